Source: an optimization exercise on an open RTL-to-GDS flow (aim: small area, a short achievable clock period and few clock cycles per item). Production flows keep margins and buffers that such runs may drop.
At most, simulation tests tie the RTL to the original design; equivalence was not proved.
Order is by start time. A run may have started before the one above it ended, and the first run may already hold edits.
Not every run is shown, and edits may drop behaviour that the tests do not exercise.
The RTL of runs 5, 7 to 9, 12 and 13 was laid out without a check of its function.

`flow/design.v`:
```
module joltage #(parameter int LENGTH = 100) (
    input logic clk, rst, start, data_valid,
    input logic [4*LENGTH-1:0] line_flat,
    output logic [15:0] joltage1_out,
    output logic [63:0] joltage2_out,
    output logic done
    );
    logic [3:0] line [0:LENGTH-1];
    genvar k;
    generate
        for (k = 0; k < LENGTH; k++) begin : unflatten
            assign line[k] = line_flat[4*k +: 4];
        end
    endgenerate
    parameter IDLE   = 4'b000_0,
              DATA   = 4'b001_0,
              CALC_1 = 4'b010_0,
              CALC_2 = 4'b011_0,
              SUM    = 4'b100_0,
              DONE   = 4'b101_1;
    logic [3:0] state;
    assign done = state[0];
    logic [3:0] buffer [0:LENGTH-1-2];
    logic [3:0] shift_last;
    assign shift_last = buffer[LENGTH-1-2];
    logic [$clog2(LENGTH)-1:0] counter;
    logic [3:0] p1_curr_jolt [0:1];
    logic p1_jolt_en [0:1];
    always_comb begin : p1_comb 
        p1_jolt_en[0] = shift_last >= p1_curr_jolt[0];
        p1_jolt_en[1] = (p1_curr_jolt[0] >= p1_curr_jolt[1]) && p1_jolt_en[0];
    end
    always_ff @(posedge clk) begin : p1_seq
        if (state == DATA) begin
            p1_curr_jolt[0] <= line[LENGTH-2];
            p1_curr_jolt[1] <= line[LENGTH-1];
        end
        else if (state == CALC_1 || state == CALC_2) begin
            p1_curr_jolt[0] <= p1_jolt_en[0] ? shift_last : p1_curr_jolt[0];
            p1_curr_jolt[1] <= p1_jolt_en[1] ? p1_curr_jolt[0] : p1_curr_jolt[1];
        end
        if (state == IDLE)
            joltage1_out <= 16'd0;
        else if (state == SUM)
            joltage1_out <= joltage1_out + p1_curr_jolt[0] * 4'd10 + p1_curr_jolt[1];
    end
    logic [3:0] p2_curr_jolt [0:11];
    logic p2_jolt_en [0:11];
    always_comb begin : p2_comb
        p2_jolt_en[0] = (shift_last >= p2_curr_jolt[0]);
        for (int z = 1; z < 12; z++) begin
            p2_jolt_en[z] = (p2_curr_jolt[z-1] >= p2_curr_jolt[z]) && p2_jolt_en[z-1];
        end
    end
    genvar i;
    generate
        for (i = 0; i < 12; i++) begin
            always_ff @(posedge clk) begin : p2_seq
                if (state == DATA) begin
                    p2_curr_jolt[i] <= line[LENGTH-12+i];
                end
                else if (state == CALC_2) begin
                    if (i == 0)
                        p2_curr_jolt[i] <= p2_jolt_en[i] ? shift_last : p2_curr_jolt[i];
                    else
                        p2_curr_jolt[i] <= p2_jolt_en[i] ? p2_curr_jolt[i-1] : p2_curr_jolt[i];
                end
            end
        end
    endgenerate
    logic [39:0] stage1, stage2, stage3, stage4, stage5, stage6;
    logic [39:0] stage7, stage8, stage9, stage10, stage11, stage12;
    always_comb begin : mult_add  
        stage1  = p2_curr_jolt[0];
        stage2  = (stage1  * 10) + p2_curr_jolt[1];
        stage3  = (stage2  * 10) + p2_curr_jolt[2];
        stage4  = (stage3  * 10) + p2_curr_jolt[3];
        stage5  = (stage4  * 10) + p2_curr_jolt[4];
        stage6  = (stage5  * 10) + p2_curr_jolt[5];
        stage7  = (stage6  * 10) + p2_curr_jolt[6];
        stage8  = (stage7  * 10) + p2_curr_jolt[7];
        stage9  = (stage8  * 10) + p2_curr_jolt[8];
        stage10 = (stage9  * 10) + p2_curr_jolt[9];
        stage11 = (stage10 * 10) + p2_curr_jolt[10];
        stage12 = (stage11 * 10) + p2_curr_jolt[11];
    end
    always_ff @(posedge clk) begin : p2_joltage_sum
        if (state == IDLE)
            joltage2_out <= 64'd0;
        else if (state == SUM) begin
            joltage2_out <= joltage2_out + stage12;
        end
    end
    always_ff @(posedge clk) begin : counter_logic
        if (state == DATA)
            counter <= '0;
        else if (state == CALC_1 || state == CALC_2)
            counter <= counter + 1'b1;
    end
    genvar j;
    generate
        for (j = 0; j < LENGTH-2; j++) begin
            always_ff @(posedge clk) begin : shift_reg
                if ((state == DATA) && data_valid) begin
                    buffer[j] <= line[j];
                end
                if (state == CALC_1 || state == CALC_2) begin
                    buffer[j] <= buffer[j-1];
                    if (j == 0)
                        buffer[j] <= 4'd0;
                end
            end
        end
    endgenerate
    always_ff @(posedge clk) begin : state_transitions
        if (rst) begin
            state <= IDLE;
        end
        else begin
            case (state)
                IDLE: state <= start ? DATA : IDLE;
                DATA: state <= data_valid ? CALC_1 : DATA;
                CALC_1: state <= counter == 4'd9 ? CALC_2 : CALC_1;
                CALC_2: state <= counter == LENGTH - 2'd3 ? SUM : CALC_2;
                SUM: state <= DONE;
                DONE: state <= start ? DATA : DONE;
                default : ;
            endcase
        end
    end
endmodule
```
`flow/run.sh`:
```
#!/bin/bash
# synth_recipe.tcl (not shown) runs the flow's synth.tcl, then flattens the netlist and writes it again
# the make line also repeats each setting of config.mk as NAME=value (left out here)
make -C /OpenROAD-flow-scripts/flow DESIGN_CONFIG=/design/flow/config.mk WORK_HOME=/design/flow/orfs CLKGATE_MAP_FILE= SYNTH_SCRIPT=/design/flow/synth_recipe.tcl finish
```
`flow/config.mk`:
```
export PLATFORM = sky130hd
export DESIGN_NAME = joltage
export DESIGN_NICKNAME = joltage
export VERILOG_FILES = /design/flow/design.v
export SDC_FILE = /design/flow/constraint.sdc
export NUM_CORES = 4
export LEC_CHECK = 0
export CAP_MARGIN = 20
export CORE_MARGIN = 2
export CORE_UTILIZATION = 40
export SLEW_MARGIN = 20
```
`flow/constraint.sdc`:
```
create_clock -name core_clock -period 25.0 [get_ports {clk}]
set_input_delay 5.0000 -clock core_clock [delete_from_list [all_inputs] [get_ports {clk}]]
set_output_delay 5.0000 -clock core_clock [all_outputs]
set_load 0.01 [all_outputs]
```
==> impl_metrics.toml, run 1 <==
[global_route]
grt_max_degree = 234
antenna_found_initial = 52
grt_pass1_vias = 40800
grt_pass1_wl_um = 209000
grtUsageTotal = 0.201
grt_overflow = 0

[detailed_routing]
num_vias = 42100
routedWlPerCell_um = 16.3
drc_errors = 0
routed_wl_um = 130000
drt-initial-drc-count = 2452
vias_per_cell = 5.27
ant_nets = 0
drtPass1Iterations = 5

[setup_path]
cp_data_arrival_time_ns = 24.22
cp-end-kind = "register"
critPathLaunchType = "register"
critical-path-top-delay-family = "adder cells"
crit_slowest_cell = "or3b_2"
cp_num_buf_inv = 6
path_max_fanout = 8
critical_path_class = "reg -> reg"
cpMostUsedCell = "ha_1"
crit_required_ns = 25.52
slowest_delay_ns = 0.53

[sta]
finalSetupViolCount = 0
fin_crit_ns = 23.70
max_freq_ghz = 0.0422
tightestPinTransition_ns = 1.20
slew_headroom = 0.200
setup_slack_ns = 1.30
maxSlewViolCount = 0
fin_skew_ns = 0.0605
timing.hold.ws_ns = 0.458
fin_crit_sh = 0.948
hold_viol = 0

[logic_synthesis]
yosysSeqAreaShare = 0.310
synthCells = 5869
yosysTopAreaCellShare = 0.271
netlist_area_um2 = 49100
synth_edf_count = 444
yosysTopAreaCell = "edfxtp_1"
synth.area.top_cells = "edfxtp_1 (27%), ha_1 (17%), nand2_1 (12%)"
async_flop_share = 0
yosysWarnings = 7
synthFlopType = "edfxtp_1"
yosysUniqueCellTypes = 104
synth_seq_cells = 539
avgSynthCellArea_um2 = 8.37

[run_status]
status = "complete, no violations"

[clocking]
insertion_delay_ns = 0.68
cts_tree = "yes"
holdBufCountCts = 0
ctsHtreeMaxLevel = 2
cts_max_path_buffers = 3
cts_root_buf = "clkbuf_16"
cts_inserted_buffers = 61
cts.sinks = 539
clk_pin_slew_ns = 0.06

[placed_design]
dp_hpwl_um = 102000
io_buffers = 484
gp_congestion = 0.854
post-place-ws_ns = -0.0578
dpl_cell_area_um2 = 55600

[floorplanning]
io_pins = 485
row_count = 128
die_area_um2 = 126000
core-area_um2 = 122000
die_y_um = 354
fp.dieW_um = 354
start_util = 0.403

[finish]
final_common_cell = "nand2_1"
finalInstanceArea_um2 = 58700
drive_gt1_frac = 0.0590
fill_cells = 11800
syn2layout_area_growth_pct = 19.6
utilization = 0.482
final_cell_mix = "nand2_1 (1535), ha_1 (638), clkdlybuf4s50_1 (484)"
nets = 7389

[worst_hold_path]
hold_class = "reg -> reg"

[flow_run]
cap_violations = 0
==> cell usage after synthesis, drive strengths merged (12+ instances only) <==
master and number:
nand2 1538, ha 655, edfxtp 444, xnor2 334
a21oi 320, nor2 299, inv 263, o21ai 226
xor2 179, clkbuf 150, nand3 136, a21o 135
nor3 106, dfxtp 95, nand2b 60, nor2b 57
a211oi 55, and3 53, o21a 50, nand4 45
and2 40, o21bai 40, a31oi 39, or3 39
nor4 35, nor3b 32, o211ai 30, o31ai 29
fa 28, or2 26, buf 22, nand3b 22
o2111ai 20, a21boi 19, a211o 17, and4 17
mux2i 17, or4 15, a2111oi 13, a311oi 12
o31a 12
==> repair_timing <==
item	CTS	global route
pin swaps	0	35
setup endpoints to repair	5	31
setup buffers	0	27
resized for setup	2	188
==> path summary, 6_finish.rpt <==
path	startpoint	end	slack (ns)	cells after the start
worst max-delay path	p2_curr_jolt[0][2]	joltage2_out[60]	1.30	104
worst min-delay path	buffer[90][3]	buffer[91][3]	0.46	2
worst max register to register	p2_curr_jolt[0][2]	joltage2_out[60]	1.30	104
worst min register to register	buffer[90][3]	buffer[91][3]	0.46	2
==> flip-flops by register name, indices dropped and copies added, names as in the netlist <==
signal        count
buffer          392
counter           7
joltage1_out     16
joltage2_out     64
p1_curr_jolt      8
p2_curr_jolt     48
state             4
==> metal layers <==
metal	up-vias	GRT usage	wire length (um)
li1	21600	-	-
met3	191	0.0521	8630
met2	702	0.346	61900
met1	19600	0.251	56900
met4	66	0.0447	2540
met5	-	0	434
==> tightest hold or removal path, delay by kind of cell, from the launching register on <==
kind | cells | cell delay (ns)
flip-flops | 1 | 0.32
AND/OR/NAND/NOR | 2 | 0.09
==> cell type report <==
class | instances | area, um^2 | area share
diodes | 16 | 40.0 | 0.000682
repair buffers | 538 | 5290 | 0.0900
clock inverters | 37 | 363 | 0.00618
inverters | 263 | 987 | 0.0168
well taps | 1625 | 2030 | 0.0346
flip-flops and latches | 539 | 15200 | 0.259
clock buffers | 79 | 1600 | 0.0273
multi-input cells | 4899 | 33200 | 0.565
==> stage by stage <==
stage	setup TNS, ns	std cells
after floorplan	0	5873
after global placement	0	7837
after detailed placement	-0.206	7837
after CTS	0	7953
after global routing	-1.59	7988
final	0	7996
==> logic make-up after synthesis <==
| logic type | after synthesis | synth area share |
|---|---|---|
| AO/OA/AOI/OAI | 1108 | 0.146 |
| XOR/XNOR | 517 | 0.0933 |
| adder cells (fa/ha/maj) | 683 | 0.178 |
| buffers and inverters | 435 | 0.0338 |
| flip-flops | 539 | 0.310 |
| multiplexers | 19 | 0.00392 |
| other | 1 | 0.0000763 |
| AND/OR/NAND/NOR | 2567 | 0.234 |
Testbench counts, summed over its fixed seeds: cycles 24,248, lines 240.
Power of run 1 is not shown: default switching activity piles up to over one toggle a cycle in this logic, so the estimate is an artifact.
==> run 2, diff against run 1 <==
==> flow/design.v (replaced) <==
module joltage #(parameter int LENGTH = 100) (
    input logic clk, rst, start, data_valid,
    input logic [4*LENGTH-1:0] line_flat,
    output logic [15:0] joltage1_out,
    output logic [63:0] joltage2_out,
    output logic done
    );
    localparam int K    = 12;                 
    localparam int N    = 5;                  
    localparam int HEAD = LENGTH - K;         
    localparam int NC   = (HEAD + N - 1) / N;
    localparam int SR   = NC * N;             
    localparam int PAD  = SR - HEAD;          
    localparam int NB   = (K + N - 1) / N;
    localparam int TBL  = NB * N;             
    localparam int TPAD = TBL - K;
    localparam int CW   = $clog2(NC + 1);
    logic [3:0] line [0:LENGTH-1];
    genvar k;
    generate
        for (k = 0; k < LENGTH; k++) begin : unflatten
            assign line[k] = line_flat[4*k +: 4];
        end
    endgenerate
    function automatic logic ge4(input logic [3:0] a, input logic [3:0] b);
        logic r;
        r = a[0] | ~b[0];
        for (int i = 1; i < 4; i++) r = (a[i] & ~b[i]) | (~(~a[i] & b[i]) & r);
        ge4 = r;
    endfunction
    function automatic logic ge8(input logic [7:0] a, input logic [7:0] b);
        logic r;
        r = a[0] | ~b[0];
        for (int i = 1; i < 8; i++) r = (a[i] & ~b[i]) | (~(~a[i] & b[i]) & r);
        ge8 = r;
    endfunction
    logic waitd, run, first, conv, acc;
    logic [CW-1:0] cnt;
    wire load = data_valid;
    always_ff @(posedge clk) begin : control
        if (rst) begin
            waitd <= 1'b0;
            run   <= 1'b0;
            first <= 1'b0;
            conv  <= 1'b0;
            acc   <= 1'b0;
            done  <= 1'b0;
            cnt   <= '0;
        end else begin
            first <= 1'b0;
            conv  <= 1'b0;
            acc   <= conv;
            if (start) begin
                waitd <= 1'b1;
                done  <= 1'b0;
            end
            if (waitd && data_valid) begin
                waitd <= 1'b0;
                run   <= 1'b1;
                first <= 1'b1;
                cnt   <= '0;
            end
            if (run) begin
                cnt <= cnt + 1'b1;
                if (cnt == CW'(NC - 1)) begin
                    run  <= 1'b0;
                    conv <= 1'b1;
                end
            end
            if (acc)
                done <= 1'b1;
        end
    end
    logic [3:0] sr [0:SR-1];
    generate
        for (k = 0; k < SR; k++) begin : shreg
            logic [3:0] ld;
            if (k < PAD) assign ld = 4'd0;
            else         assign ld = line[k-PAD];
            if (k < N) begin : bottom
                always_ff @(posedge clk) sr[k] <= ld;
            end else begin : upper
                always_ff @(posedge clk) sr[k] <= load ? ld : sr[k-N];
            end
        end
    endgenerate
    logic [3:0] tb [0:TBL-1];
    generate
        for (k = 0; k < TBL; k++) begin : tailreg
            logic [3:0] ld;
            if (k < TPAD) assign ld = 4'd0;
            else          assign ld = line[HEAD-TPAD+k];
            if (k < N) begin : bottom
                always_ff @(posedge clk) tb[k] <= load ? ld : 4'd0;
            end else begin : upper
                always_ff @(posedge clk) tb[k] <= load ? ld : tb[k-N];
            end
        end
    endgenerate
    logic [3:0] stk [0:K-1];
    logic [3:0] cs [0:N][0:K-1];
    logic [3:0] cx;
    logic ce;
    always_comb begin : chain
        for (int z = 0; z < K; z++) cs[0][z] = stk[z];
        for (int s = 0; s < N; s++) begin
            cx = sr[SR-1-s];
            ce = ge4(cx, cs[s][0]);
            cs[s+1][0] = ce ? cx : cs[s][0];
            for (int z = 1; z < K; z++) begin
                ce = ce && ge4(cs[s][z-1], cs[s][z]);
                cs[s+1][z] = ce ? cs[s][z-1] : cs[s][z];
            end
        end
    end
    generate
        for (k = 0; k < K; k++) begin : stack
            always_ff @(posedge clk) stk[k] <= load ? line[HEAD+k] : cs[N][k];
        end
    endgenerate
    function automatic logic [11:0] p1_block(input logic [4*N-1:0] w, input logic [11:0] st, input logic fst);
        logic [3:0] pm, mx;
        logic [7:0] b, c;
        pm = w[3:0];
        b = {4'd0, 4'd0};
        for (int j = 1; j < N; j++) begin
            c = {pm, w[4*j +: 4]};
            if (j == 1 || !ge8(b, c)) b = c;
            if (!ge4(pm, w[4*j +: 4])) pm = w[4*j +: 4];
        end
        if (!fst) begin
            c = {pm, st[11:8]};
            if (!ge8(b, c)) b = c;
            if (!ge8(b, st[7:0])) b = st[7:0];
            mx = ge4(pm, st[11:8]) ? pm : st[11:8];
        end else
            mx = pm;
        p1_block = {mx, b};
    endfunction
    logic [4*N-1:0] wa, wb;
    always_comb begin
        for (int j = 0; j < N; j++) begin
            wa[4*j +: 4] = sr[SR-N+j];
            wb[4*j +: 4] = tb[TBL-N+j];
        end
    end
    logic [11:0] pa, pb;
    always_ff @(posedge clk) begin : p1_seq
        pa <= p1_block(wa, pa, first);
        pb <= p1_block(wb, pb, first);
    end
    logic [39:0] v2;
    logic [6:0]  v1;
    logic [7:0]  p1b;
    logic [39:0] cv;
    always_comb begin : convert
        logic [6:0]  a [0:5];
        logic [13:0] b [0:2];
        logic [7:0]  c;
        for (int i = 0; i < 6; i++) a[i] = 7'(stk[2*i] * 4'd10) + 7'(stk[2*i+1]);
        for (int i = 0; i < 3; i++) b[i] = 14'(a[2*i] * 7'd100) + 14'(a[2*i+1]);
        cv = 40'(b[0]) * 40'd100000000 + 40'(b[1]) * 40'd10000 + 40'(b[2]);
        p1b = pa[7:0];
        c = {pa[11:8], pb[11:8]};
        if (!ge8(p1b, c)) p1b = c;
        if (!ge8(p1b, pb[7:0])) p1b = pb[7:0];
    end
    always_ff @(posedge clk) begin : conv_seq
        v2 <= cv;
        v1 <= 7'(p1b[7:4] * 4'd10) + 7'(p1b[3:0]);
    end
    always_ff @(posedge clk) begin : totals
        if (rst) begin
            joltage1_out <= 16'd0;
            joltage2_out <= 64'd0;
        end else if (acc) begin
            joltage1_out <= joltage1_out + 16'(v1);
            joltage2_out <= joltage2_out + 64'(v2);
        end
    end
endmodule
==> run 2 against run 1 <==
Die area decreased by 9.3%. Utilization decreased by 0.058 points. Final area decreased by 9.4%. Count of clock-buffer cells in the layout increased by 30. Via count decreased by 13%. Worst hold slack got worse by 0.027 ns. Flip-flop and latch count increased by 71. Critical path type unchanged. Critical endpoint is now stk[11][0].
==> impl_metrics.toml, run 2 <==
[logic_synthesis]
avgSynthCellArea_um2 = 9.11
yosysUniqueCellTypes = 122
synth_commonest_cells = "dfxtp_1 (586), inv_1 (448), ha_1 (391)"
synth_edf_count = 24
yosysTopAreaCellShare = 0.264
yosysMostFrequentCell = "dfxtp_1"
yosysSeqAreaShare = 0.280
synthCells = 4886
synth.area.top_cells = "dfxtp_1 (26%), ha_1 (11%), mux2_2 (9.7%)"
synth_seq_cells = 610
yosysTopAreaCell = "dfxtp_1"
async_flop_share = 0
synthFlopType = "dfxtp_1"
yosysWarnings = 8
netlist_area_um2 = 44500

[detailed_routing]
ant_nets = 0
num_vias = 36700
routed_wl_um = 130000
highest_layer = "met5"
drtPass1Iterations = 6
drt-initial-drc-count = 2451
wl_met3_um = 10000
drt-met1-wl_um = 54400
met2_wirelength_um = 62200
routedWlPerCell_um = 19.0
drc_errors = 0
vias_per_cell = 5.35

[run_status]
status = "complete, no violations"

[clocking]
ctsHtreeMaxLevel = 3
holdBufCountCts = 0
cts_root_buf = "clkbuf_16"
clk_pin_slew_ns = 0.06
cts_inserted_buffers = 74
insertion_delay_ns = 0.66
cts_max_path_buffers = 3
ctsResizeCount = 0
cts_tree = "yes"
postCtsSetupBuffers = 0
cts.sinks = 610

[worst_hold_path]
min_from = "tb[7][2]"
min_path_cells = 2
hold_path_end = "tb[12][2]"
hold_class = "reg -> reg"

[setup_path]
crit_slowest_cell = "nor2_2"
cp-end-kind = "register"
worstRegToRegCells = 31
critPathLaunchType = "register"
r2r_start = "stk[1][0]"
slowest_delay_ns = 0.80
cp_data_arrival_time_ns = 12.04
reg2reg_slack_ns = 13.51
crit_required_ns = 25.54
r2r_end = "stk[11][0]"
critical_path_class = "reg -> reg"
path_max_fanout = 19

[floorplanning]
core-area_um2 = 111000
row_count = 122
die_area_um2 = 114000
fp.dieW_um = 338
start_util = 0.403
die_y_um = 338
io_pins = 485

[global_route]
grt_overflow = 0
antenna_found_initial = 29
grt_pass1_vias = 35600
grt_pass1_wl_um = 201000
grtUsageTotal = 0.223
grt_max_degree = 171

[sta]
finalSetupViolCount = 0
fin_crit_sh = 0.460
slew_headroom = 0.306
max_freq_ghz = 0.0870
hold_viol = 0
maxSlewViolCount = 0
fin_skew_ns = 0.0392
tightestPinTransition_ns = 1.02
rsz0062_at_grt = "no"
fin_setup_tns_ns = 0
fin_crit_ns = 11.49

[placed_design]
gp_congestion = 0.929
io_buffers = 484
dpl_cell_area_um2 = 50700
dp_hpwl_um = 105000

[flow_run]
cap_violations = 0

[finish]
top_register = "sr"
largest_reg_flops = 352
finalInstanceArea_um2 = 53200
final_cell_mix = "dfxtp_1 (585), clkdlybuf4s50_1 (482), inv_1 (448)"
nets = 6255
drive_gt1_frac = 0.118
final_common_cell = "dfxtp_1"
syn2layout_area_growth_pct = 19.5
reg.largest.list = "sr (352), joltage2_out (64)"
fill_cells = 10600
run 2: metrics by stage:
stage,cells,setup WS [ns],utilization,hold WS [ns]
3_3_place_gp,6721,14.01,0.459,0.416
3_5_place_dp,6721,13.81,0.459,0.422
4_1_cts,6857,13.76,0.481,0.432
6_report,6863,13.51,0.481,0.431
2_1_floorplan,4886,14.91,-,0.363
5_1_grt,6859,12.50,0.481,0.449
run 2: cell type report:
class / instances / area, um^2 / area share
sequential: 610 / 12500 / 0.234
clock inverter: 27 / 324 / 0.00609
antenna: 6 / 15.0 / 0.000282
inverter: 451 / 1690 / 0.0318
timing repair buffer: 504 / 5010 / 0.0942
multi-input combinational: 3668 / 29700 / 0.558
tap: 1488 / 1860 / 0.0350
clock buffer: 109 / 2170 / 0.0407
run 2: worst max-delay path by stage:
stage	start	to	cells past startpoint
2_1_floorplan	stk[0][1]	v2[39]	38
3_3_place_gp	stk[0][3]	v2[39]	40
3_5_place_dp	stk[0][3]	v2[39]	38
4_1_cts	stk[0][3]	v2[39]	38
5_1_grt	stk[1][0]	stk[11][0]	31
6_report	stk[1][0]	stk[11][0]	31
run 2: worst max-delay path: cells and delay by family (launching register included):
kind	cells	cell delay [ns]
DFF	1	0.66
muxes	4	2.01
and+or+nand+nor	11	4.08
buffers and inverters	1	0.24
AOI/OAI and AO/OA	15	4.37
run 2: cells by family (layout without fill, tap and decap cells):
group,Yosys count,in the layout,share of synthesized area
xor+xnor,218,218,0.0429
compound gates,1145,1145,0.169
fa+ha+maj,636,636,0.199
mux,546,546,0.134
other cells,0,6,0
simple gates,1123,1123,0.121
buf+inv,608,1091,0.0537
flops,610,610,0.280
run 2: per-layer routing:
layer / track usage / vias to the layer above
li1: - / 18200
met2: 0.384 / 1107
met3: 0.0613 / 200
met4: 0.0593 / 32
met5: 0 / -
met1: 0.272 / 17200
Testbench counts for the RTL of run 2, summed over its fixed seeds: cycles 5,288, lines 240.
Power of run 2 is left out for the same reason.
==> run 3, diff against run 2 <==
==> flow/design.v (replaced) <==
module joltage #(parameter int LENGTH = 100) (
    input logic clk, rst, start, data_valid,
    input logic [4*LENGTH-1:0] line_flat,
    output logic [15:0] joltage1_out,
    output logic [63:0] joltage2_out,
    output logic done
    );
    localparam int K    = 12;                
    localparam int HEAD = LENGTH - K + 1;    
    localparam int TL   = K - 1;             
    logic [3:0] line [0:LENGTH-1];
    genvar k;
    generate
        for (k = 0; k < LENGTH; k++) begin : unflatten
            assign line[k] = line_flat[4*k +: 4];
        end
    endgenerate
    function automatic logic ge4(input logic [3:0] a, input logic [3:0] b);
        logic r;
        r = a[0] | ~b[0];
        for (int i = 1; i < 4; i++) r = (a[i] & ~b[i]) | (~(~a[i] & b[i]) & r);
        ge4 = r;
    endfunction
    function automatic logic ge8(input logic [7:0] a, input logic [7:0] b);
        logic r;
        r = a[0] | ~b[0];
        for (int i = 1; i < 8; i++) r = (a[i] & ~b[i]) | (~(~a[i] & b[i]) & r);
        ge8 = r;
    endfunction
    logic [3:0] ln [0:LENGTH-1];
    always_ff @(posedge clk) begin : line_reg
        if (data_valid)
            for (int i = 0; i < LENGTH; i++) ln[i] <= line[i];
    end
    logic [LENGTH-1:0] pl [0:3];
    always_comb begin
        for (int b = 0; b < 4; b++)
            for (int i = 0; i < LENGTH; i++) pl[b][i] = ln[i][b];
    end
    logic waitd, sel, fin;
    logic [3:0] j;
    always_ff @(posedge clk) begin : control
        if (rst) begin
            waitd <= 1'b0;
            sel   <= 1'b0;
            fin   <= 1'b0;
            done  <= 1'b0;
            j     <= '0;
        end else begin
            fin <= 1'b0;
            if (start) begin
                waitd <= 1'b1;
                done  <= 1'b0;
            end
            if (waitd && data_valid) begin
                waitd <= 1'b0;
                sel   <= 1'b1;
                j     <= '0;
            end
            if (sel) begin
                j <= j + 1'b1;
                if (j == 4'(K - 1)) begin
                    sel <= 1'b0;
                    fin <= 1'b1;
                end
            end
            if (fin)
                done <= 1'b1;
        end
    end
    logic first;                    
    logic [LENGTH-1:0] act;         
    logic [TL-1:0] hiok;            
    logic [LENGTH-1:0] cand [0:4];
    logic [3:0] mx;
    logic [LENGTH-1:0] nxt;
    always_comb begin : select
        cand[4] = {act[LENGTH-1:HEAD] & hiok & {TL{~first}}, act[HEAD-1:0] | {HEAD{first}}};
        for (int b = 3; b >= 0; b--) begin
            mx[b] = |(cand[b+1] & pl[b]);
            cand[b] = cand[b+1] & (pl[b] | {LENGTH{~mx[b]}});
        end
        nxt[0] = 1'b0;
        for (int i = 1; i < LENGTH; i++) nxt[i] = nxt[i-1] | cand[0][i-1];
    end
    always_ff @(posedge clk) begin : select_seq
        first <= waitd && data_valid;
        act   <= nxt;
        hiok  <= first ? {{(TL-1){1'b0}}, 1'b1} : {hiok[TL-2:0], 1'b1};
    end
    logic [3:0] mreg, m0, m1;
    logic [39:0] v;
    always_ff @(posedge clk) begin : horner
        mreg <= mx;
        if (sel && j == 4'd0) m0 <= mx;
        if (sel && j == 4'd1) m1 <= mx;
        if (j == 4'd0)
            v <= 40'd0;
        else
            v <= (v << 3) + (v << 1) + 40'(mreg);
    end
    logic [3:0] td;
    always_comb begin : tail_digit
        td = 4'd0;
        for (int t = 0; t < TL; t++)
            if (j == 4'(t)) td = td | ln[HEAD+t];
    end
    logic [3:0] pm, rt;
    logic [7:0] t2;
    logic [6:0] p1v;
    always_ff @(posedge clk) begin : part1
        logic [7:0] ca, p;
        if (j == 4'd0) begin
            pm <= td;
        end else if (sel && j < 4'(TL)) begin
            if (j == 4'd1 || !ge8(t2, {pm, td})) t2 <= {pm, td};
            if (!ge4(pm, td)) pm <= td;
            if (j == 4'd1 || !ge4(rt, td)) rt <= td;
        end
        ca = {m0, ge4(m1, rt) ? m1 : rt};
        p = ge8(ca, t2) ? ca : t2;
        p1v <= 7'(p[7:4] * 4'd10) + 7'(p[3:0]);
    end
    always_ff @(posedge clk) begin : totals
        if (rst) begin
            joltage1_out <= 16'd0;
            joltage2_out <= 64'd0;
        end else if (fin) begin
            joltage1_out <= joltage1_out + 16'(p1v);
            joltage2_out <= joltage2_out + (64'(v) << 3) + (64'(v) << 1) + 64'(mreg);
        end
    end
endmodule
==> run 3 against run 2 <==
Fmax about the same. Count of clock-buffer cells in the layout is 23 lower. Area after synthesis down 14%. Flip-flop and latch count up 63. Critical endpoint is now act[86].
==> impl_metrics.toml, run 3 <==
[run_status]
status = "complete, no violations"

[detailed_routing]
num_vias = 38200
drc_errors = 0
drtPass1Iterations = 7
vias_per_cell = 6.97
routed_wl_um = 236000
routedWlPerCell_um = 43.1
ant_nets = 0
drt-initial-drc-count = 6451

[logic_synthesis]
synth.area.top_cells = "edfxtp_1 (33%), dfxtp_1 (13%), ha_1 (5.9%)"
synthCells = 3669
yosysUniqueCellTypes = 105
yosysSeqAreaShare = 0.464
yosysTopAreaCell = "edfxtp_1"
async_flop_share = 0
synth_seq_cells = 673
yosysTopAreaCellShare = 0.334
synth_commonest_cells = "edfxtp_1 (424), nor2_1 (321), dfxtp_1 (249)"
synthFlopType = "edfxtp_1"
netlist_area_um2 = 38200
yosysMostFrequentCell = "edfxtp_1"
synth_edf_count = 424
yosysWarnings = 5
avgSynthCellArea_um2 = 10.4

[floorplanning]
core-area_um2 = 94700
start_util = 0.403
die_y_um = 313
row_count = 113
fp.dieW_um = 313
die_area_um2 = 97900
io_pins = 485

[setup_path]
critPathLaunchType = "register"
reg2reg_slack_ns = 13.51
r2r_end = "act[86]"
r2r_start = "first"
crit_end = "act[86]"
path_max_fanout = 67
cp_data_arrival_time_ns = 11.97
setup.worst_path.start = "first"
cp-end-kind = "register"
worstRegToRegCells = 27
critical_path_class = "reg -> reg"
crit_required_ns = 25.48

[placed_design]
gp_congestion = 1.16
dp_hpwl_um = 186000
place_inst = 5324
io_buffers = 484

[sta]
max_freq_ghz = 0.0870
fin_crit_ns = 11.49
fin_setup_tns_ns = 0
fin_crit_sh = 0.460
hold_viol = 0
fin_skew_ns = 0.0249
rsz0062_at_grt = "no"
tightestPinTransition_ns = 1.38
slew_headroom = 0.0720
maxSlewViolCount = 0
finalSetupViolCount = 0

[global_route]
met3_usage = 0.198
grtUsageMet1 = 0.549
antenna_found_initial = 31
grt_pass1_vias = 35900
grt_overflow = 0
busiest_layer = "met2"
grtUsageTotal = 0.470
grt_pass1_wl_um = 311000
grt_max_degree = 166
met2_usage = 0.685

[finish]
final_cell_mix = "clkdlybuf4s50_1 (482), edfxtp_1 (424), nor2_1 (321)"
final_common_cell = "clkdlybuf4s50_1"
utilization = 0.495
drive_gt1_frac = 0.0718
top_register = "ln"
seqCellArea_um2 = 17700
fill_cells = 8639
reg.largest.list = "ln (400), act (99), joltage2_out (64)"
syn2layout_area_growth_pct = 22.9
largest_reg_flops = 400
multi_input_area_um2 = 19000
nets = 4768
fin_cells = 5484

[clocking]
cts_max_path_buffers = 3
insertion_delay_ns = 0.66
ctsResizeCount = 0
holdBufCountCts = 0
ctsHtreeMaxLevel = 3
cts_tree = "yes"
cts_root_buf = "clkbuf_16"
clk_pin_slew_ns = 0.07
postCtsSetupBuffers = 0
cts_inserted_buffers = 75
cts.sinks = 673

[worst_hold_path]
hold_class = "reg -> reg"

[flow_run]
cap_violations = 0
==> run 3: layer usage <==
| metal | part of all wire | wire length [um] |
|---|---|---|
| met2 | 0.42 | 98700 |
| met4 | 0.092 | 21800 |
| met1 | 0.36 | 85300 |
| met5 | 0.00083 | 195 |
| met3 | 0.13 | 30100 |
==> run 3: worst min-delay path by stage <==
stage                  from        to  cells after the start
floorplan           hiok[9]  hiok[10]                      1
global placement    hiok[2]   hiok[3]                      1
detailed placement  hiok[2]   hiok[3]                      1
CTS                 hiok[2]   hiok[3]                      1
global route        hiok[2]   hiok[3]                      1
finish              hiok[2]   hiok[3]                      1
==> run 3: cell type report <==
class / count / area share
sequential: 673 / 0.378
timing repair buffer: 545 / 0.114
antenna: 24 / 0.00128
clock inverter: 48 / 0.0116
clock buffer: 86 / 0.0418
inverter: 177 / 0.0142
tap: 1265 / 0.0338
multi-input combinational: 2666 / 0.406
==> run 3: kinds of logic after synthesis <==
| logic type | after synthesis | synth area share |
|---|---|---|
| multiplexers | 39 | 0.0103 |
| flip-flops | 673 | 0.464 |
| AND/OR/NAND/NOR | 1128 | 0.152 |
| buffers and inverters | 330 | 0.0385 |
| adder cells (fa/ha/maj) | 241 | 0.0873 |
| AO/OA/AOI/OAI | 1174 | 0.229 |
| XOR/XNOR | 84 | 0.0193 |
==> run 3: critical path, stage by stage (launching register included) <==
cell	delay, ns
dfxtp_4	0.76
buf_4	0.70
buf_4	0.72
nor4b_2	0.32
nand4_1	0.18
o211ai_1	0.24
nand4_1	0.27
nor3_4	0.31
buf_4	0.66
o22a_1	0.40
a22o_1	0.25
nor4_1	0.15
a31oi_1	0.25
o211a_4	0.50
buf_4	0.59
o221ai_1	0.27
o22ai_1	0.48
nor4_1	0.16
nand2_1	0.44
nor3_4	0.04
buf_4	0.30
inv_2	0.09
buf_4	0.63
o221ai_1	0.30
nor4_1	0.41
nand4_2	0.42
nor3_2	1.01
nand3_1	0.20
==> run 3: through the flow <==
stage                     hold WS [ns]  setup WS, ns  cell area [um^2]
after floorplan                  0.430         19.05             38200
after global placement           0.440         14.38             44300
after detailed placement         0.450         14.24             44300
after CTS                        0.462         14.18             46800
after global routing             0.476         13.38             46800
final                            0.463         13.51             46900
Testbench counts for the RTL of run 3, summed over its fixed seeds: cycles 3,608, lines 240.
Power of run 3 is not shown: the default activity estimate is doubtful for this run.
==> run 4, diff against run 3 <==
--- a/flow/design.v
+++ b/flow/design.v
@@ -29,5 +29,6 @@
     endfunction
+    logic waitd;
     logic [3:0] ln [0:LENGTH-1];
     always_ff @(posedge clk) begin : line_reg
-        if (data_valid)
+        if (waitd)
             for (int i = 0; i < LENGTH; i++) ln[i] <= line[i];
@@ -39,3 +40,3 @@
     end
-    logic waitd, sel, fin;
+    logic sel, fin;
     logic [3:0] j;
@@ -92,2 +93,4 @@
     logic [39:0] v;
+    logic [63:0] sum;
+    assign sum = (fin ? joltage2_out : 64'd0) + (64'(v) << 3) + (64'(v) << 1) + 64'(mreg);
     always_ff @(posedge clk) begin : horner
@@ -99,3 +102,3 @@
         else
-            v <= (v << 3) + (v << 1) + 40'(mreg);
+            v <= sum[39:0];
     end
@@ -123,4 +126,6 @@
     end
+    logic rst_q;
+    always_ff @(posedge clk) rst_q <= rst;
     always_ff @(posedge clk) begin : totals
-        if (rst) begin
+        if (rst_q) begin
             joltage1_out <= 16'd0;
@@ -129,3 +134,3 @@
             joltage1_out <= joltage1_out + 16'(p1v);
-            joltage2_out <= joltage2_out + (64'(v) << 3) + (64'(v) << 1) + 64'(mreg);
+            joltage2_out <= sum;
         end
==> run 4 against run 3 <==
Global-route usage grew 0.94 points. Wire length shrank 0.92%. Worst hold slack gained 0.0027 ns. Cell count shrank 1.3%. Non-clock buffer count grew 19. Sequential share of layout area grew 0.55 points. Clock skew grew 0.038 ns. Utilization grew 0.84 points. Critical path type unchanged. Highest routed layer unchanged.
==> impl_metrics.toml, run 4 <==
[logic_synthesis]
yosysUniqueCellTypes = 97
avgSynthCellArea_um2 = 10.3
yosysWarnings = 5
synth.area.top_cells = "edfxtp_1 (34%), dfxtp_1 (13%), ha_1 (3.5%)"
synth_edf_count = 424
netlist_area_um2 = 37300
yosysMostFrequentCell = "edfxtp_1"
synthFlopType = "edfxtp_1"
synth_commonest_cells = "edfxtp_1 (424), nor2_1 (299), dfxtp_1 (250)"
yosysTopAreaCellShare = 0.342
synth_seq_cells = 674
synthCells = 3620
async_flop_share = 0
yosysSeqAreaShare = 0.476
yosysTopAreaCell = "edfxtp_1"

[finish]
final_cell_mix = "clkdlybuf4s50_1 (484), edfxtp_1 (424), nor2_1 (297)"
syn2layout_area_growth_pct = 24.2
drive_gt1_frac = 0.0822
reg.largest.list = "ln (400), act (99), joltage2_out (64)"
final_common_cell = "clkdlybuf4s50_1"
top_register = "ln"
largest_reg_flops = 400
nets = 4638

[floorplanning]
die_area_um2 = 95600
core-area_um2 = 91900
fp.dieW_um = 309
io_pins = 485
start_util = 0.405
row_count = 111
die_y_um = 309

[clocking]
ctsHtreeMaxLevel = 3
postCtsSetupBuffers = 0
cts_root_buf = "clkbuf_16"
ctsResizeCount = 0
insertion_delay_ns = 0.72
cts_tree = "yes"
cts_max_path_buffers = 3
clk_pin_slew_ns = 0.07
cts_inserted_buffers = 77
holdBufCountCts = 0
cts.sinks = 674

[global_route]
grt_max_degree = 151
grt_pass1_vias = 36100
met3_usage = 0.230
grt_overflow = 0
grtUsageTotal = 0.479
antenna_found_initial = 38
grtUsageMet1 = 0.541
grt_pass1_wl_um = 307000
met2_usage = 0.677
busiest_layer = "met2"

[setup_path]
critical-path-top-delay-family = "buffers and inverters"
setup.worst_path.start = "first"
critPathLaunchType = "register"
crit_slowest_cell = "buf_4"
path_max_fanout = 150
r2r_start = "first"
slowest_delay_ns = 0.74
cp_data_arrival_time_ns = 12.18
cp_num_buf_inv = 8
cpMostUsedCell = "buf_4"
critical_path_class = "reg -> reg"
crit_required_ns = 25.53
cp-end-kind = "register"

[placed_design]
dp_hpwl_um = 181000
io_buffers = 484
gp_congestion = 1.17

[flow_run]
cap_violations = 0

[detailed_routing]
drtPass1Iterations = 12
drt-initial-drc-count = 7041
routedWlPerCell_um = 43.2
vias_per_cell = 7.09
drc_errors = 0
ant_nets = 0
num_vias = 38400
routed_wl_um = 234000

[worst_hold_path]
hold_class = "reg -> reg"
min_from = "hiok[9]"

[sta]
fin_crit_sh = 0.466
tightestPinTransition_ns = 1.20
fin_crit_ns = 11.64
rsz0062_at_grt = "no"
slew_headroom = 0.190
fin_skew_ns = 0.0632
finalSetupViolCount = 0
max_freq_ghz = 0.0859
hold_viol = 0
fin_setup_tns_ns = 0
maxSlewViolCount = 0

[run_status]
status = "complete, no violations"
## run 4: cell types whose count changed after synthesis, moves of 18 or more
cell / previous run / this run
a22oi_1: 119 / 67
nand4_1: 77 / 109
a22o_1: 17 / 41
clkbuf_1: 69 / 105
ha_1: 179 / 105
o2111ai_1: 44 / 72
and2_1: 31 / 99
o221ai_1: 88 / 53
nor2_1: 321 / 299
o211ai_1: 98 / 79
nor3_1: 67 / 49
nand3_1: 132 / 165
a221oi_1: 34 / 55
## run 4: path summary, 6_finish.rpt
path / slack [ns] / depth (start not counted) / end
max reg2reg: 13.36 / 27 / act[94]
min reg2reg: 0.47 / 1 / hiok[10]
min: 0.47 / 1 / hiok[10]
max: 13.36 / 27 / act[94]
## run 4: logic make-up (layout without fill, tap and decap cells)
| group | after synthesis | count (layout) | share of synthesized area |
|---|---|---|---|
| AOI/OAI and AO/OA | 1143 | 1143 | 0.229 |
| xor gates and xnor gates | 63 | 63 | 0.0148 |
| adders and majority gates | 165 | 165 | 0.0634 |
| buffers and inverters | 351 | 880 | 0.0416 |
| DFF | 674 | 674 | 0.476 |
| muxes | 29 | 29 | 0.00806 |
| other | 0 | 19 | 0 |
| and+or+nand+nor | 1195 | 1195 | 0.167 |
## run 4: cell type report
class | instances | area (um^2)
flip-flops and latches | 674 | 17700
well taps | 1243 | 1560
diodes | 19 | 47.5
repair buffers | 564 | 5480
clock inverters | 36 | 492
multi-input cells | 2595 | 18100
inverters | 172 | 646
clock buffers | 108 | 2210
fillers | 8417 | 45700
## run 4: through the flow
stage	hold slack, ns	utilization	area, um^2	instances	setup WS, ns
after global placement	0.452	0.472	43400	5243	14.28
after floorplan	0.430	-	37300	3620	14.53
final	0.466	0.503	46300	5411	13.36
after global routing	0.475	0.503	46200	5394	13.24
after CTS	0.466	0.502	46100	5387	14.13
after detailed placement	0.455	0.472	43400	5243	14.12
## run 4: per-layer routing
layer | up-vias | share of wire
li1 | 15200 | -
met5 | - | 0.0010
met1 | 18500 | 0.35
met3 | 1229 | 0.14
met2 | 3425 | 0.41
met4 | 32 | 0.11
Testbench counts for the RTL of run 4, summed over its fixed seeds: cycles 3,608, lines 240.
Power of run 4 is not shown: the default activity estimate is doubtful for this run.
==> run 5, diff against run 4 <==
--- a/flow/design.v
+++ b/flow/design.v
@@ -30,2 +30,10 @@
     logic waitd;
+    function automatic logic [LENGTH-1:0] pfx_or(input logic [LENGTH-1:0] x);
+        logic [LENGTH-1:0] p;
+        p = x;
+        for (int l = 0; (1 << l) < LENGTH; l++)
+            for (int i = 0; i < LENGTH; i++)
+                if ((i >> l) & 1) p[i] = p[i] | p[((i >> l) << l) - 1];
+        pfx_or = {p[LENGTH-2:0], 1'b0};
+    endfunction
     logic [3:0] ln [0:LENGTH-1];
@@ -71,6 +79,5 @@
     end
-    logic first;                    
     logic [LENGTH-1:0] act;         
     logic [TL-1:0] hiok;            
-    logic [LENGTH-1:0] cand [0:4];
+    logic [LENGTH-1:0] c4, c2, c1;    
     logic [3:0] mx;
@@ -78,14 +85,26 @@
     always_comb begin : select
-        cand[4] = {act[LENGTH-1:HEAD] & hiok & {TL{~first}}, act[HEAD-1:0] | {HEAD{first}}};
-        for (int b = 3; b >= 0; b--) begin
-            mx[b] = |(cand[b+1] & pl[b]);
-            cand[b] = cand[b+1] & (pl[b] | {LENGTH{~mx[b]}});
-        end
-        nxt[0] = 1'b0;
-        for (int i = 1; i < LENGTH; i++) nxt[i] = nxt[i-1] | cand[0][i-1];
+        logic [LENGTH-1:0] t0, p0, p1;
+        logic h8, h4;
+        c4 = act & {hiok, {HEAD{1'b1}}};
+        h8 = |(c4 & pl[3]);
+        h4 = |(c4 & pl[2]);
+        mx[3] = h8;
+        mx[2] = ~h8 & h4;
+        c2 = c4 & (h8 ? pl[3] : (pl[2] | {LENGTH{~h4}}));
+        mx[1] = |(c2 & pl[1]);
+        c1 = c2 & (pl[1] | {LENGTH{~mx[1]}});
+        t0 = c1 & pl[0];
+        mx[0] = |t0;
+        p0 = pfx_or(t0);
+        p1 = pfx_or(c1);
+        nxt = mx[0] ? p0 : p1;
     end
     always_ff @(posedge clk) begin : select_seq
-        first <= waitd && data_valid;
-        act   <= nxt;
-        hiok  <= first ? {{(TL-1){1'b0}}, 1'b1} : {hiok[TL-2:0], 1'b1};
+        if (waitd) begin
+            act  <= '1;
+            hiok <= '0;
+        end else begin
+            act  <= nxt;
+            hiok <= {hiok[TL-2:0], 1'b1};
+        end
     end
==> flow/flow/run.sh (new file) <==
#!/bin/bash
# Standard layout, with repair_timing asked to leave a setup margin so that it
# sizes and buffers the design for the period it can reach, not just 25 ns.
# The SDC (clock period and I/O delays) is the design's, unchanged.
set -euo pipefail
export SETUP_SLACK_MARGIN=19
bash standard.sh > standard.log 2>&1
==> flow/standard.sh (new file) <==
#!/bin/bash
# synth_recipe.tcl (not shown) runs the flow's synth.tcl, then flattens the netlist and writes it again
# the make line also repeats each setting of config.mk as NAME=value (left out here)
make -C /OpenROAD-flow-scripts/flow DESIGN_CONFIG=/design/flow/config.mk WORK_HOME=/design/flow/orfs CLKGATE_MAP_FILE= SYNTH_SCRIPT=/design/flow/synth_recipe.tcl "${@:-finish}"
removed: flow/run.sh
==> run 5 against run 4 <==
Still clean. Count of clock-buffer cells in the layout is 9 lower. Synthesized cell count decreased by 18%. Setup slack better by 4.6 ns. Die area shrank 11%. Final area increased by 7.6%. Register-to-register slack improved by 4.6 ns. Via count decreased by 18%. Area after synthesis down 11%. Non-clock buffer count is 316 higher. Clock skew is 0.032 ns lower. Wire length shrank 29%. Sequential share of layout area decreased by 2.4 points.
==> impl_metrics.toml, run 5 <==
[logic_synthesis]
netlist_area_um2 = 33300
synth.area.top_cells = "edfxtp_1 (38%), dfxtp_1 (15%), ha_1 (3.9%)"
yosysUniqueCellTypes = 104
synthCells = 2967
synth_seq_cells = 675
synth_commonest_cells = "edfxtp_1 (424), dfxtp_1 (251), nor2_1 (246)"
yosysSeqAreaShare = 0.533
yosysTopAreaCellShare = 0.383
yosysWarnings = 4
async_flop_share = 0
yosysTopAreaCell = "edfxtp_1"
yosysMostFrequentCell = "edfxtp_1"
synthFlopType = "edfxtp_1"
synth_edf_count = 424
avgSynthCellArea_um2 = 11.2

[floorplanning]
fp.dieW_um = 292
start_util = 0.405
row_count = 105
io_pins = 485
die_y_um = 292
die_area_um2 = 85500
core-area_um2 = 82200

[finish]
nets = 4358
top_register = "ln"
multi_input_area_um2 = 17800
largest_reg_flops = 400
final_cell_mix = "edfxtp_1 (424), clkdlybuf4s50_1 (403), buf_4 (258)"
drive_gt1_frac = 0.285
syn2layout_area_growth_pct = 49.6
final_common_cell = "edfxtp_1"
seqCellArea_um2 = 17900
fill_cells = 6552
reg.largest.list = "ln (400), act (100), joltage2_out (64)"

[setup_path]
r2r_start = "ln[16][3]"
reg2reg_slack_ns = 17.99
critical_path_class = "reg -> reg"
cp-end-kind = "register"
critPathLaunchType = "register"
crit_required_ns = 25.54
worstRegToRegCells = 25
cp_data_arrival_time_ns = 7.55
r2r_end = "act[31]"
path_max_fanout = 11

[clocking]
insertion_delay_ns = 0.65
cts.sinks = 675
cts_inserted_buffers = 75
cts_max_path_buffers = 3
cts_tree = "yes"
clk_pin_slew_ns = 0.06
ctsHtreeMaxLevel = 3
cts_root_buf = "clkbuf_16"

[worst_hold_path]
min_path_cells = 1
min_from = "hiok[4]"
hold_path_end = "hiok[5]"
hold_class = "reg -> reg"

[sta]
finalSetupViolCount = 0
rsz0062_at_grt = "yes"
tightestPinTransition_ns = 1.04
fin_skew_ns = 0.0312
fin_setup_tns_ns = 0
maxSlewViolCount = 0
max_freq_ghz = 0.143
hold_viol = 0
fin_crit_sh = 0.281
slew_headroom = 0.305
fin_crit_ns = 7.01

[global_route]
antenna_found_initial = 17
grt_max_degree = 89
grt_overflow = 0
grt_pass1_wl_um = 228000
grt_pass1_vias = 31000
grtUsageTotal = 0.377

[run_status]
status = "complete, no violations"

[detailed_routing]
wl_met3_um = 19900
ant_nets = 0
routedWlPerCell_um = 33.5
vias_per_cell = 6.40
drtPass1Iterations = 7
num_vias = 31600
met2_wirelength_um = 72300
drc_errors = 0
drt-met1-wl_um = 58800
routed_wl_um = 166000
highest_layer = "met5"
drt-initial-drc-count = 3887

[placed_design]
io_buffers = 484
gp_congestion = 1.02
dp_hpwl_um = 110000

[flow_run]
cap_violations = 0
[run 5: changes by cell type in the layout (fill, tap and decap cells not counted), moves of 58 or more]
cell,previous run,this run
buf_4,77,258
buf_6,1,131
nand3_1,165,48
o21ai_0,160,69
clkdlybuf4s50_1,484,403
dfxtp_1,246,167
o21a_1,89,11
nor2_1,297,221
nand4_1,109,36
dfxtp_2,2,72
nand2_1,186,125
o2111ai_1,72,14
[run 5: how the worst max path moves through the flow]
stage                     startpoint                to  slack (ns)  cells after the start
final                      ln[16][3]           act[31]       17.99                     25
after global routing        ln[1][3]           act[31]       18.08                     27
after CTS                  ln[67][3]            act[5]       18.38                     26
after detailed placement   ln[67][3]            act[5]       14.38                     24
after global placement     ln[67][3]            act[5]       14.42                     24
after floorplan                  fin  joltage2_out[62]       19.03                     27
[run 5: logic make-up (layout without fill, tap and decap cells)]
| family | Yosys count | count (layout) | share of synthesized area |
|---|---|---|---|
| muxes | 48 | 48 | 0.0145 |
| buffers and inverters | 288 | 1180 | 0.0371 |
| other | 0 | 8 | 0 |
| AOI/OAI and AO/OA | 877 | 877 | 0.193 |
| xor gates and xnor gates | 67 | 67 | 0.0176 |
| and+or+nand+nor | 848 | 851 | 0.133 |
| adders and majority gates | 164 | 164 | 0.0707 |
| DFF | 675 | 675 | 0.533 |
[run 5: through the flow]
| stage | hold slack, ns | setup slack (ns) | cells | util | area, um^2 |
|---|---|---|---|---|---|
| after floorplan | 0.429 | 19.03 | 2967 | - | 33300 |
| final | 0.479 | 17.99 | 4940 | 0.605 | 49800 |
| after global placement | 0.458 | 14.42 | 4431 | 0.476 | 39200 |
| after global routing | 0.488 | 18.08 | 4932 | 0.605 | 49800 |
| after detailed placement | 0.450 | 14.38 | 4431 | 0.476 | 39200 |
| after CTS | 0.477 | 18.38 | 4845 | 0.583 | 47900 |
[run 5: layout make-up]
type,count,share of cell area
Clock buffer,99,0.0410
Sequential cell,675,0.359
Antenna cell,8,0.000402
Timing Repair Buffer,880,0.192
Tap cell,1070,0.0269
Multi-Input combinational cell,2007,0.357
Clock inverter,36,0.00885
Inverter,163,0.0133
Timing Repair inverter,2,0.000729
[run 5: what timing repair did]
| item | in CTS | in global routing |
|---|---|---|
| setup endpoints to repair | 215 | 207 |
| hold endpoints to repair | 0 | 0 |
| gates resized for setup | 1105 | 210 |
| setup buffers | 236 | 83 |
| pin swaps | 123 | 106 |
| gates cloned | 43 | 3 |
| hold buffers | 0 | 0 |
[run 5: worst max-delay path: stages, from the launching register on]
cell and delay (ns):
edfxtp_1 0.52, a22oi_1 0.26, nand4_1 0.55, or4_4 0.79
nor2_8 0.21, buf_4 0.14, buf_4 0.10, bufbuf_16 0.31
o221ai_1 0.33, o2111a_1 0.39, nand4bb_4 0.12, buf_6 0.12
nor3_4 0.04, buf_6 0.15, buf_6 0.13, buf_16 0.16
a21oi_4 0.19, o21ai_4 0.13, a221oi_4 0.37, nand3_2 0.19
or2_4 0.29, nor3_4 0.26, bufinv_16 0.24, buf_16 0.15
or3_4 0.39, a221o_1 0.36
[run 5: routing by layer]
| metal | track usage | vias up |
|---|---|---|
| li1 | - | 13100 |
| met3 | 0.132 | 810 |
| met5 | 0 | - |
| met4 | 0.233 | 20 |
| met2 | 0.583 | 2330 |
| met1 | 0.451 | 15400 |
Power of run 5 is not shown: the default activity estimate is doubtful for this run.
==> run 6, diff against run 5 <==
--- a/flow/design.v
+++ b/flow/design.v
@@ -81,3 +81,3 @@
     logic [TL-1:0] hiok;            
-    logic [LENGTH-1:0] c4, c2, c1;    
+    logic [LENGTH-1:0] cand [1:4];
     logic [3:0] mx;
@@ -86,15 +86,11 @@
         logic [LENGTH-1:0] t0, p0, p1;
-        logic h8, h4;
-        c4 = act & {hiok, {HEAD{1'b1}}};
-        h8 = |(c4 & pl[3]);
-        h4 = |(c4 & pl[2]);
-        mx[3] = h8;
-        mx[2] = ~h8 & h4;
-        c2 = c4 & (h8 ? pl[3] : (pl[2] | {LENGTH{~h4}}));
-        mx[1] = |(c2 & pl[1]);
-        c1 = c2 & (pl[1] | {LENGTH{~mx[1]}});
-        t0 = c1 & pl[0];
+        cand[4] = act & {hiok, {HEAD{1'b1}}};
+        for (int b = 3; b >= 1; b--) begin
+            mx[b] = |(cand[b+1] & pl[b]);
+            cand[b] = cand[b+1] & (pl[b] | {LENGTH{~mx[b]}});
+        end
+        t0 = cand[1] & pl[0];
         mx[0] = |t0;
         p0 = pfx_or(t0);
-        p1 = pfx_or(c1);
+        p1 = pfx_or(cand[1]);
         nxt = mx[0] ? p0 : p1;
--- a/flow/flow/run.sh
+++ b/flow/flow/run.sh
@@ -5,3 +5,3 @@
 set -euo pipefail
-export SETUP_SLACK_MARGIN=19
+export SETUP_SLACK_MARGIN=18
 bash standard.sh > standard.log 2>&1
==> run 6 against run 5 <==
Still clean on timing, DRC and antenna. Register-to-register slack lost 0.27 ns. Global-route usage down 3.8 points. Sequential share of layout area increased by 3.5 points. Die area increased by 3.4%. Flip-flop and latch count unchanged. Non-clock buffer count decreased by 257. Critical endpoint is now act[94].
==> impl_metrics.toml, run 6 <==
[run_status]
status = "complete, no violations"

[logic_synthesis]
yosysUniqueCellTypes = 96
synthAdderAreaFrac = 0.0687
synthXorXnorAreaFrac = 0.0170
synthFlopType = "edfxtp_1"
synth.area.top_cells = "edfxtp_1 (37%), dfxtp_1 (15%), ha_1 (3.8%)"
netlist_area_um2 = 34400
yosysTopAreaCell = "edfxtp_1"
yosysWarnings = 5
synth_top_family_by_area = "compound AO/OA/AOI/OAI gates"
yosysMostFrequentCell = "edfxtp_1"
synth_edf_count = 424
synth_compound_area_frac = 0.202
synthCells = 3148
yosysTopAreaCellShare = 0.370
avgSynthCellArea_um2 = 10.9
yosysSeqAreaShare = 0.516
synth-simple-area-share = 0.149
synth_commonest_cells = "edfxtp_1 (424), dfxtp_1 (251), nor2_1 (241)"
synth_seq_cells = 675
async_flop_share = 0
synth.area.mux_share = 0.0163

[finish]
syn2layout_area_growth_pct = 30.9
nets = 4294
fill_cells = 7612
reg.largest.list = "ln (400), act (100), joltage2_out (64)"
largest_reg_flops = 400
final_common_cell = "clkdlybuf4s50_1"
final_cell_mix = "clkdlybuf4s50_1 (484), edfxtp_1 (424), dfxtp_1 (242)"
top_register = "ln"
drive_gt1_frac = 0.115

[flow_run]
cap_violations = 0

[placed_design]
dp_hpwl_um = 116000
io_buffers = 484
gp_congestion = 1.04

[sta]
fin_crit_ns = 7.28
hold_viol = 0
tightestPinTransition_ns = 1.07
fin_crit_sh = 0.291
finalSetupViolCount = 0
fin_setup_tns_ns = 0
rsz0062_at_grt = "yes"
slew_headroom = 0.286
fin_skew_ns = 0.0225
maxSlewViolCount = 0
max_freq_ghz = 0.137

[clocking]
holdBufCountCts = 0
cts_inserted_buffers = 80
clk_pin_slew_ns = 0.06
cts_max_path_buffers = 3
ctsHtreeMaxLevel = 3
cts.sinks = 675
insertion_delay_ns = 0.65
cts_root_buf = "clkbuf_16"
cts_tree = "yes"

[worst_hold_path]
hold_class = "reg -> reg"

[global_route]
grt_overflow = 0
grtUsageTotal = 0.340
grt_max_degree = 167
antenna_found_initial = 8
grt_pass1_vias = 30200
grt_pass1_wl_um = 216000

[floorplanning]
start_util = 0.404
core-area_um2 = 85300
die_y_um = 297
fp.dieW_um = 297
row_count = 107
die_area_um2 = 88500
io_pins = 485

[setup_path]
path_max_fanout = 21
cp-end-kind = "register"
critPathLaunchType = "register"
crit_slowest_cell = "or4b_1"
slowest_delay_ns = 0.57
critical_path_class = "reg -> reg"
cp_data_arrival_time_ns = 7.80
crit_required_ns = 25.52
cpMostUsedCell = "buf_12"

[detailed_routing]
num_vias = 31100
vias_per_cell = 6.28
drt-initial-drc-count = 4201
routedWlPerCell_um = 31.5
routed_wl_um = 156000
ant_nets = 0
drc_errors = 0
drtPass1Iterations = 9
run 6: changes by cell type after synthesis, sizes merged, moves of 20 or more:
cell | before | now
nand3 | 54 | 174
o211ai | 50 | 80
nand4 | 38 | 74
o21a | 12 | 52
nand2 | 127 | 162
o21bai | 77 | 29
a21o | 43 | 63
nor3 | 52 | 29
o21ai | 106 | 158
o311ai | 71 | 1
o221a | 7 | 30
inv | 162 | 134
a21oi | 151 | 113
run 6: final cells by class:
type                            count  area [um^2]  area share
Sequential cell                   675        17800       0.394
Multi-Input combinational cell   2224        16300       0.362
Timing Repair Buffer              623         6400       0.142
Clock buffer                      101         2170      0.0482
Tap cell                         1144         1430      0.0318
Inverter                          136          524      0.0116
Clock inverter                     49          455      0.0101
Antenna cell                        6         15.0    0.000333
run 6: routing by layer:
layer  routed length, um  global-route usage  part of all wire  vias up
met3               16100              0.0852              0.10      555
li1                    -                   -                 -    13500
met1               60900               0.432              0.39    15000
met2               67400               0.517              0.43     2100
met5                  33                   0           0.00021        -
met4               11900               0.214             0.076        6
run 6: path summary, 6_finish.rpt:
kind	startpoint	endpoint	slack, ns	cells after the start
setup / recovery	ln[31][3]	act[94]	17.72	28
hold / removal	hiok[0]	hiok[1]	0.45	1
setup reg to reg	ln[31][3]	act[94]	17.72	28
hold reg to reg	hiok[0]	hiok[1]	0.45	1
run 6: kinds of logic (layout without fill, tap and decap cells):
kind of cell / after synthesis / in the layout
buffers and inverters: 253 / 909
adders and majority gates: 165 / 165
muxes: 56 / 56
AOI/OAI and AO/OA: 937 / 937
xor gates and xnor gates: 67 / 67
DFF: 675 / 675
and+or+nand+nor: 995 / 999
other: 0 / 6
run 6: critical path: cells and delay by family (launching register included):
family | cells | cell delay, ns
buf+inv | 9 | 1.71
compound gates | 8 | 1.51
flops | 1 | 0.45
simple gates | 11 | 3.39
run 6: repair_timing:
action,in CTS,in global routing
setup endpoints to repair,105,95
gates resized for setup,121,53
gates cloned,10,5
pin swaps,35,19
buffers inserted,64,30
run 6: per-stage QoR:
| step | cell area [um^2] | worst slack (ns) | std cells | hold slack, ns | util |
|---|---|---|---|---|---|
| detailed placement | 40400 | 14.53 | 4693 | 0.442 | 0.474 |
| CTS | 44500 | 17.99 | 4917 | 0.448 | 0.521 |
| floorplan | 34400 | 18.61 | 3148 | 0.429 | - |
| global placement | 40400 | 14.41 | 4693 | 0.440 | 0.474 |
| global route | 45100 | 17.88 | 4952 | 0.463 | 0.528 |
| finish | 45100 | 17.72 | 4958 | 0.453 | 0.529 |
Testbench counts for the RTL of run 6, summed over its fixed seeds: cycles 3,608, lines 240.
Power of run 6 is not shown: the default activity estimate is doubtful for this run.
==> run 7, diff against run 6 <==
==> flow/design.v (replaced) <==
module joltage #(parameter int LENGTH = 100) (
    input logic clk, rst, start, data_valid,
    input logic [4*LENGTH-1:0] line_flat,
    output logic [15:0] joltage1_out,
    output logic [63:0] joltage2_out,
    output logic done
    );
    localparam int K    = 12;                
    localparam int HEAD = LENGTH - K + 1;    
    localparam int TL   = K - 1;             
    logic [3:0] line [0:LENGTH-1];
    genvar k;
    generate
        for (k = 0; k < LENGTH; k++) begin : unflatten
            assign line[k] = line_flat[4*k +: 4];
        end
    endgenerate
    function automatic logic ge4(input logic [3:0] a, input logic [3:0] b);
        logic r;
        r = a[0] | ~b[0];
        for (int i = 1; i < 4; i++) r = (a[i] & ~b[i]) | (~(~a[i] & b[i]) & r);
        ge4 = r;
    endfunction
    function automatic logic ge8(input logic [7:0] a, input logic [7:0] b);
        logic r;
        r = a[0] | ~b[0];
        for (int i = 1; i < 8; i++) r = (a[i] & ~b[i]) | (~(~a[i] & b[i]) & r);
        ge8 = r;
    endfunction
    function automatic logic [2*LENGTH-1:0] pfx2(input logic [LENGTH-1:0] x);
        logic [LENGTH-1:0] p1, p2;
        p1 = x;
        p2 = '0;
        for (int l = 0; (1 << l) < LENGTH; l++)
            for (int i = 0; i < LENGTH; i++)
                if ((i >> l) & 1) begin
                    p2[i] = p2[i] | p2[((i >> l) << l) - 1] | (p1[i] & p1[((i >> l) << l) - 1]);
                    p1[i] = p1[i] | p1[((i >> l) << l) - 1];
                end
        pfx2 = {p2[LENGTH-2:0], 1'b0, p1[LENGTH-2:0], 1'b0};
    endfunction
    function automatic logic [4+11-1:0] max11(input logic [43:0] d, input logic [10:0] c);
        logic [10:0] p [0:3];
        logic [10:0] m;
        logic h8, h4, h1, h0;
        for (int b = 0; b < 4; b++)
            for (int i = 0; i < 11; i++) p[b][i] = d[4*i+b];
        h8 = |(c & p[3]);
        h4 = |(c & p[2]);
        m = c & (h8 ? p[3] : (p[2] | {11{~h4}}));
        h1 = |(m & p[1]);
        m = m & (p[1] | {11{~h1}});
        h0 = |(m & p[0]);
        m = m & (p[0] | {11{~h0}});
        max11 = {h8, ~h8 & h4, h1, h0, m};
    endfunction
    logic waitd, sel, fin, first;
    logic [3:0] j;                   
    logic take2;                     
    always_ff @(posedge clk) begin : control
        if (rst) begin
            waitd <= 1'b0;
            sel   <= 1'b0;
            fin   <= 1'b0;
            done  <= 1'b0;
            first <= 1'b0;
            j     <= '0;
        end else begin
            fin   <= 1'b0;
            first <= 1'b0;
            if (start) begin
                waitd <= 1'b1;
                done  <= 1'b0;
            end
            if (waitd && data_valid) begin
                waitd <= 1'b0;
                sel   <= 1'b1;
                first <= 1'b1;
                j     <= '0;
            end
            if (sel) begin
                j <= j + 4'd1 + 4'(take2);
                if (j + 4'd1 + 4'(take2) == 4'(K)) begin
                    sel <= 1'b0;
                    fin <= 1'b1;
                end
            end
            if (fin)
                done <= 1'b1;
        end
    end
    logic [3:0] ln [0:LENGTH-1];
    always_ff @(posedge clk) begin : line_reg
        if (waitd)
            for (int i = 0; i < LENGTH; i++) ln[i] <= line[i];
    end
    logic [LENGTH-1:0] pl [0:3];
    always_comb begin
        for (int b = 0; b < 4; b++)
            for (int i = 0; i < LENGTH; i++) pl[b][i] = ln[i][b];
    end
    logic [3:0] nd;
    always_comb begin : next_digit
        nd = 4'd0;
        for (int t = 0; t < TL; t++)
            if (j == 4'(t)) nd = nd | ln[HEAD+t];
    end
    logic [LENGTH-1:0] act;          
    logic [TL+1:0] hiok;             
    logic [LENGTH-1:0] c4, c2, c1, c0, a1, a2;
    logic [3:0] mx;
    always_comb begin : select
        logic h8, h4;
        c4 = act & {hiok[TL-1:0], {HEAD{1'b1}}};
        h8 = |(c4 & pl[3]);
        h4 = |(c4 & pl[2]);
        mx[3] = h8;
        mx[2] = ~h8 & h4;
        c2 = c4 & (h8 ? pl[3] : (pl[2] | {LENGTH{~h4}}));
        mx[1] = |(c2 & pl[1]);
        c1 = c2 & (pl[1] | {LENGTH{~mx[1]}});
        mx[0] = |(c1 & pl[0]);
        c0 = c1 & (pl[0] | {LENGTH{~mx[0]}});
        {a2, a1} = pfx2(c0);
        take2 = (a2[LENGTH-1] | (a1[LENGTH-1] & c0[LENGTH-1])) && ge4(mx, nd) && j != 4'(K - 1);
    end
    always_ff @(posedge clk) begin : select_seq
        if (waitd) begin
            act  <= '1;
            hiok <= '0;
        end else begin
            act  <= take2 ? a2 : a1;
            hiok <= take2 ? {hiok[TL-1:0], 2'b11} : {hiok[TL:0], 1'b1};
        end
    end
    logic [3:0] mreg, m0, m1, pd;
    logic two;                       
    logic pend;                      
    logic upd;                       
    logic [6:0] dd;                  
    logic [39:0] v;
    logic [63:0] sum;
    always_comb begin : horner_add
        upd = pend | two;
        dd = pend ? 7'(pd * 4'd10) + 7'(mreg) : 7'(mreg * 4'd11);
        sum = (fin ? joltage2_out : 64'd0) + (64'(v) << 6) + (64'(v) << 5) + (64'(v) << 2) + 64'(dd);
    end
    always_ff @(posedge clk) begin : horner
        mreg <= mx;
        two  <= take2;
        if (sel && j == 4'd0) begin
            m0 <= mx;
            if (take2) m1 <= mx;
        end
        if (sel && j == 4'd1) m1 <= mx;
        if (first) begin
            v    <= 40'd0;
            pend <= 1'b0;
        end else begin
            if (upd) v <= sum[39:0];
            if (pend == two) pd <= mreg;
            pend <= pend ^ ~two;
        end
    end
    logic [43:0] tdig;
    always_comb
        for (int t = 0; t < TL; t++) tdig[4*t +: 4] = ln[HEAD+t];
    logic [3:0] pm, rt, y;
    logic [10:0] pmm, aft;
    always_comb begin : tail
        {pm, pmm} = max11(tdig, 11'b01111111111);
        aft = 11'(pfx2(100'(pmm)));
        {y, aft} = {max11(tdig, aft)};
        rt = 4'(max11(tdig, 11'b11111111110) >> 11);
    end
    logic [7:0] t2r;
    logic [3:0] rtr;
    logic [6:0] p1v;
    always_ff @(posedge clk) begin : part1
        logic [7:0] ca, p;
        t2r <= {pm, y};
        rtr <= rt;
        ca = {m0, ge4(m1, rtr) ? m1 : rtr};
        p = ge8(ca, t2r) ? ca : t2r;
        p1v <= 7'(p[7:4] * 4'd10) + 7'(p[3:0]);
    end
    logic rst_q;
    always_ff @(posedge clk) rst_q <= rst;
    always_ff @(posedge clk) begin : totals
        if (rst_q) begin
            joltage1_out <= 16'd0;
            joltage2_out <= 64'd0;
        end else if (fin) begin
            joltage1_out <= joltage1_out + 16'(p1v);
            joltage2_out <= sum;
        end
    end
endmodule
==> flow/flow/run.sh (replaced) <==
#!/bin/bash
# Standard layout with three changes to how it is made (the SDC, clock period
# and I/O delays are the design's, unchanged):
# - repair_timing is asked for a setup margin, so that it sizes and buffers
#   the design for the period it can reach rather than just 25 ns;
# - the port buffers are buf_1 cells instead of the default choice;
# - the clock tree uses clkbuf_4 cells (set in config.mk).
set -euo pipefail
export SETUP_SLACK_MARGIN=18
export BUFFER_PORTS_ARGS="-buffer_cell sky130_fd_sc_hd__buf_1"
bash standard.sh > standard.log 2>&1
--- a/flow/config.mk
+++ b/flow/config.mk
@@ -9,3 +9,4 @@
 export CORE_MARGIN = 2
-export CORE_UTILIZATION = 40
+export CORE_UTILIZATION = 45
+export CTS_BUF_LIST = sky130_fd_sc_hd__clkbuf_4
 export SLEW_MARGIN = 20
==> run 7 against run 6 <==
Still clean on timing, DRC and antenna. Synthesized cell count rose by 32%. Clock skew rose by 0.056 ns. Wire length rose by 49%. Setup slack got worse by 2.2 ns. Fmax fell by 23%. Critical path type unchanged. Highest routed layer unchanged.
==> impl_metrics.toml, run 7 <==
[floorplanning]
io_pins = 485
die_y_um = 307
start_util = 0.452
fp.dieW_um = 307
die_area_um2 = 94200
core-area_um2 = 91200
row_count = 111

[clocking]
insertion_delay_ns = 1.22
cts.sinks = 678
cts_max_path_buffers = 3
cts_inserted_buffers = 184
ctsHtreeMaxLevel = 4
cts_tree = "yes"
cts_root_buf = "clkbuf_4"
holdBufCountCts = 0
clk_pin_slew_ns = 0.07

[sta]
fin_crit_ns = 9.51
slew_headroom = 0.0690
finalSetupViolCount = 0
fin_setup_tns_ns = 0
tightestPinTransition_ns = 1.39
rsz0062_at_grt = "yes"
max_freq_ghz = 0.105
fin_skew_ns = 0.0785
hold_viol = 0
fin_crit_sh = 0.380
maxSlewViolCount = 0

[finish]
drive_gt1_frac = 0.206
syn2layout_area_growth_pct = 26.1
final_cell_mix = "buf_1 (484), edfxtp_1 (412), nor2_1 (336)"
top_register = "ln"
largest_reg_flops = 400
finalInstanceArea_um2 = 52100
nets = 5527
reg.largest.list = "ln (400), act (100), joltage2_out (64)"
final_common_cell = "buf_1"

[logic_synthesis]
synthXorXnorAreaFrac = 0.0174
yosysWarnings = 7
synth_compound_area_frac = 0.254
avgSynthCellArea_um2 = 9.91
netlist_area_um2 = 41300
synth_seq_cells = 678
synthCells = 4164
yosysTopAreaCellShare = 0.300
yosysSeqAreaShare = 0.429
yosysUniqueCellTypes = 108
synth_top_family_by_area = "compound AO/OA/AOI/OAI gates"
yosysTopAreaCell = "edfxtp_1"
synth.area.mux_share = 0.0197
synthAdderAreaFrac = 0.0898
synth.area.top_cells = "edfxtp_1 (30%), dfxtp_1 (13%), fa_1 (4.3%)"
synthFlopType = "edfxtp_1"
synth_edf_count = 412
yosysMostFrequentCell = "edfxtp_1"
async_flop_share = 0
synth-simple-area-share = 0.149
synth_commonest_cells = "edfxtp_1 (412), nor2_1 (356), nand2_1 (267)"

[detailed_routing]
routedWlPerCell_um = 37.2
drt-initial-drc-count = 7326
drc_errors = 0
drtPass1Iterations = 9
num_vias = 43900
ant_nets = 0
routed_wl_um = 233000
vias_per_cell = 7.00

[placed_design]
dpl_cell_area_um2 = 44400
io_buffers = 484
dp_hpwl_um = 166000
gp_congestion = 1.16

[run_status]
status = "complete, no violations"

[setup_path]
critical_path_class = "reg -> reg"
cp-end-kind = "register"
slowest_delay_ns = 1.18
path_max_fanout = 32
critPathLaunchType = "register"
cp_data_arrival_time_ns = 10.54
crit_slowest_cell = "o32ai_1"
reg2reg_slack_ns = 15.49
crit_required_ns = 26.03

[global_route]
antenna_found_initial = 34
grt_overflow = 0
grt_max_degree = 90
grt_pass1_wl_um = 312000
grt_pass1_vias = 40300
grtUsageTotal = 0.479

[flow_run]
cap_violations = 0

[worst_hold_path]
hold_class = "reg -> reg"
==> run 7: cell types whose count changed after synthesis, sizes merged, moves of 34 or more <==
cell / previous run / this run
nor2: 245 / 357
nand2: 162 / 267
a21oi: 113 / 212
nand3: 174 / 80
o21ai: 158 / 237
nor3: 29 / 104
clkbuf: 64 / 130
a22oi: 48 / 108
inv: 134 / 189
fa: 45 / 88
a21o: 63 / 101
o2111ai: 30 / 68
buf: 53 / 87
==> run 7: kinds of logic after synthesis <==
| kind of cell | count (synthesis) |
|---|---|
| AO/OA/AOI/OAI | 1438 |
| XOR/XNOR | 82 |
| adder cells (fa/ha/maj) | 248 |
| buffers and inverters | 408 |
| flip-flops | 678 |
| multiplexers | 81 |
| AND/OR/NAND/NOR | 1229 |
==> run 7: layout make-up <==
class / count / area (um^2)
inverter: 191 / 754
sequential: 678 / 17700
clock buffer: 286 / 2150
timing repair inverter: 2 / 32.5
clock inverter: 50 / 265
tap: 1186 / 1480
timing repair buffer: 759 / 4890
multi-input combinational: 3083 / 24700
fill: 8070 / 39200
antenna: 27 / 67.6
==> run 7: worst max-delay path, delay by kind of cell, from the launching register on <==
family | cells | cell delay [ns]
flops | 1 | 0.50
compound gates | 9 | 4.29
buf+inv | 8 | 1.45
simple gates | 10 | 3.03
==> run 7: path summary, 6_finish.rpt <==
check	startpoint	endpoint	cells past startpoint
max	ln[13][3]	act[63]	27
min	done	done	2
max reg2reg	ln[13][3]	act[63]	27
min reg2reg	done	done	2
==> run 7: stage by stage <==
stage / setup slack [ns] / instances / hold slack (ns) / util
6_report: 15.49 / 6262 / 0.471 / 0.571
3_5_place_dp: 12.63 / 5680 / 0.462 / 0.486
4_1_cts: 16.74 / 6174 / 0.471 / 0.552
2_1_floorplan: 18.00 / 4164 / 0.440 / -
5_1_grt: 15.85 / 6241 / 0.513 / 0.570
3_3_place_gp: 12.85 / 5680 / 0.459 / 0.486
==> run 7: repair_timing <==
item | in CTS | in global routing
setup endpoints to repair | 161 | 153
buffers inserted | 139 | 55
endpoints found under the hold margin | 0 | 0
pin swaps | 134 | 139
gates cloned | 19 | 5
resized for setup | 395 | 212
==> run 7: metal layers <==
layer	track usage	part of all wire
met1	0.584	0.36
met2	0.668	0.40
met3	0.218	0.15
met4	0.335	0.094
met5	0.0186	0.0013
Power of run 7 is not shown: the default activity estimate is doubtful for this run.
==> run 8, diff against run 7 <==
==> flow/design.v (replaced) <==
module joltage #(parameter int LENGTH = 100) (
    input logic clk, rst, start, data_valid,
    input logic [4*LENGTH-1:0] line_flat,
    output logic [15:0] joltage1_out,
    output logic [63:0] joltage2_out,
    output logic done
    );
    localparam int K    = 12;                
    localparam int HEAD = LENGTH - K + 1;    
    localparam int TL   = K - 1;             
    logic [3:0] line [0:LENGTH-1];
    genvar k;
    generate
        for (k = 0; k < LENGTH; k++) begin : unflatten
            assign line[k] = line_flat[4*k +: 4];
        end
    endgenerate
    function automatic logic ge4(input logic [3:0] a, input logic [3:0] b);
        logic r;
        r = a[0] | ~b[0];
        for (int i = 1; i < 4; i++) r = (a[i] & ~b[i]) | (~(~a[i] & b[i]) & r);
        ge4 = r;
    endfunction
    function automatic logic ge8(input logic [7:0] a, input logic [7:0] b);
        logic r;
        r = a[0] | ~b[0];
        for (int i = 1; i < 8; i++) r = (a[i] & ~b[i]) | (~(~a[i] & b[i]) & r);
        ge8 = r;
    endfunction
    logic waitd;
    function automatic logic [LENGTH-1:0] pfx_or(input logic [LENGTH-1:0] x);
        logic [LENGTH-1:0] p;
        p = x;
        for (int l = 0; (1 << l) < LENGTH; l++)
            for (int i = 0; i < LENGTH; i++)
                if ((i >> l) & 1) p[i] = p[i] | p[((i >> l) << l) - 1];
        pfx_or = {p[LENGTH-2:0], 1'b0};
    endfunction
    logic [3:0] ln [0:LENGTH-1];
    always_ff @(posedge clk) begin : line_reg
        if (waitd)
            for (int i = 0; i < LENGTH; i++) ln[i] <= line[i];
    end
    logic [LENGTH-1:0] pl [0:3];
    always_comb begin
        for (int b = 0; b < 4; b++)
            for (int i = 0; i < LENGTH; i++) pl[b][i] = ln[i][b];
    end
    logic sel, fin;
    logic [3:0] j;
    always_ff @(posedge clk) begin : control
        if (rst) begin
            waitd <= 1'b0;
            sel   <= 1'b0;
            fin   <= 1'b0;
            done  <= 1'b0;
            j     <= '0;
        end else begin
            fin <= 1'b0;
            if (start) begin
                waitd <= 1'b1;
                done  <= 1'b0;
            end
            if (waitd && data_valid) begin
                waitd <= 1'b0;
                sel   <= 1'b1;
                j     <= '0;
            end
            if (sel) begin
                j <= j + 1'b1;
                if (j == 4'(K - 1)) begin
                    sel <= 1'b0;
                    fin <= 1'b1;
                end
            end
            if (fin)
                done <= 1'b1;
        end
    end
    logic [LENGTH-1:0] act;         
    logic [TL-1:0] hiok;            
    logic [LENGTH-1:0] c4, c2, c0;    
    logic [3:0] mx;
    logic [LENGTH-1:0] nxt;
    always_comb begin : select
        logic h8, h4, l3, l2, l1;
        logic [LENGTH-1:0] e3, e2, e1, e0;
        c4 = act & {hiok, {HEAD{1'b1}}};
        h8 = |(c4 & pl[3]);
        h4 = |(c4 & pl[2]);
        c2 = c4 & (h8 ? pl[3] : (pl[2] | {LENGTH{~h4}}));
        e3 = pl[1] & pl[0];
        e2 = pl[1] & ~pl[0];
        e1 = ~pl[1] & pl[0];
        e0 = ~pl[1] & ~pl[0];
        l3 = |(c2 & e3);
        l2 = |(c2 & e2);
        l1 = |(c2 & e1);
        c0 = c2 & (l3 ? e3 : l2 ? e2 : l1 ? e1 : e0);
        mx = {h8, ~h8 & h4, l3 | l2, l3 | (~l2 & l1)};
        nxt = pfx_or(c0);
    end
    always_ff @(posedge clk) begin : select_seq
        if (waitd) begin
            act  <= '1;
            hiok <= '0;
        end else begin
            act  <= nxt;
            hiok <= {hiok[TL-2:0], 1'b1};
        end
    end
    logic [3:0] mreg, m0, m1;
    logic [39:0] v;
    logic [63:0] sum;
    assign sum = (fin ? joltage2_out : 64'd0) + (64'(v) << 3) + (64'(v) << 1) + 64'(mreg);
    always_ff @(posedge clk) begin : horner
        mreg <= mx;
        if (sel && j == 4'd0) m0 <= mx;
        if (sel && j == 4'd1) m1 <= mx;
        if (j == 4'd0)
            v <= 40'd0;
        else
            v <= sum[39:0];
    end
    logic [3:0] td;
    always_comb begin : tail_digit
        td = 4'd0;
        for (int t = 0; t < TL; t++)
            if (j == 4'(t)) td = td | ln[HEAD+t];
    end
    logic [3:0] pm, rt;
    logic [7:0] t2;
    logic [6:0] p1v;
    always_ff @(posedge clk) begin : part1
        logic [7:0] ca, p;
        if (j == 4'd0) begin
            pm <= td;
        end else if (sel && j < 4'(TL)) begin
            if (j == 4'd1 || !ge8(t2, {pm, td})) t2 <= {pm, td};
            if (!ge4(pm, td)) pm <= td;
            if (j == 4'd1 || !ge4(rt, td)) rt <= td;
        end
        ca = {m0, ge4(m1, rt) ? m1 : rt};
        p = ge8(ca, t2) ? ca : t2;
        p1v <= 7'(p[7:4] * 4'd10) + 7'(p[3:0]);
    end
    logic rst_q;
    always_ff @(posedge clk) rst_q <= rst;
    always_ff @(posedge clk) begin : totals
        if (rst_q) begin
            joltage1_out <= 16'd0;
            joltage2_out <= 64'd0;
        end else if (fin) begin
            joltage1_out <= joltage1_out + 16'(p1v);
            joltage2_out <= sum;
        end
    end
endmodule
--- a/flow/flow/run.sh
+++ b/flow/flow/run.sh
@@ -6,5 +6,5 @@
 # - the port buffers are buf_1 cells instead of the default choice;
-# - the clock tree uses clkbuf_4 cells (set in config.mk).
+
 set -euo pipefail
-export SETUP_SLACK_MARGIN=18
+export SETUP_SLACK_MARGIN=18.5
 export BUFFER_PORTS_ARGS="-buffer_cell sky130_fd_sc_hd__buf_1"
--- a/flow/config.mk
+++ b/flow/config.mk
@@ -10,3 +10,2 @@
 export CORE_UTILIZATION = 45
-export CTS_BUF_LIST = sky130_fd_sc_hd__clkbuf_4
 export SLEW_MARGIN = 20
==> run 8 against run 7 <==
Highest routed layer unchanged. Sequential share of layout area is 2.5 points higher. Via count is 19% lower. Critical path depth is 1 lower. Wire length is 17% lower.
==> impl_metrics.toml, run 8 <==
[run_status]
status = "complete, no violations"

[worst_hold_path]
hold_class = "reg -> reg"

[clocking]
cts_max_path_buffers = 3
cts.sinks = 675
ctsHtreeMaxLevel = 3
insertion_delay_ns = 0.67
cts_tree = "yes"
holdBufCountCts = 0
cts_root_buf = "clkbuf_16"
cts_inserted_buffers = 76
clk_pin_slew_ns = 0.07

[detailed_routing]
drc_errors = 0
drtPass1Iterations = 10
drt-initial-drc-count = 5382
vias_per_cell = 6.86
routed_wl_um = 193000
num_vias = 35700
routedWlPerCell_um = 37.2
ant_nets = 0

[logic_synthesis]
yosysUniqueCellTypes = 102
async_flop_share = 0
synth.area.top_cells = "edfxtp_1 (35%), dfxtp_1 (14%), o2111ai_1 (5.4%)"
synthCells = 3312
yosysTopAreaCell = "edfxtp_1"
synth_commonest_cells = "edfxtp_1 (424), dfxtp_1 (251), o2111ai_1 (222)"
yosysWarnings = 4
avgSynthCellArea_um2 = 11.0
yosysSeqAreaShare = 0.489
synth_seq_cells = 675
netlist_area_um2 = 36300
synth_edf_count = 424
yosysTopAreaCellShare = 0.351
yosysMostFrequentCell = "edfxtp_1"
synthFlopType = "edfxtp_1"

[finish]
largest_reg_flops = 400
drive_gt1_frac = 0.214
final_common_cell = "buf_1"
seqCellArea_um2 = 17800
nets = 4624
reg.largest.list = "ln (400), act (100), joltage2_out (64)"
fill_cells = 6722
multi_input_area_um2 = 20500
syn2layout_area_growth_pct = 33.8
final_cell_mix = "buf_1 (484), edfxtp_1 (424), dfxtp_1 (242)"
top_register = "ln"

[sta]
rsz0062_at_grt = "yes"
finalSetupViolCount = 0
fin_skew_ns = 0.0244
hold_viol = 0
max_freq_ghz = 0.133
slew_headroom = 0.336
tightestPinTransition_ns = 0.996
fin_crit_sh = 0.300
maxSlewViolCount = 0
fin_crit_ns = 7.50
fin_setup_tns_ns = 0

[placed_design]
dp_hpwl_um = 131000
io_buffers = 484
gp_congestion = 1.08

[floorplanning]
fp.dieW_um = 288
io_pins = 485
core-area_um2 = 80200
row_count = 104
start_util = 0.453
die_area_um2 = 83000
die_y_um = 288

[setup_path]
crit_required_ns = 25.52
cp-end-kind = "register"
critical_path_class = "reg -> reg"
path_max_fanout = 21
critPathLaunchType = "register"
cp_data_arrival_time_ns = 8.02

[global_route]
grt_max_degree = 87
grt_pass1_vias = 33400
grtUsageTotal = 0.447
antenna_found_initial = 15
grt_overflow = 0
grt_pass1_wl_um = 255000

[flow_run]
cap_violations = 0
[run 8: changes by cell type after synthesis, sizes merged, moves of 44 or more]
| cell | before | now |
|---|---|---|
| o2111ai | 68 | 223 |
| nor2 | 357 | 206 |
| a21oi | 212 | 75 |
| o21ai | 237 | 118 |
| clkbuf | 130 | 51 |
| nand2 | 267 | 190 |
| nor2b | 24 | 87 |
| inv | 189 | 137 |
| xnor2 | 51 | 98 |
| nand4 | 87 | 41 |
| o221ai | 61 | 17 |
[run 8: critical path: stages, from the launching register on]
cell	delay, ns
edfxtp_1	0.57
a22o_1	0.29
a221oi_4	0.38
nand4_1	0.36
or4_4	0.70
o211ai_4	0.23
buf_6	0.16
buf_12	0.13
buf_12	0.11
buf_16	0.16
o21ai_1	0.10
o32ai_2	0.66
nor4_4	0.14
nand4_4	0.17
nor3_4	0.08
buf_12	0.15
bufbuf_16	0.33
o21ai_0	0.28
o22ai_2	0.21
a21oi_2	0.21
o2111ai_4	0.30
nor4_4	0.35
buf_4	0.18
and3_4	0.29
and4_4	0.28
inv_2	0.05
or4_1	0.40
[run 8: cell type report]
class                   instances  area share
multi-input cells            2361       0.421
diodes                          9    0.000464
repair buffers                819       0.122
clock buffers                 103      0.0430
clock inverters                37     0.00945
inverters                     137      0.0107
well taps                    1060      0.0273
flip-flops and latches        675       0.366
[run 8: path summary, 6_finish.rpt]
check,slack (ns),endpoint,start,depth (start not counted)
setup / recovery,17.50,act[72],ln[81][2],26
hold reg to reg,0.45,t2[5],pm[1],0
hold / removal,0.45,t2[5],pm[1],0
setup reg to reg,17.50,act[72],ln[81][2],26
[run 8: timing repair]
action | in CTS | in global routing
setup endpoints to repair | 125 | 113
setup buffers | 188 | 65
pin swaps | 142 | 63
resized for setup | 544 | 133
cloned | 34 | 9
[run 8: per-stage QoR]
step                      setup WS, ns  hold WS [ns]   util  instance area, um^2  cells
after detailed placement         14.02         0.432  0.486                38900   4755
after floorplan                  18.68         0.426      -                36300   3312
final                            17.50         0.448  0.606                48600   5201
after global routing             17.64         0.466  0.606                48600   5194
after global placement           13.92         0.432  0.486                38900   4755
after CTS                        18.17         0.446  0.588                47100   5117
[run 8: per-layer routing]
layer,share of wire,track usage,routed length (um),vias to the layer above
met1,0.35,0.522,67100,17100
met3,0.14,0.174,26500,1054
met2,0.42,0.666,80500,3048
met4,0.097,0.329,18800,16
met5,0.0013,0.00814,260,-
li1,-,-,-,14500
[run 8: cells by family after synthesis]
group	after synthesis	share of synthesized area
and+or+nand+nor	1009	0.148
AOI/OAI and AO/OA	985	0.208
buffers and inverters	281	0.0397
muxes	62	0.0173
adders and majority gates	166	0.0654
DFF	675	0.489
xor gates and xnor gates	134	0.0323
Power of run 8 is not shown: the default activity estimate is doubtful for this run.
==> run 9, diff against run 8 <==
--- a/flow/design.v
+++ b/flow/design.v
@@ -29,23 +29,32 @@
     endfunction
-    logic waitd;
-    function automatic logic [LENGTH-1:0] pfx_or(input logic [LENGTH-1:0] x);
-        logic [LENGTH-1:0] p;
-        p = x;
+    function automatic logic [2*LENGTH-1:0] pfx2(input logic [LENGTH-1:0] x);
+        logic [LENGTH-1:0] p1, p2;
+        p1 = x;
+        p2 = '0;
         for (int l = 0; (1 << l) < LENGTH; l++)
             for (int i = 0; i < LENGTH; i++)
-                if ((i >> l) & 1) p[i] = p[i] | p[((i >> l) << l) - 1];
-        pfx_or = {p[LENGTH-2:0], 1'b0};
-    endfunction
-    logic [3:0] ln [0:LENGTH-1];
-    always_ff @(posedge clk) begin : line_reg
-        if (waitd)
-            for (int i = 0; i < LENGTH; i++) ln[i] <= line[i];
-    end
-    logic [LENGTH-1:0] pl [0:3];
-    always_comb begin
+                if ((i >> l) & 1) begin
+                    p2[i] = p2[i] | p2[((i >> l) << l) - 1] | (p1[i] & p1[((i >> l) << l) - 1]);
+                    p1[i] = p1[i] | p1[((i >> l) << l) - 1];
+                end
+        pfx2 = {p2[LENGTH-2:0], 1'b0, p1[LENGTH-2:0], 1'b0};
+    endfunction
+    function automatic logic [4+11-1:0] max11(input logic [43:0] d, input logic [10:0] c);
+        logic [10:0] p [0:3];
+        logic [10:0] m;
+        logic h8, h4, h1, h0;
         for (int b = 0; b < 4; b++)
-            for (int i = 0; i < LENGTH; i++) pl[b][i] = ln[i][b];
-    end
-    logic sel, fin;
-    logic [3:0] j;
+            for (int i = 0; i < 11; i++) p[b][i] = d[4*i+b];
+        h8 = |(c & p[3]);
+        h4 = |(c & p[2]);
+        m = c & (h8 ? p[3] : (p[2] | {11{~h4}}));
+        h1 = |(m & p[1]);
+        m = m & (p[1] | {11{~h1}});
+        h0 = |(m & p[0]);
+        m = m & (p[0] | {11{~h0}});
+        max11 = {h8, ~h8 & h4, h1, h0, m};
+    endfunction
+    logic waitd, sel, fin, first;
+    logic [3:0] j;                   
+    logic take2;                     
     always_ff @(posedge clk) begin : control
@@ -56,5 +65,7 @@
             done  <= 1'b0;
+            first <= 1'b0;
             j     <= '0;
         end else begin
-            fin <= 1'b0;
+            fin   <= 1'b0;
+            first <= 1'b0;
             if (start) begin
@@ -66,2 +77,3 @@
                 sel   <= 1'b1;
+                first <= 1'b1;
                 j     <= '0;
@@ -69,4 +81,4 @@
             if (sel) begin
-                j <= j + 1'b1;
-                if (j == 4'(K - 1)) begin
+                j <= j + 4'd1 + 4'(take2);
+                if (j + 4'd1 + 4'(take2) == 4'(K)) begin
                     sel <= 1'b0;
@@ -79,7 +91,22 @@
     end
-    logic [LENGTH-1:0] act;         
-    logic [TL-1:0] hiok;            
-    logic [LENGTH-1:0] c4, c2, c0;    
+    logic [3:0] ln [0:LENGTH-1];
+    always_ff @(posedge clk) begin : line_reg
+        if (waitd)
+            for (int i = 0; i < LENGTH; i++) ln[i] <= line[i];
+    end
+    logic [LENGTH-1:0] pl [0:3];
+    always_comb begin
+        for (int b = 0; b < 4; b++)
+            for (int i = 0; i < LENGTH; i++) pl[b][i] = ln[i][b];
+    end
+    logic [3:0] nd;
+    always_comb begin : next_digit
+        nd = 4'd0;
+        for (int t = 0; t < TL; t++)
+            if (j == 4'(t)) nd = nd | ln[HEAD+t];
+    end
+    logic [LENGTH-1:0] act;          
+    logic [TL+1:0] hiok;             
+    logic [LENGTH-1:0] c4, c2, c0, a1, a2;
     logic [3:0] mx;
-    logic [LENGTH-1:0] nxt;
     always_comb begin : select
@@ -87,3 +114,3 @@
         logic [LENGTH-1:0] e3, e2, e1, e0;
-        c4 = act & {hiok, {HEAD{1'b1}}};
+        c4 = act & {hiok[TL-1:0], {HEAD{1'b1}}};
         h8 = |(c4 & pl[3]);
@@ -100,3 +127,4 @@
         mx = {h8, ~h8 & h4, l3 | l2, l3 | (~l2 & l1)};
-        nxt = pfx_or(c0);
+        {a2, a1} = pfx2(c0);
+        take2 = (a2[LENGTH-1] | (a1[LENGTH-1] & c0[LENGTH-1])) && ge4(mx, nd) && j != 4'(K - 1);
     end
@@ -107,27 +135,48 @@
         end else begin
-            act  <= nxt;
-            hiok <= {hiok[TL-2:0], 1'b1};
-        end
-    end
-    logic [3:0] mreg, m0, m1;
+            act  <= take2 ? a2 : a1;
+            hiok <= take2 ? {hiok[TL-1:0], 2'b11} : {hiok[TL:0], 1'b1};
+        end
+    end
+    logic [3:0] mreg, m0, m1, pd;
+    logic two;                       
+    logic pend;                      
+    logic upd;                       
+    logic [6:0] dd;                  
     logic [39:0] v;
     logic [63:0] sum;
-    assign sum = (fin ? joltage2_out : 64'd0) + (64'(v) << 3) + (64'(v) << 1) + 64'(mreg);
+    always_comb begin : horner_add
+        upd = pend | two;
+        dd = pend ? 7'(pd * 4'd10) + 7'(mreg) : 7'(mreg * 4'd11);
+        sum = (fin ? joltage2_out : 64'd0) + (64'(v) << 6) + (64'(v) << 5) + (64'(v) << 2) + 64'(dd);
+    end
     always_ff @(posedge clk) begin : horner
         mreg <= mx;
-        if (sel && j == 4'd0) m0 <= mx;
+        two  <= take2;
+        if (sel && j == 4'd0) begin
+            m0 <= mx;
+            if (take2) m1 <= mx;
+        end
         if (sel && j == 4'd1) m1 <= mx;
-        if (j == 4'd0)
-            v <= 40'd0;
-        else
-            v <= sum[39:0];
-    end
-    logic [3:0] td;
-    always_comb begin : tail_digit
-        td = 4'd0;
-        for (int t = 0; t < TL; t++)
-            if (j == 4'(t)) td = td | ln[HEAD+t];
-    end
-    logic [3:0] pm, rt;
-    logic [7:0] t2;
+        if (first) begin
+            v    <= 40'd0;
+            pend <= 1'b0;
+        end else begin
+            if (upd) v <= sum[39:0];
+            if (pend == two) pd <= mreg;
+            pend <= pend ^ ~two;
+        end
+    end
+    logic [43:0] tdig;
+    always_comb
+        for (int t = 0; t < TL; t++) tdig[4*t +: 4] = ln[HEAD+t];
+    logic [3:0] pm, rt, y;
+    logic [10:0] pmm, aft;
+    always_comb begin : tail
+        {pm, pmm} = max11(tdig, 11'b01111111111);
+        aft = 11'(pfx2(100'(pmm)));
+        {y, aft} = {max11(tdig, aft)};
+        rt = 4'(max11(tdig, 11'b11111111110) >> 11);
+    end
+    logic [7:0] t2r;
+    logic [3:0] rtr;
     logic [6:0] p1v;
@@ -135,11 +184,6 @@
         logic [7:0] ca, p;
-        if (j == 4'd0) begin
-            pm <= td;
-        end else if (sel && j < 4'(TL)) begin
-            if (j == 4'd1 || !ge8(t2, {pm, td})) t2 <= {pm, td};
-            if (!ge4(pm, td)) pm <= td;
-            if (j == 4'd1 || !ge4(rt, td)) rt <= td;
-        end
-        ca = {m0, ge4(m1, rt) ? m1 : rt};
-        p = ge8(ca, t2) ? ca : t2;
+        t2r <= {pm, y};
+        rtr <= rt;
+        ca = {m0, ge4(m1, rtr) ? m1 : rtr};
+        p = ge8(ca, t2r) ? ca : t2r;
         p1v <= 7'(p[7:4] * 4'd10) + 7'(p[3:0]);
--- a/flow/flow/run.sh
+++ b/flow/flow/run.sh
@@ -6,5 +6,5 @@
 # - the port buffers are buf_1 cells instead of the default choice;
-
+# - the clock tree uses clkbuf_8 cells (set in config.mk).
 set -euo pipefail
-export SETUP_SLACK_MARGIN=18.5
+export SETUP_SLACK_MARGIN=17.5
 export BUFFER_PORTS_ARGS="-buffer_cell sky130_fd_sc_hd__buf_1"
--- a/flow/config.mk
+++ b/flow/config.mk
@@ -10,2 +10,3 @@
 export CORE_UTILIZATION = 45
+export CTS_BUF_LIST = sky130_fd_sc_hd__clkbuf_8
 export SLEW_MARGIN = 20
==> run 9 against run 8 <==
Still clean on timing, DRC and antenna. Non-clock buffer count up 101. Utilization down 0.45 points. Die area up 16%. Register-to-register slack got worse by 2.1 ns. First-iteration DRC count increased by 12%. Synthesized cell count up 29%. Area after synthesis rose by 16%. Flip-flop and latch count is 3 higher. Fmax shrank 22%. Count of clock-buffer cells in the layout rose by 19. Via count grew 21%. Global-route usage increased by 2.4 points. Largest cell class unchanged.
==> impl_metrics.toml, run 9 <==
[setup_path]
critPathLaunchType = "register"
crit_slowest_cell = "o211ai_1"
cp-end-kind = "register"
critical_path_class = "reg -> reg"
crit_required_ns = 25.73
reg2reg_slack_ns = 15.44
cp_data_arrival_time_ns = 10.29
path_max_fanout = 6
cpMostUsedCell = "buf_12"
slowest_delay_ns = 0.81

[logic_synthesis]
avgSynthCellArea_um2 = 9.88
yosysUniqueCellTypes = 119
synthCells = 4269
yosysTopAreaCell = "edfxtp_1"
netlist_area_um2 = 42200
yosysTopAreaCellShare = 0.293
async_flop_share = 0
yosysWarnings = 7
synth_seq_cells = 678
synth.area.top_cells = "edfxtp_1 (29%), dfxtp_1 (13%), fa_1 (4.2%)"
synth_commonest_cells = "edfxtp_1 (412), nor2_1 (362), nand2_1 (302)"
synthFlopType = "edfxtp_1"
synth_edf_count = 412
yosysSeqAreaShare = 0.419
yosysMostFrequentCell = "edfxtp_1"

[floorplanning]
die_y_um = 310
row_count = 112
fp.dieW_um = 310
die_area_um2 = 96200
io_pins = 485
start_util = 0.453
core-area_um2 = 93000

[clocking]
cts_max_path_buffers = 3
insertion_delay_ns = 0.87
cts_root_buf = "clkbuf_8"
cts_tree = "yes"
cts_inserted_buffers = 116
clk_pin_slew_ns = 0.06
cts.sinks = 678
ctsHtreeMaxLevel = 3

[global_route]
grtUsageTotal = 0.471
grt_pass1_wl_um = 312000
antenna_found_initial = 19
grt_pass1_vias = 40000
grt_overflow = 0
grt_max_degree = 166

[detailed_routing]
vias_per_cell = 6.66
drt-initial-drc-count = 6021
drtPass1Iterations = 9
routedWlPerCell_um = 36.0
drc_errors = 0
routed_wl_um = 233000
num_vias = 43000
ant_nets = 0

[flow_run]
cap_violations = 0

[finish]
nets = 5717
largest_reg_flops = 400
final_cell_mix = "buf_1 (484), edfxtp_1 (412), nor2_1 (336)"
seqCellArea_um2 = 17700
top_register = "ln"
reg.largest.list = "ln (400), act (100), joltage2_out (64)"
fin_cells = 6458
syn2layout_area_growth_pct = 32.7
utilization = 0.602
drive_gt1_frac = 0.232
fill_cells = 7980
multi_input_area_um2 = 26300
final_common_cell = "buf_1"

[placed_design]
place_inst = 5862
gp_congestion = 1.07
dp_hpwl_um = 166000
io_buffers = 484

[sta]
max_freq_ghz = 0.105
tightestPinTransition_ns = 1.35
finalSetupViolCount = 0
fin_skew_ns = 0.0743
slew_headroom = 0.0947
fin_crit_sh = 0.382
hold_viol = 0
timing.hold.ws_ns = 0.479
maxSlewViolCount = 0
fin_crit_ns = 9.56
fin_setup_tns_ns = 0
rsz0062_at_grt = "yes"

[worst_hold_path]
hold_class = "reg -> reg"

[run_status]
status = "complete, no violations"
==> run 9: cell types whose count changed after synthesis, sizes merged, moves of 35 or more <==
cell,previous run,this run
inv,137,226
nand2,190,303
o21ai,118,216
nor2b,87,37
o2111ai,223,52
o311ai,4,54
nor2,206,364
a21oi,75,180
clkbuf,51,152
o21bai,15,129
and2,129,69
mux2i,57,92
fa,45,88
==> run 9: repair_timing <==
action	4_1_cts	5_1_grt
hold buffers	0	0
endpoints found under the setup margin	157	140
gates cloned	36	3
pin swaps	197	181
gates resized for setup	609	262
buffers inserted	233	89
==> run 9: worst max-delay path, delay by kind of cell (launching register included) <==
| family | cells | cell delay (ns) |
|---|---|---|
| buf+inv | 13 | 1.68 |
| compound gates | 10 | 3.47 |
| simple gates | 13 | 3.74 |
| flops | 1 | 0.47 |
==> run 9: kinds of logic after synthesis <==
group	after synthesis	synth area share
buffers and inverters	459	0.0455
and+or+nand+nor	1280	0.154
DFF	678	0.419
AOI/OAI and AO/OA	1333	0.233
xor gates and xnor gates	161	0.0334
adders and majority gates	257	0.0899
muxes	101	0.0242
==> run 9: area by class of cell <==
| type | instances | area share |
|---|---|---|
| diodes | 15 | 0.000671 |
| multi-input cells | 3136 | 0.470 |
| clock inverters | 96 | 0.0159 |
| repair inverters | 10 | 0.00338 |
| clock buffers | 122 | 0.0300 |
| well taps | 1254 | 0.0280 |
| inverters | 227 | 0.0157 |
| repair buffers | 920 | 0.119 |
| flip-flops and latches | 678 | 0.317 |
==> run 9: stage by stage <==
stage	setup WS (ns)	cell area (um^2)
floorplan	17.37	42400
global placement	12.09	45500
detailed placement	12.21	45500
CTS	16.12	53800
global route	15.57	55900
finish	15.44	56000
==> run 9: final timing paths <==
path                              start  endpoint  cells past startpoint
worst max-delay path            act[28]   act[62]                     36
worst min-delay path             t2r[0]    p1v[0]                      2
worst min register to register   t2r[0]    p1v[0]                      2
worst max register to register  act[28]   act[62]                     36
==> run 9: routing by layer <==
| layer | track usage | wire [um] |
|---|---|---|
| met2 | 0.690 | 97200 |
| met1 | 0.542 | 79600 |
| met4 | 0.421 | 26100 |
| met5 | 0.00404 | 82 |
| met3 | 0.166 | 29700 |
Power of run 9 is not shown: the default activity estimate is doubtful for this run.
==> run 10, diff against run 9 <==
==> flow/design.v: back to that of run 6 <==
==> flow/flow/run.sh (replaced) <==
#!/bin/bash
# Standard layout with two changes to how it is made (the SDC, clock period
# and I/O delays are the design's, unchanged):
# - repair_timing is asked for a setup margin, so that it sizes and buffers
#   the design for the period it can reach rather than just 25 ns;
# - the port buffers are buf_1 cells instead of the default choice.
set -euo pipefail
export SETUP_SLACK_MARGIN=18.5
export BUFFER_PORTS_ARGS="-buffer_cell sky130_fd_sc_hd__buf_1"
bash standard.sh > standard.log 2>&1
--- a/flow/config.mk
+++ b/flow/config.mk
@@ -7,6 +7,6 @@
 export LEC_CHECK = 0
+export ABC_AREA = 1
 export CAP_MARGIN = 20
 export CORE_MARGIN = 2
-export CORE_UTILIZATION = 45
-export CTS_BUF_LIST = sky130_fd_sc_hd__clkbuf_8
+export CORE_UTILIZATION = 40
 export SLEW_MARGIN = 20
==> run 10 against run 9 <==
Fmax up 48%. Highest routed layer unchanged. Worst hold slack worse by 0.051 ns. Sequential share of layout area up 9.5 points. Global-route usage down 18 points. Synthesized cell count up 6.4%. Critical endpoint is now act[66]. Wire length down 39%.
==> impl_metrics.toml, run 10 <==
[worst_hold_path]
hold_class = "reg -> reg"
min_path_cells = 2

[logic_synthesis]
yosysSeqAreaShare = 0.492
yosysTopAreaCellShare = 0.353
synth_commonest_cells = "nand2_1 (1422), inv_1 (670), nand3_1 (478)"
async_flop_share = 0
synth_edf_count = 424
avgSynthCellArea_um2 = 7.94
yosysMostFrequentCell = "nand2_1"
yosysUniqueCellTypes = 44
synth.area.top_cells = "edfxtp_1 (35%), nand2_1 (15%), dfxtp_1 (14%)"
yosysWarnings = 5
netlist_area_um2 = 36100
yosysTopAreaCell = "edfxtp_1"
synthFlopType = "edfxtp_1"
synth_seq_cells = 675
synthCells = 4544

[detailed_routing]
drc_errors = 0
drtPass1Iterations = 9
routedWlPerCell_um = 22.5
drt-initial-drc-count = 3797
ant_nets = 0
routed_wl_um = 142000
num_vias = 33400
vias_per_cell = 5.28

[finish]
utilization = 0.481
fill_cells = 8852
final_cell_mix = "nand2_1 (1396), inv_1 (667), buf_1 (484)"
reg.largest.list = "ln (400), act (100), joltage2_out (64)"
largest_reg_flops = 400
syn2layout_area_growth_pct = 19.6
multi_input_area_um2 = 15600
final_common_cell = "nand2_1"
nets = 5641
top_register = "ln"
drive_gt1_frac = 0.0598
finalInstanceArea_um2 = 43100
seqCellArea_um2 = 17800

[placed_design]
dp_hpwl_um = 103000
dpl_cell_area_um2 = 38900
io_buffers = 484
gp_congestion = 0.975
post-place-ws_ns = 14.86

[sta]
slew_headroom = 0.253
fin_crit_ns = 6.46
finalSetupViolCount = 0
fin_setup_tns_ns = 0
tightestPinTransition_ns = 1.12
fin_crit_sh = 0.258
maxSlewViolCount = 0
hold_viol = 0
max_freq_ghz = 0.155
fin_skew_ns = 0.0392
rsz0062_at_grt = "no"
setup_slack_ns = 18.54

[clocking]
cts_tree = "yes"
cts_max_path_buffers = 3
insertion_delay_ns = 0.67
ctsHtreeMaxLevel = 3
cts_root_buf = "clkbuf_16"
holdBufCountCts = 0
cts.sinks = 675
cts_inserted_buffers = 79
clk_pin_slew_ns = 0.06

[setup_path]
critical_path_class = "reg -> reg"
critPathLaunchType = "register"
cpMostUsedCell = "nand2_1"
cp-end-kind = "register"
cp_data_arrival_time_ns = 6.99
worstRegToRegCells = 46
crit_slowest_cell = "edfxtp_1"
slowest_delay_ns = 0.43
path_max_fanout = 18
crit_required_ns = 25.53

[flow_run]
cap_violations = 0

[global_route]
grt_pass1_wl_um = 200000
antenna_found_initial = 12
grt_overflow = 0
grtUsageTotal = 0.293
grt_pass1_vias = 30900
grt_max_degree = 140

[floorplanning]
die_area_um2 = 92600
start_util = 0.402
io_pins = 485
fp.dieW_um = 304
row_count = 110
die_y_um = 304
core-area_um2 = 89700

[run_status]
status = "complete, no violations"
run 10: changes by cell type after synthesis, sizes merged, moves of 58 or more:
cell / previous run / this run
a21o: 62 / 4
clkbuf: 152 / 49
o21ai: 216 / 134
mux2i: 92 / 0
nand2: 303 / 1428
o21bai: 129 / 1
nor2: 364 / 465
nand3: 79 / 478
xnor2: 129 / 24
inv: 226 / 675
and2: 69 / 0
run 10: layer usage:
| metal | vias up | global-route usage | share of wire |
|---|---|---|---|
| li1 | 15800 | - | - |
| met1 | 15400 | 0.382 | 0.40 |
| met2 | 1837 | 0.459 | 0.44 |
| met3 | 389 | 0.0618 | 0.10 |
| met4 | 6 | 0.152 | 0.058 |
| met5 | - | 0 | 0.00034 |
run 10: layout make-up:
class	instances	share of cell area
well taps	1176	0.0341
clock buffers	106	0.0515
repair buffers	571	0.0723
flip-flops and latches	675	0.412
clock inverters	39	0.00856
multi-input cells	3083	0.362
inverters	677	0.0593
diodes	3	0.000174
run 10: logic make-up (layout without fill, tap and decap cells):
kind of cell | Yosys count | after routing | synth area share
buffers and inverters | 795 | 1393 | 0.0878
AO/OA/AOI/OAI | 357 | 357 | 0.0560
XOR/XNOR | 49 | 49 | 0.0119
flip-flops | 675 | 675 | 0.492
AND/OR/NAND/NOR | 2517 | 2526 | 0.290
other | 0 | 3 | 0
adder cells (fa/ha/maj) | 151 | 151 | 0.0617
run 10: metrics by stage:
step / cells / hold WS [ns]
2_1_floorplan: 4544 / 0.403
3_3_place_gp: 6107 / 0.410
3_5_place_dp: 6107 / 0.412
4_1_cts: 6288 / 0.427
5_1_grt: 6327 / 0.459
6_report: 6330 / 0.429
run 10: path summary, 6_finish.rpt:
path                                start       to  slack, ns
worst min register to register    hiok[4]  hiok[5]       0.43
worst max register to register  ln[93][3]  act[66]      18.54
worst min-delay path              hiok[4]  hiok[5]       0.43
worst max-delay path            ln[93][3]  act[66]      18.54
run 10: repair_timing:
action,in CTS,in global routing
pin swaps,13,14
resized for setup,83,63
endpoints found under the setup margin,113,118
cloned,15,13
buffers inserted,21,26
run 10: worst max-delay path: cells and delay by family (launching register included):
kind	cells	cell delay (ns)
DFF	1	0.43
buffers and inverters	10	1.78
and+or+nand+nor	36	4.06
Testbench counts for the RTL of run 10, summed over its fixed seeds: cycles 3,608, lines 240.
Power of run 10 is not shown: the default activity estimate is doubtful for this run.
==> run 11, diff against run 10 <==
==> flow/design.v (replaced) <==
module joltage #(parameter int LENGTH = 100) (
    input logic clk, rst, start, data_valid,
    input logic [4*LENGTH-1:0] line_flat,
    output logic [15:0] joltage1_out,
    output logic [63:0] joltage2_out,
    output logic done
    );
    localparam int K    = 12;                
    localparam int HEAD = LENGTH - K + 1;    
    localparam int TL   = K - 1;             
    logic [3:0] line [0:LENGTH-1];
    genvar k;
    generate
        for (k = 0; k < LENGTH; k++) begin : unflatten
            assign line[k] = line_flat[4*k +: 4];
        end
    endgenerate
    function automatic logic ge4(input logic [3:0] a, input logic [3:0] b);
        logic r;
        r = a[0] | ~b[0];
        for (int i = 1; i < 4; i++) r = (a[i] & ~b[i]) | (~(~a[i] & b[i]) & r);
        ge4 = r;
    endfunction
    function automatic logic ge8(input logic [7:0] a, input logic [7:0] b);
        logic r;
        r = a[0] | ~b[0];
        for (int i = 1; i < 8; i++) r = (a[i] & ~b[i]) | (~(~a[i] & b[i]) & r);
        ge8 = r;
    endfunction
    function automatic logic [2*LENGTH-1:0] pfx2(input logic [LENGTH-1:0] x);
        logic [LENGTH-1:0] p1, p2;
        p1 = x;
        p2 = '0;
        for (int l = 0; (1 << l) < LENGTH; l++)
            for (int i = 0; i < LENGTH; i++)
                if ((i >> l) & 1) begin
                    p2[i] = p2[i] | p2[((i >> l) << l) - 1] | (p1[i] & p1[((i >> l) << l) - 1]);
                    p1[i] = p1[i] | p1[((i >> l) << l) - 1];
                end
        pfx2 = {p2[LENGTH-2:0], 1'b0, p1[LENGTH-2:0], 1'b0};
    endfunction
    function automatic logic two_ones(input logic [LENGTH-1:0] x);
        logic [LENGTH-1:0] p1, p2;
        int n;
        p1 = x;
        p2 = '0;
        for (n = LENGTH; n > 1; n = (n + 1) / 2)
            for (int i = 0; i < n / 2; i++) begin
                p2[i] = p2[2*i] | p2[2*i+1] | (p1[2*i] & p1[2*i+1]);
                p1[i] = p1[2*i] | p1[2*i+1];
                if (i == n / 2 - 1 && n % 2 == 1) begin
                    p2[i+1] = p2[n-1];
                    p1[i+1] = p1[n-1];
                end
            end
        two_ones = p2[0];
    endfunction
    function automatic logic [4+11-1:0] max11(input logic [43:0] d, input logic [10:0] c);
        logic [10:0] p [0:3];
        logic [10:0] m;
        logic h8, h4, h1, h0;
        for (int b = 0; b < 4; b++)
            for (int i = 0; i < 11; i++) p[b][i] = d[4*i+b];
        h8 = |(c & p[3]);
        h4 = |(c & p[2]);
        m = c & (h8 ? p[3] : (p[2] | {11{~h4}}));
        h1 = |(m & p[1]);
        m = m & (p[1] | {11{~h1}});
        h0 = |(m & p[0]);
        m = m & (p[0] | {11{~h0}});
        max11 = {h8, ~h8 & h4, h1, h0, m};
    endfunction
    logic waitd, sel, fin, first;
    logic [3:0] j;                   
    logic take2;                     
    always_ff @(posedge clk) begin : control
        if (rst) begin
            waitd <= 1'b0;
            sel   <= 1'b0;
            fin   <= 1'b0;
            done  <= 1'b0;
            first <= 1'b0;
            j     <= '0;
        end else begin
            fin   <= 1'b0;
            first <= 1'b0;
            if (start) begin
                waitd <= 1'b1;
                done  <= 1'b0;
            end
            if (waitd && data_valid) begin
                waitd <= 1'b0;
                sel   <= 1'b1;
                first <= 1'b1;
                j     <= '0;
            end
            if (sel) begin
                j <= j + 4'd1 + 4'(take2);
                if (j + 4'd1 + 4'(take2) == 4'(K)) begin
                    sel <= 1'b0;
                    fin <= 1'b1;
                end
            end
            if (fin)
                done <= 1'b1;
        end
    end
    logic [3:0] ln [0:LENGTH-1];
    always_ff @(posedge clk) begin : line_reg
        if (waitd)
            for (int i = 0; i < LENGTH; i++) ln[i] <= line[i];
    end
    logic [LENGTH-1:0] pl [0:3];
    always_comb begin
        for (int b = 0; b < 4; b++)
            for (int i = 0; i < LENGTH; i++) pl[b][i] = ln[i][b];
    end
    logic [3:0] nd;
    always_comb begin : next_digit
        nd = 4'd0;
        for (int t = 0; t < TL; t++)
            if (j == 4'(t)) nd = nd | ln[HEAD+t];
    end
    logic [LENGTH-1:0] act;          
    logic [TL+1:0] hiok;             
    logic [LENGTH-1:0] c4, c2, c1, c0, a1, a2;
    logic [3:0] mx;
    always_comb begin : select
        logic h8, h4;
        c4 = act & {hiok[TL-1:0], {HEAD{1'b1}}};
        h8 = |(c4 & pl[3]);
        h4 = |(c4 & pl[2]);
        mx[3] = h8;
        mx[2] = ~h8 & h4;
        c2 = c4 & (h8 ? pl[3] : (pl[2] | {LENGTH{~h4}}));
        mx[1] = |(c2 & pl[1]);
        c1 = c2 & (pl[1] | {LENGTH{~mx[1]}});
        mx[0] = |(c1 & pl[0]);
        c0 = c1 & (pl[0] | {LENGTH{~mx[0]}});
        {a2, a1} = pfx2(c0);
        take2 = (mx[0] ? two_ones(c1 & pl[0]) : two_ones(c1)) && ge4(mx, nd) && j != 4'(K - 1);
    end
    always_ff @(posedge clk) begin : select_seq
        if (waitd) begin
            act  <= '1;
            hiok <= '0;
        end else begin
            act  <= take2 ? a2 : a1;
            hiok <= take2 ? {hiok[TL-1:0], 2'b11} : {hiok[TL:0], 1'b1};
        end
    end
    logic [3:0] mreg, m0, m1, pd;
    logic two;                       
    logic pend;                      
    logic upd;                       
    logic [6:0] dd;                  
    logic [39:0] v;
    logic [63:0] sum;
    always_comb begin : horner_add
        upd = pend | two;
        dd = pend ? 7'(pd * 4'd10) + 7'(mreg) : 7'(mreg * 4'd11);
        sum = (fin ? joltage2_out : 64'd0) + (64'(v) << 6) + (64'(v) << 5) + (64'(v) << 2) + 64'(dd);
    end
    always_ff @(posedge clk) begin : horner
        mreg <= mx;
        two  <= take2;
        if (sel && j == 4'd0) begin
            m0 <= mx;
            if (take2) m1 <= mx;
        end
        if (sel && j == 4'd1) m1 <= mx;
        if (first) begin
            v    <= 40'd0;
            pend <= 1'b0;
        end else begin
            if (upd) v <= sum[39:0];
            if (pend == two) pd <= mreg;
            pend <= pend ^ ~two;
        end
    end
    logic [43:0] tdig;
    always_comb
        for (int t = 0; t < TL; t++) tdig[4*t +: 4] = ln[HEAD+t];
    logic [3:0] pm, rt, y;
    logic [10:0] pmm, aft;
    always_comb begin : tail
        {pm, pmm} = max11(tdig, 11'b01111111111);
        aft = 11'(pfx2(100'(pmm)));
        {y, aft} = {max11(tdig, aft)};
        rt = 4'(max11(tdig, 11'b11111111110) >> 11);
    end
    logic [7:0] t2r;
    logic [3:0] rtr;
    logic [6:0] p1v;
    always_ff @(posedge clk) begin : part1
        logic [7:0] ca, p;
        t2r <= {pm, y};
        rtr <= rt;
        ca = {m0, ge4(m1, rtr) ? m1 : rtr};
        p = ge8(ca, t2r) ? ca : t2r;
        p1v <= 7'(p[7:4] * 4'd10) + 7'(p[3:0]);
    end
    logic rst_q;
    always_ff @(posedge clk) rst_q <= rst;
    always_ff @(posedge clk) begin : totals
        if (rst_q) begin
            joltage1_out <= 16'd0;
            joltage2_out <= 64'd0;
        end else if (fin) begin
            joltage1_out <= joltage1_out + 16'(p1v);
            joltage2_out <= sum;
        end
    end
endmodule
--- a/flow/flow/run.sh
+++ b/flow/flow/run.sh
@@ -7,3 +7,3 @@
 set -euo pipefail
-export SETUP_SLACK_MARGIN=18.5
+export SETUP_SLACK_MARGIN=17
 export BUFFER_PORTS_ARGS="-buffer_cell sky130_fd_sc_hd__buf_1"
==> run 11 against run 10 <==
Count of clock-buffer cells in the layout grew 1. Register-to-register slack lost 1.5 ns. Wire length grew 37%. Global-route usage grew 5.0 points. Largest cell class is now multi-input combinational cells. Highest routed layer unchanged.
==> impl_metrics.toml, run 11 <==
[logic_synthesis]
yosysTopAreaCell = "edfxtp_1"
avgSynthCellArea_um2 = 7.35
yosysWarnings = 7
netlist_area_um2 = 43200
synthCells = 5877
synth_seq_cells = 678
synthFlopType = "edfxtp_1"
async_flop_share = 0
yosysTopAreaCellShare = 0.286
synth_commonest_cells = "nand2_1 (1714), inv_1 (852), nor2_1 (745)"
yosysMostFrequentCell = "nand2_1"
synth_edf_count = 412
synth.area.top_cells = "edfxtp_1 (29%), nand2_1 (15%), dfxtp_1 (12%)"
yosysSeqAreaShare = 0.410
yosysUniqueCellTypes = 58

[sta]
rsz0062_at_grt = "yes"
slew_headroom = 0.280
fin_skew_ns = 0.0422
tightestPinTransition_ns = 1.08
max_freq_ghz = 0.126
finalSetupViolCount = 0
fin_setup_tns_ns = 0
fin_crit_sh = 0.318
fin_crit_ns = 7.95
hold_viol = 0
maxSlewViolCount = 0

[flow_run]
cap_violations = 0

[clocking]
cts_inserted_buffers = 78
cts_root_buf = "clkbuf_16"
cts_max_path_buffers = 3
insertion_delay_ns = 0.69
clk_pin_slew_ns = 0.06
cts_tree = "yes"
cts.sinks = 678
ctsHtreeMaxLevel = 3

[setup_path]
critPathLaunchType = "register"
crit_slowest_cell = "edfxtp_1"
slowest_delay_ns = 0.39
cpMostUsedCell = "nand2_1"
crit_required_ns = 25.51
critical_path_class = "reg -> reg"
cp-end-kind = "register"
path_max_fanout = 39
worstRegToRegCells = 46
cp_data_arrival_time_ns = 8.46

[global_route]
grt_max_degree = 164
grtUsageTotal = 0.343
grt_pass1_wl_um = 274000
grt_overflow = 0
grt_pass1_vias = 40100
antenna_found_initial = 17

[detailed_routing]
vias_per_cell = 5.45
routedWlPerCell_um = 24.9
drtPass1Iterations = 7
drt-initial-drc-count = 4925
drc_errors = 0
ant_nets = 0
num_vias = 42700
routed_wl_um = 195000

[finish]
syn2layout_area_growth_pct = 15.6
largest_reg_flops = 400
reg.largest.list = "ln (400), act (100), joltage2_out (64)"
fill_cells = 10900
drive_gt1_frac = 0.0560
final_common_cell = "nand2_1"
nets = 6998
top_register = "ln"
final_cell_mix = "nand2_1 (1699), inv_1 (852), nor2_1 (722)"

[floorplanning]
row_count = 120
fp.dieW_um = 333
die_area_um2 = 111000
io_pins = 485
core-area_um2 = 107000
start_util = 0.403
die_y_um = 333

[worst_hold_path]
min_path_cells = 2
hold_class = "reg -> reg"

[placed_design]
dp_hpwl_um = 155000
io_buffers = 484
gp_congestion = 1.07

[run_status]
status = "complete, no violations"
run 11: cell count changes after synthesis, moves of 39 or more:
cell / change
nand2_1: +292
nand3b_1: +39
o21ai_0: +148
a21boi_0: +42
o22ai_1: +53
fa_1: +43
nor2_1: +292
inv_1: +182
a21oi_1: +78
run 11: timing repair:
item                                    4_1_cts  5_1_grt
endpoints found under the setup margin      125      131
gates cloned                                  4        4
buffers inserted                             18       16
hold buffers                                  0        0
resized for setup                            70       92
pin swaps                                    11       10
run 11: metrics by stage:
step                      std cells  worst slack, ns  instance area (um^2)  utilization  hold slack, ns
after floorplan                5877            18.30                 43200            -           0.429
after global placement         7651            14.68                 46300        0.432           0.449
after detailed placement       7651            14.61                 46300        0.432           0.454
after CTS                      7813            17.01                 49400        0.461           0.468
after global routing           7833            16.93                 49900        0.466           0.488
final                          7837            17.05                 49900        0.467           0.467
run 11: cell families after synthesis:
family	Yosys count	share of synthesized area
flip-flops	678	0.410
AND/OR/NAND/NOR	3150	0.304
AO/OA/AOI/OAI	748	0.101
XOR/XNOR	59	0.0120
adder cells (fa/ha/maj)	224	0.0802
multiplexers	1	0.000232
buffers and inverters	1017	0.0937
run 11: critical path, delay by kind of cell (launching register included):
family | cells | cell delay [ns]
AND/OR/NAND/NOR | 36 | 5.26
buffers and inverters | 10 | 1.95
flip-flops | 1 | 0.39
run 11: worst paths after layout:
check | start | endpoint | slack (ns)
setup / recovery | ln[62][3] | act[80] | 17.05
hold / removal | done | done | 0.47
setup reg to reg | ln[62][3] | act[80] | 17.05
hold reg to reg | done | done | 0.47
run 11: cell type report:
type / count / area, um^2 / share of cell area
inverters: 874 / 3290 / 0.0658
multi-input cells: 4188 / 21900 / 0.439
repair buffers: 550 / 2590 / 0.0518
clock buffers: 107 / 2220 / 0.0445
flip-flops and latches: 678 / 17700 / 0.355
well taps: 1403 / 1760 / 0.0351
diodes: 4 / 10.0 / 0.000200
clock inverters: 33 / 418 / 0.00837
run 11: routing by layer:
layer / part of all wire / GRT usage / vias to the layer above
met1: 0.40 / 0.438 / 20000
met5: 0.00050 / 0 / -
met3: 0.090 / 0.0608 / 501
met4: 0.068 / 0.198 / 16
met2: 0.45 / 0.546 / 2212
li1: - / - / 20000
Testbench counts for the RTL of run 11, summed over its fixed seeds: cycles 2,384, lines 240.
Power of run 11 is not shown: the default activity estimate is doubtful for this run.
==> run 12, diff against run 11 <==
--- a/flow/design.v
+++ b/flow/design.v
@@ -40,18 +40,2 @@
         pfx2 = {p2[LENGTH-2:0], 1'b0, p1[LENGTH-2:0], 1'b0};
-    endfunction
-    function automatic logic two_ones(input logic [LENGTH-1:0] x);
-        logic [LENGTH-1:0] p1, p2;
-        int n;
-        p1 = x;
-        p2 = '0;
-        for (n = LENGTH; n > 1; n = (n + 1) / 2)
-            for (int i = 0; i < n / 2; i++) begin
-                p2[i] = p2[2*i] | p2[2*i+1] | (p1[2*i] & p1[2*i+1]);
-                p1[i] = p1[2*i] | p1[2*i+1];
-                if (i == n / 2 - 1 && n % 2 == 1) begin
-                    p2[i+1] = p2[n-1];
-                    p1[i+1] = p1[n-1];
-                end
-            end
-        two_ones = p2[0];
     endfunction
@@ -125,6 +109,7 @@
     logic [TL+1:0] hiok;             
-    logic [LENGTH-1:0] c4, c2, c1, c0, a1, a2;
+    logic [LENGTH-1:0] c4, c2, c1, t0, nxt;
     logic [3:0] mx;
     always_comb begin : select
-        logic h8, h4;
+        logic h8, h4, last, tk1, tk0;
+        logic [LENGTH-1:0] q1, q2, r1, r2;
         c4 = act & {hiok[TL-1:0], {HEAD{1'b1}}};
@@ -137,6 +122,11 @@
         c1 = c2 & (pl[1] | {LENGTH{~mx[1]}});
-        mx[0] = |(c1 & pl[0]);
-        c0 = c1 & (pl[0] | {LENGTH{~mx[0]}});
-        {a2, a1} = pfx2(c0);
-        take2 = (mx[0] ? two_ones(c1 & pl[0]) : two_ones(c1)) && ge4(mx, nd) && j != 4'(K - 1);
+        t0 = c1 & pl[0];
+        mx[0] = |t0;
+        {q2, q1} = pfx2(t0);
+        {r2, r1} = pfx2(c1);
+        last = j == 4'(K - 1);
+        tk1 = (q2[LENGTH-1] | (q1[LENGTH-1] & t0[LENGTH-1])) && ge4({mx[3:1], 1'b1}, nd) && !last;
+        tk0 = (r2[LENGTH-1] | (r1[LENGTH-1] & c1[LENGTH-1])) && ge4({mx[3:1], 1'b0}, nd) && !last;
+        take2 = mx[0] ? tk1 : tk0;
+        nxt = mx[0] ? (tk1 ? q2 : q1) : (tk0 ? r2 : r1);
     end
@@ -147,3 +137,3 @@
         end else begin
-            act  <= take2 ? a2 : a1;
+            act  <= nxt;
             hiok <= take2 ? {hiok[TL-1:0], 2'b11} : {hiok[TL:0], 1'b1};
==> flow/flow/run.sh (replaced) <==
#!/bin/bash
# Standard layout with three changes to how it is made (the SDC, clock period
# and I/O delays are the design's, unchanged):
# - repair_timing is asked for a setup margin, so that it sizes and buffers
#   the design for the period it can reach rather than just 25 ns;
# - the port buffers are buf_1 cells instead of the default choice;
# - the clock tree uses clkbuf_8 cells (set in config.mk).
set -euo pipefail
export SETUP_SLACK_MARGIN=17.5
export BUFFER_PORTS_ARGS="-buffer_cell sky130_fd_sc_hd__buf_1"
bash standard.sh > standard.log 2>&1
--- a/flow/config.mk
+++ b/flow/config.mk
@@ -11,2 +11,3 @@
 export CORE_UTILIZATION = 40
+export CTS_BUF_LIST = sky130_fd_sc_hd__clkbuf_8
 export SLEW_MARGIN = 20
==> run 12 against run 11 <==
Register-to-register slack gained 0.58 ns. Cell count grew 12%. Setup slack gained 0.58 ns. Flip-flop and latch count is the same. Fmax grew 7.8%. Clock skew grew 0.046 ns. Critical endpoint is now act[36]. Largest cell class unchanged. Highest routed layer unchanged.
==> impl_metrics.toml, run 12 <==
[clocking]
clk_pin_slew_ns = 0.06
cts_tree = "yes"
insertion_delay_ns = 0.90
cts_max_path_buffers = 3
holdBufCountCts = 0
cts_root_buf = "clkbuf_8"
cts_inserted_buffers = 118
cts.sinks = 678
ctsHtreeMaxLevel = 3

[finish]
utilization = 0.459
fill_cells = 12100
drive_gt1_frac = 0.0658
final_common_cell = "nand2_1"
finalInstanceArea_um2 = 53300
multi_input_area_um2 = 25100
seqCellArea_um2 = 17700
final_cell_mix = "nand2_1 (1815), inv_1 (931), nor2_1 (845)"
top_register = "ln"
nets = 7761
reg.largest.list = "ln (400), act (100), joltage2_out (64)"
largest_reg_flops = 400
syn2layout_area_growth_pct = 13.9

[detailed_routing]
num_vias = 47600
routedWlPerCell_um = 22.9
vias_per_cell = 5.43
drc_errors = 0
drtPass1Iterations = 8
ant_nets = 0
drt-initial-drc-count = 5566
routed_wl_um = 201000

[placed_design]
io_buffers = 484
post-place-ws_ns = 14.38
gp_congestion = 0.995
dp_hpwl_um = 148000
dpl_cell_area_um2 = 49700

[logic_synthesis]
async_flop_share = 0
synthCells = 6647
synthFlopType = "edfxtp_1"
yosysTopAreaCellShare = 0.264
synth.area.top_cells = "edfxtp_1 (26%), nand2_1 (15%), dfxtp_1 (11%)"
yosysUniqueCellTypes = 64
yosysSeqAreaShare = 0.378
yosysMostFrequentCell = "nand2_1"
yosysTopAreaCell = "edfxtp_1"
avgSynthCellArea_um2 = 7.04
synth_seq_cells = 678
netlist_area_um2 = 46800
yosysWarnings = 7
synth_commonest_cells = "nand2_1 (1831), inv_1 (895), nor2_1 (865)"
synth_edf_count = 412

[setup_path]
critical_path_class = "reg -> reg"
cpMostUsedCell = "nand2_1"
path_max_fanout = 47
critPathLaunchType = "register"
crit_required_ns = 25.80
slowest_delay_ns = 0.47
cp_num_buf_inv = 5
crit_slowest_cell = "buf_4"
critical-path-top-delay-family = "simple AND/OR/NAND/NOR gates"
cp_data_arrival_time_ns = 8.17
cp-end-kind = "register"

[flow_run]
cap_violations = 0

[global_route]
grt_max_degree = 147
grtUsageTotal = 0.323
grt_pass1_wl_um = 288000
grt_pass1_vias = 45100
grt_overflow = 0
antenna_found_initial = 10

[run_status]
status = "complete, no violations"

[sta]
fin_crit_ns = 7.37
tightestPinTransition_ns = 0.932
setup_slack_ns = 17.63
rsz0062_at_grt = "no"
fin_crit_sh = 0.295
fin_setup_tns_ns = 0
maxSlewViolCount = 0
fin_skew_ns = 0.0885
max_freq_ghz = 0.136
slew_headroom = 0.379
hold_viol = 0
finalSetupViolCount = 0

[worst_hold_path]
hold_class = "reg -> reg"

[floorplanning]
core-area_um2 = 116000
die_area_um2 = 120000
fp.dieW_um = 346
die_y_um = 346
row_count = 125
start_util = 0.403
io_pins = 485
==> run 12: cell count changes after synthesis, moves of 27 or more <==
cell and delta:
clkbuf_1 +42, nand2_1 +117, a21oi_1 +60, a21boi_0 -31, inv_1 +43, inv_2 +27, nor2_1 +120, nor3_1 +85
o22ai_1 -37, nand3_1 +215
==> run 12: final timing paths <==
check / from / endpoint / slack (ns) / cells past startpoint
hold reg to reg: done / done / 0.46 / 2
setup reg to reg: ln[61][3] / act[36] / 17.63 / 36
hold / removal: done / done / 0.46 / 2
setup / recovery: ln[61][3] / act[36] / 17.63 / 36
==> run 12: cells by family (layout without fill, tap and decap cells) <==
family	Yosys count	in the layout	synth area share
other cells	0	8	0
flops	678	678	0.378
simple gates	3737	3751	0.339
xor+xnor	58	58	0.0109
mux	2	2	0.000428
buf+inv	1156	1729	0.100
fa+ha+maj	226	226	0.0744
compound gates	790	790	0.0967
==> run 12: worst reg2reg max path: cells and delay by family, from the launching register on <==
| kind | cells | cell delay, ns |
|---|---|---|
| flops | 1 | 0.42 |
| simple gates | 28 | 4.59 |
| buf+inv | 5 | 1.35 |
| compound gates | 3 | 0.98 |
==> run 12: final cells by class <==
cell class	count	area share
Antenna cell	8	0.000376
Clock buffer	127	0.0328
Clock inverter	94	0.0134
Inverter	946	0.0669
Multi-Input combinational cell	4827	0.470
Sequential cell	678	0.332
Tap cell	1524	0.0358
Timing Repair Buffer	562	0.0483
==> run 12: what timing repair did <==
item | 4_1_cts | 5_1_grt
gates resized for setup | 70 | 74
setup endpoints to repair | 129 | 134
buffers inserted | 18 | 22
pin swaps | 13 | 16
gates cloned | 11 | 5
==> run 12: per-stage QoR <==
step,hold slack (ns),std cells
3_3_place_gp,0.449,8481
2_1_floorplan,0.429,6647
5_1_grt,0.492,8762
4_1_cts,0.466,8731
3_5_place_dp,0.456,8481
6_report,0.464,8766
==> run 12: routing by layer <==
metal | share of wire | global-route usage | routed length [um]
met3 | 0.092 | 0.0750 | 18400
met2 | 0.44 | 0.504 | 87800
met4 | 0.067 | 0.188 | 13400
met5 | 0.00011 | 0 | 23
met1 | 0.40 | 0.408 | 80900
Power of run 12 is not shown: the default activity estimate is doubtful for this run.
==> run 13, diff against run 12 <==
--- a/flow/design.v
+++ b/flow/design.v
@@ -40,2 +40,18 @@
         pfx2 = {p2[LENGTH-2:0], 1'b0, p1[LENGTH-2:0], 1'b0};
+    endfunction
+    function automatic logic two_ones(input logic [LENGTH-1:0] x);
+        logic [LENGTH-1:0] p1, p2;
+        int n;
+        p1 = x;
+        p2 = '0;
+        for (n = LENGTH; n > 1; n = (n + 1) / 2)
+            for (int i = 0; i < n / 2; i++) begin
+                p2[i] = p2[2*i] | p2[2*i+1] | (p1[2*i] & p1[2*i+1]);
+                p1[i] = p1[2*i] | p1[2*i+1];
+                if (i == n / 2 - 1 && n % 2 == 1) begin
+                    p2[i+1] = p2[n-1];
+                    p1[i+1] = p1[n-1];
+                end
+            end
+        two_ones = p2[0];
     endfunction
@@ -109,24 +125,17 @@
     logic [TL+1:0] hiok;             
-    logic [LENGTH-1:0] c4, c2, c1, t0, nxt;
+    logic [LENGTH-1:0] c4, c0, a1, a2;
     logic [3:0] mx;
     always_comb begin : select
-        logic h8, h4, last, tk1, tk0;
-        logic [LENGTH-1:0] q1, q2, r1, r2;
+        logic [9:1] any;
+        logic [LENGTH-1:0] ge [1:9];
         c4 = act & {hiok[TL-1:0], {HEAD{1'b1}}};
-        h8 = |(c4 & pl[3]);
-        h4 = |(c4 & pl[2]);
-        mx[3] = h8;
-        mx[2] = ~h8 & h4;
-        c2 = c4 & (h8 ? pl[3] : (pl[2] | {LENGTH{~h4}}));
-        mx[1] = |(c2 & pl[1]);
-        c1 = c2 & (pl[1] | {LENGTH{~mx[1]}});
-        t0 = c1 & pl[0];
-        mx[0] = |t0;
-        {q2, q1} = pfx2(t0);
-        {r2, r1} = pfx2(c1);
-        last = j == 4'(K - 1);
-        tk1 = (q2[LENGTH-1] | (q1[LENGTH-1] & t0[LENGTH-1])) && ge4({mx[3:1], 1'b1}, nd) && !last;
-        tk0 = (r2[LENGTH-1] | (r1[LENGTH-1] & c1[LENGTH-1])) && ge4({mx[3:1], 1'b0}, nd) && !last;
-        take2 = mx[0] ? tk1 : tk0;
-        nxt = mx[0] ? (tk1 ? q2 : q1) : (tk0 ? r2 : r1);
+        for (int v = 1; v <= 9; v++) begin
+            for (int i = 0; i < LENGTH; i++) ge[v][i] = ln[i] >= 4'(v);
+            any[v] = |(c4 & ge[v]);
+        end
+        mx = 4'd0;
+        for (int v = 1; v <= 9; v++) if (any[v]) mx = 4'(v);
+        for (int i = 0; i < LENGTH; i++) c0[i] = c4[i] & (ln[i] == mx);
+        {a2, a1} = pfx2(c0);
+        take2 = (a2[LENGTH-1] | (a1[LENGTH-1] & c0[LENGTH-1])) && ge4(mx, nd) && j != 4'(K - 1);
     end
@@ -137,3 +146,3 @@
         end else begin
-            act  <= nxt;
+            act  <= take2 ? a2 : a1;
             hiok <= take2 ? {hiok[TL-1:0], 2'b11} : {hiok[TL:0], 1'b1};
@@ -174,8 +183,17 @@
     logic [3:0] pm, rt, y;
-    logic [10:0] pmm, aft;
     always_comb begin : tail
+        logic [3:0] sf [0:TL-1];     
+        logic [10:0] pmm;
+        logic seen;
+        sf[TL-1] = ln[LENGTH-1];
+        for (int t = TL - 2; t >= 0; t--)
+            sf[t] = ge4(ln[HEAD+t], sf[t+1]) ? ln[HEAD+t] : sf[t+1];
+        rt = sf[1];
         {pm, pmm} = max11(tdig, 11'b01111111111);
-        aft = 11'(pfx2(100'(pmm)));
-        {y, aft} = {max11(tdig, aft)};
-        rt = 4'(max11(tdig, 11'b11111111110) >> 11);
+        y = 4'd0;
+        seen = 1'b0;
+        for (int t = 0; t < TL - 1; t++) begin
+            if (pmm[t] && !seen) y = sf[t+1];
+            seen = seen | pmm[t];
+        end
     end
--- a/flow/flow/run.sh
+++ b/flow/flow/run.sh
@@ -8,3 +8,3 @@
 set -euo pipefail
-export SETUP_SLACK_MARGIN=17.5
+export SETUP_SLACK_MARGIN=17
 export BUFFER_PORTS_ARGS="-buffer_cell sky130_fd_sc_hd__buf_1"
==> run 13 against run 12 <==
Wire length rose by 19%. Synthesized cell count fell by 8.9%. Critical path depth shrank 1. Fmax fell by 6.5%. Area after synthesis down 0.66%. Clock skew down 0.032 ns. Largest cell class unchanged.
==> impl_metrics.toml, run 13 <==
[placed_design]
io_buffers = 484
dp_hpwl_um = 190000
gp_congestion = 1.12
place_inst = 7966

[clocking]
insertion_delay_ns = 0.92
cts_root_buf = "clkbuf_8"
ctsHtreeMaxLevel = 4
cts.sinks = 678
clk_pin_slew_ns = 0.06
cts_tree = "yes"
cts_inserted_buffers = 131
cts_max_path_buffers = 3
holdBufCountCts = 0

[sta]
rsz0062_at_grt = "yes"
fin_skew_ns = 0.0567
tightestPinTransition_ns = 1.13
hold_viol = 0
slew_headroom = 0.245
fin_crit_sh = 0.316
fin_crit_ns = 7.89
maxSlewViolCount = 0
finalSetupViolCount = 0
max_freq_ghz = 0.127
fin_setup_tns_ns = 0

[detailed_routing]
highest_layer = "met5"
num_vias = 48100
vias_per_cell = 5.77
drc_errors = 0
routedWlPerCell_um = 28.5
ant_nets = 0
drt-met1-wl_um = 91200
wl_met3_um = 21100
routed_wl_um = 238000
met2_wirelength_um = 104000
drt-initial-drc-count = 5213
drtPass1Iterations = 8

[floorplanning]
start_util = 0.402
row_count = 125
fp.dieW_um = 345
die_area_um2 = 119000
io_pins = 485
die_y_um = 345
core-area_um2 = 116000

[logic_synthesis]
yosysTopAreaCellShare = 0.266
synthCells = 6057
synth_commonest_cells = "nand2_1 (983), inv_1 (846), nor2_1 (805)"
avgSynthCellArea_um2 = 7.68
synth.area.top_cells = "edfxtp_1 (27%), dfxtp_1 (11%), nand2_1 (7.9%)"
synth_edf_count = 412
netlist_area_um2 = 46500
yosysWarnings = 7
synthFlopType = "edfxtp_1"
yosysTopAreaCell = "edfxtp_1"
yosysMostFrequentCell = "nand2_1"
synth_seq_cells = 678
async_flop_share = 0
yosysUniqueCellTypes = 80
yosysSeqAreaShare = 0.381

[finish]
reg.largest.list = "ln (400), act (100), joltage2_out (64)"
fin_cells = 8334
final_common_cell = "nand2_1"
largest_reg_flops = 400
top_register = "ln"
nets = 7328
final_cell_mix = "nand2_1 (962), inv_1 (868), nor2_1 (785)"
syn2layout_area_growth_pct = 17.9
utilization = 0.474
drive_gt1_frac = 0.113

[worst_hold_path]
hold_class = "reg -> reg"
min_path_cells = 2
min_from = "done"
hold_path_end = "done"

[setup_path]
cp-end-kind = "register"
crit_slowest_cell = "or4_4"
cp_data_arrival_time_ns = 8.70
r2r_start = "ln[14][3]"
reg2reg_slack_ns = 17.11
setup.worst_path.start = "ln[14][3]"
slowest_delay_ns = 0.56
worstRegToRegCells = 35
r2r_end = "act[49]"
crit_required_ns = 25.81
path_max_fanout = 51
critical_path_class = "reg -> reg"
critPathLaunchType = "register"

[global_route]
grt_pass1_vias = 45100
antenna_found_initial = 18
grt_pass1_wl_um = 324000
grtUsageTotal = 0.387
grt_max_degree = 143
grt_overflow = 0

[flow_run]
cap_violations = 0

[run_status]
status = "complete, no violations"
run 13: how the worst max path moves through the flow:
stage | endpoint | slack [ns] | cells past startpoint
3_5_place_dp | act[49] | 14.35 | 38
2_1_floorplan | joltage2_out[63] | 17.03 | 50
5_1_grt | joltage2_out[63] | 16.64 | 50
6_report | act[49] | 17.11 | 35
3_3_place_gp | act[34] | 14.40 | 36
4_1_cts | joltage2_out[63] | 16.98 | 49
run 13: per-layer routing:
metal | vias up | global-route usage
met5 | - | 0
met4 | 10 | 0.286
met3 | 693 | 0.0775
met2 | 2666 | 0.601
met1 | 22800 | 0.476
li1 | 21900 | -
run 13: worst max-delay path, delay by kind of cell, from the launching register on:
| kind | cells | cell delay [ns] |
|---|---|---|
| buffers and inverters | 11 | 2.54 |
| flip-flops | 1 | 0.53 |
| AO/OA/AOI/OAI | 4 | 0.62 |
| AND/OR/NAND/NOR | 20 | 3.90 |
run 13: what timing repair did:
action                                  in CTS  in global routing
setup buffers                               38                 75
resized for setup                          148                117
pin swaps                                   29                 67
gates cloned                                 3                  7
endpoints found under the setup margin     156                128
run 13: layout make-up:
| type | count | area (um^2) |
|---|---|---|
| clock buffers | 140 | 1930 |
| multi-input cells | 4299 | 25500 |
| well taps | 1524 | 1910 |
| inverters | 937 | 3560 |
| diodes | 7 | 17.5 |
| fillers | 11600 | 60900 |
| flip-flops and latches | 678 | 17700 |
| clock inverters | 96 | 818 |
| repair buffers | 653 | 3430 |
run 13: cells by family (layout without fill, tap and decap cells):
family,Yosys count,count (layout),synth area share
xor+xnor,222,222,0.0418
other cells,0,7,0
mux,1,1,0.000215
compound gates,1348,1348,0.172
buf+inv,1086,1826,0.0943
simple gates,2497,2503,0.236
flops,678,678,0.381
fa+ha+maj,225,225,0.0747
run 13: metrics by stage:
stage	setup WS [ns]	instance area, um^2	hold WS (ns)
after floorplan	17.03	46500	0.454
after global placement	14.40	49800	0.452
after detailed placement	14.35	49800	0.460
after CTS	16.98	53600	0.469
after global routing	16.64	54800	0.494
final	17.11	54800	0.466
Power of run 13 is not shown: the default activity estimate is doubtful for this run.
==> run 14, diff against run 13 <==
--- a/flow/design.v
+++ b/flow/design.v
@@ -125,17 +125,18 @@
     logic [TL+1:0] hiok;             
-    logic [LENGTH-1:0] c4, c0, a1, a2;
+    logic [LENGTH-1:0] c4, c2, c1, c0, a1, a2;
     logic [3:0] mx;
     always_comb begin : select
-        logic [9:1] any;
-        logic [LENGTH-1:0] ge [1:9];
+        logic h8, h4;
         c4 = act & {hiok[TL-1:0], {HEAD{1'b1}}};
-        for (int v = 1; v <= 9; v++) begin
-            for (int i = 0; i < LENGTH; i++) ge[v][i] = ln[i] >= 4'(v);
-            any[v] = |(c4 & ge[v]);
-        end
-        mx = 4'd0;
-        for (int v = 1; v <= 9; v++) if (any[v]) mx = 4'(v);
-        for (int i = 0; i < LENGTH; i++) c0[i] = c4[i] & (ln[i] == mx);
+        h8 = |(c4 & pl[3]);
+        h4 = |(c4 & pl[2]);
+        mx[3] = h8;
+        mx[2] = ~h8 & h4;
+        c2 = c4 & (h8 ? pl[3] : (pl[2] | {LENGTH{~h4}}));
+        mx[1] = |(c2 & pl[1]);
+        c1 = c2 & (pl[1] | {LENGTH{~mx[1]}});
+        mx[0] = |(c1 & pl[0]);
+        c0 = c1 & (pl[0] | {LENGTH{~mx[0]}});
         {a2, a1} = pfx2(c0);
-        take2 = (a2[LENGTH-1] | (a1[LENGTH-1] & c0[LENGTH-1])) && ge4(mx, nd) && j != 4'(K - 1);
+        take2 = (mx[0] ? two_ones(c1 & pl[0]) : two_ones(c1)) && ge4(mx, nd) && j != 4'(K - 1);
     end
@@ -183,17 +184,8 @@
     logic [3:0] pm, rt, y;
+    logic [10:0] pmm, aft;
     always_comb begin : tail
-        logic [3:0] sf [0:TL-1];     
-        logic [10:0] pmm;
-        logic seen;
-        sf[TL-1] = ln[LENGTH-1];
-        for (int t = TL - 2; t >= 0; t--)
-            sf[t] = ge4(ln[HEAD+t], sf[t+1]) ? ln[HEAD+t] : sf[t+1];
-        rt = sf[1];
         {pm, pmm} = max11(tdig, 11'b01111111111);
-        y = 4'd0;
-        seen = 1'b0;
-        for (int t = 0; t < TL - 1; t++) begin
-            if (pmm[t] && !seen) y = sf[t+1];
-            seen = seen | pmm[t];
-        end
+        aft = 11'(pfx2(100'(pmm)));
+        {y, aft} = {max11(tdig, aft)};
+        rt = 4'(max11(tdig, 11'b11111111110) >> 11);
     end
==> run 14 against run 13 <==
Critical path depth grew 7. Utilization down 0.91 points. First-iteration DRC count decreased by 9.0%. Flip-flop and latch count did not move. Register-to-register slack lost 0.02 ns. Die area fell by 7.0%. Setup slack got worse by 0.022 ns.
==> impl_metrics.toml, run 14 <==
[detailed_routing]
met2_wirelength_um = 87300
wl_met3_um = 17200
vias_per_cell = 5.40
routed_wl_um = 195000
drt-initial-drc-count = 4743
drt-met1-wl_um = 77700
drtPass1Iterations = 6
highest_layer = "met5"
routedWlPerCell_um = 24.7
drc_errors = 0
ant_nets = 0
num_vias = 42800

[logic_synthesis]
yosysTopAreaCellShare = 0.286
yosysWarnings = 7
synth.area.top_cells = "edfxtp_1 (29%), nand2_1 (15%), dfxtp_1 (12%)"
synth_commonest_cells = "nand2_1 (1714), inv_1 (852), nor2_1 (745)"
yosysTopAreaCell = "edfxtp_1"
synth_edf_count = 412
yosysMostFrequentCell = "nand2_1"
async_flop_share = 0
yosysUniqueCellTypes = 58
synthFlopType = "edfxtp_1"
yosysSeqAreaShare = 0.410
netlist_area_um2 = 43200
avgSynthCellArea_um2 = 7.35
synthCells = 5877
synth_seq_cells = 678

[setup_path]
slowest_delay_ns = 0.39
cp-end-kind = "register"
cpMostUsedCell = "nand2_1"
path_max_fanout = 39
critical_path_class = "reg -> reg"
cp_data_arrival_time_ns = 8.54
critPathLaunchType = "register"
crit_required_ns = 25.63
crit_slowest_cell = "edfxtp_1"

[floorplanning]
die_y_um = 333
row_count = 120
io_pins = 485
start_util = 0.403
core-area_um2 = 107000
fp.dieW_um = 333
die_area_um2 = 111000

[clocking]
holdBufCountCts = 0
ctsHtreeMaxLevel = 3
cts_max_path_buffers = 3
insertion_delay_ns = 0.83
cts_tree = "yes"
cts_root_buf = "clkbuf_8"
cts_inserted_buffers = 117
clk_pin_slew_ns = 0.07
cts.sinks = 678

[global_route]
antenna_found_initial = 13
grtUsageTotal = 0.344
grt_pass1_wl_um = 275000
grt_max_degree = 164
grt_overflow = 0
grt_pass1_vias = 40400

[sta]
tightestPinTransition_ns = 1.10
maxSlewViolCount = 0
max_freq_ghz = 0.126
finalSetupViolCount = 0
rsz0062_at_grt = "yes"
fin_skew_ns = 0.0366
fin_crit_sh = 0.316
fin_crit_ns = 7.91
slew_headroom = 0.264
hold_viol = 0
fin_setup_tns_ns = 0

[finish]
top_register = "ln"
largest_reg_flops = 400
fill_cells = 11000
drive_gt1_frac = 0.0648
final_cell_mix = "nand2_1 (1699), inv_1 (875), nor2_1 (720)"
nets = 7032
reg.largest.list = "ln (400), act (100), joltage2_out (64)"
syn2layout_area_growth_pct = 15.2
final_common_cell = "nand2_1"

[worst_hold_path]
hold_class = "reg -> reg"

[run_status]
status = "complete, no violations"

[placed_design]
dp_hpwl_um = 155000
gp_congestion = 1.07
io_buffers = 484

[flow_run]
cap_violations = 0
[run 14: cell count changes in the layout (fill, tap and decap cells not counted), sizes merged, moves of 78 or more]
cell,previous run,this run
a21oi,424,203
xor2,158,40
buf,649,544
nor2,848,770
nor4,115,6
nand3,202,450
o21ai,526,303
nand2,1046,1732
[run 14: repair_timing]
action | CTS | global route
gates cloned | 4 | 3
setup endpoints to repair | 124 | 136
setup buffers | 16 | 14
gates resized for setup | 70 | 91
pin swaps | 11 | 7
[run 14: final timing paths]
check,startpoint,end,slack (ns),depth (start not counted)
max,ln[62][3],act[49],17.09,42
min,done,done,0.47,2
max reg2reg,ln[62][3],act[49],17.09,42
min reg2reg,done,done,0.47,2
[run 14: kinds of logic (layout without fill, tap and decap cells)]
kind of cell	Yosys count	in the layout	synth area share
and+or+nand+nor	3150	3155	0.304
DFF	678	678	0.410
other	0	6	0
buffers and inverters	1017	1643	0.0937
AOI/OAI and AO/OA	748	748	0.101
muxes	1	1	0.000232
xor gates and xnor gates	59	59	0.0120
adders and majority gates	224	224	0.0802
[run 14: stage by stage]
step | area [um^2] | cells | setup WS, ns | hold slack [ns] | utilization
after floorplan | 43200 | 5877 | 18.30 | 0.429 | -
after global placement | 46300 | 7651 | 14.68 | 0.449 | 0.432
after detailed placement | 46300 | 7651 | 14.61 | 0.454 | 0.432
after CTS | 49200 | 7894 | 17.00 | 0.468 | 0.460
after global routing | 49700 | 7913 | 16.93 | 0.487 | 0.465
final | 49700 | 7917 | 17.09 | 0.465 | 0.465
[run 14: routing by layer]
metal | vias up | global-route usage
li1 | 20100 | -
met3 | 497 | 0.0695
met1 | 20000 | 0.435
met4 | 10 | 0.198
met5 | - | 0
met2 | 2195 | 0.546
[run 14: cell type report]
type                       instances  area, um^2  share of cell area
antenna                            6        15.0            0.000302
multi-input combinational       4187       21900               0.440
clock inverter                    86         631              0.0127
timing repair buffer             546        2550              0.0512
tap                             1403        1760              0.0353
clock buffer                     137        1890              0.0379
sequential                       678       17700               0.356
inverter                         874        3290              0.0661
[run 14: critical path: cells and delay by family, from the launching register on]
kind            cells  cell delay [ns]
buf+inv             9             1.76
compound gates      1             0.27
flops               1             0.39
simple gates       32             5.13
Testbench counts for the RTL of run 14, summed over its fixed seeds: cycles 2,384, lines 240.
Power of run 14 is not shown: the default activity estimate is doubtful for this run.
==> run 15, diff against run 14 <==
==> flow/run.sh (new file) <==
#!/bin/bash
# synth_recipe.tcl (not shown) runs the flow's synth.tcl, then flattens the netlist and writes it again
# the make line also repeats each setting of config.mk as NAME=value (left out here)
make -C /OpenROAD-flow-scripts/flow DESIGN_CONFIG=/design/flow/config.mk WORK_HOME=/design/flow/orfs CLKGATE_MAP_FILE= SYNTH_SCRIPT=/design/flow/synth_recipe.tcl finish
--- a/flow/config.mk
+++ b/flow/config.mk
@@ -11,3 +11,3 @@
 export CORE_UTILIZATION = 40
-export CTS_BUF_LIST = sky130_fd_sc_hd__clkbuf_8
+export SETUP_SLACK_MARGIN = 5
 export SLEW_MARGIN = 20
removed: flow/flow/run.sh
removed: flow/standard.sh
==> run 15 against run 14 <==
Die area stayed put. Flip-flop and latch count stayed put. Area after synthesis stayed put. Non-clock buffer count is 29 lower. Fmax is 33% lower. Cell count is 1.4% lower. Clock skew is 0.0070 ns lower. Final area is 4.4% higher. Synthesized cell count stayed put. Highest routed layer unchanged.
==> impl_metrics.toml, run 15 <==
[run_status]
status = "complete, no violations"

[logic_synthesis]
yosysWarnings = 7
yosysSeqAreaShare = 0.410
synth.area.top_cells = "edfxtp_1 (29%), nand2_1 (15%), dfxtp_1 (12%)"
synth_commonest_cells = "nand2_1 (1714), inv_1 (852), nor2_1 (745)"
synth_edf_count = 412
yosysMostFrequentCell = "nand2_1"
synth-simple-area-share = 0.304
netlist_area_um2 = 43200
synth_compound_area_frac = 0.101
synthXorXnorAreaFrac = 0.0120
synthFlopType = "edfxtp_1"
avgSynthCellArea_um2 = 7.35
synth_top_family_by_area = "simple AND/OR/NAND/NOR gates"
synthCells = 5877
yosysUniqueCellTypes = 58
synth_seq_cells = 678
yosysTopAreaCell = "edfxtp_1"
synth.area.mux_share = 0.000232
yosysTopAreaCellShare = 0.286
async_flop_share = 0
synthAdderAreaFrac = 0.0802

[setup_path]
critPathLaunchType = "register"
critical_path_class = "reg -> reg"
reg2reg_slack_ns = 13.13
setup.worst_path.start = "ln[34][3]"
worstRegToRegCells = 50
crit_slowest_cell = "buf_4"
crit_end = "fin"
cp-end-kind = "register"
cp_data_arrival_time_ns = 12.49
r2r_start = "ln[34][3]"
path_max_fanout = 68
cpMostUsedCell = "nand2_1"
crit_required_ns = 25.62
slowest_delay_ns = 0.84
r2r_end = "fin"

[clocking]
ctsHtreeMaxLevel = 3
cts_inserted_buffers = 79
cts_tree = "yes"
cts.sinks = 678
clk_pin_slew_ns = 0.06
cts_root_buf = "clkbuf_16"
ctsResizeCount = 0
holdBufCountCts = 0
postCtsSetupBuffers = 0
insertion_delay_ns = 0.69
cts_max_path_buffers = 3

[finish]
reg.largest.list = "ln (400), act (100), joltage2_out (64)"
syn2layout_area_growth_pct = 20.3
drive_gt1_frac = 0.0410
final_common_cell = "nand2_1"
largest_reg_flops = 400
final_cell_mix = "nand2_1 (1713), inv_1 (851), nor2_1 (745)"
nets = 6960
top_register = "ln"

[detailed_routing]
ant_nets = 0
vias_per_cell = 5.41
routed_wl_um = 196000
routedWlPerCell_um = 25.1
num_vias = 42200
drt-initial-drc-count = 4566
drc_errors = 0
drtPass1Iterations = 8

[global_route]
grtUsageTotal = 0.348
antenna_found_initial = 14
grt_pass1_wl_um = 277000
grt_overflow = 0
grt_max_degree = 84
grt_pass1_vias = 39800

[floorplanning]
die_area_um2 = 111000
fp.dieW_um = 333
start_util = 0.403
die_y_um = 333
core-area_um2 = 107000
row_count = 120
io_pins = 485

[sta]
max_freq_ghz = 0.0843
slew_headroom = 0.238
rsz0062_at_grt = "no"
tightestPinTransition_ns = 1.13
fin_crit_sh = 0.475
fin_crit_ns = 11.87
fin_skew_ns = 0.0297
hold_viol = 0
fin_setup_tns_ns = 0
finalSetupViolCount = 0
timing.hold.ws_ns = 0.464
maxSlewViolCount = 0

[placed_design]
io_buffers = 484
gp_congestion = 1.07
dp_hpwl_um = 159000

[worst_hold_path]
hold_class = "reg -> reg"

[flow_run]
cap_violations = 0
==> run 15: cell counts after synthesis <==
No cell type changed its count.
==> run 15: stage by stage <==
stage / setup WS, ns / cells / area (um^2) / util
2_1_floorplan: 14.74 / 5877 / 43200 / -
3_3_place_gp: 13.54 / 7653 / 49300 / 0.460
3_5_place_dp: 13.43 / 7653 / 49300 / 0.460
4_1_cts: 13.42 / 7800 / 51900 / 0.485
5_1_grt: 12.72 / 7805 / 51900 / 0.485
6_report: 13.13 / 7807 / 51900 / 0.485
==> run 15: worst min-delay path by stage <==
stage	startpoint	endpoint	slack (ns)	depth (start not counted)
6_report	done	done	0.46	2
5_1_grt	joltage2_out[63]	joltage2_out[63]	0.49	2
4_1_cts	done	done	0.47	2
3_5_place_dp	done	done	0.46	2
3_3_place_gp	joltage2_out[63]	joltage2_out[63]	0.45	2
2_1_floorplan	t2r[0]	p1v[0]	0.43	2
==> run 15: logic make-up after synthesis <==
| family | after synthesis |
|---|---|
| buf+inv | 1017 |
| compound gates | 748 |
| mux | 1 |
| flops | 678 |
| xor+xnor | 59 |
| fa+ha+maj | 224 |
| simple gates | 3150 |
==> run 15: layer usage <==
metal	global-route usage	share of wire	up-vias
met5	0	0.00033	-
met4	0.206	0.066	10
met3	0.0662	0.090	455
met2	0.556	0.45	2192
met1	0.439	0.39	19700
li1	-	-	19900
==> run 15: critical path, delay by kind of cell, from the launching register on <==
| kind | cells | cell delay [ns] |
|---|---|---|
| and+or+nand+nor | 37 | 6.58 |
| buffers and inverters | 10 | 3.89 |
| adders and majority gates | 2 | 0.44 |
| DFF | 1 | 0.41 |
| AOI/OAI and AO/OA | 1 | 0.19 |
==> run 15: final cells by class <==
class	instances	area (um^2)
repair buffers	517	5100
fillers	10600	55100
multi-input cells	4182	21500
clock buffers	101	2120
flip-flops and latches	678	17700
clock inverters	46	510
diodes	6	15.0
well taps	1403	1760
inverters	874	3280
Power of run 15 is not shown: the default activity estimate is doubtful for this run.
==> run 16, diff against run 15 <==
--- a/flow/design.v
+++ b/flow/design.v
@@ -125,4 +125,5 @@
     logic [TL+1:0] hiok;             
-    logic [LENGTH-1:0] c4, c2, c1, c0, a1, a2;
-    logic [3:0] mx;
+    logic [LENGTH-1:0] c4, c2, c1, c0, a1, a2, an;
+    logic [3:0] mx, sv;               
+    logic nle;                        
     always_comb begin : select
@@ -140,3 +141,6 @@
         {a2, a1} = pfx2(c0);
-        take2 = (mx[0] ? two_ones(c1 & pl[0]) : two_ones(c1)) && ge4(mx, nd) && j != 4'(K - 1);
+        nle = ge4(mx, nd);
+        take2 = ((mx[0] ? two_ones(c1 & pl[0]) : two_ones(c1)) || !nle) && j != 4'(K - 1);
+        sv = nle ? mx : nd;
+        an = {~{hiok[TL-2:0], 1'b1}, {HEAD{1'b0}}};
     end
@@ -147,3 +151,3 @@
         end else begin
-            act  <= take2 ? a2 : a1;
+            act  <= take2 ? (nle ? a2 : an) : a1;
             hiok <= take2 ? {hiok[TL-1:0], 2'b11} : {hiok[TL:0], 1'b1};
@@ -151,3 +155,3 @@
     end
-    logic [3:0] mreg, m0, m1, pd;
+    logic [3:0] mreg, sreg, m0, m1, pd;
     logic two;                       
@@ -160,3 +164,3 @@
         upd = pend | two;
-        dd = pend ? 7'(pd * 4'd10) + 7'(mreg) : 7'(mreg * 4'd11);
+        dd = pend ? 7'(pd * 4'd10) + 7'(mreg) : 7'(mreg * 4'd10) + 7'(sreg);
         sum = (fin ? joltage2_out : 64'd0) + (64'(v) << 6) + (64'(v) << 5) + (64'(v) << 2) + 64'(dd);
@@ -165,2 +169,3 @@
         mreg <= mx;
+        sreg <= sv;
         two  <= take2;
@@ -168,3 +173,3 @@
             m0 <= mx;
-            if (take2) m1 <= mx;
+            if (take2) m1 <= sv;
         end
@@ -176,3 +181,3 @@
             if (upd) v <= sum[39:0];
-            if (pend == two) pd <= mreg;
+            if (pend == two) pd <= pend ? sreg : mreg;
             pend <= pend ^ ~two;
==> flow/flow/run.sh (new file) <==
#!/bin/bash
# Standard layout with three changes to how it is made (the SDC, clock period
# and I/O delays are the design's, unchanged):
# - repair_timing is asked for a setup margin, so that it sizes and buffers
#   the design for the period it can reach rather than just 25 ns;
# - the port buffers are buf_1 cells instead of the default choice;
# - the clock tree uses clkbuf_8 cells (set in config.mk).
set -euo pipefail
export SETUP_SLACK_MARGIN=17
export BUFFER_PORTS_ARGS="-buffer_cell sky130_fd_sc_hd__buf_1"
bash standard.sh > standard.log 2>&1
==> flow/standard.sh (new file) <==
#!/bin/bash
# synth_recipe.tcl (not shown) runs the flow's synth.tcl, then flattens the netlist and writes it again
# the make line also repeats each setting of config.mk as NAME=value (left out here)
make -C /OpenROAD-flow-scripts/flow DESIGN_CONFIG=/design/flow/config.mk WORK_HOME=/design/flow/orfs CLKGATE_MAP_FILE= SYNTH_SCRIPT=/design/flow/synth_recipe.tcl "${@:-finish}"
--- a/flow/config.mk
+++ b/flow/config.mk
@@ -11,3 +11,3 @@
 export CORE_UTILIZATION = 40
-export SETUP_SLACK_MARGIN = 5
+export CTS_BUF_LIST = sky130_fd_sc_hd__clkbuf_8
 export SLEW_MARGIN = 20
removed: flow/run.sh
==> run 16 against run 15 <==
Highest routed layer unchanged. Clock skew up 0.0089 ns. Register-to-register slack improved by 3.8 ns. Cell count rose by 0.19%. Still clean on timing, DRC and antenna. Fmax grew 48%. Critical endpoint is now act[17]. Synthesized cell count shrank 1.8%. Flip-flop and latch count grew 4. Area after synthesis is 0.55% lower. Sequential share of layout area is 1.7 points higher. First-iteration DRC count down 0.57%. Global-route usage grew 1.5 points. Critical path type unchanged. Wire length increased by 5.0%.
==> impl_metrics.toml, run 16 <==
[clocking]
cts_inserted_buffers = 120
cts_max_path_buffers = 3
cts.sinks = 682
insertion_delay_ns = 0.85
clk_pin_slew_ns = 0.06
cts_tree = "yes"
ctsHtreeMaxLevel = 3
holdBufCountCts = 0
cts_root_buf = "clkbuf_8"

[placed_design]
post-place-ws_ns = 12.99
gp_congestion = 1.09
dp_hpwl_um = 163000
io_buffers = 484

[floorplanning]
fp.dieW_um = 332
die_y_um = 332
die_area_um2 = 110000
core-area_um2 = 107000
row_count = 120
start_util = 0.402
io_pins = 485

[detailed_routing]
drtPass1Iterations = 10
num_vias = 42800
drc_errors = 0
vias_per_cell = 5.48
routedWlPerCell_um = 26.3
routed_wl_um = 206000
ant_nets = 0
drt-initial-drc-count = 4540

[setup_path]
r2r_start = "ln[72][3]"
cp-end-kind = "register"
path_max_fanout = 46
crit_required_ns = 25.74
cp_data_arrival_time_ns = 8.78
slowest_delay_ns = 0.62
cpMostUsedCell = "nand2_1"
critical_path_class = "reg -> reg"
critPathLaunchType = "register"
crit_slowest_cell = "a21boi_0"
setup.worst_path.start = "ln[72][3]"

[worst_hold_path]
hold_class = "reg -> reg"
min_from = "done"

[sta]
finalSetupViolCount = 0
fin_skew_ns = 0.0386
fin_crit_sh = 0.321
rsz0062_at_grt = "yes"
fin_crit_ns = 8.04
tightestPinTransition_ns = 1.05
setup_slack_ns = 16.96
slew_headroom = 0.298
fin_setup_tns_ns = 0
maxSlewViolCount = 0
timing.hold.ws_ns = 0.462
hold_viol = 0
max_freq_ghz = 0.124

[finish]
top_register = "ln"
final_cell_mix = "nand2_1 (1637), inv_1 (815), nor2_1 (681)"
reg.largest.list = "ln (400), act (100), joltage2_out (64)"
nets = 6933
final_common_cell = "nand2_1"
largest_reg_flops = 400
syn2layout_area_growth_pct = 15.8
drive_gt1_frac = 0.0691

[logic_synthesis]
synthFlopType = "edfxtp_1"
yosysTopAreaCellShare = 0.288
yosysTopAreaCell = "edfxtp_1"
netlist_area_um2 = 42900
yosysUniqueCellTypes = 62
yosysMostFrequentCell = "nand2_1"
synth_commonest_cells = "nand2_1 (1662), inv_1 (791), nor2_1 (717)"
synth_seq_cells = 682
yosysWarnings = 7
synthCells = 5772
synth.area.top_cells = "edfxtp_1 (29%), nand2_1 (15%), dfxtp_1 (13%)"
synth_edf_count = 412
async_flop_share = 0
avgSynthCellArea_um2 = 7.44
yosysSeqAreaShare = 0.414

[flow_run]
cap_violations = 0

[global_route]
grtUsageTotal = 0.364
grt_pass1_vias = 40500
grt_overflow = 0
grt_max_degree = 81
grt_pass1_wl_um = 286000
antenna_found_initial = 10

[run_status]
status = "complete, no violations"
==> run 16: changes by cell type in the layout (fill, tap and decap cells not counted), moves of 22 or more <==
cell	delta
buf_1	+484
clkdlybuf4s50_1	-484
clkbuf_8	+119
clkbuf_16	-76
nand2_1	-76
nor2_1	-64
nand3_1	-63
inv_1	-36
nor2_2	+26
nand3_2	+22
==> run 16: area by class of cell <==
type / instances / area, um^2
fill: 10900 / 57000
antenna: 6 / 15.0
inverter: 814 / 3070
multi-input combinational: 4130 / 21900
timing repair buffer: 561 / 2740
clock buffer: 124 / 1710
clock inverter: 102 / 806
tap: 1403 / 1760
sequential: 682 / 17800
==> run 16: timing repair <==
action | 4_1_cts | 5_1_grt
cloned | 7 | 4
gates resized for setup | 110 | 78
pin swaps | 11 | 11
setup buffers | 16 | 20
setup endpoints to repair | 130 | 131
==> run 16: per-layer routing <==
metal  track usage  part of all wire
met2         0.587              0.45
met4         0.294             0.096
met5             0           0.00034
met3        0.0663             0.080
met1         0.425              0.37
==> run 16: final timing paths <==
check | to | slack, ns | cells after the start
setup / recovery | act[17] | 16.96 | 39
hold / removal | done | 0.46 | 2
setup reg to reg | act[17] | 16.96 | 39
hold reg to reg | done | 0.46 | 2
==> run 16: logic make-up after synthesis <==
| family | after synthesis | synth area share |
|---|---|---|
| AOI/OAI and AO/OA | 807 | 0.108 |
| and+or+nand+nor | 3039 | 0.295 |
| DFF | 682 | 0.414 |
| buffers and inverters | 965 | 0.0914 |
| muxes | 1 | 0.000233 |
| xor gates and xnor gates | 57 | 0.0116 |
| adders and majority gates | 221 | 0.0799 |
==> run 16: critical path, delay by kind of cell, from the launching register on <==
family / cells / cell delay, ns
and+or+nand+nor: 29 / 4.22
AOI/OAI and AO/OA: 3 / 1.26
buffers and inverters: 7 / 1.78
DFF: 1 / 0.48
==> run 16: stage by stage <==
step / utilization / cell area, um^2 / instances
floorplan: - / 43000 / 5772
global placement: 0.430 / 45900 / 7542
finish: 0.466 / 49700 / 7822
global route: 0.466 / 49700 / 7820
detailed placement: 0.430 / 45900 / 7542
CTS: 0.461 / 49200 / 7791
Testbench counts for the RTL of run 16, summed over its fixed seeds: cycles 2,313, lines 240.
Power of run 16 is not shown: the default activity estimate is doubtful for this run.
==> run 17, diff against run 16 <==
--- a/flow/design.v
+++ b/flow/design.v
@@ -125,3 +125,3 @@
     logic [TL+1:0] hiok;             
-    logic [LENGTH-1:0] c4, c2, c1, c0, a1, a2, an;
+    logic [LENGTH-1:0] c4, c2, c1, t0, an, nxt;
     logic [3:0] mx, sv;               
@@ -129,3 +129,4 @@
     always_comb begin : select
-        logic h8, h4;
+        logic h8, h4, last, tk1, tk0, ge1, ge0;
+        logic [LENGTH-1:0] q1, q2, r1, r2;
         c4 = act & {hiok[TL-1:0], {HEAD{1'b1}}};
@@ -138,9 +139,16 @@
         c1 = c2 & (pl[1] | {LENGTH{~mx[1]}});
-        mx[0] = |(c1 & pl[0]);
-        c0 = c1 & (pl[0] | {LENGTH{~mx[0]}});
-        {a2, a1} = pfx2(c0);
-        nle = ge4(mx, nd);
-        take2 = ((mx[0] ? two_ones(c1 & pl[0]) : two_ones(c1)) || !nle) && j != 4'(K - 1);
+        t0 = c1 & pl[0];
+        mx[0] = |t0;
+        {q2, q1} = pfx2(t0);
+        {r2, r1} = pfx2(c1);
+        last = j == 4'(K - 1);
+        ge1 = ge4({mx[3:1], 1'b1}, nd);
+        ge0 = ge4({mx[3:1], 1'b0}, nd);
+        tk1 = ((q2[LENGTH-1] | (q1[LENGTH-1] & t0[LENGTH-1])) || !ge1) && !last;
+        tk0 = ((r2[LENGTH-1] | (r1[LENGTH-1] & c1[LENGTH-1])) || !ge0) && !last;
+        nle = mx[0] ? ge1 : ge0;
+        take2 = mx[0] ? tk1 : tk0;
         sv = nle ? mx : nd;
         an = {~{hiok[TL-2:0], 1'b1}, {HEAD{1'b0}}};
+        nxt = !take2 ? (mx[0] ? q1 : r1) : !nle ? an : (mx[0] ? q2 : r2);
     end
@@ -151,3 +159,3 @@
         end else begin
-            act  <= take2 ? (nle ? a2 : an) : a1;
+            act  <= nxt;
             hiok <= take2 ? {hiok[TL-1:0], 2'b11} : {hiok[TL:0], 1'b1};
--- a/flow/flow/run.sh
+++ b/flow/flow/run.sh
@@ -8,3 +8,3 @@
 set -euo pipefail
-export SETUP_SLACK_MARGIN=17
+export SETUP_SLACK_MARGIN=17.5
 export BUFFER_PORTS_ARGS="-buffer_cell sky130_fd_sc_hd__buf_1"
==> run 17 against run 16 <==
First-iteration DRC count grew 17%. Highest routed layer unchanged. Via count is 10% higher. Sequential share of layout area is 2.2 points lower. Critical path depth is 4 lower. Worst hold slack better by 0.0090 ns. Wire length is 3.0% lower. Global-route usage decreased by 3.6 points. Cell count rose by 10%. Area after synthesis is 7.9% higher.
==> impl_metrics.toml, run 17 <==
[flow_run]
cap_violations = 0

[clocking]
cts.sinks = 682
cts_tree = "yes"
cts_inserted_buffers = 133
holdBufCountCts = 0
cts_max_path_buffers = 3
insertion_delay_ns = 0.87
clk_pin_slew_ns = 0.06
ctsHtreeMaxLevel = 4
cts_root_buf = "clkbuf_8"

[sta]
slew_headroom = 0.204
fin_crit_ns = 7.34
finalSetupViolCount = 0
fin_skew_ns = 0.0471
rsz0062_at_grt = "yes"
maxSlewViolCount = 0
tightestPinTransition_ns = 1.19
hold_viol = 0
fin_setup_tns_ns = 0
max_freq_ghz = 0.136
fin_crit_sh = 0.294

[global_route]
grt_pass1_vias = 44400
antenna_found_initial = 9
grt_max_degree = 173
grt_overflow = 0
grtUsageTotal = 0.328
grt_pass1_wl_um = 285000

[placed_design]
place_inst = 8319
dp_hpwl_um = 149000
io_buffers = 484
gp_congestion = 1.03

[floorplanning]
start_util = 0.404
die_y_um = 344
core-area_um2 = 115000
row_count = 124
fp.dieW_um = 344
die_area_um2 = 119000
io_pins = 485

[detailed_routing]
drt-initial-drc-count = 5297
ant_nets = 0
drc_errors = 0
routed_wl_um = 200000
drtPass1Iterations = 9
num_vias = 47300
routedWlPerCell_um = 23.2
vias_per_cell = 5.50

[setup_path]
path_max_fanout = 56
critical_path_class = "reg -> reg"
crit_slowest_cell = "buf_4"
cpMostUsedCell = "nand2_1"
reg2reg_slack_ns = 17.66
cp-end-kind = "register"
worstRegToRegCells = 35
r2r_start = "ln[71][2]"
crit_required_ns = 25.71
r2r_end = "act[64]"
critPathLaunchType = "register"
slowest_delay_ns = 0.71
cp_data_arrival_time_ns = 8.05

[logic_synthesis]
yosysUniqueCellTypes = 64
yosysTopAreaCell = "edfxtp_1"
yosysTopAreaCellShare = 0.267
synth_edf_count = 412
yosysWarnings = 7
yosysMostFrequentCell = "nand2_1"
async_flop_share = 0
synthFlopType = "edfxtp_1"
synth_commonest_cells = "nand2_1 (1748), inv_1 (889), nor2_1 (839)"
synth.area.top_cells = "edfxtp_1 (27%), nand2_1 (14%), dfxtp_1 (12%)"
avgSynthCellArea_um2 = 7.16
netlist_area_um2 = 46400
yosysSeqAreaShare = 0.383
synth_seq_cells = 682
synthCells = 6479

[worst_hold_path]
min_path_cells = 2
min_from = "done"
hold_class = "reg -> reg"
hold_path_end = "done"

[finish]
drive_gt1_frac = 0.0608
largest_reg_flops = 400
syn2layout_area_growth_pct = 14.5
final_cell_mix = "nand2_1 (1736), inv_1 (924), nor2_1 (822)"
nets = 7606
final_common_cell = "nand2_1"
reg.largest.list = "ln (400), act (100), joltage2_out (64)"
top_register = "ln"
fill_cells = 11800
fin_cells = 8606

[run_status]
status = "complete, no violations"
## run 17: changes by cell type after synthesis, sizes merged, moves of 31 or more
| cell | previous run | this run |
|---|---|---|
| nand2 | 1672 | 1766 |
| nor3 | 31 | 102 |
| nor2 | 744 | 880 |
| o21ai | 320 | 357 |
| inv | 808 | 910 |
| o22ai | 82 | 32 |
| and2 | 1 | 32 |
| nand3 | 411 | 543 |
## run 17: timing repair
action                                 in CTS  in global routing
endpoints found under the hold margin       0                  0
cloned                                     10                  4
setup endpoints to repair                 129                147
pin swaps                                   9                  7
buffers inserted                           12                 14
gates resized for setup                    62                 71
## run 17: final cells by class
| type | instances | area (um^2) | share of cell area |
|---|---|---|---|
| multi-input combinational | 4698 | 24600 | 0.463 |
| sequential | 682 | 17800 | 0.335 |
| inverter | 914 | 3470 | 0.0655 |
| timing repair buffer | 553 | 2550 | 0.0480 |
| clock buffer | 151 | 2080 | 0.0392 |
| tap | 1512 | 1890 | 0.0356 |
| clock inverter | 92 | 708 | 0.0133 |
| antenna | 4 | 10.0 | 0.000189 |
## run 17: worst max-delay path by stage
stage / startpoint / endpoint / slack (ns) / cells after the start
2_1_floorplan: pd[1] / joltage2_out[61] / 18.69 / 36
4_1_cts: ln[94][3] / fin / 17.52 / 44
5_1_grt: pd[0] / joltage2_out[61] / 17.42 / 38
3_3_place_gp: ln[94][3] / fin / 15.01 / 44
3_5_place_dp: ln[94][3] / fin / 14.86 / 44
6_report: ln[71][2] / act[64] / 17.66 / 35
## run 17: cell families (layout without fill, tap and decap cells)
group,count (synthesis),in the layout,synth area share
simple gates,3527,3537,0.325
buf+inv,1109,1710,0.0968
compound gates,883,883,0.110
flops,682,682,0.383
fa+ha+maj,220,220,0.0738
xor+xnor,57,57,0.0108
mux,1,1,0.000216
other cells,0,4,0
## run 17: through the flow
step	hold WS (ns)	area [um^2]	util	worst slack, ns
floorplan	0.429	46400	-	18.69
global placement	0.462	49400	0.431	15.01
detailed placement	0.461	49400	0.431	14.86
CTS	0.471	52600	0.459	17.52
global route	0.507	53100	0.463	17.42
finish	0.471	53100	0.463	17.66
## run 17: metal layers
| layer | up-vias | part of all wire | track usage |
|---|---|---|---|
| met5 | - | 0.00028 | 0 |
| met4 | 8 | 0.065 | 0.194 |
| met3 | 570 | 0.10 | 0.0807 |
| met2 | 2513 | 0.44 | 0.510 |
| met1 | 22000 | 0.39 | 0.413 |
| li1 | 22200 | - | - |
## run 17: critical path, delay by kind of cell, from the launching register on
family,cells,cell delay (ns)
and+or+nand+nor,29,4.73
DFF,1,0.47
buffers and inverters,5,1.60
AOI/OAI and AO/OA,1,0.17
Testbench counts for the RTL of run 17, summed over its fixed seeds: cycles 2,313, lines 240.
Power of run 17 is not shown: the default activity estimate is doubtful for this run.

-- static timing again, ports no longer ideal --
How much do the figures lean on ideal ports? The routed layouts below were timed once more, with nothing changed but the port constraints. Step 1: set_driving_cell puts a clkbuf_16 on clk and a buf_2 on each other input, an assumption about the parent block. Step 2 times the ports against the registers' clock, not the clock port: input delays grow and output delays shrink by t, the midpoint of the rising clock arrivals with the driver on. a / b / c = ideal ports / drivers / drivers and shift; a / b = the first two.
run | t (ns) | setup slack, ns | cell pins on the clock port's net
run 1 | 0.730 | 1.297 / 1.297 / 1.297 | 1
run 2 | 0.705 | 13.508 / 13.508 / 13.508 | 1
run 3 | 0.732 | 13.511 / 13.511 / 13.511 | 1
run 4 | 0.765 | 13.357 / 13.357 / 13.357 | 1
run 5 | 0.718 | 17.987 / 17.987 / 17.987 | 1
run 6 | 0.711 | 17.721 / 17.721 / 17.721 | 1
run 7 | 1.262 | 15.489 / 15.489 / 15.489 | 1
run 8 | 0.731 | 17.500 / 17.500 / 17.500 | 1
run 9 | 0.911 | 15.444 / 15.444 / 15.444 | 1
run 10 | 0.728 | 18.543 / 18.543 / 18.543 | 1
run 11 | 0.742 | 17.050 / 17.050 / 17.050 | 1
run 12 | 0.940 | 17.626 / 17.626 / 17.626 | 1
run 13 | 0.972 | 17.110 / 17.110 / 17.110 | 1
run 14 | 0.895 | 17.088 / 17.088 / 17.088 | 1
run 15 | 0.758 | 13.133 / 13.133 / 13.133 | 1
run 16 | 0.909 | 16.965 / 16.965 / 16.965 | 1
run 17 | 0.927 | 17.661 / 17.661 / 17.661 | 1
After both steps setup and hold are still met in every run listed.
